From an optimization exercise on the open Yosys and OpenROAD flow, aimed at small area; shortcuts taken in it are not production practice. RTL that was checked went through simulation tests only; none was proved equivalent to the original. Runs are listed by start time; runs that overlapped did not see each other's results, and the first one shown may already differ from the original design. The series may have gaps, and a smaller design here may also do less where the tests do not look. Only the layout flow was run in run 4; the RTL was not checked for function there. No driver is modelled on the clock port, so clocking that relies on it looks cheaper here than on a real chip.

==> design/flow/design.v <==
module ecc(input wire [11 - 1:0] packet,
		   input wire [16 - 1:0] frame,
		   output reg [16 - 1:0] codeword,
		   output reg [11 - 1:0] data,
		   input wire operation,
		   output reg irq,
		   output reg correct);
	reg p1, p2, p4, p8;
	reg d3, d5, d6, d7, d9, d10, d11, d12, d13, d14, d15;
	reg o, o2;  
	reg s1, s2, s4, s8;
	always @(*)
	begin
		irq = 1'b0;
		correct = 0;
		{s1, s2, s4, s8, o2} = 5'b0;
		if (operation == 1'b0)
		begin
			{d15, d14, d13, d12, d11, d10, d9, d7, d6, d5, d3} = packet[11 - 1:0];
			p1 = d3 + d5 +  d7 +  d9 +  d11 + d13 + d15;
			p2 = d3 + d6 +  d7 +  d10 + d11 + d14 + d15;
			p4 = d5 + d6 +  d7 +  d12 + d13 + d14 + d15;
			p8 = d9 + d10 + d11 + d12 + d13 + d14 + d15;
			o = p1 + p2 + d3 + p4 + d5 + d6 + d7 + p8 + d9 + d10 + d11 + d12 + d13 + d14 + d15;
			codeword = {o, d15, d14, d13, d12, d11, d10, d9, p8, d7, d6, d5, p4, d3, p2, p1};
			data = 0;
			irq = 1;
		end else
		begin
			{o, d15, d14, d13, d12, d11, d10, d9, p8, d7, d6, d5, p4, d3, p2, p1} = frame;
			s1 = p1 + d3 + d5 +  d7 +  d9 +  d11 + d13 + d15;
			s2 = p2 + d3 + d6 +  d7 +  d10 + d11 + d14 + d15;
			s4 = p4 + d5 + d6 +  d7 +  d12 + d13 + d14 + d15;
			s8 = p8 + d9 + d10 + d11 + d12 + d13 + d14 + d15;
			o2 = o + p1 + p2 + d3 + p4 + d5 + d6 + d7 + p8 + d9 + d10 + d11 + d12 + d13 + d14 + d15;
			case ({o2, s8, s4, s2, s1})
				5'b0_0000: begin correct = 1; end
				5'b1_0000: begin correct = 1; end
				5'b1_0001: begin correct = 1; end 				 
				5'b1_0010: begin correct = 1; end				 
				5'b1_0011: begin d3 = !d3; correct = 1; end 	 
				5'b1_0100: begin correct = 1; end				 
				5'b1_0101: begin d5 = !d5; correct = 1; end 	 
				5'b1_0110: begin d6 = !d6; correct = 1; end 	 
				5'b1_0111: begin d7 = !d7; correct = 1; end 	 
				5'b1_1000: begin correct = 1; end				 
				5'b1_1001: begin d9 = !d9; correct = 1; end		 
				5'b1_1010: begin d10 = !d10; correct = 1; end	 
				5'b1_1011: begin d11 = !d11; correct = 1; end	 
				5'b1_1100: begin d12 = !d12; correct = 1; end	 
				5'b1_1101: begin d13 = !d13; correct = 1; end	 
				5'b1_1110: begin d14 = !d14; correct = 1; end	 
				5'b1_1111: begin d15 = !d15; correct = 1; end	 
				default: correct = 0;
			endcase
			if (correct == 1)
				data = {d15, d14, d13, d12, d11, d10, d9, d7, d6, d5, d3};
			else
				data = 0;
			codeword = 0;
			irq = 1;
		end
	end
endmodule
module encoder(input wire clock,
			   input wire reset,
			   input wire start,
			   input wire [16 - 1:0] data, 
			   output reg led,
			   output reg irq); 
	reg [4 - 1:0]	counter;
	reg [4:0]		current_bit;
	reg [1:0]					current_state;	
	always @(posedge clock)
	begin
		led <= 0;
		if (reset == 1)
		begin
			counter			<= 0;
			current_bit		<= 0;
			irq 			<= 0;
			current_state	<= 0;
		end else
		begin
			if (start && current_state == 0)
			begin
				current_bit <= 0;
				counter <= 0;
				current_state <= 1;
				led <= 1;
			end else if (start && current_state == 1)
			begin
				if (current_bit < 16)
				begin
					counter <= counter + 1'b1;
					if (data[current_bit] == 0 &&
					   counter == 2)
					begin
						led	<= 1;
						counter	<= 0;
						current_bit <= current_bit + 1'b1;
					end else if (data[current_bit] == 1 &&
							counter == 4)
					begin
						led	<= 1;
						counter	<= 0;
						current_bit <= current_bit + 1'b1;
					end			
				end else
				begin
					current_state <= 2;
					irq <= 1;
				end
			end else if (start == 0)
			begin
				current_state <= 0;
				irq <= 0;
			end
		end
	end
endmodule
module decoder(input wire clock,
			   input wire reset,
			   input wire signal,
			   output reg [16 - 1:0] data,
			   output reg irq);
	reg [4 - 1:0] 	counter;
	reg [4:0] 		current_bit;
	reg							started;
	reg [16 - 1:0] temp_data;
	reg finished;
	always @(posedge clock)
	begin
		if (finished)
			data <= temp_data;
		if (reset == 1)
		begin
			data		<= 0;
			temp_data	<= 0;
			current_bit	<= 0;
			counter		<= 0;
			started		<= 0;
			irq			<= 0;
			finished	<= 0;
		end else
		begin
			if (signal == 1)
			begin
				if (started == 0)
				begin
					started <= 1;
					irq <= 0;
					current_bit <= 0;
					counter <= 0;
				end else
				begin
					if (counter >= 4 - 1)
					begin
						temp_data[current_bit] <= 1;
					end else if (counter >= 2 - 1)
					begin
						temp_data[current_bit] <= 0;
					end
					if (current_bit == 16 - 1)
					begin
						finished <= 1;
						irq <= 1;
						current_bit <= 0;
						started <= 0;
					end else if (counter != 0)
					begin
						current_bit <= current_bit + 1'b1;
					end
					counter <= 0;
				end
			end else if (started == 1)
			begin
				if (counter > 4)
				begin
					data		<= 0;
					current_bit	<= 0;
					counter		<= 0;
					started		<= 0;
					irq			<= 0;
				end else
					counter <= counter + 1'b1;
			end
		end
	end
endmodule
module transceiver(
	input wire clock,
	input wire reset,
	input wire tx_enable,
	input wire signal,
	input wire [16 - 1:0] data_in,
	output wire [16 - 1:0] data_out,
	output wire led,
	output wire irq_tx,
	output wire irq_rx);
	encoder encoder(
		.clock(clock),
		.reset(reset),
		.data(data_in),
		.irq(irq_tx),
		.start(tx_enable),
		.led(led));
	decoder decoder(
		.clock(clock),
		.reset(reset),
		.signal(signal),
		.data(data_out),
		.irq(irq_rx));
endmodule
module arbiter(input wire clock,
			   input wire reset,
			   input wire in_priority,
			   input wire in_normal,
			   output reg out_priority,
			   output reg out_normal);
	reg [1:0] state;
	reg [1:0] n_state;
	reg n_out_priority;
	reg n_out_normal;
	always @(*)
	begin
		n_out_priority = out_priority;
		n_out_normal = out_normal;
		n_state = state;
		if (n_state == 1 && in_priority == 0)
		begin
			n_out_priority = 0;
			n_state = 0;
		end else if (n_state == 2 && in_normal == 0)
		begin
			n_out_normal = 0;
			n_state = 0;
		end
		if (n_state == 0)
		begin
			if (in_priority == 1)
			begin
				n_out_priority = 1;
				n_state = 1;
			end else if (in_normal == 1)
			begin
				n_out_normal = 1;
				n_state = 2;
			end
		end
	end
	always @(posedge clock)
	begin
		if (reset)
		begin
			out_normal <= 0;
			out_priority <= 0;
			state <= 0;
		end else
		begin
			out_normal <= n_out_normal;
			out_priority <= n_out_priority;
			state <= n_state;
		end
	end
endmodule
module message_timer #(parameter divider = 256)(
	input wire clock,
	input wire reset,
	output reg irq);
	reg [8:0] counter;
	always @(posedge clock)
	begin
		irq <= 0;
		if (reset)
			counter <= 0;
		else begin
			if (counter == divider)
			begin
				irq <= 1;
				counter <= 0;
			end else
				counter <= counter + 1'b1;
		end
	end
endmodule
module petra(
	input wire clock,
	input wire reset,
	input wire send_message,
	input wire [8 - 1:0] data_in,
	output reg [8 - 1:0] data_out,
	output reg irq_tx,
	output reg irq_rx,
	input wire signal,
	output wire led
	);
	reg [3:0] tx_state;
	reg [3:0] rx_state;
	wire rx_ecc_operation;
	assign rx_ecc_operation = 1'b1;
	wire tx_ecc_operation;
	assign tx_ecc_operation = 1'b0;
	reg tx_seq;  
	reg rx_seq;  
	reg arbiter_message;  
	reg arbiter_ack;  
	reg tx_sent_ack;  
	reg [1:0] rx_ack;  
	reg [8 - 1:0] current_message;  
	reg [11 - 1:0] current_packet;  
	wire [16 - 1:0] current_frame;  
	wire [16 - 1:0] received_frame;  
	wire [11 - 1:0] received_packet;  
	wire rx_correct;  
	reg [1:0] current_type;  
	wire ack_send;  
	wire message_send;  
	reg tx_start_transfer;  
	wire tx_ecc_irq;  
	wire rx_ecc_irq;  
	wire tx_timeout;  
	wire transceiver_irq_rx;
	wire transceiver_irq_tx;
	reg [1:0] rx_notify_ack;  
	reg tx_timer_reset;  
	wire [16 - 1:0] useless_frame;
	assign useless_frame = 0;
	wire [11 - 1:0] useless_packet;
	assign useless_packet = 0;
	wire [11 - 1:0] useless_packet2;
	wire [16 - 1:0] useless_frame2;
	wire useless_wire;
	ecc tx_ecc(.packet(current_packet),
			   .frame(useless_frame),
			   .codeword(current_frame),
			   .irq(tx_ecc_irq),
			   .data(useless_packet2),
			   .operation(tx_ecc_operation),
			   .correct(useless_wire));
	ecc rx_ecc(.packet(useless_packet),
			   .frame(received_frame),
			   .data(received_packet),
			   .codeword(useless_frame2),
			   .irq(rx_ecc_irq),
			   .operation(rx_ecc_operation),
			   .correct(rx_correct));
	transceiver transceiver(.clock(clock),
							.reset(reset),
							.tx_enable(tx_start_transfer),
							.signal(signal),
							.led(led),
							.data_in(current_frame),
							.data_out(received_frame),
							.irq_tx(transceiver_irq_tx),
							.irq_rx(transceiver_irq_rx));
	arbiter arbiter(.clock(clock),
					.reset(reset),
					.in_priority(arbiter_ack),
					.in_normal(arbiter_message),
					.out_priority(ack_send),
					.out_normal(message_send));
	message_timer tx_timer(.clock(clock),
						   .reset(reset | tx_timer_reset),
						   .irq(tx_timeout));
	always @(posedge clock)
	begin
		if (reset)
		begin
			tx_state <= 0;
			rx_state <= 0;
			current_packet <= 0;
			current_type <= 0;
			arbiter_message <= 0;
			arbiter_ack <= 0;
			tx_seq <= 0;
			rx_seq <= 0;
			rx_notify_ack <= 0;
			irq_tx <= 0;
			irq_rx <= 0;
			tx_start_transfer <= 0;
			tx_timer_reset <= 0;
			tx_sent_ack <= 0;
			rx_ack <= 0;
			current_message <= 0;
			data_out <= 0;
		end else
		begin
			case (tx_state)
				0: begin
					if (ack_send)
					begin
						if (rx_ack == 0)
						begin
							current_packet <= {rx_seq, 2'b01, 8'b0000_0000};
							current_type <= 2'b01;
						end
						else if (rx_ack == 1)
						begin
							current_packet <= {rx_seq, 2'b10, 8'b0000_0000};
							current_type <= 2'b10;
						end
						tx_state <= 2;
					end else if (send_message)
					begin
						current_message <= data_in;
						current_type <= 2'b00;
						tx_state <= 1;
						arbiter_message <= 1;
					end
				end
				1: begin
					if (message_send)
					begin
						tx_state <= 2;
						current_packet <= {tx_seq, 2'b00, current_message};
					end
				end
				2: begin
					if (tx_ecc_irq) begin
						tx_state <= 3;
					end				
				end
				3: begin
					if (current_type == 2'b00)
						tx_state <= 4;
					else if (current_type == 2'b01 || current_type == 2'b10)
						tx_state <= 6;
					tx_start_transfer <= 1;
				end			
				4: begin
					tx_timer_reset <= 1;
					tx_state <= 5;
				end
				5: begin
					tx_timer_reset <= 0;
					if (tx_timeout || rx_notify_ack == 2'b10)
					begin
						tx_start_transfer <= 0;
						tx_state <= 3;
						rx_notify_ack <= 0;
					end else if (rx_notify_ack == 2'b01)
					begin
						tx_seq <= !tx_seq;
						arbiter_message <= 0;
						tx_state <= 0;
						rx_notify_ack <= 0;
						irq_tx <= 1;
					end
				end
				6: begin
					if (transceiver_irq_tx)
					begin
						arbiter_ack <= 0;
						tx_sent_ack <= 1;
						tx_state <= 0;
					end
				end
			endcase
			case (rx_state)
				0: begin
					if (transceiver_irq_rx)
					begin
						if (rx_ecc_irq)
						begin
							rx_state <= 1;
						end
					end
				end
				1: begin
					if (rx_correct)
					begin
						if (received_packet[9:8] == 2'b00 &&
							received_packet[10] == rx_seq)
						begin
							rx_ack <= 0;
							tx_sent_ack <= 0;
							rx_state <= 2;
							arbiter_ack <= 1;			
						end else if (received_packet[9:8] == 2'b00 &&
									  received_packet[10] != rx_seq)
						begin
							rx_ack <= 1;
							rx_state <= 0;
							arbiter_ack <= 1;
						end else if (received_packet[9:8] == 2'b01 ||
									 received_packet[9:8] == 2'b10)
						begin
							 rx_notify_ack <= received_packet[9:8];
							 rx_state <= 0;
						end
					end else
					begin
						arbiter_ack <= 1;
						rx_ack <= 1;
						rx_state <= 0;
					end
				end
				2: begin
					if (tx_sent_ack)
					begin
						data_out <= received_packet[7:0];
						irq_rx <= 1;
						rx_state <= 0;
						rx_seq <= !rx_seq;
					end
				end
			endcase
		end
	end
endmodule
==> design/flow/run.sh <==
#!/bin/bash
# synth_recipe.tcl (not shown) runs the flow's synth.tcl, then flattens the netlist and writes it again
# the make line also repeats each setting of config.mk as NAME=value (left out here)
make -C /OpenROAD-flow-scripts/flow DESIGN_CONFIG=/design/flow/config.mk WORK_HOME=/design/flow/orfs CLKGATE_MAP_FILE= SYNTH_SCRIPT=/design/flow/synth_recipe.tcl finish
==> design/flow/config.mk <==
export PLATFORM = sky130hd
export DESIGN_NAME = petra
export DESIGN_NICKNAME = petra
export VERILOG_FILES = /design/flow/design.v
export SDC_FILE = /design/flow/constraint.sdc
export NUM_CORES = 4
export LEC_CHECK = 0
export CAP_MARGIN = 20
export CORE_MARGIN = 2
export CORE_UTILIZATION = 40
export SLEW_MARGIN = 20
==> design/flow/constraint.sdc <==
create_clock -name core_clock -period 10.0 [get_ports {clock}]
set_input_delay 2.0000 -clock core_clock [delete_from_list [all_inputs] [get_ports {clock}]]
set_output_delay 2.0000 -clock core_clock [all_outputs]
set_load 0.01 [all_outputs]
==> results of run 1 <==
## cell type report
type | instances | area (um2) | area share [%]
Clock buffer | 19 | 453 | 6.34
Clock inverter | 13 | 204 | 2.86
Inverter | 20 | 75.1 | 1.05
Multi-Input combinational cell | 556 | 3600 | 50.4
Sequential cell | 117 | 2340 | 32.8
Tap cell | 188 | 235 | 3.29
Timing Repair Buffer | 24 | 230 | 3.22
## kinds of logic (layout without fill, tap and decap cells)
group / after synthesis / count (layout) / synth area share (%)
muxes: 26 / 26 / 4.46
DFF: 117 / 117 / 37.9
adders and majority gates: 17 / 17 / 3.44
buffers and inverters: 59 / 76 / 3.93
xor gates and xnor gates: 55 / 55 / 11.1
AOI/OAI and AO/OA: 166 / 166 / 16.5
and+or+nand+nor: 292 / 292 / 22.6
## layer usage
layer | GRT usage [%] | vias to the layer above | wire length (um)
met3 | 4.42 | 8 | 379
li1 | - | 2582 | -
met1 | 21.4 | 2434 | 6250
met4 | 6.14 | 0 | 128
met5 | 0 | - | 0
met2 | 27.9 | 68 | 6420
## path summary, 6_finish.rpt
path | from | to | slack [ps] | cells after the start
worst max register to register | transceiver.decoder.data[8]$_SDFF_PP0_ | rx_state[0]$_SDFFE_PP0P_ | 6110 | 12
worst min register to register | tx_timer_reset$_SDFFE_PP0N_ | tx_timer.irq$_SDFF_PP0_ | 460 | 1
worst max-delay path | signal | transceiver.decoder.current_bit[2]$_SDFFE_PP0P_ | 5960 | 8
worst min-delay path | tx_timer_reset$_SDFFE_PP0N_ | tx_timer.irq$_SDFF_PP0_ | 460 | 1
## per-stage QoR
stage	utilization (%)	std cells	instance area [um2]	hold WS, ps	worst slack [ps]
after floorplan	-	732	6180	423	6670
after global placement	42.8	905	6470	442	5700
after detailed placement	42.8	905	6470	459	5590
after CTS	47.1	937	7130	466	5980
after global routing	47.1	937	7140	494	5750
final	47.1	937	7140	460	5960
## placed cells by master, fill, tap and decap left out, types with 20 or more instances in the layout
| cell | n |
|---|---|
| nor3_1 | 34 |
| inv_1 | 20 |
| mux2i_1 | 23 |
| o21ai_0 | 34 |
| nand2_1 | 63 |
| xnor2_1 | 23 |
| nor2_1 | 111 |
| clkdlybuf4s50_1 | 21 |
| dfxtp_1 | 117 |
| a21oi_1 | 71 |
==> Flow_metrics.wiki, run 1 <==
{| class="wikitable"
! Metric !! Value
|-
| Hpwl dp || about 9000 um
|-
| Sequence of cells on the critical path || clkdlybuf4s50_1 -> inv_1 -> a21oi_1 -> nor2_1 -> a21oi_1 -> nor2_1 -> or4b_2 -> a21oi_1
|-
| DIE WIDTH || between 100 and 150 um
|-
| Pin count of the biggest net entering global routing || 87
|-
| Cell types with the largest area share after synthesis || dfxtp_1 38%, nor2_1 6.7%, a21oi_1 5.8%, nand2_1 3.8%, mux2i_1 3.7%
|-
| Number of buffers inserted by hold repair at cts || 0
|-
| Rel. slew slack || between 30% and 40%
|-
| Area enclosed by the die boundary || 0.0165 mm2
|-
| Setup Skew || between 5 and 6 ps
|-
| Synthesis warning total || 6
|-
| Category of the worst setup path launch point || input pin
|-
| Number of hold-slack violations in the final timing report || 0
|-
| Arr. time, crit path || 4370 ps
|-
| # Max-Cap Violations || 0
|-
| Highest clock rate || 0.248 GHz
|-
| Post-Route Setup TNS || 0 ps
|-
| Commonest cells post-synth || 117 x dfxtp_1, 111 x nor2_1, 71 x a21oi_1
|-
| Min cycle time layout || 4040 ps
|-
| Iter 0 DRT Violations || 286
|-
| Netlist area before placement || 0.00618 mm2
|-
| Number of antenna cells inserted || 0
|-
| Required time of the critical path || 10340 ps
|-
| Routability Congestion || 0.849
|-
| I/O pin total || 23
|-
| Die height || 128 um
|-
| Synth Flop Type || dfxtp_1
|-
| Number of cells upsized or downsized after cts || 0
|-
| Total global routing track utilization || 17.0%
|-
| Number of register bits inferred by synthesis || approximately 120
|-
| Routed vias || 5092
|-
| Cell accounting for the most synthesized area || dfxtp_1
|-
| Most common cell in the netlist || dfxtp_1
|-
| Outcome || no timing/DRC/antenna violations
|-
| Worst stage delay on the critical path || about 780 ps
|-
| Share of the synthesized area in the top cell type || 37.9%
|-
| CTS max path bufs || 2
|-
| Total Routed Length || 13200 um
|-
| CORE AREA || approximately 0.015 mm2
|-
| CTS tree || done
|-
| Number of nets with antenna violations after routing || 0
|-
| Clk sinks || 117
|-
| Classification of the worst setup path || in -> reg
|-
| Synthesized Nets || about 760
|-
| Sum of overflow across all layers after global routing || 0
|-
| Detailed-routing iteration count for the pre-antenna-repair pass || 7
|-
| Count of flip-flops with a built-in enable after synthesis || 0
|-
| Type of the most critical hold path || reg -> reg
|-
| Share of cells above drive strength 1 || 8.01%
|-
| Initial cell density of the core || 40.8%
|-
| Setup Viol. Count Final || 0
|-
| Gate family responsible for the most delay along the worst path || buffers and inverters
|-
| Buffer count from post-CTS setup fixing || 0
|-
| Post-layout nets || 765
|-
| Fraction of the yosys area taken by sequential cells || 37.9%
|-
| Syn-to-layout area delta || 15.6%
|-
| CTS buffer count || 17
|-
| Slew of the pin with the lowest slew margin || about 1000 ps
|-
| Number of levels the H-tree was split into || 4
|-
| Initial antenna violation count || 0
|-
| Remaining routing DRC violations || 0
|-
| Standard-cell row count || 45
|-
| Vias per cell || about 5.4
|-
| Vias in the first global route || 4783
|-
| Post-synthesis average cell area || 8.44 um2
|-
| Wire length per cell after detailed routing || between 10 and 15 um
|-
| Clock insertion delay at the later pin of the skew report || 420 ps
|-
| Final critical-path share of the clock period || 40.4%
|-
| Count of port buffers added during placement || 22
|-
| Post-synth cell types || 70
|-
| Clock slew at the register clock pins of the worst setup and hold paths || 60 ps
|-
| Clock Tree Root || clkbuf_16
|-
| Number of max-slew violations in the final report || 0
|-
| Combined buffer and inverter count along the critical path || 2
|-
| Number of cells produced by synthesis || 732
|-
| Proportion of synthesized flip-flops having asynchronous set or reset || 0%
|-
| Largest driver fanout on the critical path || 15
|-
| Filler cells || roughly 1400
|-
| Element type at the critical path end || flip-flop
|-
| Slowest cell on the critical path || clkdlybuf4s50_1
|-
| RSZ-0062 raised after global routing || no
|-
| Cell seen most often among critical-path stages || a21oi_1
|-
| Wire length of the first global-routing pass || approximately 23000 um
|}
Power of run 1 is not shown: the default activity estimate is doubtful for this run.
==> inputs of run 2 (changes only) <==
==> design/flow/design.v (replaced) <==
module petra(
	input wire clock,
	input wire reset,
	input wire send_message,
	input wire [8 - 1:0] data_in,
	output reg [8 - 1:0] data_out,
	output reg irq_tx,
	output reg irq_rx,
	input wire signal,
	output reg led
	);
	localparam T_INIT = 3'd0;
	localparam T_WAIT = 3'd1;
	localparam T_ECC  = 3'd2;
	localparam T_TS   = 3'd3;
	localparam T_NORM = 3'd4;
	localparam T_IP1  = 3'd5;
	localparam T_IP   = 3'd6;
	localparam T_ACK  = 3'd7;
	localparam R_INIT = 2'd0;
	localparam R_RECV = 2'd1;
	localparam R_WAIT = 2'd2;
	reg [2:0] tx_state;
	reg [1:0] rx_state;
	reg tx_seq;
	reg rx_seq;
	reg arbiter_ack;
	reg ack_send;       
	reg message_send;   
	reg tx_sent_ack;
	reg rx_ack;         
	reg [1:0] rx_notify_ack;
	reg tx_start_transfer;
	reg [7:0] current_message;
	reg [10:0] current_packet;
	reg [8:0] tm;
	wire tx_timeout = tm[8] & ~tm[0];
	wire timer_reset = reset | (tx_state == T_IP1);
	always @(posedge clock)
	begin
		tm <= tm[8] ? 9'd0 : tm + 1'b1;
		if (timer_reset)
		begin
			tm[8] <= 1'b1;
			tm[0] <= 1'b1;
		end
	end
	wire d3  = current_packet[0];
	wire d5  = current_packet[1];
	wire d6  = current_packet[2];
	wire d7  = current_packet[3];
	wire d9  = current_packet[4];
	wire d10 = current_packet[5];
	wire d11 = current_packet[6];
	wire d12 = current_packet[7];
	wire d13 = current_packet[8];
	wire d14 = current_packet[9];
	wire d15 = current_packet[10];
	wire p1 = d3 ^ d5 ^ d7 ^ d9 ^ d11 ^ d13 ^ d15;
	wire p2 = d3 ^ d6 ^ d7 ^ d10 ^ d11 ^ d14 ^ d15;
	wire p4 = d5 ^ d6 ^ d7 ^ d12 ^ d13 ^ d14 ^ d15;
	wire p8 = d9 ^ d10 ^ d11 ^ d12 ^ d13 ^ d14 ^ d15;
	wire po = p1 ^ p2 ^ d3 ^ p4 ^ d5 ^ d6 ^ d7 ^ p8 ^ d9 ^ d10 ^ d11 ^ d12 ^ d13 ^ d14 ^ d15;
	wire [15:0] tx_frame = {po, d15, d14, d13, d12, d11, d10, d9, p8, d7, d6, d5, p4, d3, p2, p1};
	reg [4:0] enc_pos;
	reg [3:0] enc_cnt;
	wire enc_idle = enc_pos[4] & enc_pos[3];
	wire enc_irq = enc_pos[4] & ~enc_pos[3] & enc_pos[0];
	wire enc_bit = tx_frame[enc_pos[3:0]];
	wire enc_match = enc_bit ? (enc_cnt == 4'd4) : (enc_cnt == 4'd2);
	always @(posedge clock)
	begin
		led <= 1'b0;
		if (reset)
		begin
			enc_pos[4] <= 1'b1;
			enc_pos[3] <= 1'b1;
		end else if (!tx_start_transfer)
		begin
			enc_pos[4] <= 1'b1;
			enc_pos[3] <= 1'b1;
		end else if (enc_idle)
		begin
			enc_pos <= 5'd0;
			enc_cnt <= 4'd0;
			led <= 1'b1;
		end else if (!enc_pos[4])
		begin
			enc_cnt <= enc_cnt + 1'b1;
			if (enc_match)
			begin
				led <= 1'b1;
				enc_cnt <= 4'd0;
				enc_pos <= enc_pos + 1'b1;
			end
		end else if (!enc_pos[0])
			enc_pos[0] <= 1'b1;
	end
	reg [15:0] dec_d;       
	reg dec_pv;             
	reg dec_pval;           
	reg dec_zero;           
	reg [3:0] dec_bit;
	reg [2:0] dec_cnt;
	reg dec_started;
	reg dec_irq;
	reg dec_finished;
	wire dec_abort = dec_started & ~signal & dec_cnt[2] & dec_cnt[0];
	wire [3:0] dec_pidx = dec_bit - 1'b1;
	always @(posedge clock)
	begin
		if (dec_pv)
			dec_d[dec_pidx] <= dec_pval;
		dec_pv <= dec_started & signal & (dec_cnt != 3'd0);
		dec_pval <= dec_cnt[2] | (dec_cnt[1] & dec_cnt[0]);
		dec_zero <= reset | dec_abort | ~dec_finished;
		dec_cnt <= signal ? 3'd0 : dec_cnt + 1'b1;
		if (signal & ~dec_started)
			dec_bit <= 4'd0;
		else if (signal & (dec_cnt != 3'd0))
			dec_bit <= dec_bit + 1'b1;
		if (reset)
		begin
			dec_d[15] <= 1'b0;
			dec_pv <= 1'b0;
			dec_started <= 1'b0;
			dec_irq <= 1'b0;
			dec_finished <= 1'b0;
		end else if (signal)
		begin
			if (!dec_started)
			begin
				dec_started <= 1'b1;
				dec_irq <= 1'b0;
			end else if (dec_bit == 4'd15)
			begin
				dec_finished <= 1'b1;
				dec_irq <= 1'b1;
				dec_started <= 1'b0;
			end
		end else if (dec_abort)
		begin
			dec_started <= 1'b0;
			dec_irq <= 1'b0;
		end
	end
	wire [15:0] f = dec_d;
	wire s1 = f[0] ^ f[2] ^ f[4] ^ f[6] ^ f[8] ^ f[10] ^ f[12] ^ f[14];
	wire s2 = f[1] ^ f[2] ^ f[5] ^ f[6] ^ f[9] ^ f[10] ^ f[13] ^ f[14];
	wire s4 = f[3] ^ f[4] ^ f[5] ^ f[6] ^ f[11] ^ f[12] ^ f[13] ^ f[14];
	wire s8 = f[7] ^ f[8] ^ f[9] ^ f[10] ^ f[11] ^ f[12] ^ f[13] ^ f[14];
	wire o2 = ^f;
	wire [3:0] syn = {s8, s4, s2, s1};
	wire syn0 = (syn == 4'd0);
	wire rx_correct = dec_zero | o2 | syn0;
	wire [10:0] dec_pkt = {
		f[14] ^ (o2 & (syn == 4'd15)), f[13] ^ (o2 & (syn == 4'd14)),
		f[12] ^ (o2 & (syn == 4'd13)), f[11] ^ (o2 & (syn == 4'd12)),
		f[10] ^ (o2 & (syn == 4'd11)), f[9]  ^ (o2 & (syn == 4'd10)),
		f[8]  ^ (o2 & (syn == 4'd9)),  f[6]  ^ (o2 & (syn == 4'd7)),
		f[5]  ^ (o2 & (syn == 4'd6)),  f[4]  ^ (o2 & (syn == 4'd5)),
		f[2]  ^ (o2 & (syn == 4'd3))};
	wire [10:0] received_packet = (dec_zero | ~(o2 | syn0)) ? 11'd0 : dec_pkt;
	wire arbiter_message = (tx_state == T_WAIT) | (tx_state == T_NORM) |
	                       (tx_state == T_IP1) | (tx_state == T_IP) |
	                       (((tx_state == T_ECC) | (tx_state == T_TS)) &
	                        (current_packet[9:8] == 2'b00));
	always @(posedge clock)
	begin
		if (reset)
		begin
			ack_send <= 1'b0;
			message_send <= 1'b0;
		end else
		begin
			message_send <= arbiter_message & (message_send | ~arbiter_ack);
			ack_send <= arbiter_ack & ~(message_send & arbiter_message);
		end
	end
	always @(posedge clock)
	begin
		if (reset)
		begin
			tx_state <= T_INIT;
			rx_state <= R_INIT;
			arbiter_ack <= 1'b0;
			tx_seq <= 1'b0;
			rx_seq <= 1'b0;
			rx_notify_ack <= 2'b00;
			irq_tx <= 1'b0;
			irq_rx <= 1'b0;
			tx_start_transfer <= 1'b0;
			data_out <= 8'd0;
		end else
		begin
			case (tx_state)
				T_INIT: begin
					if (ack_send)
					begin
						current_packet <= {rx_seq, rx_ack, ~rx_ack, 8'b0000_0000};
						tx_state <= T_ECC;
					end else if (send_message)
					begin
						current_message <= data_in;
						tx_state <= T_WAIT;
					end
				end
				T_WAIT: begin
					if (message_send)
					begin
						tx_state <= T_ECC;
						current_packet <= {tx_seq, 2'b00, current_message};
					end
				end
				T_ECC: tx_state <= T_TS;
				T_TS: begin
					tx_state <= (current_packet[9:8] == 2'b00) ? T_NORM : T_ACK;
					tx_start_transfer <= 1'b1;
				end
				T_NORM: tx_state <= T_IP1;
				T_IP1, T_IP: begin
					tx_state <= T_IP;
					if (tx_timeout || rx_notify_ack == 2'b10)
					begin
						tx_start_transfer <= 1'b0;
						tx_state <= T_TS;
						rx_notify_ack <= 2'b00;
					end else if (rx_notify_ack == 2'b01)
					begin
						tx_seq <= ~tx_seq;
						tx_state <= T_INIT;
						rx_notify_ack <= 2'b00;
						irq_tx <= 1'b1;
					end
				end
				T_ACK: begin
					if (enc_irq)
					begin
						arbiter_ack <= 1'b0;
						tx_sent_ack <= 1'b1;
						tx_state <= T_INIT;
					end
				end
			endcase
			case (rx_state)
				R_INIT: begin
					if (dec_irq)
						rx_state <= R_RECV;
				end
				R_RECV: begin
					if (rx_correct)
					begin
						if (received_packet[9:8] == 2'b00 &&
							received_packet[10] == rx_seq)
						begin
							rx_ack <= 1'b0;
							tx_sent_ack <= 1'b0;
							rx_state <= R_WAIT;
							arbiter_ack <= 1'b1;
						end else if (received_packet[9:8] == 2'b00)
						begin
							rx_ack <= 1'b1;
							rx_state <= R_INIT;
							arbiter_ack <= 1'b1;
						end else if (received_packet[9:8] != 2'b11)
						begin
							rx_notify_ack <= received_packet[9:8];
							rx_state <= R_INIT;
						end
					end else
					begin
						arbiter_ack <= 1'b1;
						rx_ack <= 1'b1;
						rx_state <= R_INIT;
					end
				end
				default: begin
					if (tx_sent_ack)
					begin
						data_out <= received_packet[7:0];
						irq_rx <= 1'b1;
						rx_state <= R_INIT;
						rx_seq <= ~rx_seq;
					end
				end
			endcase
		end
	end
endmodule
==> Flow_metrics.wiki, run 2 <==
{| class="wikitable"
! Metric !! Value
|-
| Classification of the worst setup path || in -> reg
|-
| Post-synth cell types || 59
|-
| Cell types with the largest area share after synthesis || edfxtp_1 25%, dfxtp_1 19%, xnor2_1 6.2%, xor2_1 4.4%, nand2_1 3.8%
|-
| Post-Route Setup TNS || 0 ps
|-
| Count of flip-flops with a built-in enable after synthesis || 43
|-
| Registers with the highest flip-flop counts || dec_d (16), current_packet (11), tm (9)
|-
| # Max-Cap Violations || 0
|-
| Fraction of the yosys area taken by sequential cells || 43.7%
|-
| Post-layout nets || 577
|-
| Clock slew at the register clock pins of the worst setup and hold paths || around 70 ps
|-
| Most common cell in the netlist || nand2_1
|-
| RSZ-0062 raised after global routing || no
|-
| Number of cells produced by synthesis || about 540
|-
| CORE AREA || ~0.013 mm2
|-
| Min cycle time layout || about 3600 ps
|-
| Standard-cell row count || 41
|-
| Syn-to-layout area delta || 13.1%
|-
| Share of the synthesized area in the top cell type || 24.9%
|-
| Synthesis warning total || 1
|-
| Synthesized Nets || 561
|-
| Leading cell type in the layout, fill and taps excluded || nand2_1
|-
| Post-synthesis average cell area || 9.66 um2
|-
| Share of cells above drive strength 1 || about 6.6%
|-
| Most frequent cells in the layout || 52 x nand2_1, 49 x dfxtp_1, 48 x nor2_1
|-
| DIE WIDTH || 118 um
|-
| Cell accounting for the most synthesized area || edfxtp_1
|-
| Largest driver fanout on the critical path || 30
|-
| Number of hold-slack violations in the final timing report || 0
|-
| Initial antenna violation count || 0
|-
| Hpwl dp || slightly above 8000 um
|-
| Number of register bits inferred by synthesis || 92
|-
| Flip-flop count of the largest register after layout || 16
|-
| Setup Skew || roughly 7.3 ps
|-
| PnR worst setup slack || 6390 ps
|-
| Number of buffers inserted by hold repair at cts || 0
|-
| Category of the worst setup path launch point || input pin
|-
| Rel. slew slack || 26.3%
|-
| Final critical-path share of the clock period || 36.1%
|-
| Buffer count from post-CTS setup fixing || 0
|-
| Pin count of the biggest net entering global routing || 31
|-
| Routability Congestion || between 0.7 and 0.8
|-
| CTS max path bufs || 2
|-
| CTS tree || done
|-
| Arr. time, crit path || 3570 ps
|-
| Netlist area before placement || 0.00519 mm2
|-
| Wire length per cell after detailed routing || 14.5 um
|-
| Number of levels the H-tree was split into || 3
|-
| I/O pin total || 23
|-
| Iter 0 DRT Violations || between 200 and 250
|-
| Remaining routing DRC violations || 0
|-
| Number of nets with antenna violations after routing || 0
|-
| Clock insertion delay at the later pin of the skew report || around 340 ps
|-
| Slew of the pin with the lowest slew margin || between 1000 and 1500 ps
|-
| Proportion of synthesized flip-flops having asynchronous set or reset || 0%
|-
| Minimum setup slack among reg-to-reg paths || between 7000 and 8000 ps
|-
| Highest clock rate || roughly 0.28 GHz
|-
| Number of max-slew violations in the final report || 0
|-
| Type of the most critical hold path || reg -> reg
|-
| Count of port buffers added during placement || 22
|-
| Outcome || no timing/DRC/antenna violations
|-
| Total Routed Length || roughly 11000 um
|-
| Synth Flop Type || dfxtp_1
|-
| Setup Viol. Count Final || 0
|-
| Clock Tree Root || clkbuf_16
|-
| Sum of overflow across all layers after global routing || 0
|-
| Wire length of the first global-routing pass || 17900 um
|-
| Detailed-routing iteration count for the pre-antenna-repair pass || 5
|-
| Die height || roughly 120 um
|-
| Initial cell density of the core || 41.0%
|-
| Number of cells upsized or downsized after cts || 0
|-
| Routed vias || 3790
|-
| Commonest cells post-synth || 52 x nand2_1, 49 x dfxtp_1, 48 x nor2_1
|-
| Required time of the critical path || 9960 ps
|-
| Area enclosed by the die boundary || 0.0139 mm2
|-
| CTS buffer count || 9
|-
| Vias per cell || 5.18
|-
| Total global routing track utilization || 16.0%
|-
| Number of antenna cells inserted || 0
|-
| Element type at the critical path end || flip-flop
|-
| Clk sinks || 92
|-
| Vias in the first global route || 3743
|-
| Filler cells || 1235
|-
| Worst slack, placed || around 6000 ps
|-
| Top reg by flops || dec_d
|}
==> run 2: layout make-up <==
cell class                      count  area [um2]  share of cell area, %
Inverter                           20        75.1                   1.28
Multi-Input combinational cell    408        2790                   47.5
Sequential cell                    92        2270                   38.7
Clock inverter                      7        68.8                   1.17
Timing Repair Buffer               23         228                   3.88
Tap cell                          172         215                   3.66
Clock buffer                        9         225                   3.83
==> run 2: worst paths after layout <==
| kind | end | start | cells past startpoint |
|---|---|---|---|
| max | current_message[4]$_DFFE_PP_ | reset | 3 |
| min | dec_zero$_DFF_P_ | dec_finished$_SDFFE_PP0P_ | 1 |
| max reg2reg | tx_sent_ack$_DFFE_PN_ | dec_d[11]$_DFFE_PP_ | 8 |
| min reg2reg | dec_zero$_DFF_P_ | dec_finished$_SDFFE_PP0P_ | 1 |
==> run 2: cells by family after synthesis <==
kind of cell	after synthesis	share of synthesized area, %
AOI/OAI and AO/OA	111	13.7
DFF	92	43.7
muxes	12	2.72
adders and majority gates	11	2.65
buffers and inverters	38	2.87
xor gates and xnor gates	75	15.8
and+or+nand+nor	199	18.5
==> run 2: metal layers <==
layer  up-vias  track usage (%)  share of wire (%)  wire (um)
met5         -                0                  0          0
met4         0             4.89               0.66         70
met3         4             3.73                3.2        340
met2        55             28.1                 51       5380
met1      1783             19.3                 45       4820
li1       1948                -                  -          -
==> run 2: through the flow <==
step	hold WS (ps)	cell area (um2)	utilization, %	std cells
after floorplan	368	5190	-	538
after global placement	383	5570	44.0	715
after detailed placement	391	5570	44.0	715
after CTS	407	5860	46.3	731
after global routing	424	5870	46.4	731
final	403	5870	46.4	731
==> run 2: worst max-delay path, stage by stage <==
cell and delay, ps:
clkdlybuf4s50_1 400, buf_4 230, nor3b_1 920
Power of run 2 is not shown: the default activity estimate is doubtful for this run.
==> inputs of run 3 (changes only) <==
==> design/flow/flow/run.sh (new file) <==
#!/bin/bash
bash standard.sh > standard_run.log 2>&1
==> design/flow/standard.sh (new file) <==
#!/bin/bash
# synth_recipe.tcl (not shown) runs the flow's synth.tcl, then flattens the netlist and writes it again
# the make line also repeats each setting of config.mk as NAME=value (left out here)
make -C /OpenROAD-flow-scripts/flow DESIGN_CONFIG=/design/flow/config.mk WORK_HOME=/design/flow/orfs CLKGATE_MAP_FILE= SYNTH_SCRIPT=/design/flow/synth_recipe.tcl "${@:-finish}"
removed: design/flow/run.sh
==> Flow_metrics.wiki, run 3 <==
{| class="wikitable"
! Metric !! Value
|-
| Registers with the highest flip-flop counts || dec_d (16), current_packet (11), tm (9)
|-
| Syn-to-layout area delta || 13.1%
|-
| Remaining routing DRC violations || 0
|-
| Post-synth cell types || 59
|-
| Synth Flop Type || dfxtp_1
|-
| Met2 Use GR || approximately 28%
|-
| Leading cell type in the layout, fill and taps excluded || nand2_1
|-
| Cell accounting for the most synthesized area || edfxtp_1
|-
| Category of the worst setup path launch point || input pin
|-
| Top reg by flops || dec_d
|-
| Number of cells upsized or downsized after cts || 0
|-
| Number of hold-slack violations in the final timing report || 0
|-
| Complex-gate fraction of the synthesized area || 13.7%
|-
| Outcome || no timing/DRC/antenna violations
|-
| Number of nets with antenna violations after routing || 0
|-
| Slew of the pin with the lowest slew margin || between 1000 and 1500 ps
|-
| Finished Core Util || 46.4%
|-
| Initial cell density of the core || 41.0%
|-
| CTS buffer count || 9
|-
| Post-layout nets || 577
|-
| Share of synthesized cell area in full adder, half adder and majority cells || 2.65%
|-
| Number of buffers inserted by hold repair at cts || 0
|-
| Final critical-path share of the clock period || 36.1%
|-
| Buffer count from post-CTS setup fixing || 0
|-
| Clock slew at the register clock pins of the worst setup and hold paths || 70 ps
|-
| Total Routed Length || 10600 um
|-
| Number of antenna cells inserted || 0
|-
| Standard-cell row count || 41
|-
| Cell types with the largest area share after synthesis || edfxtp_1 25%, dfxtp_1 19%, xnor2_1 6.2%, xor2_1 4.4%, nand2_1 3.8%
|-
| Count of flip-flops with a built-in enable after synthesis || 43
|-
| Die height || 118 um
|-
| Largest driver fanout on the critical path || 30
|-
| Element type at the critical path end || flip-flop
|-
| Iter 0 DRT Violations || 245
|-
| Detailed-routing iteration count for the pre-antenna-repair pass || 5
|-
| Netlist area before placement || 0.00519 mm2
|-
| Highest clock rate || 0.277 GHz
|-
| Count of port buffers added during placement || 22
|-
| Arr. time, crit path || 3570 ps
|-
| Clk sinks || 92
|-
| Flip-flop count of the largest register after layout || 16
|-
| Worst stage delay on the critical path || 920 ps
|-
| Dominant combinational cell family by area after synthesis || simple AND/OR/NAND/NOR gates
|-
| Met1 Use GR || 19.3%
|-
| Most frequent cells in the layout || 52 x nand2_1, 49 x dfxtp_1, 48 x nor2_1
|-
| Proportion of synthesized flip-flops having asynchronous set or reset || 0%
|-
| Hpwl dp || roughly 8100 um
|-
| Post-Route Setup TNS || 0 ps
|-
| Classification of the worst setup path || in -> reg
|-
| CORE AREA || roughly 0.013 mm2
|-
| Share of the synthesized area in the top cell type || 24.9%
|-
| RSZ-0062 raised after global routing || no
|-
| DIE WIDTH || roughly 120 um
|-
| Rel. slew slack || 26.3%
|-
| Synthesis warning total || 1
|-
| CTS tree || done
|-
| Vias in the first global route || 3743
|-
| Required time of the critical path || 9960 ps
|-
| Pin count of the biggest net entering global routing || 31
|-
| Commonest cells post-synth || 52 x nand2_1, 49 x dfxtp_1, 48 x nor2_1
|-
| Fraction of the yosys area taken by sequential cells || 43.7%
|-
| # Max-Cap Violations || 0
|-
| Min cycle time layout || 3610 ps
|-
| Wire length per cell after detailed routing || approximately 15 um
|-
| Number of cells produced by synthesis || 538
|-
| Type of the most critical hold path || reg -> reg
|-
| I/O pin total || 23
|-
| Number of register bits inferred by synthesis || 92
|-
| Synthesized Nets || 561
|-
| Post-synthesis share of cell area spent on xor and xnor gates || between 10% and 20%
|-
| Area enclosed by the die boundary || roughly 0.014 mm2
|-
| Share of cells above drive strength 1 || 6.62%
|-
| Number of levels the H-tree was split into || 3
|-
| Sum of overflow across all layers after global routing || 0
|-
| Slowest cell on the critical path || nor3b_1
|-
| Number of max-slew violations in the final report || 0
|-
| Setup Skew || 7.34 ps
|-
| Initial antenna violation count || 0
|-
| Post-synthesis average cell area || roughly 9.7 um2
|-
| Post-synthesis share of cell area spent on and, or, nand and nor gates || 18.5%
|-
| Wire length of the first global-routing pass || 17900 um
|-
| Sequence of cells on the critical path || clkdlybuf4s50_1 -> buf_4 -> nor3b_1
|-
| Setup Viol. Count Final || 0
|-
| Post-synthesis mux area share || 2.72%
|-
| Routed vias || approximately 3800
|-
| Vias per cell || about 5.2
|-
| Combined buffer and inverter count along the critical path || 2
|-
| Clock insertion delay at the later pin of the skew report || 340 ps
|-
| Total global routing track utilization || 16.0%
|-
| Global routing usage on met3 || 3.73%
|-
| Gate family responsible for the most delay along the worst path || simple AND/OR/NAND/NOR gates
|-
| Minimum setup slack among reg-to-reg paths || 7040 ps
|-
| Routability Congestion || 0.790
|-
| CTS max path bufs || 2
|-
| Busiest layer in global routing || met2
|-
| Clock Tree Root || clkbuf_16
|-
| Most common cell in the netlist || nand2_1
|}
run 3: cell counts after synthesis:
Identical to the previous run, type by type.
run 3: per-stage QoR:
stage | setup WS (ps) | hold slack (ps) | std cells | cell area (um2)
5_1_grt | 6330 | 424 | 731 | 5870
6_report | 6390 | 403 | 731 | 5870
3_3_place_gp | 6050 | 383 | 715 | 5570
4_1_cts | 6390 | 407 | 731 | 5860
2_1_floorplan | 6240 | 368 | 538 | 5190
3_5_place_dp | 6010 | 391 | 715 | 5570
run 3: per-layer routing:
metal / vias to the layer above / wire, um
li1: 1948 / -
met4: 0 / 70
met5: - / 0
met2: 55 / 5380
met3: 4 / 340
met1: 1783 / 4820
run 3: area by class of cell:
cell class,instances,area (um2)
tap,172,215
sequential,92,2270
clock inverter,7,68.8
timing repair buffer,23,228
clock buffer,9,225
fill,1235,6800
inverter,20,75.1
multi-input combinational,408,2790
run 3: cell families (layout without fill, tap and decap cells):
group | Yosys count | after routing
adder cells (fa/ha/maj) | 11 | 11
XOR/XNOR | 75 | 75
AO/OA/AOI/OAI | 111 | 111
buffers and inverters | 38 | 59
flip-flops | 92 | 92
multiplexers | 12 | 12
AND/OR/NAND/NOR | 199 | 199
run 3: worst paths after layout:
path | from | endpoint | cells past startpoint
hold / removal | dec_finished$_SDFFE_PP0P_ | dec_zero$_DFF_P_ | 1
setup reg to reg | dec_d[11]$_DFFE_PP_ | tx_sent_ack$_DFFE_PN_ | 8
setup / recovery | reset | current_message[4]$_DFFE_PP_ | 3
hold reg to reg | dec_finished$_SDFFE_PP0P_ | dec_zero$_DFF_P_ | 1
Power of run 3 is not shown: the default activity estimate is doubtful for this run.
==> inputs of run 4 (changes only) <==
--- a/design/flow/design.v
+++ b/design/flow/design.v
@@ -45,28 +45,23 @@
 			tm[0] <= 1'b1;
 		end
 	end
-	wire d3  = current_packet[0];
-	wire d5  = current_packet[1];
-	wire d6  = current_packet[2];
-	wire d7  = current_packet[3];
-	wire d9  = current_packet[4];
-	wire d10 = current_packet[5];
-	wire d11 = current_packet[6];
-	wire d12 = current_packet[7];
-	wire d13 = current_packet[8];
-	wire d14 = current_packet[9];
-	wire d15 = current_packet[10];
-	wire p1 = d3 ^ d5 ^ d7 ^ d9 ^ d11 ^ d13 ^ d15;
-	wire p2 = d3 ^ d6 ^ d7 ^ d10 ^ d11 ^ d14 ^ d15;
-	wire p4 = d5 ^ d6 ^ d7 ^ d12 ^ d13 ^ d14 ^ d15;
-	wire p8 = d9 ^ d10 ^ d11 ^ d12 ^ d13 ^ d14 ^ d15;
-	wire po = p1 ^ p2 ^ d3 ^ p4 ^ d5 ^ d6 ^ d7 ^ p8 ^ d9 ^ d10 ^ d11 ^ d12 ^ d13 ^ d14 ^ d15;
-	wire [15:0] tx_frame = {po, d15, d14, d13, d12, d11, d10, d9, p8, d7, d6, d5, p4, d3, p2, p1};
 	reg [4:0] enc_pos;
+	wire [10:0] enc_mask;
+	assign enc_mask[0] = (enc_pos[3:0] == 4'd0) | (enc_pos[3:0] == 4'd1) | (enc_pos[3:0] == 4'd2) | (enc_pos[3:0] == 4'd15);
+	assign enc_mask[1] = (enc_pos[3:0] == 4'd0) | (enc_pos[3:0] == 4'd3) | (enc_pos[3:0] == 4'd4) | (enc_pos[3:0] == 4'd15);
+	assign enc_mask[2] = (enc_pos[3:0] == 4'd1) | (enc_pos[3:0] == 4'd3) | (enc_pos[3:0] == 4'd5) | (enc_pos[3:0] == 4'd15);
+	assign enc_mask[3] = (enc_pos[3:0] == 4'd0) | (enc_pos[3:0] == 4'd1) | (enc_pos[3:0] == 4'd3) | (enc_pos[3:0] == 4'd6);
+	assign enc_mask[4] = (enc_pos[3:0] == 4'd0) | (enc_pos[3:0] == 4'd7) | (enc_pos[3:0] == 4'd8) | (enc_pos[3:0] == 4'd15);
+	assign enc_mask[5] = (enc_pos[3:0] == 4'd1) | (enc_pos[3:0] == 4'd7) | (enc_pos[3:0] == 4'd9) | (enc_pos[3:0] == 4'd15);
+	assign enc_mask[6] = (enc_pos[3:0] == 4'd0) | (enc_pos[3:0] == 4'd1) | (enc_pos[3:0] == 4'd7) | (enc_pos[3:0] == 4'd10);
+	assign enc_mask[7] = (enc_pos[3:0] == 4'd3) | (enc_pos[3:0] == 4'd7) | (enc_pos[3:0] == 4'd11) | (enc_pos[3:0] == 4'd15);
+	assign enc_mask[8] = (enc_pos[3:0] == 4'd0) | (enc_pos[3:0] == 4'd3) | (enc_pos[3:0] == 4'd7) | (enc_pos[3:0] == 4'd12);
+	assign enc_mask[9] = (enc_pos[3:0] == 4'd1) | (enc_pos[3:0] == 4'd3) | (enc_pos[3:0] == 4'd7) | (enc_pos[3:0] == 4'd13);
+	assign enc_mask[10] = (enc_pos[3:0] == 4'd0) | (enc_pos[3:0] == 4'd1) | (enc_pos[3:0] == 4'd3) | (enc_pos[3:0] == 4'd7) | (enc_pos[3:0] == 4'd14) | (enc_pos[3:0] == 4'd15);
+	wire enc_bit = ^(current_packet & enc_mask);
 	reg [3:0] enc_cnt;
 	wire enc_idle = enc_pos[4] & enc_pos[3];
 	wire enc_irq = enc_pos[4] & ~enc_pos[3] & enc_pos[0];
-	wire enc_bit = tx_frame[enc_pos[3:0]];
 	wire enc_match = enc_bit ? (enc_cnt == 4'd4) : (enc_cnt == 4'd2);
 	always @(posedge clock)
 	begin
@@ -101,20 +96,20 @@
 	reg dec_pval;           
 	reg dec_zero;           
 	reg [3:0] dec_bit;
-	reg [2:0] dec_cnt;
+	reg [2:0] dec_cnt;      
 	reg dec_started;
 	reg dec_irq;
 	reg dec_finished;
-	wire dec_abort = dec_started & ~signal & dec_cnt[2] & dec_cnt[0];
+	wire dec_abort = dec_started & ~signal & dec_cnt[2] & ~dec_cnt[1];
 	wire [3:0] dec_pidx = dec_bit - 1'b1;
 	always @(posedge clock)
 	begin
 		if (dec_pv)
 			dec_d[dec_pidx] <= dec_pval;
 		dec_pv <= dec_started & signal & (dec_cnt != 3'd0);
-		dec_pval <= dec_cnt[2] | (dec_cnt[1] & dec_cnt[0]);
+		dec_pval <= dec_cnt[2];
 		dec_zero <= reset | dec_abort | ~dec_finished;
-		dec_cnt <= signal ? 3'd0 : dec_cnt + 1'b1;
+		dec_cnt <= signal ? 3'd0 : {dec_cnt[1:0], ~dec_cnt[2]};
 		if (signal & ~dec_started)
 			dec_bit <= 4'd0;
 		else if (signal & (dec_cnt != 3'd0))
@@ -144,23 +139,33 @@
 			dec_irq <= 1'b0;
 		end
 	end
-	wire [15:0] f = dec_d;
-	wire s1 = f[0] ^ f[2] ^ f[4] ^ f[6] ^ f[8] ^ f[10] ^ f[12] ^ f[14];
-	wire s2 = f[1] ^ f[2] ^ f[5] ^ f[6] ^ f[9] ^ f[10] ^ f[13] ^ f[14];
-	wire s4 = f[3] ^ f[4] ^ f[5] ^ f[6] ^ f[11] ^ f[12] ^ f[13] ^ f[14];
-	wire s8 = f[7] ^ f[8] ^ f[9] ^ f[10] ^ f[11] ^ f[12] ^ f[13] ^ f[14];
-	wire o2 = ^f;
-	wire [3:0] syn = {s8, s4, s2, s1};
-	wire syn0 = (syn == 4'd0);
+	wire [15:0] x = {dec_d[14:0], dec_d[15]};
+	wire [7:0] xa, xb;
+	genvar m;
+	generate for (m = 0; m < 8; m = m + 1) begin : g_pair
+		assign xa[m] = x[2*m] ^ x[2*m+1];
+		assign xb[m] = x[2*m+1];
+	end endgenerate
+	wire s1 = ((xb[0] ^ xb[1]) ^ (xb[2] ^ xb[3])) ^ ((xb[4] ^ xb[5]) ^ (xb[6] ^ xb[7]));
+	wire c67 = xa[6] ^ xa[7];
+	wire c23 = xa[2] ^ xa[3];
+	wire c45 = xa[4] ^ xa[5];
+	wire s4 = c23 ^ c67;
+	wire s8 = c45 ^ c67;
+	wire s2 = (xa[1] ^ xa[3]) ^ (xa[5] ^ xa[7]);
+	wire o2 = (xa[0] ^ xa[1]) ^ (s4 ^ c45);
+	wire syn0 = ~(s1 | s2 | s4 | s8);
 	wire rx_correct = dec_zero | o2 | syn0;
-	wire [10:0] dec_pkt = {
-		f[14] ^ (o2 & (syn == 4'd15)), f[13] ^ (o2 & (syn == 4'd14)),
-		f[12] ^ (o2 & (syn == 4'd13)), f[11] ^ (o2 & (syn == 4'd12)),
-		f[10] ^ (o2 & (syn == 4'd11)), f[9]  ^ (o2 & (syn == 4'd10)),
-		f[8]  ^ (o2 & (syn == 4'd9)),  f[6]  ^ (o2 & (syn == 4'd7)),
-		f[5]  ^ (o2 & (syn == 4'd6)),  f[4]  ^ (o2 & (syn == 4'd5)),
-		f[2]  ^ (o2 & (syn == 4'd3))};
-	wire [10:0] received_packet = (dec_zero | ~(o2 | syn0)) ? 11'd0 : dec_pkt;
+	wire [3:0] syn_lo = {s2 & s1, s2 & ~s1, ~s2 & s1, ~s2 & ~s1};
+	wire [3:0] syn_hi = {s8 & s4, s8 & ~s4, ~s8 & s4, ~s8 & ~s4} & {4{o2}};
+	wire [15:0] flip;
+	generate for (m = 0; m < 16; m = m + 1) begin : g_flip
+		assign flip[m] = syn_hi[m/4] & syn_lo[m%4];
+	end endgenerate
+	wire [15:0] cx = x ^ flip;
+	wire keep = ~dec_zero & (o2 | syn0);
+	wire [10:0] received_packet = {cx[15], cx[14], cx[13], cx[12], cx[11], cx[10], cx[9],
+	                               cx[7], cx[6], cx[5], cx[3]} & {11{keep}};
 	wire arbiter_message = (tx_state == T_WAIT) | (tx_state == T_NORM) |
 	                       (tx_state == T_IP1) | (tx_state == T_IP) |
 	                       (((tx_state == T_ECC) | (tx_state == T_TS)) &
==> design/flow/flow/run.sh (replaced) <==
#!/bin/bash
# Layout: the standard flow (standard.sh) with
#  - the standard synthesis, but an area-oriented ABC script for the logic
#  - small port buffers
#  - a clock tree without dummy loads, from small clock buffers
set -euo pipefail
export FLOW_WORK=$(pwd)
export AREA_ABC_SCRIPT=$FLOW_WORK/flow/area.abc
bash standard.sh \
  SYNTH_SCRIPT=$FLOW_WORK/flow/synth.tcl \
  "BUFFER_PORTS_ARGS=-buffer_cell sky130_fd_sc_hd__buf_1" \
  "CTS_ARGS=-sink_clustering_enable -repair_clock_nets -dont_use_dummy_load -buf_list sky130_fd_sc_hd__clkbuf_8 -sink_clustering_size 50 -sink_clustering_max_diameter 200" \
  finish > flow_make.log 2>&1
==> design/flow/flow/area.abc (new file) <==
strash
&get -n
&deepsyn -T 90
&put
dch -f
amap
topo
==> design/flow/flow/synth.tcl (new file) <==
# The standard flow's own synthesis script (synth_recipe.tcl), with only the ABC
# script of the combinational mapping replaced by an area-oriented one
proc abc {args} {
  set i [lsearch -exact $args -script]
  if { $i >= 0 } { lset args [expr {$i + 1}] $::env(AREA_ABC_SCRIPT) }
  yosys abc {*}$args
}
source $::env(FLOW_WORK)/synth_recipe.tcl
==> Flow_metrics.wiki, run 4 <==
{| class="wikitable"
! Metric !! Value
|-
| Outcome || no timing/DRC/antenna violations
|-
| Number of buffers inserted by hold repair at cts || 0
|-
| Largest driver fanout on the critical path || 6
|-
| CTS tree || done
|-
| Die height || 110 um
|-
| Initial cell density of the core || ~41%
|-
| Sum of overflow across all layers after global routing || 0
|-
| Detailed-routing iteration count for the pre-antenna-repair pass || 4
|-
| Final critical-path share of the clock period || between 30 and 40%
|-
| Sequence of cells on the critical path || clkinv_1 -> ha_1 -> nor3_1 -> clkinv_1 -> o2111ai_1 -> xor2_1 -> nor2_1 -> a21oi_1 -> xor2_1 -> o22ai_1 -> nor2_1 -> a21oi_1 -> a21oi_1 -> or2_0 -> nor2_1 -> nand2b_1 -> nor2_1 -> clkinv_1 -> nor2b_1 -> nor2_1 -> nor2_1
|-
| Gate family responsible for the most delay along the worst path || simple AND/OR/NAND/NOR gates
|-
| Cell types with the largest area share after synthesis || edfxtp_1 29%, dfxtp_1 22%, nor2_1 7.9%, o21ai_0 6.7%, clkinv_1 6.1%
|-
| Routability Congestion || 0.830
|-
| Pin count of the biggest net entering global routing || 18
|-
| Routed vias || 3595
|-
| CORE AREA || 0.0109 mm2
|-
| Cell accounting for the most synthesized area || edfxtp_1
|-
| Count of flip-flops with a built-in enable after synthesis || 43
|-
| Number of register bits inferred by synthesis || 92
|-
| Syn-to-layout area delta || 8.91%
|-
| Synth Flop Type || dfxtp_1
|-
| Area enclosed by the die boundary || 0.0120 mm2
|-
| Top reg by flops || dec_d
|-
| Slowest cell on the critical path || edfxtp_1
|-
| Storage cell area || 0.00227 mm2
|-
| Most frequent cells in the layout || 94 x nor2_1, 72 x clkinv_1, 60 x o21ai_0
|-
| Clock insertion delay at the later pin of the skew report || 360 ps
|-
| Min cycle time layout || 3800 ps
|-
| Buffer count from post-CTS setup fixing || 0
|-
| Number of antenna cells inserted || 0
|-
| Element type at the critical path end || flip-flop
|-
| Register-to-Register Path Depth || 21
|-
| Wire length per cell after detailed routing || 13.0 um
|-
| Cell seen most often among critical-path stages || nor2_1
|-
| Wire length of the first global-routing pass || 15000 um
|-
| Share of cells above drive strength 1 || 2.15%
|-
| Slew of the pin with the lowest slew margin || approximately 740 ps
|-
| Highest clock rate || 0.263 GHz
|-
| Arr. time, crit path || around 3900 ps
|-
| Number of hold-slack violations in the final timing report || 0
|-
| Share of the synthesized area in the top cell type || between 20 and 30%
|-
| Synthesized Nets || 551
|-
| Number of cells produced by synthesis || around 530
|-
| Clock slew at the register clock pins of the worst setup and hold paths || approximately 80 ps
|-
| CTS max path bufs || 2
|-
| Hpwl dp || about 7100 um
|-
| Fraction of the yosys area taken by sequential cells || 50.9%
|-
| Most common cell in the netlist || nor2_1
|-
| Registers with the highest flip-flop counts || dec_d (16), current_packet (11), tm (9)
|-
| Post-Route Setup TNS || 0 ps
|-
| Commonest cells post-synth || 94 x nor2_1, 72 x clkinv_1, 60 x o21ai_0
|-
| Number of max-slew violations in the final report || 0
|-
| Setup Skew || between 10 and 15 ps
|-
| Classification of the worst setup path || reg -> reg
|-
| Clk sinks || 92
|-
| Initial antenna violation count || 0
|-
| Total number of cells along the worst setup path || 21
|-
| Post-synthesis average cell area || 8.49 um2
|-
| RSZ-0062 raised after global routing || no
|-
| Type of the most critical hold path || reg -> reg
|-
| Category of the worst setup path launch point || flip-flop
|-
| # Max-Cap Violations || 0
|-
| Number of levels the H-tree was split into || 3
|-
| DIE WIDTH || ~110 um
|-
| Combined buffer and inverter count along the critical path || 3
|-
| Netlist area before placement || 0.00447 mm2
|-
| Vias in the first global route || roughly 3300
|-
| Required time of the critical path || 10060 ps
|-
| Remaining routing DRC violations || 0
|-
| Filler cells || 1094
|-
| Count of port buffers added during placement || 22
|-
| Number of nets with antenna violations after routing || 0
|-
| Cell depth of the worst hold path || 1
|-
| PnR worst setup slack || 6200 ps
|-
| Leading cell type in the layout, fill and taps excluded || nor2_1
|-
| Setup Viol. Count Final || 0
|-
| Rel. slew slack || between 50% and 60%
|-
| Total Routed Length || 9090 um
|-
| Worst stage delay on the critical path || between 400 and 500 ps
|-
| Post-synth cell types || 40
|-
| Total area of multi-input combinational cells || 0.00193 mm2
|-
| I/O pin total || 23
|-
| Synthesis warning total || 1
|-
| Clock Tree Root || clkbuf_8
|-
| Post-layout nets || 585
|-
| Number of cells upsized or downsized after cts || 0
|-
| Standard-cell row count || 38
|-
| Iter 0 DRT Violations || 196
|-
| CTS buffer count || 9
|-
| Vias per cell || 5.15
|-
| Proportion of synthesized flip-flops having asynchronous set or reset || 0%
|-
| Worst slack, placed || 6160 ps
|-
| Flip-flop count of the largest register after layout || 16
|-
| Total global routing track utilization || between 15 and 20%
|}
run 4: logic make-up (layout without fill, tap and decap cells):
family / count (synthesis) / count (layout) / share of synthesized area (%)
adders and majority gates: 13 / 13 / 3.64
AOI/OAI and AO/OA: 143 / 143 / 18.7
xor gates and xnor gates: 4 / 4 / 0.784
and+or+nand+nor: 201 / 201 / 19.9
DFF: 92 / 92 / 50.9
buffers and inverters: 73 / 105 / 6.13
run 4: metrics by stage:
stage	cells	area [um2]	utilization (%)	hold WS, ps
finish	698	4860	44.7	395
global route	698	4860	44.7	405
CTS	698	4860	44.6	398
detailed placement	689	4740	43.5	380
global placement	689	4740	43.5	379
floorplan	526	4470	-	364
run 4: final cells by class:
type | count | share of cell area [%]
multi-input cells | 361 | 39.6
flip-flops and latches | 92 | 46.7
inverters | 72 | 5.56
clock buffers | 9 | 2.55
repair buffers | 24 | 2.01
well taps | 140 | 3.60
run 4: layer usage:
layer / global-route usage (%) / vias up / share of wire, % / wire length (um)
met1: 20.7 / 1609 / 47 / 4280
met4: 6.87 / 0 / 2.2 / 202
li1: - / 1906 / - / -
met2: 26.2 / 62 / 47 / 4260
met5: 0 / - / 0 / 0
met3: 4.15 / 18 / 3.8 / 346
run 4: path summary, 6_finish.rpt:
check | start | to | slack [ps]
hold / removal | dec_finished$_SDFFE_PP0P_ | dec_zero$_DFF_P_ | 390
setup reg to reg | enc_pos[0]$_SDFFCE_PP0P_ | enc_pos[2]$_SDFFCE_PP0P_ | 6200
hold reg to reg | dec_finished$_SDFFE_PP0P_ | dec_zero$_DFF_P_ | 390
setup / recovery | enc_pos[0]$_SDFFCE_PP0P_ | enc_pos[2]$_SDFFCE_PP0P_ | 6200
run 4: worst reg2reg max path, cell delays in order (launching register included):
cell and delay (ps):
edfxtp_1 460, clkinv_1 130, ha_1 270, nor3_1 290, clkinv_1 110, o2111ai_1 210
xor2_1 210, nor2_1 60, a21oi_1 150, xor2_1 90, o22ai_1 160, nor2_1 60
a21oi_1 130, a21oi_1 50, or2_0 240, nor2_1 80, nand2b_1 140, nor2_1 70
clkinv_1 40, nor2b_1 220, nor2_1 90, nor2_1 200
Power of run 4 is not shown: the default activity estimate is doubtful for this run.
==> inputs of run 5 (changes only) <==
--- a/design/flow/design.v
+++ b/design/flow/design.v
@@ -33,36 +33,42 @@
 	reg tx_start_transfer;
 	reg [7:0] current_message;
 	reg [10:0] current_packet;
-	reg [8:0] tm;
-	wire tx_timeout = tm[8] & ~tm[0];
+	function [3:0] db_next(input [3:0] c);
+		db_next = {c[2:0], c[3] ^ c[2] ^ ~(c[2] | c[1] | c[0])};
+	endfunction
+	reg tm_zero;
+	reg [7:0] tm;
+	wire tx_timeout = tm_zero & ~tm[0];
 	wire timer_reset = reset | (tx_state == T_IP1);
+	wire [7:0] tm_next = {tm[6:0], tm[7] ^ tm[5] ^ tm[4] ^ tm[3] ^ ~|tm[6:0]};
 	always @(posedge clock)
 	begin
-		tm <= tm[8] ? 9'd0 : tm + 1'b1;
+		tm <= tm_zero ? 8'd0 : tm_next;
+		tm_zero <= ~tm_zero & (tm == 8'b1000_0000);
 		if (timer_reset)
 		begin
-			tm[8] <= 1'b1;
+			tm_zero <= 1'b1;
 			tm[0] <= 1'b1;
 		end
 	end
 	reg [4:0] enc_pos;
 	wire [10:0] enc_mask;
-	assign enc_mask[0] = (enc_pos[3:0] == 4'd0) | (enc_pos[3:0] == 4'd1) | (enc_pos[3:0] == 4'd2) | (enc_pos[3:0] == 4'd15);
-	assign enc_mask[1] = (enc_pos[3:0] == 4'd0) | (enc_pos[3:0] == 4'd3) | (enc_pos[3:0] == 4'd4) | (enc_pos[3:0] == 4'd15);
-	assign enc_mask[2] = (enc_pos[3:0] == 4'd1) | (enc_pos[3:0] == 4'd3) | (enc_pos[3:0] == 4'd5) | (enc_pos[3:0] == 4'd15);
-	assign enc_mask[3] = (enc_pos[3:0] == 4'd0) | (enc_pos[3:0] == 4'd1) | (enc_pos[3:0] == 4'd3) | (enc_pos[3:0] == 4'd6);
-	assign enc_mask[4] = (enc_pos[3:0] == 4'd0) | (enc_pos[3:0] == 4'd7) | (enc_pos[3:0] == 4'd8) | (enc_pos[3:0] == 4'd15);
-	assign enc_mask[5] = (enc_pos[3:0] == 4'd1) | (enc_pos[3:0] == 4'd7) | (enc_pos[3:0] == 4'd9) | (enc_pos[3:0] == 4'd15);
-	assign enc_mask[6] = (enc_pos[3:0] == 4'd0) | (enc_pos[3:0] == 4'd1) | (enc_pos[3:0] == 4'd7) | (enc_pos[3:0] == 4'd10);
-	assign enc_mask[7] = (enc_pos[3:0] == 4'd3) | (enc_pos[3:0] == 4'd7) | (enc_pos[3:0] == 4'd11) | (enc_pos[3:0] == 4'd15);
-	assign enc_mask[8] = (enc_pos[3:0] == 4'd0) | (enc_pos[3:0] == 4'd3) | (enc_pos[3:0] == 4'd7) | (enc_pos[3:0] == 4'd12);
-	assign enc_mask[9] = (enc_pos[3:0] == 4'd1) | (enc_pos[3:0] == 4'd3) | (enc_pos[3:0] == 4'd7) | (enc_pos[3:0] == 4'd13);
-	assign enc_mask[10] = (enc_pos[3:0] == 4'd0) | (enc_pos[3:0] == 4'd1) | (enc_pos[3:0] == 4'd3) | (enc_pos[3:0] == 4'd7) | (enc_pos[3:0] == 4'd14) | (enc_pos[3:0] == 4'd15);
+	assign enc_mask[0] = (enc_pos[3:0] == 4'b0000) | (enc_pos[3:0] == 4'b0001) | (enc_pos[3:0] == 4'b0010) | (enc_pos[3:0] == 4'b1000);
+	assign enc_mask[1] = (enc_pos[3:0] == 4'b0000) | (enc_pos[3:0] == 4'b0100) | (enc_pos[3:0] == 4'b1001) | (enc_pos[3:0] == 4'b1000);
+	assign enc_mask[2] = (enc_pos[3:0] == 4'b0001) | (enc_pos[3:0] == 4'b0100) | (enc_pos[3:0] == 4'b0011) | (enc_pos[3:0] == 4'b1000);
+	assign enc_mask[3] = (enc_pos[3:0] == 4'b0000) | (enc_pos[3:0] == 4'b0001) | (enc_pos[3:0] == 4'b0100) | (enc_pos[3:0] == 4'b0110);
+	assign enc_mask[4] = (enc_pos[3:0] == 4'b0000) | (enc_pos[3:0] == 4'b1101) | (enc_pos[3:0] == 4'b1010) | (enc_pos[3:0] == 4'b1000);
+	assign enc_mask[5] = (enc_pos[3:0] == 4'b0001) | (enc_pos[3:0] == 4'b1101) | (enc_pos[3:0] == 4'b0101) | (enc_pos[3:0] == 4'b1000);
+	assign enc_mask[6] = (enc_pos[3:0] == 4'b0000) | (enc_pos[3:0] == 4'b0001) | (enc_pos[3:0] == 4'b1101) | (enc_pos[3:0] == 4'b1011);
+	assign enc_mask[7] = (enc_pos[3:0] == 4'b0100) | (enc_pos[3:0] == 4'b1101) | (enc_pos[3:0] == 4'b0111) | (enc_pos[3:0] == 4'b1000);
+	assign enc_mask[8] = (enc_pos[3:0] == 4'b0000) | (enc_pos[3:0] == 4'b0100) | (enc_pos[3:0] == 4'b1101) | (enc_pos[3:0] == 4'b1111);
+	assign enc_mask[9] = (enc_pos[3:0] == 4'b0001) | (enc_pos[3:0] == 4'b0100) | (enc_pos[3:0] == 4'b1101) | (enc_pos[3:0] == 4'b1110);
+	assign enc_mask[10] = (enc_pos[3:0] == 4'b0000) | (enc_pos[3:0] == 4'b0001) | (enc_pos[3:0] == 4'b0100) | (enc_pos[3:0] == 4'b1101) | (enc_pos[3:0] == 4'b1100) | (enc_pos[3:0] == 4'b1000);
 	wire enc_bit = ^(current_packet & enc_mask);
 	reg [3:0] enc_cnt;
 	wire enc_idle = enc_pos[4] & enc_pos[3];
 	wire enc_irq = enc_pos[4] & ~enc_pos[3] & enc_pos[0];
-	wire enc_match = enc_bit ? (enc_cnt == 4'd4) : (enc_cnt == 4'd2);
+	wire enc_match = enc_bit ? (enc_cnt == 4'b1001) : (enc_cnt == 4'b0010);
 	always @(posedge clock)
 	begin
 		led <= 1'b0;
@@ -81,12 +87,14 @@
 			led <= 1'b1;
 		end else if (!enc_pos[4])
 		begin
-			enc_cnt <= enc_cnt + 1'b1;
+			enc_cnt <= db_next(enc_cnt);
 			if (enc_match)
 			begin
 				led <= 1'b1;
 				enc_cnt <= 4'd0;
-				enc_pos <= enc_pos + 1'b1;
+				enc_pos[3:0] <= db_next(enc_pos[3:0]);
+				if (enc_pos[3:0] == 4'b1000)
+					enc_pos[4] <= 1'b1;
 			end
 		end else if (!enc_pos[0])
 			enc_pos[0] <= 1'b1;
@@ -100,12 +108,30 @@
 	reg dec_started;
 	reg dec_irq;
 	reg dec_finished;
+	integer i;
 	wire dec_abort = dec_started & ~signal & dec_cnt[2] & ~dec_cnt[1];
-	wire [3:0] dec_pidx = dec_bit - 1'b1;
+	wire [15:0] dec_wsel;
+	assign dec_wsel[0] = (dec_bit == 4'b0001);
+	assign dec_wsel[1] = (dec_bit == 4'b0010);
+	assign dec_wsel[2] = (dec_bit == 4'b0100);
+	assign dec_wsel[3] = (dec_bit == 4'b1001);
+	assign dec_wsel[4] = (dec_bit == 4'b0011);
+	assign dec_wsel[5] = (dec_bit == 4'b0110);
+	assign dec_wsel[6] = (dec_bit == 4'b1101);
+	assign dec_wsel[7] = (dec_bit == 4'b1010);
+	assign dec_wsel[8] = (dec_bit == 4'b0101);
+	assign dec_wsel[9] = (dec_bit == 4'b1011);
+	assign dec_wsel[10] = (dec_bit == 4'b0111);
+	assign dec_wsel[11] = (dec_bit == 4'b1111);
+	assign dec_wsel[12] = (dec_bit == 4'b1110);
+	assign dec_wsel[13] = (dec_bit == 4'b1100);
+	assign dec_wsel[14] = (dec_bit == 4'b1000);
+	assign dec_wsel[15] = (dec_bit == 4'b0000);
 	always @(posedge clock)
 	begin
-		if (dec_pv)
-			dec_d[dec_pidx] <= dec_pval;
+		for (i = 0; i < 16; i = i + 1)
+			if (dec_pv & dec_wsel[i])
+				dec_d[i] <= dec_pval;
 		dec_pv <= dec_started & signal & (dec_cnt != 3'd0);
 		dec_pval <= dec_cnt[2];
 		dec_zero <= reset | dec_abort | ~dec_finished;
@@ -113,7 +139,7 @@
 		if (signal & ~dec_started)
 			dec_bit <= 4'd0;
 		else if (signal & (dec_cnt != 3'd0))
-			dec_bit <= dec_bit + 1'b1;
+			dec_bit <= db_next(dec_bit);
 		if (reset)
 		begin
 			dec_d[15] <= 1'b0;
@@ -127,7 +153,7 @@
 			begin
 				dec_started <= 1'b1;
 				dec_irq <= 1'b0;
-			end else if (dec_bit == 4'd15)
+			end else if (dec_bit == 4'b1000)
 			begin
 				dec_finished <= 1'b1;
 				dec_irq <= 1'b1;
@@ -164,8 +190,8 @@
 	end endgenerate
 	wire [15:0] cx = x ^ flip;
 	wire keep = ~dec_zero & (o2 | syn0);
-	wire [10:0] received_packet = {cx[15], cx[14], cx[13], cx[12], cx[11], cx[10], cx[9],
-	                               cx[7], cx[6], cx[5], cx[3]} & {11{keep}};
+	wire [7:0] received_data = {cx[12], cx[11], cx[10], cx[9], cx[7], cx[6], cx[5], cx[3]} & {8{keep}};
+	wire [2:0] received_head = {cx[15], cx[14], cx[13]} & {3{~dec_zero}};
 	wire arbiter_message = (tx_state == T_WAIT) | (tx_state == T_NORM) |
 	                       (tx_state == T_IP1) | (tx_state == T_IP) |
 	                       (((tx_state == T_ECC) | (tx_state == T_TS)) &
@@ -255,21 +281,21 @@
 				R_RECV: begin
 					if (rx_correct)
 					begin
-						if (received_packet[9:8] == 2'b00 &&
-							received_packet[10] == rx_seq)
+						if (received_head[1:0] == 2'b00 &&
+							received_head[2] == rx_seq)
 						begin
 							rx_ack <= 1'b0;
 							tx_sent_ack <= 1'b0;
 							rx_state <= R_WAIT;
 							arbiter_ack <= 1'b1;
-						end else if (received_packet[9:8] == 2'b00)
+						end else if (received_head[1:0] == 2'b00)
 						begin
 							rx_ack <= 1'b1;
 							rx_state <= R_INIT;
 							arbiter_ack <= 1'b1;
-						end else if (received_packet[9:8] != 2'b11)
+						end else if (received_head[1:0] != 2'b11)
 						begin
-							rx_notify_ack <= received_packet[9:8];
+							rx_notify_ack <= received_head[1:0];
 							rx_state <= R_INIT;
 						end
 					end else
@@ -282,7 +308,7 @@
 				default: begin
 					if (tx_sent_ack)
 					begin
-						data_out <= received_packet[7:0];
+						data_out <= received_data;
 						irq_rx <= 1'b1;
 						rx_state <= R_INIT;
 						rx_seq <= ~rx_seq;
==> design/flow/flow/run.sh (replaced) <==
#!/bin/bash
# Layout: the standard flow (standard.sh) with
#  - the standard synthesis, but an area-oriented ABC script for the logic
#  - small port buffers
#  - a clock tree without dummy loads, its buffers then shrunk as far as
#    the flip-flop clock pin slew allows (flow/post_cts.tcl)
set -euo pipefail
export FLOW_WORK=$(pwd)
export AREA_ABC_SCRIPT=$FLOW_WORK/flow/area.abc
export POST_CTS_TCL=$FLOW_WORK/flow/post_cts.tcl
bash standard.sh \
  SYNTH_SCRIPT=$FLOW_WORK/flow/synth.tcl \
  "BUFFER_PORTS_ARGS=-buffer_cell sky130_fd_sc_hd__buf_1" \
  "CTS_ARGS=-sink_clustering_enable -repair_clock_nets -dont_use_dummy_load -buf_list sky130_fd_sc_hd__clkbuf_8" \
  finish > flow_make.log 2>&1
==> design/flow/flow/post_cts.tcl (new file) <==
# Shrink each clock tree buffer to the smallest clock buffer that keeps
# every flip-flop clock pin's slew under a target, checked on placement
# parasitics. Leaves are tried first, then the root.
proc clk_max_sink_slew {} {
  set worst 0
  foreach pin [get_pins -hierarchical */CLK] {
    set s [get_property $pin slew_max]
    if {$s > $worst} { set worst $s }
  }
  return $worst
}
set target 0.118
set sizes {sky130_fd_sc_hd__clkbuf_1 sky130_fd_sc_hd__clkbuf_2 sky130_fd_sc_hd__clkbuf_4 sky130_fd_sc_hd__clkbuf_8 sky130_fd_sc_hd__clkbuf_16}
estimate_parasitics -placement
set bufs {}
foreach inst [get_cells -hierarchical clkbuf_*] {
  # leaves (driving flip-flops) before the root
  if {[string match "clkbuf_0_*" [get_name $inst]]} { lappend bufs [list 1 $inst] } else { lappend bufs [list 0 $inst] }
}
foreach item [lsort -index 0 $bufs] {
  set inst [lindex $item 1]
  set name [get_name $inst]
  set orig [get_name [get_lib_cells -of_objects $inst]]
  foreach m $sizes {
    if {$m eq $orig} { break }
    replace_cell $name $m
    estimate_parasitics -placement
    if {[clk_max_sink_slew] <= $target} {
      puts "post_cts: $name $orig -> $m"
      break
    }
    replace_cell $name $orig
    estimate_parasitics -placement
  }
}
puts "post_cts: worst clock pin slew [clk_max_sink_slew]"
==> Flow_metrics.wiki, run 5 <==
{| class="wikitable"
! Metric !! Value
|-
| Required time of the critical path || 10180 ps
|-
| Routed vias || 3291
|-
| Arr. time, crit path || approximately 4300 ps
|-
| Iter 0 DRT Violations || 143
|-
| Most common cell in the netlist || nor2_1
|-
| Setup Skew || 41.2 ps
|-
| Cell depth of the worst hold path || 0
|-
| Number of cells produced by synthesis || 483
|-
| Share of the synthesized area in the top cell type || 30.8%
|-
| Commonest cells post-synth || 116 x nor2_1, 52 x clkinv_1, 49 x dfxtp_1
|-
| RSZ-0062 raised after global routing || no
|-
| Wire length of the first global-routing pass || 13900 um
|-
| Total number of cells along the worst setup path || 21
|-
| Post-synth cell types || 33
|-
| Slowest cell on the critical path || dfxtp_1
|-
| Proportion of synthesized flip-flops having asynchronous set or reset || 0%
|-
| I/O pin total || 23
|-
| Type of the most critical hold path || reg -> reg
|-
| Vias in the first global route || 3092
|-
| Number of max-slew violations in the final report || 0
|-
| Number of nets with antenna violations after routing || 0
|-
| Worst stage delay on the critical path || 420 ps
|-
| Synth Flop Type || dfxtp_1
|-
| Remaining routing DRC violations || 0
|-
| Post-layout nets || 538
|-
| Number of antenna cells inserted || 0
|-
| Most frequent cells in the layout || 116 x nor2_1, 52 x clkinv_1, 49 x dfxtp_1
|-
| Post-Route Setup TNS || 0 ps
|-
| Rel. slew slack || 47.5%
|-
| Netlist area before placement || 0.00419 mm2
|-
| Largest driver fanout on the critical path || 7
|-
| Leading cell type in the layout, fill and taps excluded || nor2_1
|-
| Register-to-Register Path Depth || 21
|-
| Initial antenna violation count || 0
|-
| Registers with the highest flip-flop counts || dec_d (16), current_packet (11)
|-
| Clk sinks || 92
|-
| Highest clock rate || 0.243 GHz
|-
| Area enclosed by the die boundary || 0.0113 mm2
|-
| Count of port buffers added during placement || 22
|-
| Standard-cell row count || 37
|-
| Initial cell density of the core || between 40 and 50%
|-
| Synthesized Nets || 505
|-
| Total Routed Length || 8160 um
|-
| Outcome || no timing/DRC/antenna violations
|-
| Post-synthesis average cell area || 8.67 um2
|-
| CTS tree || done
|-
| Wire length per cell after detailed routing || 12.6 um
|-
| Clock insertion delay at the later pin of the skew report || 550 ps
|-
| Setup Viol. Count Final || 0
|-
| Sum of overflow across all layers after global routing || 0
|-
| Sequence of cells on the critical path || clkinv_1 -> ha_1 -> nor2_1 -> nor2_1 -> o21ai_0 -> nor2_1 -> a211oi_1 -> o21ai_0 -> o22ai_1 -> a21oi_1 -> nor2_1 -> a21oi_1 -> a22oi_1 -> xor2_1 -> nor2_1 -> a21oi_1 -> a21oi_1 -> or2_0 -> nor2b_1 -> nor2_1 -> nor3_1
|-
| Vias per cell || roughly 5.1
|-
| Element type at the critical path end || flip-flop
|-
| Flip-flop count of the largest register after layout || 16
|-
| CORE AREA || slightly above 0.01 mm2
|-
| Top reg by flops || dec_d
|-
| Final critical-path share of the clock period || 41.1%
|-
| Slew of the pin with the lowest slew margin || around 790 ps
|-
| Clock slew at the register clock pins of the worst setup and hold paths || 90 ps
|-
| Die height || 106 um
|-
| Combined buffer and inverter count along the critical path || 1
|-
| Share of cells above drive strength 1 || 1.95%
|-
| Total global routing track utilization || 15.5%
|-
| Cell types with the largest area share after synthesis || edfxtp_1 31%, dfxtp_1 23%, nor2_1 10%, clkinv_1 4.7%, o21ai_0 4.5%
|-
| Cell accounting for the most synthesized area || edfxtp_1
|-
| Hpwl dp || approximately 6300 um
|-
| Syn-to-layout area delta || 8.43%
|-
| DIE WIDTH || 106 um
|-
| Classification of the worst setup path || reg -> reg
|-
| Cell seen most often among critical-path stages || nor2_1
|-
| Detailed-routing iteration count for the pre-antenna-repair pass || 5
|-
| Min cycle time layout || 4110 ps
|-
| Count of flip-flops with a built-in enable after synthesis || 43
|-
| Pin count of the biggest net entering global routing || 18
|-
| Number of register bits inferred by synthesis || 92
|-
| Number of hold-slack violations in the final timing report || 0
|-
| # Max-Cap Violations || 0
|-
| Gate family responsible for the most delay along the worst path || compound AO/OA/AOI/OAI gates
|-
| Fraction of the yosys area taken by sequential cells || 54.3%
|-
| Synthesis warning total || 1
|-
| Category of the worst setup path launch point || flip-flop
|-
| Routability Congestion || between 0.8 and 0.9
|-
| Finished Core Util || 44.4%
|}
## run 5: changes by cell type in the layout (fill, tap and decap cells not counted), moves of 3 or more
cell | before | now
nor2_1 | 94 | 116
o21ai_0 | 60 | 38
clkinv_1 | 72 | 52
o22ai_1 | 16 | 8
a211oi_1 | 9 | 3
nand2b_1 | 6 | 0
and3_1 | 5 | 0
nor2b_1 | 17 | 22
nor3_1 | 17 | 22
clkbuf_8 | 9 | 5
clkbuf_4 | 0 | 3
ha_1 | 13 | 10
## run 5: worst paths after layout
| kind | slack (ps) | start | end |
|---|---|---|---|
| setup / recovery | 5890 | enc_pos[3]$_SDFFE_PP1P_ | enc_pos[1]$_SDFFCE_PP0P_ |
| hold / removal | 400 | dec_cnt[2]$_SDFF_PP0_ | dec_pval$_DFF_P_ |
| setup reg to reg | 5890 | enc_pos[3]$_SDFFE_PP1P_ | enc_pos[1]$_SDFFCE_PP0P_ |
| hold reg to reg | 400 | dec_cnt[2]$_SDFF_PP0_ | dec_pval$_DFF_P_ |
## run 5: cell type report
class | instances | area (um2)
Multi-Input combinational cell | 338 | 1720
Fill cell | 1001 | 5690
Tap cell | 136 | 170
Inverter | 52 | 195
Sequential cell | 92 | 2270
Clock buffer | 9 | 96.3
Timing Repair Buffer | 23 | 90.1
## run 5: logic make-up after synthesis
group / Yosys count / share of synthesized area, %
AO/OA/AOI/OAI: 102 / 14.4
buffers and inverters: 53 / 4.75
flip-flops: 92 / 54.3
adder cells (fa/ha/maj): 10 / 2.99
AND/OR/NAND/NOR: 224 / 23.2
XOR/XNOR: 2 / 0.418
## run 5: worst reg2reg max path, cell delays in order (launching register included)
cell and delay (ps):
dfxtp_1 420, clkinv_1 210, ha_1 320, nor2_1 170, nor2_1 70, o21ai_0 230
nor2_1 70, a211oi_1 210, o21ai_0 190, o22ai_1 200, a21oi_1 70, nor2_1 110
a21oi_1 50, a22oi_1 190, xor2_1 200, nor2_1 60, a21oi_1 160, a21oi_1 50
or2_0 210, nor2b_1 200, nor2_1 90, nor3_1 310
## run 5: stage by stage
step           instance area (um2)  instances  hold slack [ps]  setup slack, ps
2_1_floorplan                 4190        483              364             6380
3_3_place_gp                  4440        641              384             6040
6_report                      4540        650              395             5890
3_5_place_dp                  4440        641              383             5910
5_1_grt                       4540        650              415             5320
## run 5: metal layers
layer  vias to the layer above  routed length [um]  track usage (%)
met5                         -                   0                0
li1                       1726                   -                -
met1                      1473                3630             18.5
met4                         0                 215             8.08
met3                        21                 312             3.25
met2                        71                4000             26.1
Power of run 5 is not shown: the default activity estimate is doubtful for this run.
==> inputs of run 6 (changes only) <==
--- a/design/flow/design.v
+++ b/design/flow/design.v
@@ -72,11 +72,7 @@
 	always @(posedge clock)
 	begin
 		led <= 1'b0;
-		if (reset)
-		begin
-			enc_pos[4] <= 1'b1;
-			enc_pos[3] <= 1'b1;
-		end else if (!tx_start_transfer)
+		if (!tx_start_transfer)
 		begin
 			enc_pos[4] <= 1'b1;
 			enc_pos[3] <= 1'b1;
@@ -98,6 +94,8 @@
 			end
 		end else if (!enc_pos[0])
 			enc_pos[0] <= 1'b1;
+		if (reset)
+			led <= 1'b0;
 	end
 	reg [15:0] dec_d;       
 	reg dec_pv;             
@@ -231,10 +229,8 @@
 						current_packet <= {rx_seq, rx_ack, ~rx_ack, 8'b0000_0000};
 						tx_state <= T_ECC;
 					end else if (send_message)
-					begin
-						current_message <= data_in;
 						tx_state <= T_WAIT;
-					end
+					current_message <= data_in;
 				end
 				T_WAIT: begin
 					if (message_send)
==> design/flow/flow/area.abc (replaced) <==
strash
&get -n
&deepsyn -T 60 -S 1
&put
dch -f
amap
topo
--- a/design/flow/flow/post_cts.tcl
+++ b/design/flow/flow/post_cts.tcl
@@ -9,7 +9,7 @@
   }
   return $worst
 }
-set target 0.118
+set target 0.122
 set sizes {sky130_fd_sc_hd__clkbuf_1 sky130_fd_sc_hd__clkbuf_2 sky130_fd_sc_hd__clkbuf_4 sky130_fd_sc_hd__clkbuf_8 sky130_fd_sc_hd__clkbuf_16}
 estimate_parasitics -placement
 set bufs {}
==> Flow_metrics.wiki, run 6 <==
{| class="wikitable"
! Metric !! Value
|-
| Slew of the pin with the lowest slew margin || 874 ps
|-
| Total Routed Length || 8100 um
|-
| Non-filler cells, final || ~650
|-
| Standard-cell row count || 37
|-
| Outcome || no timing/DRC/antenna violations
|-
| Filler cells || 1018
|-
| Post-layout nets || between 500 and 600
|-
| Post-Route Setup TNS || 0 ps
|-
| Clock insertion delay at the later pin of the skew report || 510 ps
|-
| Iter 0 DRT Violations || roughly 160
|-
| Total global routing track utilization || about 16%
|-
| Wire length of the first global-routing pass || 14000 um
|-
| DIE WIDTH || 106 um
|-
| Clock slew at the register clock pins of the worst setup and hold paths || roughly 90 ps
|-
| Beginning of the worst hold path || dec_cnt[2]$_SDFF_PP0_
|-
| Share of cells above drive strength 1 || 1.96%
|-
| Sum of overflow across all layers after global routing || 0
|-
| Pin count of the biggest net entering global routing || 25
|-
| Leading cell type in the layout, fill and taps excluded || nor2_1
|-
| Type of the most critical hold path || reg -> reg
|-
| Number of antenna cells inserted || 0
|-
| Registers with the highest flip-flop counts || dec_d (16), current_packet (11)
|-
| Total area of multi-input combinational cells || 0.00170 mm2
|-
| Remaining routing DRC violations || 0
|-
| Minimum setup slack among reg-to-reg paths || 6190 ps
|-
| Area enclosed by the die boundary || approximately 0.011 mm2
|-
| Startpoint of the worst setup timing path || enc_pos[2]$_SDFFCE_PP0P_
|-
| CTS tree || done
|-
| Detailed-routing iteration count for the pre-antenna-repair pass || 4
|-
| Number of register bits inferred by synthesis || 92
|-
| Setup Viol. Count Final || 0
|-
| Wire length per cell after detailed routing || 12.5 um
|-
| Required time of the critical path || between 10000 and 15000 ps
|-
| Flip-flop count of the largest register after layout || 16
|-
| Cells after DPL || approximately 640
|-
| Proportion of synthesized flip-flops having asynchronous set or reset || 0%
|-
| Routability Congestion || 0.898
|-
| Number of max-slew violations in the final report || 0
|-
| Number of hold-slack violations in the final timing report || 0
|-
| Rel. slew slack || between 40% and 50%
|-
| Arr. time, crit path || 4020 ps
|-
| Netlist area before placement || 0.00418 mm2
|-
| Number of cells produced by synthesis || 478
|-
| Category of the worst setup path launch point || flip-flop
|-
| Synth Flop Type || dfxtp_1
|-
| Reg-to-reg startpoint || enc_pos[2]$_SDFFCE_PP0P_
|-
| Initial antenna violation count || 0
|-
| Min cycle time layout || 3810 ps
|-
| Most common cell in the netlist || nor2_1
|-
| Post-synthesis average cell area || 8.74 um2
|-
| Storage cell area || 0.00227 mm2
|-
| Final critical-path share of the clock period || a little under two fifths
|-
| I/O pin total || 23
|-
| Top reg by flops || dec_d
|-
| Classification of the worst setup path || reg -> reg
|-
| Largest driver fanout on the critical path || 7
|-
| Element type at the critical path end || flip-flop
|-
| Count of flip-flops with a built-in enable after synthesis || 43
|-
| Synthesis warning total || 1
|-
| RSZ-0062 raised after global routing || no
|-
| Commonest cells post-synth || 105 x nor2_1, 55 x clkinv_1, 49 x dfxtp_1
|-
| Cell types with the largest area share after synthesis || edfxtp_1 31%, dfxtp_1 23%, nor2_1 9.4%, clkinv_1 4.9%, a21oi_1 4.1%
|-
| Vias per cell || 4.97
|-
| CORE AREA || roughly 0.010 mm2
|-
| Clk sinks || 92
|-
| Number of nets with antenna violations after routing || 0
|-
| Fraction of the yosys area taken by sequential cells || between 50 and 60%
|-
| Setup Skew || 28.0 ps
|-
| Hpwl dp || 6150 um
|-
| Share of the synthesized area in the top cell type || approximately 31%
|-
| Syn-to-layout area delta || 8.24%
|-
| # Max-Cap Violations || 0
|-
| Cell accounting for the most synthesized area || edfxtp_1
|-
| Synthesized Nets || 500
|-
| Count of port buffers added during placement || 22
|-
| Routed vias || 3213
|-
| Vias in the first global route || 3146
|-
| Most frequent cells in the layout || 105 x nor2_1, 55 x clkinv_1, 49 x dfxtp_1
|-
| Worst hold slack after final layout || 380 ps
|-
| Highest clock rate || 0.262 GHz
|-
| Finished Core Util || between 40% and 50%
|-
| Die height || 106 um
|-
| Initial cell density of the core || 40.8%
|-
| Post-synth cell types || 32
|}
## run 6: changes by cell type in the layout (fill, tap and decap cells not counted), sizes merged, moves of 3 or more
cell / change
o21bai: +4
a211oi: +3
a21oi: +3
nor2: -11
clkinv: +3
a31oi: +4
o21ai: -4
nor2b: -5
o31ai: +3
o221ai: -3
o32ai: -3
## run 6: stage by stage
| step | setup slack [ps] | area [um2] |
|---|---|---|
| 6_report | 6190 | 4520 |
| 5_1_grt | 5910 | 4520 |
| 3_5_place_dp | 6300 | 4440 |
| 3_3_place_gp | 6450 | 4440 |
| 2_1_floorplan | 6770 | 4180 |
## run 6: cell type report
cell class,instances,area share [%]
Sequential cell,92,50.2
Multi-Input combinational cell,331,37.6
Inverter,55,4.57
Tap cell,136,3.76
Timing Repair Buffer,23,1.99
Clock buffer,9,1.85
## run 6: worst paths after layout
check,depth (start not counted),end
worst max-delay path,15,enc_pos[2]$_SDFFCE_PP0P_
worst max register to register,15,enc_pos[2]$_SDFFCE_PP0P_
worst min register to register,0,dec_pval$_DFF_P_
worst min-delay path,0,dec_pval$_DFF_P_
## run 6: cells by family (layout without fill, tap and decap cells)
| kind of cell | after synthesis | after routing | synth area share [%] |
|---|---|---|---|
| simple gates | 208 | 208 | 21.5 |
| buf+inv | 55 | 87 | 4.94 |
| xor+xnor | 2 | 2 | 0.419 |
| fa+ha+maj | 10 | 10 | 2.99 |
| flops | 92 | 92 | 54.4 |
| compound gates | 111 | 111 | 15.8 |
## run 6: critical path, cell delays in order (launching register included)
cell      delay (ps)
edfxtp_1         500
clkinv_1         170
ha_1             270
o21ai_0          260
clkinv_1         120
o21ai_0          230
nor2_1            90
a211oi_1         290
o21ai_0          140
o21ai_0          210
nor2_1            60
a21oi_1          170
clkinv_1          80
a221oi_1         450
o21ai_0          260
nor2_1           210
## run 6: per-layer routing
| metal | track usage, % | vias up | wire length [um] | share of wire [%] |
|---|---|---|---|---|
| met2 | 26.3 | 45 | 3890 | 48 |
| li1 | - | 1715 | - | - |
| met4 | 7.33 | 0 | 195 | 2.4 |
| met1 | 18.6 | 1438 | 3750 | 46 |
| met5 | 0 | - | 0 | 0 |
| met3 | 3.92 | 15 | 262 | 3.2 |
Power of run 6 is not shown: the default activity estimate is doubtful for this run.
==> inputs of run 7 (changes only) <==
--- a/design/flow/config.mk
+++ b/design/flow/config.mk
@@ -7,5 +7,5 @@
 export LEC_CHECK = 0
 export CAP_MARGIN = 20
 export CORE_MARGIN = 2
-export CORE_UTILIZATION = 40
+export CORE_UTILIZATION = 65
 export SLEW_MARGIN = 20
==> Flow_metrics.wiki, run 7 <==
{| class="wikitable"
! Metric !! Value
|-
| Startpoint of the worst setup timing path || enc_pos[3]$_SDFFE_PN1P_
|-
| Final critical-path share of the clock period || 37.2%
|-
| Largest driver fanout on the critical path || 6
|-
| Top reg by flops || dec_d
|-
| Pin count of the biggest net entering global routing || 25
|-
| Die height || 84.2 um
|-
| Fraction of the yosys area taken by sequential cells || a little over half
|-
| Gate family responsible for the most delay along the worst path || compound AO/OA/AOI/OAI gates
|-
| Count of flip-flops with a built-in enable after synthesis || 43
|-
| Area enclosed by the die boundary || 0.00708 mm2
|-
| Met1 Use GR || 32.9%
|-
| Synthesized Nets || 500
|-
| # Max-Cap Violations || 0
|-
| Global routing usage on met3 || 3.93%
|-
| Number of antenna cells inserted || 0
|-
| Combined buffer and inverter count along the critical path || 4
|-
| Busiest layer in global routing || met2
|-
| Number of max-slew violations in the final report || 0
|-
| Vias per cell || 5.53
|-
| Register-to-Register Path Depth || 16
|-
| Detailed-routing iteration count for the pre-antenna-repair pass || 4
|-
| Sequence of cells on the critical path || clkinv_1 -> ha_1 -> o21ai_0 -> clkinv_1 -> o21ai_0 -> nor2_1 -> a211oi_1 -> o21ai_0 -> o21ai_0 -> nor2_1 -> a21oi_1 -> clkinv_1 -> a221oi_1 -> clkinv_1 -> o21ai_0 -> a211oi_1
|-
| FF-to-FF End || enc_cnt[0]$_SDFFCE_PP0P_
|-
| Classification of the worst setup path || reg -> reg
|-
| Commonest cells post-synth || 105 x nor2_1, 55 x clkinv_1, 49 x dfxtp_1
|-
| Rel. slew slack || 35.6%
|-
| Count of port buffers added during placement || 22
|-
| Share of cells above drive strength 1 || 1.77%
|-
| Sum of overflow across all layers after global routing || 0
|-
| Leading cell type in the layout, fill and taps excluded || nor2_1
|-
| Outcome || no timing/DRC/antenna violations
|-
| RSZ-0062 raised after global routing || no
|-
| Post-synthesis average cell area || 8.74 um2
|-
| Share of the synthesized area in the top cell type || 30.9%
|-
| Flip-flop count of the largest register after layout || 16
|-
| Initial cell density of the core || between 60% and 70%
|-
| CTS tree || done
|-
| Standard-cell row count || 29
|-
| Critical path capture point || enc_cnt[0]$_SDFFCE_PP0P_
|-
| Netlist area before placement || ~0.0042 mm2
|-
| Number of nets with antenna violations after routing || 0
|-
| Worst slack, placed || 6290 ps
|-
| Non-filler cells, final || between 500 and 600
|-
| Post-synth cell types || 32
|-
| Required time of the critical path || 10140 ps
|-
| DIE WIDTH || ~84 um
|-
| Met2 Use GR || 33.4%
|-
| Clock insertion delay at the later pin of the skew report || 420 ps
|-
| Setup Skew || 40.9 ps
|-
| PnR worst setup slack || 6280 ps
|-
| Hpwl dp || 5770 um
|-
| Most frequent cells in the layout || 105 x nor2_1, 55 x clkinv_1, 49 x dfxtp_1
|-
| Routed vias || 3242
|-
| Minimum setup slack among reg-to-reg paths || approximately 6300 ps
|-
| Synth Flop Type || dfxtp_1
|-
| Initial antenna violation count || 0
|-
| Iter 0 DRT Violations || 172
|-
| Number of hold-slack violations in the final timing report || 0
|-
| Remaining routing DRC violations || 0
|-
| Syn-to-layout area delta || 6.20%
|-
| Cell types with the largest area share after synthesis || edfxtp_1 31%, dfxtp_1 23%, nor2_1 9.4%, clkinv_1 4.9%, a21oi_1 4.1%
|-
| Filler cells || 509
|-
| Total number of cells along the worst setup path || 16
|-
| Number of register bits inferred by synthesis || 92
|-
| Post-Route Setup TNS || 0 ps
|-
| Element type at the critical path end || flip-flop
|-
| Setup Viol. Count Final || 0
|-
| Synthesis warning total || 1
|-
| Vias in the first global route || 2913
|-
| CORE AREA || 0.00628 mm2
|-
| Clock slew at the register clock pins of the worst setup and hold paths || 120 ps
|-
| Most common cell in the netlist || nor2_1
|-
| Slew of the pin with the lowest slew margin || 967 ps
|-
| Number of cells produced by synthesis || between 400 and 500
|-
| Type of the most critical hold path || reg -> reg
|-
| Total area of multi-input combinational cells || 0.00170 mm2
|-
| Cell seen most often among critical-path stages || o21ai_0
|-
| Cell accounting for the most synthesized area || edfxtp_1
|-
| Storage cell area || 0.00227 mm2
|-
| Post-layout nets || 533
|-
| Worst stage delay on the critical path || 480 ps
|-
| Wire length of the first global-routing pass || 12800 um
|-
| Min cycle time layout || 3720 ps
|-
| Total global routing track utilization || between 20% and 30%
|-
| Clk sinks || 92
|-
| Arr. time, crit path || about 3900 ps
|-
| Total Routed Length || 7500 um
|-
| Registers with the highest flip-flop counts || dec_d (16), current_packet (11)
|-
| Cells after DPL || 577
|-
| Wire length per cell after detailed routing || ~13 um
|-
| I/O pin total || 23
|-
| Reg-to-reg startpoint || enc_pos[3]$_SDFFE_PN1P_
|-
| Routability Congestion || ~0.9
|-
| Category of the worst setup path launch point || flip-flop
|-
| Slowest cell on the critical path || dfxtp_1
|-
| Proportion of synthesized flip-flops having asynchronous set or reset || 0%
|-
| Highest clock rate || 0.269 GHz
|}
==> run 7: kinds of logic after synthesis <==
group	Yosys count	share of synthesized area, %
and+or+nand+nor	208	21.5
AOI/OAI and AO/OA	111	15.8
DFF	92	54.4
buffers and inverters	55	4.94
adders and majority gates	10	2.99
xor gates and xnor gates	2	0.419
==> run 7: layer usage <==
layer  share of wire, %  routed length (um)
met1                 51                3800
met2                 44                3300
met3                3.1                 235
met4                2.2                 168
met5                  0                   0
==> run 7: worst min-delay path by stage <==
stage	cells after the start	slack (ps)	startpoint	endpoint
finish	0	390	dec_cnt[2]$_SDFF_PP0_	dec_pval$_DFF_P_
global route	0	400	dec_cnt[2]$_SDFF_PP0_	dec_pval$_DFF_P_
detailed placement	0	370	dec_cnt[2]$_SDFF_PP0_	dec_pval$_DFF_P_
global placement	0	360	dec_cnt[2]$_SDFF_PP0_	dec_pval$_DFF_P_
floorplan	0	350	dec_cnt[2]$_SDFF_PP0_	dec_pval$_DFF_P_
==> run 7: metrics by stage <==
stage / cell area [um2] / hold WS [ps] / utilization [%]
after detailed placement: 4360 / 369 / 69.4
after global routing: 4440 / 398 / 70.7
after global placement: 4360 / 362 / 69.4
final: 4440 / 387 / 70.7
after floorplan: 4180 / 351 / -
==> run 7: cell type report <==
type	count	share of cell area, %
Timing Repair Buffer	22	1.86
Multi-Input combinational cell	331	38.3
Clock buffer	9	1.80
Tap cell	77	2.17
Sequential cell	92	51.2
Inverter	55	4.65
==> run 7: worst register-to-register path, stage by stage, from the launching register on <==
cell and delay, ps:
dfxtp_1 480, clkinv_1 210, ha_1 270, o21ai_0 250, clkinv_1 110, o21ai_0 210, nor2_1 70, a211oi_1 250
o21ai_0 130, o21ai_0 220, nor2_1 60, a21oi_1 180, clkinv_1 90, a221oi_1 440, clkinv_1 210, o21ai_0 190
a211oi_1 80
Power of run 7 is not shown: the default activity estimate is doubtful for this run.
==> inputs of run 8 (changes only) <==
==> design/flow/flow/run.sh (replaced) <==
#!/bin/bash
# Layout: the standard flow (standard.sh) with
#  - the standard synthesis, but the logic mapped by the smallest of
#    several area-oriented ABC scripts (flow/synth.tcl, flow/abc/)
#  - small port buffers
#  - a clock tree without dummy loads, its buffers then shrunk as far as
#    the flip-flop clock pin slew allows (flow/post_cts.tcl)
set -euo pipefail
export FLOW_WORK=$(pwd)
export POST_CTS_TCL=$FLOW_WORK/flow/post_cts.tcl
bash standard.sh \
  SYNTH_SCRIPT=$FLOW_WORK/flow/synth.tcl \
  "BUFFER_PORTS_ARGS=-buffer_cell sky130_fd_sc_hd__buf_1" \
  "CTS_ARGS=-sink_clustering_enable -repair_clock_nets -dont_use_dummy_load -buf_list sky130_fd_sc_hd__clkbuf_8" \
  finish > flow_make.log 2>&1
==> design/flow/flow/abc/area1.abc (new file) <==
strash
&get -n
&deepsyn -T 60 -S 1
&put
dch -f
amap
topo
==> design/flow/flow/abc/area2.abc (new file) <==
strash
&get -n
&deepsyn -T 60 -S 2
&put
dch -f
amap
topo
==> design/flow/flow/abc/area3.abc (new file) <==
strash
&get -n
&deepsyn -T 60 -S 3
&put
dch -f
amap
topo
==> design/flow/flow/abc/area4.abc (new file) <==
strash
&get -n
&deepsyn -T 60 -S 4
&put
dch -f
amap
topo
==> design/flow/flow/abc/area5.abc (new file) <==
strash
&get -n
&deepsyn -T 60 -S 5
&put
dch -f
amap
topo
==> design/flow/flow/abc/area6.abc (new file) <==
strash
&get -n
&deepsyn -T 60 -S 6
&put
dch -f
amap
topo
==> design/flow/flow/abc/area7.abc (new file) <==
strash
dch -f
amap
topo
--- a/design/flow/flow/post_cts.tcl
+++ b/design/flow/flow/post_cts.tcl
@@ -9,7 +9,7 @@
   }
   return $worst
 }
-set target 0.122
+set target 0.118
 set sizes {sky130_fd_sc_hd__clkbuf_1 sky130_fd_sc_hd__clkbuf_2 sky130_fd_sc_hd__clkbuf_4 sky130_fd_sc_hd__clkbuf_8 sky130_fd_sc_hd__clkbuf_16}
 estimate_parasitics -placement
 set bufs {}
==> design/flow/flow/synth.tcl (replaced) <==
# The standard flow's own synthesis script (synth_recipe.tcl), with only the ABC
# mapping of the combinational logic changed: every area-oriented ABC
# script in flow/abc/ is run on the same design and the smallest result
# (by liberty cell area) is kept.
proc abc {args} {
  set i [lsearch -exact $args -script]
  set j [lsearch -exact $args -liberty]
  set lib [lindex $args [expr {$j + 1}]]
  yosys design -save pre_abc
  set best 1e30
  foreach s [lsort [glob $::env(FLOW_WORK)/flow/abc/area*.abc]] {
    yosys design -load pre_abc
    lset args [expr {$i + 1}] $s
    yosys abc {*}$args
    yosys tee -q -o $::env(RESULTS_DIR)/abc_area.txt stat -liberty $lib
    set f [open $::env(RESULTS_DIR)/abc_area.txt]
    set t [read $f]
    close $f
    regexp {Chip area for module[^:]*:\s*([0-9.]+)} $t -> a
    puts "area abc: [file tail $s] $a"
    if {$a < $best} {
      set best $a
      yosys design -save best_abc
    }
  }
  yosys design -load best_abc
}
source $::env(FLOW_WORK)/synth_recipe.tcl
--- a/design/flow/config.mk
+++ b/design/flow/config.mk
@@ -7,5 +7,5 @@
 export LEC_CHECK = 0
 export CAP_MARGIN = 20
 export CORE_MARGIN = 2
-export CORE_UTILIZATION = 65
+export CORE_UTILIZATION = 40
 export SLEW_MARGIN = 20
removed: design/flow/flow/area.abc
==> Flow_metrics.wiki, run 8 <==
{| class="wikitable"
! Metric !! Value
|-
| Outcome || no timing/DRC/antenna violations
|-
| Routability Congestion || 0.898
|-
| Initial antenna violation count || 0
|-
| Type of the most critical hold path || reg -> reg
|-
| Slew of the pin with the lowest slew margin || 874 ps
|-
| Clock slew at the register clock pins of the worst setup and hold paths || 90 ps
|-
| Post-synth cell types || 32
|-
| Sequence of cells on the critical path || clkinv_1 -> ha_1 -> o21ai_0 -> clkinv_1 -> o21ai_0 -> nor2_1 -> a211oi_1 -> o21ai_0 -> o21ai_0 -> nor2_1 -> a21oi_1 -> clkinv_1 -> a221oi_1 -> o21ai_0 -> nor2_1
|-
| Pin count of the biggest net entering global routing || 25
|-
| Setup Viol. Count Final || 0
|-
| Setup Skew || 28.0 ps
|-
| Startpoint of the worst setup timing path || enc_pos[2]$_SDFFCE_PP0P_
|-
| Synthesis warning total || 1
|-
| Category of the worst setup path launch point || flip-flop
|-
| Total Routed Length || approximately 8100 um
|-
| Fraction of the yosys area taken by sequential cells || 54.4%
|-
| Final critical-path share of the clock period || around two fifths
|-
| CTS tree || done
|-
| Synthesized Nets || 500
|-
| Wire length per cell after detailed routing || 12.5 um
|-
| Cell types with the largest area share after synthesis || edfxtp_1 31%, dfxtp_1 23%, nor2_1 9.4%, clkinv_1 4.9%, a21oi_1 4.1%
|-
| Leading cell type in the layout, fill and taps excluded || nor2_1
|-
| Layout Cell Area excl Fill || 0.00452 mm2
|-
| Worst stage delay on the critical path || 500 ps
|-
| Clk sinks || 92
|-
| Count of flip-flops with a built-in enable after synthesis || 43
|-
| Highest clock rate || 0.262 GHz
|-
| Synth Flop Type || dfxtp_1
|-
| Cell seen most often among critical-path stages || o21ai_0
|-
| Iter 0 DRT Violations || between 150 and 200
|-
| Most common cell in the netlist || nor2_1
|-
| Worst hold slack after final layout || approximately 380 ps
|-
| Number of max-slew violations in the final report || 0
|-
| Post-layout nets || approximately 530
|-
| Dominant combinational cell family by area after synthesis || simple AND/OR/NAND/NOR gates
|-
| Complex-gate fraction of the synthesized area || 15.8%
|-
| Reg-to-reg startpoint || enc_pos[2]$_SDFFCE_PP0P_
|-
| Vias in the first global route || about 3100
|-
| Number of antenna cells inserted || 0
|-
| Detailed-routing iteration count for the pre-antenna-repair pass || 4
|-
| RSZ-0062 raised after global routing || no
|-
| Sum of overflow across all layers after global routing || 0
|-
| Clock insertion delay at the later pin of the skew report || 510 ps
|-
| Standard-cell row count || 37
|-
| Area enclosed by the die boundary || 0.0113 mm2
|-
| Post-synthesis mux area share || 0%
|-
| Routed vias || between 3000 and 4000
|-
| Largest driver fanout on the critical path || 7
|-
| I/O pin total || 23
|-
| Post-DP Area || 0.00444 mm2
|-
| Share of cells above drive strength 1 || around 2.0%
|-
| Syn-to-layout area delta || 8.24%
|-
| Count of port buffers added during placement || 22
|-
| Remaining routing DRC violations || 0
|-
| Classification of the worst setup path || reg -> reg
|-
| Registers with the highest flip-flop counts || dec_d (16), current_packet (11)
|-
| Required time of the critical path || 10200 ps
|-
| Most frequent cells in the layout || 105 x nor2_1, 55 x clkinv_1, 49 x dfxtp_1
|-
| Post-synthesis average cell area || 8.74 um2
|-
| Beginning of the worst hold path || dec_cnt[2]$_SDFF_PP0_
|-
| DIE WIDTH || 106 um
|-
| Post-synthesis share of cell area spent on and, or, nand and nor gates || 21.5%
|-
| Share of the synthesized area in the top cell type || 30.9%
|-
| Total global routing track utilization || 15.6%
|-
| Min cycle time layout || between 3000 and 4000 ps
|-
| Number of cells produced by synthesis || 478
|-
| Number of register bits inferred by synthesis || roughly 90
|-
| Post-Route Setup TNS || 0 ps
|-
| Netlist area before placement || 0.00418 mm2
|-
| Element type at the critical path end || flip-flop
|-
| Rel. slew slack || 41.5%
|-
| Number of nets with antenna violations after routing || 0
|-
| Arr. time, crit path || 4020 ps
|-
| Share of synthesized cell area in full adder, half adder and majority cells || 2.99%
|-
| Cell accounting for the most synthesized area || edfxtp_1
|-
| Finished Core Util || 44.2%
|-
| Vias per cell || 4.97
|-
| CORE AREA || 0.0102 mm2
|-
| Initial cell density of the core || 40.8%
|-
| Die height || 106 um
|-
| Number of hold-slack violations in the final timing report || 0
|-
| Slowest cell on the critical path || edfxtp_1
|-
| Gate family responsible for the most delay along the worst path || compound AO/OA/AOI/OAI gates
|-
| Top reg by flops || dec_d
|-
| Combined buffer and inverter count along the critical path || 3
|-
| Post-synthesis share of cell area spent on xor and xnor gates || 0.419%
|-
| Proportion of synthesized flip-flops having asynchronous set or reset || 0%
|-
| # Max-Cap Violations || 0
|-
| Commonest cells post-synth || 105 x nor2_1, 55 x clkinv_1, 49 x dfxtp_1
|-
| Flip-flop count of the largest register after layout || 16
|-
| Hpwl dp || 6150 um
|-
| Wire length of the first global-routing pass || 14000 um
|}
==> run 8: cell counts after synthesis <==
Identical to the previous run, type by type.
==> run 8: cell families after synthesis <==
| family | after synthesis |
|---|---|
| AO/OA/AOI/OAI | 111 |
| XOR/XNOR | 2 |
| buffers and inverters | 55 |
| AND/OR/NAND/NOR | 208 |
| adder cells (fa/ha/maj) | 10 |
| flip-flops | 92 |
==> run 8: final timing paths <==
check / to / slack, ps / cells after the start
worst max register to register: enc_pos[2]$_SDFFCE_PP0P_ / 6190 / 15
worst max-delay path: enc_pos[2]$_SDFFCE_PP0P_ / 6190 / 15
worst min register to register: dec_pval$_DFF_P_ / 380 / 0
worst min-delay path: dec_pval$_DFF_P_ / 380 / 0
==> run 8: metrics by stage <==
| stage | setup WS [ps] | instances |
|---|---|---|
| floorplan | 6770 | 478 |
| global placement | 6450 | 637 |
| detailed placement | 6300 | 637 |
| global route | 5910 | 646 |
| finish | 6190 | 646 |
==> run 8: metal layers <==
layer	global-route usage [%]	routed length (um)	vias to the layer above
li1	-	-	1715
met1	18.6	3750	1438
met2	26.3	3890	45
met3	3.92	262	15
met4	7.33	195	0
met5	0	0	-
==> run 8: layout make-up <==
type | count | area [um2]
clock buffers | 9 | 83.8
flip-flops and latches | 92 | 2270
inverters | 55 | 206
fillers | 1018 | 5710
well taps | 136 | 170
repair buffers | 23 | 90.1
multi-input cells | 331 | 1700
==> run 8: worst reg2reg max path: stages (launching register included) <==
cell	delay, ps
edfxtp_1	500
clkinv_1	170
ha_1	270
o21ai_0	260
clkinv_1	120
o21ai_0	230
nor2_1	90
a211oi_1	290
o21ai_0	140
o21ai_0	210
nor2_1	60
a21oi_1	170
clkinv_1	80
a221oi_1	450
o21ai_0	260
nor2_1	210
Power of run 8 is not shown: the default activity estimate is doubtful for this run.
==> inputs of run 9 (changes only) <==
==> design/flow/flow/abc/area7.abc (replaced) <==
strash
&get -n
&deepsyn -T 60 -S 7
&put
dch -f
amap
topo
==> design/flow/flow/abc/area8.abc (new file) <==
strash
&get -n
&deepsyn -T 60 -S 8
&put
dch -f
amap
topo
==> design/flow/flow/abc/area9.abc (new file) <==
strash
&get -n
&deepsyn -T 120 -S 1
&put
dch -f
amap
topo
==> design/flow/flow/abc/areaa.abc (new file) <==
strash
dch -f
amap
topo
==> Flow_metrics.wiki, run 9 <==
{| class="wikitable"
! Metric !! Value
|-
| Number of max-slew violations in the final report || 0
|-
| Setup Viol. Count Final || 0
|-
| Min cycle time layout || 3810 ps
|-
| Count of flip-flops with a built-in enable after synthesis || 43
|-
| PnR worst setup slack || 6190 ps
|-
| Highest clock rate || 0.262 GHz
|-
| Routed vias || 3213
|-
| Syn-to-layout area delta || 8.24%
|-
| Number of register bits inferred by synthesis || 92
|-
| Routability Congestion || 0.898
|-
| Cell seen most often among critical-path stages || o21ai_0
|-
| Outcome || no timing/DRC/antenna violations
|-
| Total Routed Length || 8100 um
|-
| Registers with the highest flip-flop counts || dec_d (16), current_packet (11)
|-
| Most frequent cells in the layout || 105 x nor2_1, 55 x clkinv_1, 49 x dfxtp_1
|-
| Clk sinks || 92
|-
| Number of hold-slack violations in the final timing report || 0
|-
| Final critical-path share of the clock period || 38.1%
|-
| Proportion of synthesized flip-flops having asynchronous set or reset || 0%
|-
| Hpwl dp || 6150 um
|-
| I/O pin total || 23
|-
| Standard-cell row count || 37
|-
| Share of synthesized cell area in full adder, half adder and majority cells || 2.99%
|-
| Number of nets with antenna violations after routing || 0
|-
| Wire length of the first global-routing pass || 14000 um
|-
| Setup Skew || 28.0 ps
|-
| Area enclosed by the die boundary || 0.0113 mm2
|-
| Netlist area before placement || ~0.0042 mm2
|-
| Cell types with the largest area share after synthesis || edfxtp_1 31%, dfxtp_1 23%, nor2_1 9.4%, clkinv_1 4.9%, a21oi_1 4.1%
|-
| Fraction of the yosys area taken by sequential cells || 54.4%
|-
| Reg-to-reg startpoint || enc_pos[2]$_SDFFCE_PP0P_
|-
| Startpoint of the worst setup timing path || enc_pos[2]$_SDFFCE_PP0P_
|-
| Count of port buffers added during placement || 22
|-
| Dominant combinational cell family by area after synthesis || simple AND/OR/NAND/NOR gates
|-
| Slew of the pin with the lowest slew margin || 874 ps
|-
| CORE AREA || 0.0102 mm2
|-
| DIE WIDTH || roughly 110 um
|-
| Top reg by flops || dec_d
|-
| Element type at the critical path end || flip-flop
|-
| RSZ-0062 raised after global routing || no
|-
| Rel. slew slack || about two fifths
|-
| Initial cell density of the core || between 40% and 50%
|-
| Beginning of the worst hold path || dec_cnt[2]$_SDFF_PP0_
|-
| Total global routing track utilization || between 10% and 20%
|-
| Leading cell type in the layout, fill and taps excluded || nor2_1
|-
| Vias per cell || 4.97
|-
| Post-synthesis share of cell area spent on and, or, nand and nor gates || 21.5%
|-
| Post-layout nets || 534
|-
| Number of antenna cells inserted || 0
|-
| Synthesis warning total || 1
|-
| Initial antenna violation count || 0
|-
| Sequence of cells on the critical path || clkinv_1 -> ha_1 -> o21ai_0 -> clkinv_1 -> o21ai_0 -> nor2_1 -> a211oi_1 -> o21ai_0 -> o21ai_0 -> nor2_1 -> a21oi_1 -> clkinv_1 -> a221oi_1 -> o21ai_0 -> nor2_1
|-
| Die height || about 110 um
|-
| Sum of overflow across all layers after global routing || 0
|-
| Gate family responsible for the most delay along the worst path || compound AO/OA/AOI/OAI gates
|-
| Most common cell in the netlist || nor2_1
|-
| Slowest cell on the critical path || edfxtp_1
|-
| Cell accounting for the most synthesized area || edfxtp_1
|-
| Clock slew at the register clock pins of the worst setup and hold paths || 90 ps
|-
| # Max-Cap Violations || 0
|-
| Share of the synthesized area in the top cell type || 30.9%
|-
| Vias in the first global route || 3146
|-
| Category of the worst setup path launch point || flip-flop
|-
| Commonest cells post-synth || 105 x nor2_1, 55 x clkinv_1, 49 x dfxtp_1
|-
| Number of cells produced by synthesis || 478
|-
| Post-synthesis share of cell area spent on xor and xnor gates || 0.419%
|-
| Remaining routing DRC violations || 0
|-
| Filler cells || 1018
|-
| Worst stage delay on the critical path || 500 ps
|-
| Combined buffer and inverter count along the critical path || 3
|-
| Classification of the worst setup path || reg -> reg
|-
| Detailed-routing iteration count for the pre-antenna-repair pass || 4
|-
| Iter 0 DRT Violations || between 150 and 200
|-
| Post-synth cell types || 32
|-
| Arr. time, crit path || 4020 ps
|-
| Pin count of the biggest net entering global routing || 25
|-
| Wire length per cell after detailed routing || approximately 13 um
|-
| Synth Flop Type || dfxtp_1
|-
| CTS tree || done
|-
| Post-synthesis average cell area || 8.74 um2
|-
| Worst hold slack after final layout || 380 ps
|-
| Worst slack, placed || 6300 ps
|-
| Clock insertion delay at the later pin of the skew report || 510 ps
|-
| Post-synthesis mux area share || 0%
|-
| Type of the most critical hold path || reg -> reg
|-
| Synthesized Nets || 500
|-
| Post-Route Setup TNS || 0 ps
|-
| Required time of the critical path || 10200 ps
|-
| Largest driver fanout on the critical path || 7
|-
| Share of cells above drive strength 1 || 1.96%
|-
| Complex-gate fraction of the synthesized area || 15.8%
|-
| Flip-flop count of the largest register after layout || 16
|}
run 9: layout make-up:
| class | instances | area, um2 | share of cell area [%] |
|---|---|---|---|
| Clock buffer | 9 | 83.8 | 1.85 |
| Inverter | 55 | 206 | 4.57 |
| Multi-Input combinational cell | 331 | 1700 | 37.6 |
| Sequential cell | 92 | 2270 | 50.2 |
| Tap cell | 136 | 170 | 3.76 |
| Timing Repair Buffer | 23 | 90.1 | 1.99 |
run 9: cells by family after synthesis:
group / Yosys count
adders and majority gates: 10
AOI/OAI and AO/OA: 111
DFF: 92
xor gates and xnor gates: 2
and+or+nand+nor: 208
buffers and inverters: 55
run 9: worst paths after layout:
kind / to / slack (ps) / cells past startpoint
setup / recovery: enc_pos[2]$_SDFFCE_PP0P_ / 6190 / 15
hold / removal: dec_pval$_DFF_P_ / 380 / 0
setup reg to reg: enc_pos[2]$_SDFFCE_PP0P_ / 6190 / 15
hold reg to reg: dec_pval$_DFF_P_ / 380 / 0
run 9: worst reg2reg max path, delay by kind of cell (launching register included):
kind	cells	cell delay, ps
simple gates	3	360
compound gates	8	2010
buf+inv	3	370
fa+ha+maj	1	270
flops	1	500
run 9: metal layers:
| layer | wire (um) | part of all wire, % | vias to the layer above | track usage [%] |
|---|---|---|---|---|
| li1 | - | - | 1715 | - |
| met1 | 3750 | 46 | 1438 | 18.6 |
| met2 | 3890 | 48 | 45 | 26.3 |
| met3 | 262 | 3.2 | 15 | 3.92 |
| met4 | 195 | 2.4 | 0 | 7.33 |
| met5 | 0 | 0 | - | 0 |
run 9: stage by stage:
| stage | instances | utilization [%] | instance area, um2 |
|---|---|---|---|
| after global routing | 646 | 44.2 | 4520 |
| final | 646 | 44.2 | 4520 |
| after floorplan | 478 | - | 4180 |
| after global placement | 637 | 43.4 | 4440 |
| after detailed placement | 637 | 43.4 | 4440 |
Power of run 9 is not shown: the default activity estimate is doubtful for this run.
==> inputs of run 10 (changes only) <==
==> design/flow/flow/run.sh (replaced) <==
#!/bin/bash
# Layout: the standard flow (standard.sh) with
#  - the standard synthesis, but the logic mapped by the smallest of
#    several area-oriented ABC scripts (flow/synth.tcl, flow/abc/), and
#    with no half/full adder cells extracted before ABC (ADDER_MAP_FILE
#    empty), so ABC maps all of the logic
#  - small port buffers
#  - a clock tree without dummy loads, its buffers then shrunk as far as
#    the flip-flop clock pin slew allows (flow/post_cts.tcl)
set -euo pipefail
export FLOW_WORK=$(pwd)
export POST_CTS_TCL=$FLOW_WORK/flow/post_cts.tcl
bash standard.sh \
  SYNTH_SCRIPT=$FLOW_WORK/flow/synth.tcl \
  ADDER_MAP_FILE= \
  "BUFFER_PORTS_ARGS=-buffer_cell sky130_fd_sc_hd__buf_1" \
  "CTS_ARGS=-sink_clustering_enable -repair_clock_nets -dont_use_dummy_load -buf_list sky130_fd_sc_hd__clkbuf_8" \
  finish > flow_make.log 2>&1
==> design/flow/flow/abc/area7.abc (replaced) <==
strash
dch -f
amap
topo
removed: design/flow/flow/abc/area8.abc
removed: design/flow/flow/abc/area9.abc
removed: design/flow/flow/abc/areaa.abc
==> Flow_metrics.wiki, run 10 <==
{| class="wikitable"
! Metric !! Value
|-
| Share of cells above drive strength 1 || 1.79%
|-
| I/O pin total || 23
|-
| Initial antenna violation count || 0
|-
| Netlist area before placement || 0.00407 mm2
|-
| Top reg by flops || dec_d
|-
| Leading cell type in the layout, fill and taps excluded || nor2_1
|-
| Iter 0 DRT Violations || 143
|-
| Number of max-slew violations in the final report || 0
|-
| Min cycle time layout || 3740 ps
|-
| Share of the synthesized area in the top cell type || 31.7%
|-
| Total Routed Length || around 7700 um
|-
| Met2 routed wirelength || ~3200 um
|-
| CORE AREA || 0.00982 mm2
|-
| Total global routing track utilization || roughly 15%
|-
| Synth Flop Type || dfxtp_1
|-
| Largest driver fanout on the critical path || 7
|-
| Area enclosed by the die boundary || about 0.011 mm2
|-
| Number of hold-slack violations in the final timing report || 0
|-
| RSZ-0062 raised after global routing || no
|-
| Vias per cell || around 5
|-
| Cell accounting for the most synthesized area || edfxtp_1
|-
| Detailed-routing iteration count for the pre-antenna-repair pass || 4
|-
| Synthesis warning total || 1
|-
| Classification of the worst setup path || reg -> reg
|-
| Combined buffer and inverter count along the critical path || 3
|-
| Number of register bits inferred by synthesis || 92
|-
| Wire length per cell after detailed routing || 12.1 um
|-
| Post-synth cell types || 34
|-
| Type of the most critical hold path || reg -> reg
|-
| Synthesized Nets || ~480
|-
| Sum of overflow across all layers after global routing || 0
|-
| Most frequent cells in the layout || 113 x nor2_1, 60 x clkinv_1, 49 x dfxtp_1
|-
| DIE WIDTH || around 100 um
|-
| Die height || around 100 um
|-
| Number of antenna cells inserted || 0
|-
| Syn-to-layout area delta || 8.55%
|-
| Element type at the critical path end || flip-flop
|-
| Highest clock rate || 0.267 GHz
|-
| # Max-Cap Violations || 0
|-
| Clock slew at the register clock pins of the worst setup and hold paths || ~100 ps
|-
| Clock insertion delay at the later pin of the skew report || 360 ps
|-
| Filler cells || about 1000
|-
| Slowest cell on the critical path || a2111oi_0
|-
| Post-Route Setup TNS || 0 ps
|-
| Proportion of synthesized flip-flops having asynchronous set or reset || 0%
|-
| Most common cell in the netlist || nor2_1
|-
| Post-synthesis mux area share || 0%
|-
| Post-synthesis average cell area || ~8.6 um2
|-
| Final critical-path share of the clock period || 37.4%
|-
| Met3 wire length || 267 um
|-
| Total number of cells along the worst setup path || 16
|-
| Slew of the pin with the lowest slew margin || approximately 850 ps
|-
| Flip-flop count of the largest register after layout || 16
|-
| Count of port buffers added during placement || 22
|-
| Hpwl dp || 5820 um
|-
| Sequence of cells on the critical path || clkinv_1 -> nor3_1 -> nor2_1 -> o32ai_1 -> nor2_1 -> a221oi_1 -> nor2_1 -> a21oi_1 -> nor2_1 -> a21oi_1 -> nor2b_1 -> a2111oi_0 -> clkinv_1 -> a21oi_1 -> nand2_1 -> clkinv_1
|-
| Wire length of the first global-routing pass || between 10000 and 15000 um
|-
| Complex-gate fraction of the synthesized area || 17.5%
|-
| Dominant combinational cell family by area after synthesis || simple AND/OR/NAND/NOR gates
|-
| Pin count of the biggest net entering global routing || 19
|-
| Cell types with the largest area share after synthesis || edfxtp_1 32%, dfxtp_1 24%, nor2_1 10%, clkinv_1 5.5%, a21oi_1 5.0%
|-
| Cell depth of the worst hold path || 1
|-
| Commonest cells post-synth || 113 x nor2_1, 60 x clkinv_1, 49 x dfxtp_1
|-
| Outcome || no timing/DRC/antenna violations
|-
| Standard-cell row count || 36
|-
| Gate family responsible for the most delay along the worst path || compound AO/OA/AOI/OAI gates
|-
| Share of synthesized cell area in full adder, half adder and majority cells || 0%
|-
| Number of nets with antenna violations after routing || 0
|-
| Count of flip-flops with a built-in enable after synthesis || 43
|-
| Post-layout nets || 516
|-
| Remaining routing DRC violations || 0
|-
| Registers with the highest flip-flop counts || dec_d (16), current_packet (11)
|-
| Setup Viol. Count Final || 0
|-
| Required time of the critical path || 10050 ps
|-
| Cell seen most often among critical-path stages || nor2_1
|-
| Number of cells produced by synthesis || approximately 470
|-
| Setup Skew || 38.3 ps
|-
| Rel. slew slack || a little over two fifths
|-
| Fraction of the yosys area taken by sequential cells || between 50 and 60%
|-
| Category of the worst setup path launch point || flip-flop
|-
| Register-to-Register Path Depth || 16
|-
| CTS tree || done
|-
| Routability Congestion || around 0.8
|-
| Clk sinks || 92
|-
| Vias in the first global route || 2900
|-
| Worst stage delay on the critical path || approximately 510 ps
|-
| Initial cell density of the core || 41.4%
|-
| Top Metal Used || met4
|-
| Routed vias || 3187
|-
| Wire length on met1 || 4110 um
|-
| Post-synthesis share of cell area spent on xor and xnor gates || 0%
|-
| Post-synthesis share of cell area spent on and, or, nand and nor gates || 21.1%
|-
| Arr. time, crit path || 3790 ps
|}
[run 10: cell type report]
class	count	area [um2]	share of cell area, %
Inverter	60	225	5.10
Multi-Input combinational cell	319	1570	35.6
Timing Repair Buffer	22	82.6	1.87
Sequential cell	92	2270	51.5
Tap cell	133	166	3.77
Clock buffer	9	98.8	2.24
[run 10: stage by stage]
step                utilization (%)  hold WS (ps)  cell area, um2  instances  setup WS (ps)
floorplan                         -           361            4070        471           6670
global placement               44.0           377            4320        626           6150
detailed placement             44.0           376            4320        626           6100
global route                   45.0           398            4420        635           5900
finish                         45.0           376            4420        635           6260
[run 10: worst register-to-register path: stages, from the launching register on]
cell	delay [ps]
edfxtp_1	500
clkinv_1	230
nor3_1	360
nor2_1	100
o32ai_1	180
nor2_1	90
a221oi_1	290
nor2_1	70
a21oi_1	160
nor2_1	70
a21oi_1	150
nor2b_1	60
a2111oi_0	510
clkinv_1	260
a21oi_1	270
nand2_1	110
clkinv_1	80
[run 10: routing by layer]
metal  global-route usage, %  up-vias
met5                       0        -
met4                    5.90        0
met3                    2.62       13
met2                    21.3       62
met1                    21.6     1420
li1                        -     1692
[run 10: worst paths after layout]
| kind | start | end | slack [ps] |
|---|---|---|---|
| worst min-delay path | dec_finished$_SDFFE_PP0P_ | dec_zero$_DFF_P_ | 380 |
| worst min register to register | dec_finished$_SDFFE_PP0P_ | dec_zero$_DFF_P_ | 380 |
| worst max-delay path | enc_pos[0]$_SDFFCE_PP0P_ | enc_pos[1]$_SDFFCE_PP0P_ | 6260 |
| worst max register to register | enc_pos[0]$_SDFFCE_PP0P_ | enc_pos[1]$_SDFFCE_PP0P_ | 6260 |
[run 10: cells by family (layout without fill, tap and decap cells)]
group           after synthesis  count (layout)
simple gates                200             200
compound gates              119             119
flops                        92              92
buf+inv                      60              91
Power of run 10 is not shown: the default activity estimate is doubtful for this run.
==> inputs of run 11 (changes only) <==
==> design/flow/flow/abc/area01.abc (new file) <==
strash
&get -n
&deepsyn -T 60 -S 1
&put
dch -f
amap
topo
==> design/flow/flow/abc/area02.abc (new file) <==
strash
&get -n
&deepsyn -T 60 -S 2
&put
dch -f
amap
topo
==> design/flow/flow/abc/area03.abc (new file) <==
strash
&get -n
&deepsyn -T 60 -S 3
&put
dch -f
amap
topo
==> design/flow/flow/abc/area04.abc (new file) <==
strash
&get -n
&deepsyn -T 60 -S 4
&put
dch -f
amap
topo
==> design/flow/flow/abc/area05.abc (new file) <==
strash
&get -n
&deepsyn -T 60 -S 5
&put
dch -f
amap
topo
==> design/flow/flow/abc/area06.abc (new file) <==
strash
&get -n
&deepsyn -T 60 -S 6
&put
dch -f
amap
topo
==> design/flow/flow/abc/area07.abc (new file) <==
strash
&get -n
&deepsyn -T 60 -S 7
&put
dch -f
amap
topo
==> design/flow/flow/abc/area08.abc (new file) <==
strash
&get -n
&deepsyn -T 60 -S 8
&put
dch -f
amap
topo
==> design/flow/flow/abc/area09.abc (new file) <==
strash
&get -n
&deepsyn -T 60 -S 9
&put
dch -f
amap
topo
==> design/flow/flow/abc/area10.abc (new file) <==
strash
&get -n
&deepsyn -T 60 -S 10
&put
dch -f
amap
topo
==> design/flow/flow/abc/area11.abc (new file) <==
strash
&get -n
&deepsyn -T 60 -S 11
&put
dch -f
amap
topo
==> design/flow/flow/abc/area12.abc (new file) <==
strash
&get -n
&deepsyn -T 60 -S 12
&put
dch -f
amap
topo
==> design/flow/flow/abc/area99.abc (new file) <==
strash
dch -f
amap
topo
removed: design/flow/flow/abc/area1.abc
removed: design/flow/flow/abc/area2.abc
removed: design/flow/flow/abc/area3.abc
removed: design/flow/flow/abc/area4.abc
removed: design/flow/flow/abc/area5.abc
removed: design/flow/flow/abc/area6.abc
removed: design/flow/flow/abc/area7.abc
==> Flow_metrics.wiki, run 11 <==
{| class="wikitable"
! Metric !! Value
|-
| Outcome || no timing/DRC/antenna violations
|-
| Share of cells above drive strength 1 || 2.39%
|-
| Netlist area before placement || 0.00404 mm2
|-
| Storage cell area || 0.00227 mm2
|-
| Count of flip-flops with a built-in enable after synthesis || 43
|-
| CORE AREA || 0.00977 mm2
|-
| Registers with the highest flip-flop counts || dec_d (16), current_packet (11)
|-
| Initial antenna violation count || 0
|-
| Share of the synthesized area in the top cell type || 31.9%
|-
| Cells after DPL || ~630
|-
| Syn-to-layout area delta || 8.98%
|-
| Fraction of the yosys area taken by sequential cells || 56.2%
|-
| Top Metal Used || met4
|-
| Largest driver fanout on the critical path || 10
|-
| Number of antenna cells inserted || 0
|-
| Number of cells produced by synthesis || 469
|-
| Count of port buffers added during placement || 22
|-
| Wire length on met1 || 3640 um
|-
| Leading cell type in the layout, fill and taps excluded || nor2_1
|-
| Most common cell in the netlist || nor2_1
|-
| Wire length of the first global-routing pass || 13600 um
|-
| Setup Skew || 29.8 ps
|-
| Arr. time, crit path || approximately 3600 ps
|-
| Commonest cells post-synth || 110 x nor2_1, 53 x clkinv_1, 49 x dfxtp_1
|-
| Vias in the first global route || 3024
|-
| Number of max-slew violations in the final report || 0
|-
| Post-layout nets || a little over 500
|-
| Rel. slew slack || 35.3%
|-
| Cell depth of the worst hold path || 0
|-
| Synthesized Nets || 481
|-
| Type of the most critical hold path || reg -> reg
|-
| Post-Route Setup TNS || 0 ps
|-
| Synthesis warning total || 1
|-
| Die height || 105 um
|-
| Classification of the worst setup path || reg -> reg
|-
| Filler cells || 1002
|-
| Total area of multi-input combinational cells || 0.00158 mm2
|-
| Number of register bits inferred by synthesis || 92
|-
| # Max-Cap Violations || 0
|-
| Sum of overflow across all layers after global routing || 0
|-
| Clk sinks || around 90
|-
| Finished Core Util || a little under half
|-
| Post-synth cell types || 30
|-
| Slew of the pin with the lowest slew margin || 962 ps
|-
| Layout Cell Area excl Fill || between 0.004 and 0.005 mm2
|-
| Synth Flop Type || dfxtp_1
|-
| Flip-flop count of the largest register after layout || 16
|-
| Element type at the critical path end || flip-flop
|-
| Required time of the critical path || 10100 ps
|-
| Proportion of synthesized flip-flops having asynchronous set or reset || 0%
|-
| Min cycle time layout || 3510 ps
|-
| Pin count of the biggest net entering global routing || 20
|-
| Cell accounting for the most synthesized area || edfxtp_1
|-
| Post-DP Area || between 0.004 and 0.005 mm2
|-
| Clock insertion delay at the later pin of the skew report || 370 ps
|-
| Setup Viol. Count Final || 0
|-
| Cell types with the largest area share after synthesis || edfxtp_1 32%, dfxtp_1 24%, nor2_1 10%, clkinv_1 4.9%, a21oi_1 4.7%
|-
| Most frequent cells in the layout || 110 x nor2_1, 53 x clkinv_1, 49 x dfxtp_1
|-
| Total global routing track utilization || 15.5%
|-
| CTS tree || done
|-
| Routability Congestion || around 0.92
|-
| Post-synthesis average cell area || 8.62 um2
|-
| I/O pin total || 23
|-
| Standard-cell row count || 36
|-
| Met3 wire length || 300 um
|-
| Total Routed Length || 8060 um
|-
| Iter 0 DRT Violations || 156
|-
| Routed vias || 3190
|-
| Initial cell density of the core || 41.4%
|-
| Register-to-Register Path Depth || 14
|-
| Non-filler cells, final || 635
|-
| Number of nets with antenna violations after routing || 0
|-
| Vias per cell || 5.02
|-
| Clock slew at the register clock pins of the worst setup and hold paths || ~110 ps
|-
| Top reg by flops || dec_d
|-
| Remaining routing DRC violations || 0
|-
| Detailed-routing iteration count for the pre-antenna-repair pass || 4
|-
| Met2 routed wirelength || 4020 um
|-
| DIE WIDTH || 105 um
|-
| Category of the worst setup path launch point || flip-flop
|-
| Final critical-path share of the clock period || 35.1%
|-
| Wire length per cell after detailed routing || 12.7 um
|-
| Number of hold-slack violations in the final timing report || 0
|-
| Highest clock rate || between 0.2 and 0.3 GHz
|-
| Hpwl dp || 6080 um
|-
| RSZ-0062 raised after global routing || no
|-
| Area enclosed by the die boundary || between 0.01 and 0.015 mm2
|}
[run 11: changes by cell type after synthesis, moves of 3 or more]
cell      delta
o21a_1       -3
o21ai_0      +3
nor3_1       +9
nand2_1      +5
or2_0        +7
nor2_1       -3
a21oi_1      -3
or3_1        -4
o32ai_1      -4
clkinv_1     -7
[run 11: per-stage QoR]
| step | setup slack (ps) | hold WS (ps) |
|---|---|---|
| 2_1_floorplan | 6650 | 351 |
| 6_report | 6490 | 377 |
| 3_3_place_gp | 6500 | 366 |
| 5_1_grt | 6120 | 387 |
| 3_5_place_dp | 6450 | 368 |
[run 11: worst paths after layout]
check,startpoint,end,slack (ps)
min reg2reg,dec_cnt[2]$_SDFF_PP0_,dec_pval$_DFF_P_,380
max,enc_pos[0]$_SDFFCE_PP0P_,enc_pos[2]$_SDFFCE_PP0P_,6490
min,dec_cnt[2]$_SDFF_PP0_,dec_pval$_DFF_P_,380
max reg2reg,enc_pos[0]$_SDFFCE_PP0P_,enc_pos[2]$_SDFFCE_PP0P_,6490
[run 11: final cells by class]
| class | instances | area share, % |
|---|---|---|
| inverters | 53 | 4.52 |
| repair buffers | 24 | 2.22 |
| multi-input cells | 324 | 35.8 |
| flip-flops and latches | 92 | 51.6 |
| well taps | 133 | 3.78 |
| clock buffers | 9 | 2.10 |
[run 11: worst max-delay path, stage by stage (launching register included)]
cell and delay, ps:
edfxtp_1 560, clkinv_1 240, nor2_1 240, clkinv_1 150, a221oi_1 230, a2111oi_0 130, o21ai_0 220, o22ai_1 110
o21ai_0 230, xor2_1 220, a221oi_1 100, o21ai_0 190, clkinv_1 140, o21ai_0 340, nor2_1 120
[run 11: kinds of logic after synthesis]
family	synth area share, %
flops	56.2
xor+xnor	0.217
compound gates	15.8
simple gates	22.8
buf+inv	4.92
[run 11: metal layers]
layer / GRT usage [%] / vias up
met5: 0 / -
met3: 4.24 / 10
met1: 18.6 / 1434
met4: 5.98 / 0
met2: 26.4 / 53
li1: - / 1693
Power of run 11 is not shown: the default activity estimate is doubtful for this run.
==> inputs of run 12 (changes only) <==
==> design/flow/flow/abc/area13.abc (new file) <==
strash
&get -n
&deepsyn -T 60 -S 13
&put
dch -f
amap
topo
==> design/flow/flow/abc/area14.abc (new file) <==
strash
&get -n
&deepsyn -T 60 -S 14
&put
dch -f
amap
topo
==> design/flow/flow/abc/area15.abc (new file) <==
strash
&get -n
&deepsyn -T 60 -S 15
&put
dch -f
amap
topo
==> design/flow/flow/abc/area16.abc (new file) <==
strash
&get -n
&deepsyn -T 60 -S 16
&put
dch -f
amap
topo
==> design/flow/flow/abc/area17.abc (new file) <==
strash
&get -n
&deepsyn -T 60 -S 17
&put
dch -f
amap
topo
==> design/flow/flow/abc/area18.abc (new file) <==
strash
&get -n
&deepsyn -T 60 -S 18
&put
dch -f
amap
topo
==> design/flow/flow/abc/area19.abc (new file) <==
strash
&get -n
&deepsyn -T 60 -S 19
&put
dch -f
amap
topo
==> design/flow/flow/abc/area20.abc (new file) <==
strash
&get -n
&deepsyn -T 60 -S 20
&put
dch -f
amap
topo
==> design/flow/flow/abc/area21.abc (new file) <==
strash
&get -n
&deepsyn -T 60 -S 21
&put
dch -f
amap
topo
==> design/flow/flow/abc/area22.abc (new file) <==
strash
&get -n
&deepsyn -T 60 -S 22
&put
dch -f
amap
topo
==> design/flow/flow/abc/area23.abc (new file) <==
strash
&get -n
&deepsyn -T 60 -S 23
&put
dch -f
amap
topo
==> design/flow/flow/abc/area24.abc (new file) <==
strash
&get -n
&deepsyn -T 60 -S 24
&put
dch -f
amap
topo
removed: design/flow/flow/abc/area01.abc
removed: design/flow/flow/abc/area03.abc
removed: design/flow/flow/abc/area04.abc
removed: design/flow/flow/abc/area05.abc
removed: design/flow/flow/abc/area06.abc
removed: design/flow/flow/abc/area07.abc
removed: design/flow/flow/abc/area08.abc
removed: design/flow/flow/abc/area09.abc
removed: design/flow/flow/abc/area10.abc
removed: design/flow/flow/abc/area12.abc
==> Flow_metrics.wiki, run 12 <==
{| class="wikitable"
! Metric !! Value
|-
| Routability Congestion || 0.942
|-
| Most common cell in the netlist || nor2_1
|-
| Vias per cell || about 4.9
|-
| DIE WIDTH || 104 um
|-
| Required time of the critical path || 10240 ps
|-
| Cell types with the largest area share after synthesis || edfxtp_1 32%, dfxtp_1 24%, nor2_1 11%, clkinv_1 5.1%, a21oi_1 4.6%
|-
| Arr. time, crit path || 4060 ps
|-
| Area enclosed by the die boundary || 0.0109 mm2
|-
| Final critical-path share of the clock period || around two fifths
|-
| Wire length of the first global-routing pass || 13200 um
|-
| Highest clock rate || approximately 0.26 GHz
|-
| Commonest cells post-synth || 118 x nor2_1, 55 x clkinv_1, 49 x dfxtp_1
|-
| CTS tree || done
|-
| Clk sinks || 92
|-
| Gate family responsible for the most delay along the worst path || compound AO/OA/AOI/OAI gates
|-
| Synth Flop Type || dfxtp_1
|-
| Category of the worst setup path launch point || flip-flop
|-
| Proportion of synthesized flip-flops having asynchronous set or reset || 0%
|-
| Number of antenna cells inserted || 0
|-
| Count of flip-flops with a built-in enable after synthesis || 43
|-
| Die height || 104 um
|-
| Post-synthesis average cell area || approximately 8.6 um2
|-
| Cell depth of the worst hold path || 0
|-
| Combined buffer and inverter count along the critical path || 4
|-
| Iter 0 DRT Violations || 204
|-
| Sequence of cells on the critical path || clkinv_1 -> nor2_1 -> clkinv_1 -> nor2_1 -> nor2_1 -> o22a_1 -> nor2_1 -> a21oi_1 -> o21ai_0 -> nor2_1 -> a21oi_1 -> nor2_1 -> a2111oi_0 -> clkinv_1 -> a21oi_1 -> nand2_1 -> clkinv_1
|-
| Total number of cells along the worst setup path || 17
|-
| Vias in the first global route || roughly 2900
|-
| Clock slew at the register clock pins of the worst setup and hold paths || around 100 ps
|-
| Storage cell area || 0.00227 mm2
|-
| Synthesized Nets || 479
|-
| Flip-flop count of the largest register after layout || 16
|-
| CORE AREA || 0.00977 mm2
|-
| Pin count of the biggest net entering global routing || 23
|-
| Min cycle time layout || 3810 ps
|-
| Most frequent cells in the layout || 118 x nor2_1, 55 x clkinv_1, 49 x dfxtp_1
|-
| Wire length per cell after detailed routing || 12.2 um
|-
| Hpwl dp || 5870 um
|-
| Syn-to-layout area delta || 8.40%
|-
| Total area of multi-input combinational cells || 0.00156 mm2
|-
| I/O pin total || 23
|-
| Clock insertion delay at the later pin of the skew report || around 520 ps
|-
| Fraction of the yosys area taken by sequential cells || 56.3%
|-
| Setup Viol. Count Final || 0
|-
| Count of port buffers added during placement || 22
|-
| Remaining routing DRC violations || 0
|-
| Element type at the critical path end || flip-flop
|-
| Initial cell density of the core || approximately two fifths
|-
| Number of hold-slack violations in the final timing report || 0
|-
| Netlist area before placement || 0.00404 mm2
|-
| Outcome || no timing/DRC/antenna violations
|-
| Post-synth cell types || 35
|-
| Total Routed Length || between 7000 and 8000 um
|-
| Worst stage delay on the critical path || ~480 ps
|-
| Post-Route Setup TNS || 0 ps
|-
| Total global routing track utilization || about 15%
|-
| Routed vias || 3122
|-
| Number of cells produced by synthesis || 467
|-
| Register-to-Register Path Depth || 17
|-
| Leading cell type in the layout, fill and taps excluded || nor2_1
|-
| Standard-cell row count || 36
|-
| Share of the synthesized area in the top cell type || 32.0%
|-
| Slowest cell on the critical path || dfxtp_1
|-
| Classification of the worst setup path || reg -> reg
|-
| Type of the most critical hold path || reg -> reg
|-
| Slew of the pin with the lowest slew margin || between 900 and 1000 ps
|-
| Post-layout nets || approximately 500
|-
| Registers with the highest flip-flop counts || dec_d (16), current_packet (11)
|-
| Cell seen most often among critical-path stages || nor2_1
|-
| Synthesis warning total || 1
|-
| Detailed-routing iteration count for the pre-antenna-repair pass || 5
|-
| Filler cells || 967
|-
| # Max-Cap Violations || 0
|-
| Number of max-slew violations in the final report || 0
|-
| Setup Skew || slightly below 30 ps
|-
| Sum of overflow across all layers after global routing || 0
|-
| Initial antenna violation count || 0
|-
| Rel. slew slack || 34.0%
|-
| Share of cells above drive strength 1 || under 10%
|-
| Largest driver fanout on the critical path || 7
|-
| Cell accounting for the most synthesized area || edfxtp_1
|-
| RSZ-0062 raised after global routing || no
|-
| Number of nets with antenna violations after routing || 0
|-
| Number of register bits inferred by synthesis || 92
|-
| Top reg by flops || dec_d
|}
-- run 12: cell types whose count changed after synthesis, sizes merged, moves of 2 or more --
cell,before,now
nor2,110,118
nor3,20,14
or2,9,4
o21ai,34,30
nand2,42,39
o221ai,0,3
a211oi,4,2
clkinv,53,55
nand2b,0,2
nand4,2,0
nor2b,18,16
or3,1,3
-- run 12: area by class of cell --
type                    instances  area share (%)
inverters                      55            4.72
clock buffers                   9            2.06
well taps                     133            3.80
repair buffers                 22            1.89
multi-input cells             320            35.6
flip-flops and latches         92            51.9
-- run 12: worst paths after layout --
check        slack, ps                        to                     from
max reg2reg       6190  enc_pos[1]$_SDFFCE_PP0P_  enc_pos[3]$_SDFFE_PN1P_
max               6190  enc_pos[1]$_SDFFCE_PP0P_  enc_pos[3]$_SDFFE_PN1P_
min reg2reg        380          dec_pval$_DFF_P_    dec_cnt[2]$_SDFF_PP0_
min                380          dec_pval$_DFF_P_    dec_cnt[2]$_SDFF_PP0_
-- run 12: cell families (layout without fill, tap and decap cells) --
| logic type | after synthesis | in the layout | share of synthesized area, % |
|---|---|---|---|
| AOI/OAI and AO/OA | 111 | 111 | 16.4 |
| xor gates and xnor gates | 1 | 1 | 0.217 |
| buffers and inverters | 55 | 86 | 5.11 |
| DFF | 92 | 92 | 56.3 |
| and+or+nand+nor | 208 | 208 | 22.0 |
-- run 12: per-layer routing --
metal	vias to the layer above	wire length, um	global-route usage (%)
met2	56	3300	21.6
met5	-	0	0
li1	1673	-	-
met1	1385	4010	21.3
met3	8	286	2.88
met4	0	125	7.05
-- run 12: per-stage QoR --
step | hold WS (ps) | worst slack (ps) | std cells | utilization (%) | cell area, um2
after floorplan | 351 | 6790 | 467 | - | 4040
after global placement | 361 | 6340 | 622 | 43.8 | 4290
after detailed placement | 373 | 6240 | 622 | 43.8 | 4290
after global routing | 390 | 5660 | 631 | 44.8 | 4380
final | 381 | 6190 | 631 | 44.8 | 4380
-- run 12: worst reg2reg max path, cell delays in order, from the launching register on --
cell	delay, ps
dfxtp_1	480
clkinv_1	230
nor2_1	220
clkinv_1	150
nor2_1	320
nor2_1	90
o22a_1	220
nor2_1	100
a21oi_1	60
o21ai_0	220
nor2_1	70
a21oi_1	170
nor2_1	50
a2111oi_0	460
clkinv_1	240
a21oi_1	280
nand2_1	110
clkinv_1	70
Power of run 12 is not shown: the default activity estimate is doubtful for this run.
==> inputs of run 13 (changes only) <==
==> design/flow/flow/abc/area25.abc (new file) <==
strash
&get -n
&deepsyn -T 60 -S 25
&put
dch -f
amap
topo
==> design/flow/flow/abc/area26.abc (new file) <==
strash
&get -n
&deepsyn -T 60 -S 26
&put
dch -f
amap
topo
==> design/flow/flow/abc/area27.abc (new file) <==
strash
&get -n
&deepsyn -T 60 -S 27
&put
dch -f
amap
topo
==> design/flow/flow/abc/area28.abc (new file) <==
strash
&get -n
&deepsyn -T 60 -S 28
&put
dch -f
amap
topo
==> design/flow/flow/abc/area29.abc (new file) <==
strash
&get -n
&deepsyn -T 60 -S 29
&put
dch -f
amap
topo
==> design/flow/flow/abc/area30.abc (new file) <==
strash
&get -n
&deepsyn -T 60 -S 30
&put
dch -f
amap
topo
==> design/flow/flow/abc/area31.abc (new file) <==
strash
&get -n
&deepsyn -T 60 -S 31
&put
dch -f
amap
topo
==> design/flow/flow/abc/areaL11.abc (new file) <==
strash
&get -n
&deepsyn -T 90 -S 11
&put
dch -f
amap
topo
==> design/flow/flow/abc/areaL13.abc (new file) <==
strash
&get -n
&deepsyn -T 90 -S 13
&put
dch -f
amap
topo
==> design/flow/flow/abc/areaL19.abc (new file) <==
strash
&get -n
&deepsyn -T 90 -S 19
&put
dch -f
amap
topo
removed: design/flow/flow/abc/area02.abc
removed: design/flow/flow/abc/area11.abc
removed: design/flow/flow/abc/area14.abc
removed: design/flow/flow/abc/area15.abc
removed: design/flow/flow/abc/area16.abc
removed: design/flow/flow/abc/area17.abc
removed: design/flow/flow/abc/area18.abc
removed: design/flow/flow/abc/area20.abc
removed: design/flow/flow/abc/area21.abc
removed: design/flow/flow/abc/area22.abc
removed: design/flow/flow/abc/area23.abc
removed: design/flow/flow/abc/area24.abc
removed: design/flow/flow/abc/area99.abc
==> Flow_metrics.wiki, run 13 <==
{| class="wikitable"
! Metric !! Value
|-
| Outcome || no timing/DRC/antenna violations
|-
| Setup Skew || 29.2 ps
|-
| Area enclosed by the die boundary || 0.0109 mm2
|-
| Clock insertion delay at the later pin of the skew report || 520 ps
|-
| Setup Viol. Count Final || 0
|-
| Largest driver fanout on the critical path || 7
|-
| Netlist area before placement || approximately 0.004 mm2
|-
| Complex-gate fraction of the synthesized area || 16.4%
|-
| Fraction of the yosys area taken by sequential cells || 56.3%
|-
| Total Routed Length || 7720 um
|-
| Iter 0 DRT Violations || 204
|-
| # Max-Cap Violations || 0
|-
| Proportion of synthesized flip-flops having asynchronous set or reset || 0%
|-
| Post-Route Setup TNS || 0 ps
|-
| Initial antenna violation count || 0
|-
| Post-synth cell types || 35
|-
| Clock slew at the register clock pins of the worst setup and hold paths || 100 ps
|-
| Routed vias || 3122
|-
| Gate family responsible for the most delay along the worst path || compound AO/OA/AOI/OAI gates
|-
| Sequence of cells on the critical path || clkinv_1 -> nor2_1 -> clkinv_1 -> nor2_1 -> nor2_1 -> o22a_1 -> nor2_1 -> a21oi_1 -> o21ai_0 -> nor2_1 -> a21oi_1 -> nor2_1 -> a2111oi_0 -> clkinv_1 -> a21oi_1 -> nand2_1 -> clkinv_1
|-
| Wire length per cell after detailed routing || around 12 um
|-
| Top reg by flops || dec_d
|-
| Commonest cells post-synth || 118 x nor2_1, 55 x clkinv_1, 49 x dfxtp_1
|-
| Synthesized Nets || 479
|-
| Vias per cell || around 4.9
|-
| Slew of the pin with the lowest slew margin || 990 ps
|-
| Classification of the worst setup path || reg -> reg
|-
| Total area of multi-input combinational cells || 0.00156 mm2
|-
| Min cycle time layout || around 3800 ps
|-
| Synth Flop Type || dfxtp_1
|-
| Slowest cell on the critical path || dfxtp_1
|-
| Wire length of the first global-routing pass || 13200 um
|-
| I/O pin total || 23
|-
| Most common cell in the netlist || nor2_1
|-
| Cell accounting for the most synthesized area || edfxtp_1
|-
| Share of the synthesized area in the top cell type || a little under a third
|-
| Post-synthesis average cell area || 8.64 um2
|-
| Post-synthesis share of cell area spent on xor and xnor gates || 0.217%
|-
| Share of synthesized cell area in full adder, half adder and majority cells || 0%
|-
| Dominant combinational cell family by area after synthesis || simple AND/OR/NAND/NOR gates
|-
| CORE AREA || 0.00977 mm2
|-
| Category of the worst setup path launch point || flip-flop
|-
| Final critical-path share of the clock period || 38.1%
|-
| Number of antenna cells inserted || 0
|-
| Initial cell density of the core || between 40% and 50%
|-
| Type of the most critical hold path || reg -> reg
|-
| Post-synthesis share of cell area spent on and, or, nand and nor gates || between 20% and 30%
|-
| Detailed-routing iteration count for the pre-antenna-repair pass || 5
|-
| Standard-cell row count || 36
|-
| Highest clock rate || 0.262 GHz
|-
| Rel. slew slack || between 30 and 40%
|-
| Total global routing track utilization || ~15%
|-
| Post-synthesis mux area share || 0%
|-
| Arr. time, crit path || a little over 4000 ps
|-
| Combined buffer and inverter count along the critical path || 4
|-
| Post-layout nets || ~500
|-
| Number of cells produced by synthesis || 467
|-
| Count of flip-flops with a built-in enable after synthesis || 43
|-
| Worst stage delay on the critical path || about 480 ps
|-
| Clk sinks || 92
|-
| Share of cells above drive strength 1 || 1.81%
|-
| Storage cell area || 0.00227 mm2
|-
| Filler cells || 967
|-
| Number of max-slew violations in the final report || 0
|-
| Sum of overflow across all layers after global routing || 0
|-
| Number of register bits inferred by synthesis || 92
|-
| Synthesis warning total || 1
|-
| Vias in the first global route || 2908
|-
| Syn-to-layout area delta || 8.40%
|-
| DIE WIDTH || 104 um
|-
| Count of port buffers added during placement || 22
|-
| Number of nets with antenna violations after routing || 0
|-
| Flip-flop count of the largest register after layout || 16
|-
| Die height || 104 um
|-
| RSZ-0062 raised after global routing || no
|-
| CTS tree || done
|-
| Hpwl dp || about 5900 um
|-
| Cell seen most often among critical-path stages || nor2_1
|-
| Remaining routing DRC violations || 0
|-
| Required time of the critical path || a little over 10000 ps
|-
| Routability Congestion || 0.942
|-
| Most frequent cells in the layout || 118 x nor2_1, 55 x clkinv_1, 49 x dfxtp_1
|-
| Registers with the highest flip-flop counts || dec_d (16), current_packet (11)
|-
| Leading cell type in the layout, fill and taps excluded || nor2_1
|-
| Number of hold-slack violations in the final timing report || 0
|-
| Cell types with the largest area share after synthesis || edfxtp_1 32%, dfxtp_1 24%, nor2_1 11%, clkinv_1 5.1%, a21oi_1 4.6%
|-
| Pin count of the biggest net entering global routing || 23
|-
| Element type at the critical path end || flip-flop
|}
## run 13: worst register-to-register path, delay by kind of cell (launching register included)
| kind | cells | cell delay [ps] |
|---|---|---|
| and+or+nand+nor | 7 | 960 |
| DFF | 1 | 480 |
| AOI/OAI and AO/OA | 6 | 1410 |
| buffers and inverters | 4 | 690 |
## run 13: routing by layer
metal | track usage (%) | part of all wire, % | vias up
met5 | 0 | 0 | -
met4 | 7.05 | 1.6 | 0
met3 | 2.88 | 3.7 | 8
met2 | 21.6 | 43 | 56
met1 | 21.3 | 52 | 1385
li1 | - | - | 1673
## run 13: layout make-up
| class | count | share of cell area [%] |
|---|---|---|
| clock buffer | 9 | 2.06 |
| inverter | 55 | 4.72 |
| multi-input combinational | 320 | 35.6 |
| sequential | 92 | 51.9 |
| tap | 133 | 3.80 |
| timing repair buffer | 22 | 1.89 |
## run 13: final timing paths
path	cells after the start	from	slack (ps)	endpoint
hold reg to reg	0	dec_cnt[2]$_SDFF_PP0_	380	dec_pval$_DFF_P_
setup / recovery	17	enc_pos[3]$_SDFFE_PN1P_	6190	enc_pos[1]$_SDFFCE_PP0P_
setup reg to reg	17	enc_pos[3]$_SDFFE_PN1P_	6190	enc_pos[1]$_SDFFCE_PP0P_
hold / removal	0	dec_cnt[2]$_SDFF_PP0_	380	dec_pval$_DFF_P_
## run 13: cells by family (layout without fill, tap and decap cells)
logic type	count (synthesis)	count (layout)
buffers and inverters	55	86
and+or+nand+nor	208	208
DFF	92	92
xor gates and xnor gates	1	1
AOI/OAI and AO/OA	111	111
## run 13: stage by stage
step	cell area (um2)	setup slack, ps	instances	hold WS [ps]	util [%]
3_3_place_gp	4290	6340	622	361	43.8
2_1_floorplan	4040	6790	467	351	-
6_report	4380	6190	631	381	44.8
5_1_grt	4380	5660	631	390	44.8
3_5_place_dp	4290	6240	622	373	43.8
Power of run 13 is not shown: the default activity estimate is doubtful for this run.

afterwards: timing with drivers on the ports:
The results above use ideal ports. As a check the final layouts listed here were re-extracted and re-timed, cells and wires unchanged.
Step 1 (the two cells are an assumption about what drives the block):
set clk [get_ports {clock}]
set_driving_cell -lib_cell sky130_fd_sc_hd__clkbuf_16 $clk
set_driving_cell -lib_cell sky130_fd_sc_hd__buf_2 [delete_from_list [all_inputs] $clk]
Step 2, shift: input delay + t, output delay - t, t = (earliest + latest rising clock arrival at the registers) / 2. This alone moves slack from input paths to output paths.
Slacks: no drivers / after step 1 / after step 2; pairs: no drivers / after step 1.
run	shift t [ns]	slack for setup (ns)	worst setup path after step 2	latest minus earliest clock arrival (ns)	worst slew at a driven data input, ns
run 1	0.455	5.962 / 5.980 / 5.525	input to register	0.009 / 0.009	0.05
run 2	0.376	6.395 / 6.410 / 6.034	input to register	0.008 / 0.009	0.06
run 3	0.376	6.395 / 6.410 / 6.034	input to register	0.008 / 0.009	0.06
run 4	0.386	6.204 / 6.204 / 6.204	register to register	0.014 / 0.015	0.04
run 5	0.556	5.889 / 5.889 / 5.889	register to register	0.041 / 0.041	0.04
run 6	0.520	6.188 / 6.188 / 6.188	register to register	0.029 / 0.029	0.04
run 7	0.431	6.276 / 6.276 / 6.276	register to register	0.041 / 0.041	0.03
run 8	0.520	6.188 / 6.188 / 6.188	register to register	0.029 / 0.029	0.04
run 9	0.520	6.188 / 6.188 / 6.188	register to register	0.029 / 0.029	0.04
run 10	0.368	6.259 / 6.259 / 6.133	input to register	0.038 / 0.039	0.03
run 11	0.387	6.490 / 6.490 / 6.474	input to register	0.030 / 0.030	0.07
run 12	0.536	6.188 / 6.188 / 6.188	register to register	0.030 / 0.029	0.03
run 13	0.536	6.188 / 6.188 / 6.188	register to register	0.030 / 0.029	0.03
After both steps every run listed still meets setup and hold. For run 1, which loses most, drivers alone change the setup slack by +0.018 ns; drivers and shift together by -0.437 ns.
